From an optimization exercise on the open Yosys and OpenROAD flow, aimed at small area; shortcuts taken in it are not production practice. RTL that was checked went through simulation tests only; none was proved equivalent to the original. Runs are listed by start time; runs that overlapped did not see each other's results, and the first one shown may already differ from the original design. The series may have gaps, and a smaller design here may also do less where the tests do not look. Function not checked in runs 3 to 8: the RTL went through the layout flow alone. Power figures rest on the tool's default switching activity, not on a simulated workload.

==> flow/design.v <==
`timescale 1ns / 1ps
module top_FIFO(Read_Data, Write_Data, Full, Empty, Half_Empty, Clock, Reset, WE, RE, EN);
parameter M = 32;
parameter N = 16;
localparam A = $clog2(M);          
integer i;                         
output logic [N-1:0] Read_Data;    
output logic Full, Empty, Half_Empty;
input [N-1:0] Write_Data;          
input Clock, Reset, WE, RE, EN;    
logic [A:0] Write_Pointer, Read_Pointer;  
logic [A:0] Count;                        
logic [N-1:0] Memory [M-1:0];     
assign Count = Write_Pointer - Read_Pointer;
assign Full = ( (Count == M) ? 1 : 0 );
assign Empty = (Write_Pointer == Read_Pointer) ? 1 : 0;
assign Half_Empty = ( (Count <= (M/2)) ? 1 : 0 );
always @(posedge Clock)
begin
  if (EN == 0)
  begin
    if (Reset)
      begin
        for (i=0; i<=(M-1); i++)
        begin
            Memory[i] <= 0;
        end
        Read_Data <= 0; Write_Pointer <= 0; Read_Pointer <= 0;
      end
    else if (WE & !Full)
      begin
        Memory[Write_Pointer[A-1:0]] <= Write_Data;
        Write_Pointer <= Write_Pointer + 1;
      end
    else if (RE & !Empty)
      begin
        Read_Data <= Memory[Read_Pointer[A-1:0]];
        Read_Pointer <= Read_Pointer + 1;
      end
  end
  else
  begin
  end
end
endmodule
==> flow/run.sh <==
#!/bin/bash
# synth_recipe.tcl (not shown) runs the flow's synth.tcl, then flattens the netlist and writes it again
# the make line also repeats each setting of config.mk as NAME=value (left out here)
make -C /OpenROAD-flow-scripts/flow DESIGN_CONFIG=/design/flow/config.mk WORK_HOME=/design/flow/orfs CLKGATE_MAP_FILE= SYNTH_SCRIPT=/design/flow/synth_recipe.tcl finish
==> flow/config.mk <==
export PLATFORM = sky130hd
export DESIGN_NAME = top_FIFO
export DESIGN_NICKNAME = top_FIFO
export VERILOG_FILES = /design/flow/design.v
export SDC_FILE = /design/flow/constraint.sdc
export NUM_CORES = 4
export LEC_CHECK = 0
export CAP_MARGIN = 20
export CORE_MARGIN = 2
export CORE_UTILIZATION = 40
export SLEW_MARGIN = 20
==> flow/constraint.sdc <==
create_clock -name core_clock -period 6.0 [get_ports {Clock}]
set_input_delay 1.2000 -clock core_clock [delete_from_list [all_inputs] [get_ports {Clock}]]
set_output_delay 1.2000 -clock core_clock [all_outputs]
set_load 0.01 [all_outputs]
==> notes.md, run 1 <==
postcts setup bufs 0; P&R area growth vs syn 12.8%; Post-synth top flop edfxtp_1; H-Tree Depth 2; layout cells sized above 1 0.186; number of placement rows 89; P_leak 8.75 nW; Worst setup EP type output port; RSZ-0062 raised after global routing false; flops & latches, synth 540; Die X 249 um; Max IR drop VDD between 200 and 300 uV; Worst-Skew Late Latency 0.63 ns; Worst Hold Depth 1; Detailed Place HPWL 44900 um; Worst Hold Class reg2reg; reg2reg start Read_Pointer[3]; DRT Wirelength 71500 um; mux share of post-synthesis cell area 0.119; die footprint 62000 um^2; root buf cell clkbuf_16; period utilisation layout 0.834; CTS tree done; die height around 250 um; drt via density between 5 and 6; GRT Overall Usage 0.232; reg2reg path depth 9; status complete, no violations; Ys Warns 1; met1 Use GR 0.320; CTS Buf Count 56; # setup viols final 0; Initial DRC Count roughly 1800; Async SR Flop Fraction 0; global-route met2 utilization 0.374; Mapped Area 24000 um^2; Final Critical Period 5.00 ns; Post-Synthesis Cells about 1700; PD cells 319 nW/um^2; routed via count 15100; DRC 0; Fin. Hold Viols 0; slew margin rel. 0.230; Post-CTS Hold Buffers 0; Reg2Reg Setup Slack between 2 and 2.5 ns; CP Launch Type register; IO Count 40; Synth Area in XOR/XNOR 0.00401; reg-to-reg endpoint Memory[30][3]; CP Class reg2out; total grt overflow 0; Worst Skew 0.0291 ns; most frequent cells in the layout nor2_1 (552), edfxtp_1 (540), nand2_1 (112), mux4_2 (101); Synth Area in Compound Gates 0.0525; post-route ant nets 0; worst slew pin tran 1.15 ns; fmax 200 MHz; first drt pass iteration count 7; CTS max path bufs 3; vias in the first global route around 15000; min-delay src Write_Pointer[0]; global-route wire length before repair 104000 um; Initial Util 0.406; critical path required time 4.80 ns; largest net degree at the start of global routing roughly 120; M3 GR Usage 0.0390; initial antenna violation count 0; Synth Area in Simple Gates 0.110; Tot Pwr around 0.0086 W; Fill cells 5192; Mean Syn Cell Area about 14 um^2; nets 1773; GRT Max-Usage Layer met2; n_diodes 0; commonest non-fill, non-tap cell in the layout nor2_1; Netlist cell types 50; Worst-path clk slew 0.06 ns; CP arrival 3.80 ns; Synth Area in Adders 0.00521; max_cap viols 0; routed len/inst 27.9 um; max-slew violations 0; Port Buffers 39; CP max FO 14; TNS Setup 0 ns; CTS Sinks 540; WHS Endpoint Write_Pointer[0]; EDFF count, synth 540; largest family of logic cells by synthesized area multiplexers; Final Wtd Congestion 0.860; register area share after synthesis 0.675; Core ar. 59100 um^2; cts repair resizes 0
[kinds of logic after synthesis]
kind of cell,after synthesis
flops,540
simple gates,689
mux,155
compound gates,173
buf+inv,123
xor+xnor,11
fa+ha+maj,10
[worst max-delay path by stage]
stage	startpoint	end	slack [ns]	depth (start not counted)
2_1_floorplan	Reset	Memory[16][0]	1.96	6
3_3_place_gp	Write_Pointer[2]	Full	1.76	7
3_5_place_dp	Write_Pointer[2]	Full	1.63	7
4_1_cts	Write_Pointer[2]	Full	0.98	7
5_1_grt	Read_Pointer[3]	Full	0.80	8
6_report	Write_Pointer[2]	Full	1.0	7
[per-stage QoR]
step / utilization / instances / cell area [um^2] / hold slack, ns / setup slack [ns]
after global placement: 0.426 / 2457 / 25200 / 0.642 / 1.76
after global routing: 0.458 / 2558 / 27100 / 0.697 / 0.805
after detailed placement: 0.426 / 2457 / 25200 / 0.655 / 1.63
after CTS: 0.458 / 2558 / 27100 / 0.663 / 0.983
final: 0.458 / 2558 / 27100 / 0.653 / 0.998
after floorplan: - / 1701 / 24000 / 0.599 / 1.96
[worst max-delay path, cell delays in order, from the launching register on]
cell	delay [ns]
edfxtp_1	0.53
ha_1	0.41
o21ai_1	0.14
a21oi_1	0.11
or4_1	0.43
o311a_2	0.31
nor2_1	0.58
clkdlybuf4s50_1	0.67
[sequential cells by signal, indices dropped and copies added (netlist names)]
register and flops:
Memory 512, Write_Pointer 6, Read_Pointer 6, Read_Data 16
[routing by layer]
layer | wire (um) | part of all wire | vias up
met1 | 28600 | 0.40 | 7854
li1 | - | - | 6379
met4 | 2190 | 0.031 | 0
met5 | 0 | 0 | -
met2 | 34100 | 0.48 | 745
met3 | 6550 | 0.092 | 137
[power breakdown]
group | leakage [nW] | switching, W | internal, W
combinational | 2.50 | 0.000525 | 0.000243
clock | 0.919 | 0.00151 | 0.00206
sequential | 5.33 | 0.0000356 | 0.00426
total | 8.75 | 0.00207 | 0.00656
[cell usage after synthesis, types with 2 or more instances]
cell type | count | area (um^2)
nor2_1 | 555 | 2080
edfxtp_1 | 540 | 16200
nand2_1 | 112 | 420
mux4_2 | 101 | 2270
o21ai_0 | 44 | 220
buf_6 | 37 | 417
mux2_2 | 36 | 405
clkbuf_1 | 32 | 120
buf_2 | 29 | 145
a21oi_1 | 22 | 110
mux2i_1 | 18 | 180
a221oi_1 | 17 | 149
a22oi_1 | 17 | 128
o22ai_1 | 14 | 87.6
buf_1 | 10 | 37.5
ha_1 | 10 | 125
a31oi_1 | 9 | 56.3
a211oi_1 | 8 | 60.1
a41o_1 | 8 | 80.1
inv_1 | 8 | 30.0
a22o_1 | 7 | 61.3
o32ai_1 | 7 | 61.3
xnor2_1 | 7 | 61.3
buf_4 | 6 | 45.0
o211ai_4 | 6 | 128
nor2b_1 | 5 | 31.3
xor2_1 | 4 | 35.0
nand2b_1 | 3 | 18.8
nand3_1 | 3 | 15.0
o21a_1 | 3 | 22.5
and2_1 | 2 | 12.5
o211ai_2 | 2 | 25.0
o21ai_1 | 2 | 10.0
[layout make-up]
type	count	area [um^2]	area share
Clock buffer	61	1420	0.0524
Clock inverter	40	440	0.0163
Inverter	9	33.8	0.00125
Multi-Input combinational cell	1038	7150	0.264
Sequential cell	540	16200	0.599
Tap cell	773	967	0.0357
Timing Repair Buffer	97	851	0.0314
==> inputs of run 2 (changes only) <==
==> flow/design.v (replaced) <==
`timescale 1ns / 1ps
module top_FIFO(Read_Data, Write_Data, Full, Empty, Half_Empty, Clock, Reset, WE, RE, EN);
parameter M = 32;
parameter N = 16;
localparam A = $clog2(M);
output logic [N-1:0] Read_Data;
output logic Full, Empty, Half_Empty;
input [N-1:0] Write_Data;
input Clock, Reset, WE, RE, EN;
logic [A:0] Count;                
logic [N-1:0] Memory [M-1:0];     
logic [N-1:0] Next [M-1:0];
logic Write, Read, Keep;
logic [M-1:0] Sel;                
logic [N-1:0] Oldest;
assign Full = Count[A];
assign Empty = (Count == 0);
assign Half_Empty = (Count <= (M/2));
assign Write = !EN && !Reset && WE && !Full;
assign Read  = !EN && !Reset && !(WE && !Full) && RE && !Empty;
assign Keep  = !Write;
genvar g, b;
generate
  for (g = 0; g < M; g++)
  begin : row
    for (b = 0; b < N; b++)
    begin : col
      fifo_hold h (.q(Memory[g][b]), .k(Keep), .qp(g == 0 ? Write_Data[b] : Memory[g == 0 ? 0 : g-1][b]),
                   .s(Write), .d(Next[g][b]));
    end
  end
endgenerate
always @(posedge Clock)
  for (int i = 0; i < M; i++) Memory[i] <= Next[i];
always_comb
  for (int i = 0; i < M; i++) Sel[i] = (Count == i + 1);
logic [N-1:0] Part_n [10:0];
generate
  for (g = 0; g < 11; g++)
  begin : grp
    for (b = 0; b < N; b++)
    begin : col
      fifo_ao222_n a (.a1(Sel[3*g]), .b1(Memory[3*g][b]),
                      .a2(Sel[3*g+1]), .b2(Memory[3*g+1][b]),
                      .a3(g < 10 ? Sel[g < 10 ? 3*g+2 : 0] : 1'b0),
                      .b3(g < 10 ? Memory[g < 10 ? 3*g+2 : 0][b] : 1'b0),
                      .y_n(Part_n[g][b]));
    end
  end
endgenerate
always_comb
begin
  Oldest = '0;
  for (int j = 0; j < 11; j++) Oldest = Oldest | ~Part_n[j];
end
always @(posedge Clock)
begin
  if (!EN)
  begin
    if (Reset)
    begin
      Count <= 0;
      Read_Data <= 0;
    end
    else if (Write)
      Count <= Count + 1;
    else if (Read)
    begin
      Count <= Count - 1;
      Read_Data <= Oldest;
    end
  end
end
endmodule
module fifo_hold(input q, input k, input qp, input s, output d);
assign d = (q & k) | (qp & s);
endmodule
module fifo_ao222_n(input a1, input b1, input a2, input b2, input a3, input b3, output y_n);
assign y_n = !((a1 & b1) | (a2 & b2) | (a3 & b3));
endmodule
--- a/flow/config.mk
+++ b/flow/config.mk
@@ -11 +11,3 @@
 export SLEW_MARGIN = 20
+export SYNTH_HIERARCHICAL = 1
+export SYNTH_MINIMUM_KEEP_SIZE = 0
==> notes.md, run 2 <==
worst slew pin tran 1.21 ns; PD cells about 350 nW/um^2; max-slew violations 0; P&R area growth vs syn 17.8%; dpl cells 2078; Worst Skew 0.0153 ns; P_int 0.00575 W; largest register by flop count Memory; top flop regs Memory x512, Read_Data x16, Count x6; post-route ant nets 0; critical path required time 6.52 ns; Initial Util 0.407; nets 1567; Setup WS pre-CTS 1.79 ns; CP Class in2reg; Die X 217 um; postcts setup bufs 0; # setup viols final 0; CTS tree done; root buf cell clkbuf_16; total grt overflow 0; die footprint 47000 um^2; Core ar. 44400 um^2; CTS max path bufs 3; Mapped Area 18100 um^2; status complete, no violations; number of placement rows 77; slew margin rel. 0.194; Max IR drop VDD about 210 uV; Largest register FFs 512; Mean Syn Cell Area between 10 and 15 um^2; Synth top cells by count a22o_1 (512), dfxtp_1 (512), a222oi_1 (176); CP max FO 158; Final Wtd Congestion 0.765; largest net degree at the start of global routing 256; Async SR Flop Fraction 0; flops & latches, synth 534; P_leak approximately 8 nW; clock power share 0.422; routed len/inst 19.5 um; most frequent cells in the layout dfxtp_1 (512), a22o_1 (512), a222oi_1 (176), nor2_1 (54), clkbuf_16 (53); Flop pwr share 0.525; CTS Sinks 534; first drt pass iteration count 9; EDFF count, synth 22; worst setup margin 2.24 ns; vias in the first global route 12000; area leader, netlist dfxtp_1; max_cap viols 0; GRT Overall Usage 0.177; share of the synthesized area in the top cell type 0.566; TNS Setup 0 ns; Post-CTS Hold Buffers 0; Post-Synthesis Cells 1386; Ys Warns 11; IO Count 40; H-Tree Depth 2; Netlist cell types 33; RSZ-0062 raised after global routing false; layout cells sized above 1 0.0810; global-route wire length before repair 68000 um; cts repair resizes 0; Fin. Hold Viols 0; Post-synth top flop dfxtp_1; CTS Buf Count 52; routed via count roughly 13000; DRC 0; Worst Hold Class reg2reg; Worst-path clk slew about 0.06 ns; Finished Layout Cells 2173; initial antenna violation count 0; drt via density 6.06; period utilisation layout 0.627; main area contributors after synthesis dfxtp_1 (57%), a22o_1 (25%), a222oi_1 (9.7%); Initial DRC Count 1815; Fill cells 3941; fmax about 270 MHz; Final Critical Period 3.76 ns; Comb pwr share 0.053; P_sw ~0.0017 W; Detailed Place HPWL 25600 um; register area share after synthesis 0.603; CP arrival 4.28 ns; n_diodes 0; CP Launch Type primary input; Port Buffers 39; DRT Wirelength 42400 um; Worst-Skew Late Latency 0.59 ns; Switching Share 0.224; Worst setup EP type register; Tot Pwr 0.00741 W; die height 217 um
==> run 2: worst paths after layout <==
| check | startpoint | end | slack, ns | cells past startpoint |
|---|---|---|---|---|
| worst max-delay path | Reset | Memory[26][3] | 2.24 | 7 |
| worst min-delay path | Memory[31][1] | Memory[31][1] | 0.49 | 1 |
| worst max register to register | Count[5] | Memory[26][3] | 2.92 | 5 |
| worst min register to register | Memory[31][1] | Memory[31][1] | 0.49 | 1 |
==> run 2: area by class of cell <==
| type | count | area, um^2 | area share |
|---|---|---|---|
| Clock buffer | 77 | 1520 | 0.0711 |
| Clock inverter | 17 | 119 | 0.00558 |
| Inverter | 6 | 30.0 | 0.00141 |
| Multi-Input combinational cell | 868 | 7250 | 0.340 |
| Sequential cell | 534 | 10900 | 0.512 |
| Tap cell | 592 | 741 | 0.0347 |
| Timing Repair Buffer | 79 | 748 | 0.0351 |
==> run 2: per-module statistics from Yosys (local to each module, per instance) <==
module	cells inside	area (um^2)	flops+latches	times used
fifo_ao222_n	1	10.0	0	176
fifo_hold	1	8.76	0	512
top_FIFO	698	11900	534	1
==> run 2: worst max-delay path, stage by stage <==
cell	delay [ns]
clkdlybuf4s50_1	0.40
buf_4	0.25
nor4b_4	0.47
buf_12	0.52
buf_12	0.47
buf_16	0.48
a22o_1	0.22
==> run 2: per-layer routing <==
layer	global-route usage	share of wire	up-vias
li1	-	-	6402
met1	0.270	0.51	6409
met5	0	0	-
met2	0.255	0.43	315
met4	0.0511	0.015	0
met3	0.0284	0.052	44
==> run 2: per-stage QoR <==
stage | cell area [um^2] | utilization | hold slack, ns
floorplan | 18200 | - | 0.456
global placement | 19700 | 0.443 | 0.468
detailed placement | 19700 | 0.443 | 0.472
CTS | 21300 | 0.479 | 0.492
global route | 21300 | 0.480 | 0.507
finish | 21300 | 0.480 | 0.490
==> run 2: cell families after synthesis <==
family	count (synthesis)	share of synthesized area
AO/OA/AOI/OAI	713	0.356
XOR/XNOR	2	0.000968
adder cells (fa/ha/maj)	5	0.00346
buffers and inverters	15	0.00366
flip-flops	534	0.603
multiplexers	4	0.00235
other	1	0.000207
AND/OR/NAND/NOR	112	0.0306
==> run 2: power by group through the flow <==
stage / registers (W) / clock network [W] / logic (W)
after floorplan: 0.00394 / 0 / 0.000288
after global placement: 0.00396 / 0 / 0.000379
after detailed placement: 0.00397 / 0 / 0.000389
after CTS: 0.00389 / 0.00321 / 0.000391
after global routing: 0.00392 / 0.00335 / 0.000429
final: 0.00389 / 0.00313 / 0.000392
==> inputs of run 3 (changes only) <==
==> flow/design.v (replaced) <==
`timescale 1ns / 1ps
module top_FIFO(Read_Data, Write_Data, Full, Empty, Half_Empty, Clock, Reset, WE, RE, EN);
parameter M = 32;
parameter N = 16;
localparam A = $clog2(M);
output logic [N-1:0] Read_Data;
output logic Full, Empty, Half_Empty;
input [N-1:0] Write_Data;
input Clock, Reset, WE, RE, EN;
logic [A:0] Count;                
logic [N-1:0] Memory [M-1:0];     
logic [N-1:0] Next [M-1:0];
logic Write, Read, Keep, Hold;
logic [M-1:0] Sel;                
logic [N-1:0] Part_n [10:0];
logic [N-1:0] Or_Part [2:0];
logic [N-1:0] Read_Next;
assign Full = Count[A];
assign Empty = (Count == 0);
assign Half_Empty = (Count <= (M/2));
assign Write = !EN && !Reset && WE && !Full;
assign Read  = !EN && !Reset && !(WE && !Full) && RE && !Empty;
assign Keep  = !Write;
assign Hold  = EN || (!Reset && !Read);    
genvar g, b;
generate
  for (g = 0; g < M; g++)
  begin : row
    for (b = 0; b < N; b++)
    begin : col
      if (g == 0)
        fifo_hold h (.q(Memory[g][b]), .k(Keep), .qp(Write_Data[b]), .s(Write), .d(Next[g][b]));
      else
        fifo_hold h (.q(Memory[g][b]), .k(Keep), .qp(Memory[g-1][b]), .s(Write), .d(Next[g][b]));
    end
  end
endgenerate
always @(posedge Clock)
  for (int i = 0; i < M; i++) Memory[i] <= Next[i];
always_comb
  for (int i = 0; i < M; i++) Sel[i] = Read && (Count == i + 1);
generate
  for (b = 0; b < N; b++)
  begin : rd
    for (g = 0; g < 11; g++)
    begin : grp
      if (g < 10)
        fifo_ao222_n a (.a1(Sel[3*g]), .b1(Memory[3*g][b]),
                        .a2(Sel[3*g+1]), .b2(Memory[3*g+1][b]),
                        .a3(Sel[3*g+2]), .b3(Memory[3*g+2][b]), .y_n(Part_n[g][b]));
      else
        fifo_ao222_n a (.a1(Sel[30]), .b1(Memory[30][b]),
                        .a2(Sel[31]), .b2(Memory[31][b]),
                        .a3(Hold), .b3(Read_Data[b]), .y_n(Part_n[g][b]));
    end
    fifo_nand4 n0 (.a(Part_n[0][b]), .b(Part_n[1][b]), .c(Part_n[2][b]), .d(Part_n[3][b]), .y(Or_Part[0][b]));
    fifo_nand4 n1 (.a(Part_n[4][b]), .b(Part_n[5][b]), .c(Part_n[6][b]), .d(Part_n[7][b]), .y(Or_Part[1][b]));
    fifo_nand3 n2 (.a(Part_n[8][b]), .b(Part_n[9][b]), .c(Part_n[10][b]), .y(Or_Part[2][b]));
    fifo_or3 o (.a(Or_Part[0][b]), .b(Or_Part[1][b]), .c(Or_Part[2][b]), .y(Read_Next[b]));
  end
endgenerate
always @(posedge Clock)
  Read_Data <= Read_Next;
always @(posedge Clock)
begin
  if (!EN)
  begin
    if (Reset)
      Count <= 0;
    else if (Write)
      Count <= Count + 1;
    else if (Read)
      Count <= Count - 1;
  end
end
endmodule
module fifo_hold(input q, input k, input qp, input s, output d);
assign d = (q & k) | (qp & s);
endmodule
module fifo_ao222_n(input a1, input b1, input a2, input b2, input a3, input b3, output y_n);
assign y_n = !((a1 & b1) | (a2 & b2) | (a3 & b3));
endmodule
module fifo_nand4(input a, input b, input c, input d, output y);
assign y = !(a & b & c & d);
endmodule
module fifo_nand3(input a, input b, input c, output y);
assign y = !(a & b & c);
endmodule
module fifo_or3(input a, input b, input c, output y);
assign y = a | b | c;
endmodule
--- a/flow/config.mk
+++ b/flow/config.mk
@@ -10,2 +10,5 @@
 export CORE_UTILIZATION = 40
+export CTS_BUF_LIST = sky130_fd_sc_hd__clkbuf_4
+export CTS_CLUSTER_DIAMETER = 30
+export CTS_CLUSTER_SIZE = 10
 export SLEW_MARGIN = 20
==> notes.md, run 3 <==
status complete, no violations; H-Tree Depth 3; Async SR Flop Fraction 0; initial antenna violation count 5; Reg2Reg Setup Slack 2.45 ns; first drt pass iteration count 9; share of the synthesized area in the top cell type 0.587; RSZ-0062 raised after global routing false; Netlist cell types 34; DRT Wirelength 48300 um; Detailed Place HPWL 27200 um; routed via count 14000; Ys Warns 12; drt via density 6.36; CP Launch Type register; area leader, netlist dfxtp_1; global-route wire length before repair 75200 um; Min Hold Slack 0.476 ns; root buf cell clkbuf_4; main area contributors after synthesis dfxtp_1 (59%), a22o_1 (25%), a222oi_1 (9.8%); Post-synth top flop dfxtp_1; Worst Hold Class reg2reg; Setup WS pre-CTS 1.57 ns; Initial DRC Count 2171; max-slew violations 0; Worst-Skew Late Latency 0.83 ns; Final Critical Period 4.30 ns; multi-input logic area 7260 um^2; max_cap viols 0; CP max FO 8; commonest non-fill, non-tap cell in the layout dfxtp_1; reg-to-reg endpoint Read_Data[5]; Mapped Area 18000 um^2; largest register by flop count Memory; Largest register FFs slightly above 500; Worst-path clk slew ~0.1 ns; total grt overflow 0; P_leak 7.92 nW; Port Buffers 39; Final Wtd Congestion 0.782; die footprint 46700 um^2; CP Class reg2out; vias in the first global route 13000; cts repair resizes 0; Initial Util 0.406; die height 216 um; Max IR drop VDD 215 uV; Post-Synthesis Cells 1382; period utilisation layout 0.717; critical path required time between 4 and 5 ns; register area share after synthesis 0.597; postcts setup bufs 0; layout cells sized above 1 0.123; IO Count 40; Worst Setup EP Half_Empty; CP startpoint Count[0]; reg2reg start Count[0]; worst setup margin 1.70 ns; Worst setup EP type output port; TNS Setup 0 ns; DRC 0; P&R area growth vs syn 16.6%; PD cells 351 nW/um^2; largest net degree at the start of global routing ~230; # setup viols final 0; Fill cells 4105; top flop regs Memory x512, Read_Data x16, Count x6; Worst Skew 0.0524 ns; reg2reg path depth 8; CTS Buf Count 100; Core ar. 44300 um^2; Synth top cells by count dfxtp_1 (528), a22o_1 (512), a222oi_1 (176); CTS tree done; FF+latch area 10800 um^2; worst slew pin tran 1.17 ns; CTS Sinks about 530; EDFF count, synth 6; fmax 233 MHz; Mean Syn Cell Area ~13 um^2; routed len/inst roughly 22 um; number of placement rows 77; slew margin rel. 0.220; most frequent cells in the layout dfxtp_1 (528), a22o_1 (512), a222oi_1 (176), clkbuf_4 (107), clkdlybuf4s50_1 (39); flops & latches, synth 534; GRT Overall Usage 0.201; Die X between 200 and 250 um; Post-CTS Hold Buffers 0; CTS max path bufs 3; nets 1552; CP arrival ~3.1 ns; most frequent cell after synthesis dfxtp_1; Fin. Hold Viols 0; post-route ant nets 0
run 3: kinds of logic after synthesis:
kind of cell	share of synthesized area
compound gates	0.349
buf+inv	0.00250
mux	0.00355
flops	0.597
simple gates	0.0433
xor+xnor	0.000487
fa+ha+maj	0.00348
run 3: report_power, final:
group	switching, W	internal [W]
Clock	0.00153	0.00164
Combinational	0.000132	0.000180
Sequential	0.000163	0.00373
Total	0.00182	0.00555
run 3: worst min path at each step:
stage	start	to	cells past startpoint
after floorplan	Memory[31][0]	Memory[31][0]	1
after CTS	Memory[6][6]	Memory[7][6]	1
after detailed placement	Memory[31][13]	Memory[31][13]	1
after global routing	Memory[4][1]	Memory[5][1]	1
after global placement	Memory[31][4]	Memory[31][4]	1
final	Memory[5][4]	Memory[6][4]	1
run 3: layout make-up:
class,instances,share of cell area
Clock buffer,107,0.0383
Antenna cell,1,0.000119
Multi-Input combinational cell,838,0.346
Clock inverter,79,0.0418
Timing Repair Buffer,49,0.0255
Tap cell,592,0.0353
Inverter,3,0.000894
Sequential cell,534,0.512
run 3: per-module statistics from Yosys, one instance, submodules excluded:
module / cell area, um^2 / flops+latches / copies in the design
fifo_nand3: 5.00 / 0 / 16
fifo_nand4: 6.26 / 0 / 32
top_FIFO: 11400 / 534 / 1
fifo_ao222_n: 10.0 / 0 / 176
fifo_hold: 8.76 / 0 / 512
fifo_or3: 6.26 / 0 / 16
run 3: per-layer routing:
layer	wire, um	vias to the layer above	GRT usage
met3	3790	92	0.0415
met1	23200	6892	0.305
met5	0	-	0
met4	1090	0	0.0662
li1	-	6479	-
met2	20300	540	0.283
run 3: per-stage QoR:
step,util,std cells,power (W),area (um^2)
final,0.474,2203,0.00737,21000
after global routing,0.474,2203,0.00766,21000
after CTS,0.473,2201,0.00744,21000
after detailed placement,0.435,2015,0.00429,19300
after global placement,0.435,2015,0.00429,19300
after floorplan,-,1382,0.00417,18000
run 3: critical path, stage by stage (launching register included):
cell and delay (ns):
edfxtp_1 0.51, inv_1 0.15, ha_1 0.32, or3b_2 0.57, a21oi_1 0.17, clkdlybuf4s50_1 0.55
==> inputs of run 4 (changes only) <==
--- a/flow/config.mk
+++ b/flow/config.mk
@@ -10,5 +10,5 @@
 export CORE_UTILIZATION = 40
-export CTS_BUF_LIST = sky130_fd_sc_hd__clkbuf_4
-export CTS_CLUSTER_DIAMETER = 30
-export CTS_CLUSTER_SIZE = 10
+export CTS_BUF_LIST = sky130_fd_sc_hd__clkbuf_8
+export CTS_CLUSTER_DIAMETER = 40
+export CTS_CLUSTER_SIZE = 16
 export SLEW_MARGIN = 20
==> notes.md, run 4 <==
Core ar. 44300 um^2; n_diodes 0; register area share after synthesis 0.597; Final Critical Period 4.12 ns; max_cap viols 0; Worst Hold Class reg2reg; slew margin rel. 0.200; most frequent cell after synthesis dfxtp_1; RSZ-0062 raised after global routing false; Mapped Area roughly 18000 um^2; area leader, netlist dfxtp_1; CTS max path bufs 3; fmax 243 MHz; Largest register FFs 512; Fill cells 4070; main area contributors after synthesis dfxtp_1 (59%), a22o_1 (25%), a222oi_1 (9.8%); Detailed Place HPWL 27200 um; Fin. Hold Viols 0; flops & latches, synth 534; CP Launch Type register; PD cells 345 nW/um^2; Worst Skew about 0.032 ns; DP Area 19300 um^2; Async SR Flop Fraction 0; Setup WS pre-CTS 1.57 ns; routed via count 13800; P&R area growth vs syn 15.8%; initial antenna violation count 7; share of the synthesized area in the top cell type 0.587; dpl cells just over 2000; EDFF count, synth 6; Netlist cell types 34; Mean Syn Cell Area 13.0 um^2; P_sw 0.00183 W; Ys Warns 12; DRC 0; P_leak 7.79 nW; Switching Share 0.255; die footprint ~47000 um^2; Post-CTS Hold Buffers 0; Initial Util 0.406; TNS Setup 0 ns; root buf cell clkbuf_8; vias in the first global route 12600; P_int 0.00535 W; Finished Layout Cells 2139; Post-synth top flop dfxtp_1; Final Core Density 0.470; H-Tree Depth 3; CP max FO 8; FF+latch area 10800 um^2; # setup viols final 0; drt via density 6.43; IO Count 40; Max IR drop VDD around 190 uV; multi-input logic area roughly 7300 um^2; largest net degree at the start of global routing 233; Worst-path clk slew 0.08 ns; CTS Sinks 534; CP arrival 2.92 ns; CTS tree done; worst slew pin tran 1.20 ns; Worst setup EP type output port; max-slew violations 0; status complete, no violations; CP Class reg2out; most frequent cells in the layout dfxtp_1 (528), a22o_1 (512), a222oi_1 (176), clkbuf_8 (73), clkdlybuf4s50_1 (39); period utilisation layout 0.687; cts repair resizes 0; clock power share 0.414; number of placement rows 77; nets 1519; top flop regs Memory x512, Read_Data x16, Count x6; total grt overflow 0; GRT Overall Usage 0.199; commonest non-fill, non-tap cell in the layout dfxtp_1; worst setup margin 1.88 ns; layout cells sized above 1 0.0944; routed len/inst 22.5 um; global-route wire length before repair roughly 74000 um; postcts setup bufs 0; DRT Wirelength 48200 um; CTS Buf Count 68; Flop pwr share 0.542; largest register by flop count Memory; fin area ~21000 um^2; Port Buffers 39; first drt pass iteration count 9; post-route ant nets 0; Final Wtd Congestion 0.782; critical path required time between 4 and 5 ns; Post-Synthesis Cells 1382; Synth top cells by count dfxtp_1 (528), a22o_1 (512), a222oi_1 (176); die height 216 um; Comb pwr share 0.043; Initial DRC Count 2244; Die X 216 um; Worst-Skew Late Latency 0.65 ns
## run 4: cell counts after synthesis
Identical to the previous run, type by type.
## run 4: critical path, stage by stage, from the launching register on
cell and delay [ns]:
edfxtp_1 0.51, inv_1 0.15, ha_1 0.32, or3b_2 0.57, a21oi_1 0.17, clkdlybuf4s50_1 0.55
## run 4: worst paths after layout
path,cells past startpoint,from,endpoint,slack (ns)
setup / recovery,5,Count[0],Half_Empty,1.88
hold / removal,1,Memory[25][10],Memory[26][10],0.49
setup reg to reg,8,Count[0],Read_Data[5],2.44
hold reg to reg,1,Memory[25][10],Memory[26][10],0.49
## run 4: Yosys stat by module, one instance, submodules excluded
module / cells / flops+latches / cell area, um^2
fifo_ao222_n: 1 / 0 / 10.0
fifo_hold: 1 / 0 / 8.76
fifo_nand3: 1 / 0 / 5.00
fifo_nand4: 1 / 0 / 6.26
fifo_or3: 1 / 0 / 6.26
top_FIFO: 630 / 534 / 11400
## run 4: logic make-up (layout without fill, tap and decap cells)
| logic type | after synthesis | in the layout | synth area share |
|---|---|---|---|
| muxes | 6 | 6 | 0.00355 |
| adders and majority gates | 5 | 5 | 0.00348 |
| xor gates and xnor gates | 1 | 1 | 0.000487 |
| AOI/OAI and AO/OA | 694 | 694 | 0.349 |
| buffers and inverters | 10 | 175 | 0.00250 |
| DFF | 534 | 534 | 0.597 |
| and+or+nand+nor | 132 | 132 | 0.0433 |
## run 4: final cells by class
type                            count  area share
Clock buffer                       73      0.0482
Clock inverter                     51      0.0267
Inverter                            3    0.000901
Multi-Input combinational cell    838       0.348
Sequential cell                   534       0.516
Tap cell                          592      0.0355
Timing Repair Buffer               48      0.0244
## run 4: per-layer routing
| layer | wire length, um | track usage | part of all wire | vias to the layer above |
|---|---|---|---|---|
| met5 | 0 | 0 | 0 | - |
| met4 | 1180 | 0.0646 | 0.025 | 0 |
| met3 | 3560 | 0.0364 | 0.074 | 90 |
| met2 | 19900 | 0.276 | 0.41 | 499 |
| met1 | 23500 | 0.308 | 0.49 | 6807 |
| li1 | - | - | - | 6357 |
## run 4: stage by stage
stage | power [W] | hold WS, ns
2_1_floorplan | 0.00417 | 0.456
3_3_place_gp | 0.00429 | 0.467
3_5_place_dp | 0.00429 | 0.470
4_1_cts | 0.00724 | 0.473
5_1_grt | 0.00745 | 0.494
6_report | 0.00718 | 0.487
## run 4: power groups by stage
stage	combinational, W	clock, W	sequential [W]
after detailed placement	0.000310	0	0.00398
after global routing	0.000341	0.00319	0.00392
final	0.000312	0.00298	0.00390
after floorplan	0.000253	0	0.00391
after CTS	0.000312	0.00304	0.00389
after global placement	0.000304	0	0.00398
==> inputs of run 5 (changes only) <==
==> flow/flow/run.sh (new file) <==
#!/bin/bash
# Layout flow: the standard ORFS flow, with the port buffers and the
# clock tree built from smaller cells and no CTS dummy loads.
export BUFFER_PORTS_ARGS="-buffer_cell sky130_fd_sc_hd__buf_1"
export CTS_ARGS="-sink_clustering_enable -repair_clock_nets -sink_clustering_size 20 -sink_clustering_max_diameter 45 -buf_list sky130_fd_sc_hd__clkbuf_8 -dont_use_dummy_load"
bash standard.sh > standard.log 2>&1
==> flow/standard.sh (new file) <==
#!/bin/bash
# synth_recipe.tcl (not shown) runs the flow's synth.tcl, then flattens the netlist and writes it again
# the make line also repeats each setting of config.mk as NAME=value (left out here)
make -C /OpenROAD-flow-scripts/flow DESIGN_CONFIG=/design/flow/config.mk WORK_HOME=/design/flow/orfs CLKGATE_MAP_FILE= SYNTH_SCRIPT=/design/flow/synth_recipe.tcl "${@:-finish}"
removed: flow/run.sh
==> notes.md, run 5 <==
# setup viols final 0; Netlist cell types 34; Port Buffers 39; clock power share 0.311; Synth Area in Compound Gates 0.349; Mean Syn Cell Area between 10 and 15 um^2; CTS Sinks 534; P_leak 7.29 nW; CP Class reg2out; CTS tree done; Initial DRC Count approximately 1900; status complete, no violations; Initial Util 0.406; CP arrival approximately 2.5 ns; CTS max path bufs 3; Async SR Flop Fraction 0; Synth Area in XOR/XNOR 0.000487; Synth top cells by count dfxtp_1 (528), a22o_1 (512), a222oi_1 (176); largest register by flop count Memory; vias in the first global route ~12000; Final Wtd Congestion ~0.76; CP max FO 8; DRT Wirelength around 47000 um; Max IR drop VDD 160 uV; largest family of logic cells by synthesized area compound AO/OA/AOI/OAI gates; flops & latches, synth between 500 and 600; Worst Skew 0.0665 ns; Post-CTS Hold Buffers 0; period utilisation layout 0.620; RSZ-0062 raised after global routing false; CP max stage cell or3b_2; slew margin rel. 0.253; commonest non-fill, non-tap cell in the layout dfxtp_1; fin area 19700 um^2; area leader, netlist dfxtp_1; initial antenna violation count 1; Reg2Reg Setup Slack 2.53 ns; post-route ant nets 0; Ys Warns 12; H-Tree Depth 2; global-route wire length before repair 73100 um; Post-synth top flop dfxtp_1; worst slew pin tran 1.12 ns; drt via density approximately 6.5; Detailed Place HPWL 26700 um; P&R area growth vs syn 9.61%; register area share after synthesis 0.597; fmax 269 MHz; Post-Synthesis Cells around 1400; P_int ~0.0047 W; Worst-Skew Late Latency 0.67 ns; CP startpoint Count[0]; routed via count 13400; Comb pwr share 0.049; critical path required time roughly 4.8 ns; CTS Buf Count 52; crit-path cells inv_1, ha_1, or3b_2, a21oi_1, buf_1; cts repair resizes 0; most frequent cell after synthesis dfxtp_1; nets 1501; crit-path max cell delay 0.59 ns; max-slew violations 0; layout cells sized above 1 0.0502; Worst setup EP type output port; Synth Area in Adders 0.00348; Fill cells 4117; Flop pwr share 0.639; reg-to-reg endpoint Read_Data[2]; CP Launch Type register; most frequent cells in the layout dfxtp_1 (528), a22o_1 (512), a222oi_1 (176), clkbuf_8 (52), buf_1 (39); Switching Share 0.232; Worst Hold Class reg2reg; die footprint 46700 um^2; DP Area 19000 um^2; share of the synthesized area in the top cell type 0.587; reg2reg path depth 8; Worst Setup EP Half_Empty; max_cap viols 0; Fin. Hold Viols 0; largest net degree at the start of global routing 214; EDFF count, synth 6; total grt overflow 0; die height around 220 um; Mapped Area 18000 um^2; root buf cell clkbuf_8; top flop regs Memory x512, Read_Data x16, Count x6; postcts setup bufs 0; Worst-path clk slew 0.09 ns; DRC 0; P_sw 0.00141 W; Die X between 200 and 250 um; Final Critical Period between 3 and 4 ns; mux share of post-synthesis cell area 0.00355; GRT Overall Usage 0.194; first drt pass iteration count 7; number of placement rows 77; Synth Area in Simple Gates 0.0433; PD cells 308 nW/um^2; routed len/inst 22.6 um; Largest register FFs 512; reg2reg start Count[0]; TNS Setup 0 ns; main area contributors after synthesis dfxtp_1 (59%), a22o_1 (25%), a222oi_1 (9.8%); Core ar. 44300 um^2; IO Count 40; min-delay src Memory[30][13]
[run 5: cell counts after synthesis]
Identical to the previous run, type by type.
[run 5: critical path, delay by kind of cell (launching register included)]
family          cells  cell delay, ns
fa+ha+maj           1            0.32
flops               1            0.51
compound gates      1            0.18
simple gates        1            0.59
buf+inv             2            0.31
[run 5: cell type report]
class | count | area [um^2] | area share
repair buffers | 46 | 249 | 0.0126
clock buffers | 52 | 716 | 0.0363
well taps | 592 | 741 | 0.0375
multi-input cells | 838 | 7250 | 0.368
diodes | 1 | 2.50 | 0.000127
flip-flops and latches | 534 | 10800 | 0.545
inverters | 3 | 18.8 | 0.000951
[run 5: through the flow]
step | utilization | total power [W] | instances | setup WS (ns) | hold slack (ns)
CTS | 0.445 | 0.00615 | 2065 | 2.26 | 0.441
floorplan | - | 0.00417 | 1382 | -24.76 | 0.456
global placement | 0.429 | 0.00427 | 2013 | 1.97 | 0.470
global route | 0.445 | 0.00633 | 2066 | 2.16 | 0.452
detailed placement | 0.429 | 0.00427 | 2013 | 1.93 | 0.470
finish | 0.445 | 0.00609 | 2066 | 2.28 | 0.451
[run 5: worst min path at each step]
stage,to,slack [ns],cells past startpoint
final,Memory[31][13],0.45,1
after global routing,Memory[27][11],0.45,1
after CTS,Memory[31][13],0.44,1
after detailed placement,Memory[31][10],0.47,1
after global placement,Memory[31][6],0.47,1
after floorplan,Memory[31][0],0.46,1
[run 5: per-module statistics from Yosys, one instance, submodules excluded]
module | copies in the design | cell area, um^2 | cells inside | flops+latches
top_FIFO | 1 | 11400 | 630 | 534
fifo_ao222_n | 176 | 10.0 | 1 | 0
fifo_hold | 512 | 8.76 | 1 | 0
fifo_nand4 | 32 | 6.26 | 1 | 0
fifo_or3 | 16 | 6.26 | 1 | 0
fifo_nand3 | 16 | 5.00 | 1 | 0
[run 5: layer usage]
metal,up-vias,GRT usage,wire (um)
met2,444,0.279,19700
met5,-,0,0
li1,6261,-,-
met4,0,0.0452,698
met1,6646,0.298,23000
met3,52,0.0382,3330
[run 5: kinds of logic after synthesis]
kind of cell             Yosys count
AO/OA/AOI/OAI                    694
XOR/XNOR                           1
adder cells (fa/ha/maj)            5
buffers and inverters             10
flip-flops                       534
multiplexers                       6
AND/OR/NAND/NOR                  132
[run 5: power by group through the flow]
stage               registers (W)  clock network [W]  logic, W
floorplan                 0.00391                  0  0.000253
global placement          0.00398                  0  0.000289
detailed placement        0.00397                  0  0.000299
CTS                       0.00389            0.00196  0.000300
global route              0.00392            0.00209  0.000330
finish                    0.00389            0.00190  0.000299
==> inputs of run 6 (changes only) <==
==> flow/flow/run.sh (replaced) <==
#!/bin/bash
# Layout flow: the standard ORFS flow, with the port buffers and the
# clock tree built from smaller cells and no CTS dummy loads.
export BUFFER_PORTS_ARGS="-buffer_cell sky130_fd_sc_hd__buf_1"
export CTS_ARGS="-sink_clustering_enable -repair_clock_nets -sink_clustering_size 30 -sink_clustering_max_diameter 60 -buf_list sky130_fd_sc_hd__clkbuf_16 -dont_use_dummy_load"
bash standard.sh > standard.log 2>&1
==> notes.md, run 6 <==
status complete, no violations; Async SR Flop Fraction 0; top flop regs Memory x512, Read_Data x16, Count x6; max-slew violations 0; Worst Hold Class reg2reg; die height 216 um; Post-Synthesis Cells between 1000 and 1500; post-route ant nets 0; Netlist cell types 34; commonest non-fill, non-tap cell in the layout dfxtp_1; met1 Use GR 0.297; Synth top cells by count dfxtp_1 (528), a22o_1 (512), a222oi_1 (176); main area contributors after synthesis dfxtp_1 (59%), a22o_1 (25%), a222oi_1 (9.8%); Final Core Density 0.449; Final Wtd Congestion 0.756; DRT Wirelength 46600 um; Port Buffers 39; postcts setup bufs 0; largest net degree at the start of global routing 214; Detailed Place HPWL 26700 um; Worst Skew 0.0792 ns; Core ar. 44300 um^2; RSZ-0062 raised after global routing false; drt via density 6.51; Max IR drop VDD 211 uV; share of the synthesized area in the top cell type 0.587; Initial Util 0.406; CTS max path bufs 3; root buf cell clkbuf_16; P&R area growth vs syn 10.6%; PD cells around 320 nW/um^2; total grt overflow 0; max_cap viols 0; fin area 19900 um^2; routed len/inst 22.8 um; Worst-Skew Late Latency 0.58 ns; DP Area 19000 um^2; H-Tree Depth 2; Mean Syn Cell Area roughly 13 um^2; largest register by flop count Memory; P_leak 7.36 nW; vias in the first global route 12200; Min Hold Slack 0.462 ns; global-route met2 utilization 0.276; flops & latches, synth 534; # setup viols final 0; period utilisation layout 0.600; Ys Warns 12; Worst setup EP type output port; CP Class reg2out; Initial DRC Count 2127; CTS Buf Count 36; global-route wire length before repair 72600 um; Mapped Area 18000 um^2; routed via count between 10000 and 15000; M3 GR Usage 0.0376; Post-CTS Hold Buffers 0; die footprint between 40000 and 50000 um^2; Fin. Hold Viols 0; cts repair resizes 0; register area share after synthesis 0.597; Reg2Reg Setup Slack around 2.6 ns; CP arrival 2.40 ns; fmax between 200 and 300 MHz; most frequent cell after synthesis dfxtp_1; worst slew pin tran 1.31 ns; GRT Overall Usage 0.193; Final Critical Period 3.60 ns; Worst-path clk slew 0.10 ns; CP max FO 8; EDFF count, synth 6; CP Launch Type register; critical path required time 4.80 ns; Largest register FFs between 500 and 600; first drt pass iteration count 8; Post-synth top flop dfxtp_1; IO Count 40; initial antenna violation count 2; CTS Sinks 534; number of placement rows 77; Die X ~220 um; nets about 1500; area leader, netlist dfxtp_1; slew margin rel. 0.124; CTS tree done; layout cells sized above 1 0.0398; n_diodes 0; TNS Setup 0 ns; most frequent cells in the layout dfxtp_1 (528), a22o_1 (512), a222oi_1 (176), buf_1 (39), clkbuf_16 (36); GRT Max-Usage Layer met1; DRC 0
## run 6: where the power goes
| part | total [W] | switching, W | internal, W |
|---|---|---|---|
| combinational | 0.000299 | 0.000131 | 0.000168 |
| sequential | 0.00389 | 0.000157 | 0.00373 |
| clock | 0.00222 | 0.00116 | 0.00107 |
| total | 0.00641 | 0.00144 | 0.00497 |
## run 6: final cells by class
| class | instances | area, um^2 |
|---|---|---|
| Fill cell | 4095 | 24400 |
| Sequential cell | 534 | 10800 |
| Multi-Input combinational cell | 838 | 7250 |
| Clock buffer | 36 | 901 |
| Tap cell | 592 | 741 |
| Timing Repair Buffer | 46 | 249 |
| Inverter | 3 | 18.8 |
## run 6: path summary, 6_finish.rpt
path | start | to | cells after the start
worst max register to register | Count[0] | Read_Data[8] | 8
worst max-delay path | Count[0] | Half_Empty | 5
worst min-delay path | Memory[4][2] | Memory[5][2] | 1
worst min register to register | Memory[4][2] | Memory[5][2] | 1
## run 6: kinds of logic after synthesis
family          after synthesis  share of synthesized area
simple gates                132                     0.0433
flops                       534                      0.597
fa+ha+maj                     5                    0.00348
buf+inv                      10                    0.00250
compound gates              694                      0.349
mux                           6                    0.00355
xor+xnor                      1                   0.000487
## run 6: metal layers
metal | routed length (um) | vias to the layer above
li1 | - | 6234
met1 | 23200 | 6659
met2 | 19600 | 400
met3 | 3070 | 48
met4 | 769 | 0
met5 | 0 | -
## run 6: worst max-delay path: stages, from the launching register on
cell and delay [ns]:
edfxtp_1 0.51, inv_1 0.15, ha_1 0.30, or3b_2 0.58, a21oi_1 0.18, buf_1 0.16
## run 6: stage by stage
step	setup WS, ns	power (W)	instances
floorplan	-24.76	0.00417	1382
global placement	1.97	0.00427	2013
detailed placement	1.93	0.00427	2013
CTS	2.37	0.00647	2049
global route	2.27	0.00665	2049
finish	2.40	0.00641	2049
## run 6: per-module statistics from Yosys, one instance, submodules excluded
module        cell area [um^2]  copies in the design  cells inside
fifo_ao222_n              10.0                   176             1
fifo_nand4                6.26                    32             1
top_FIFO                 11400                     1           630
fifo_nand3                5.00                    16             1
fifo_hold                 8.76                   512             1
fifo_or3                  6.26                    16             1
==> inputs of run 7 (changes only) <==
==> flow/flow/run.sh (replaced) <==
#!/bin/bash
# Layout flow: the standard ORFS flow, with the port buffers and the
# clock tree built from smaller cells and no CTS dummy loads.
export BUFFER_PORTS_ARGS="-buffer_cell sky130_fd_sc_hd__buf_1"
export CTS_ARGS="-sink_clustering_enable -repair_clock_nets -sink_clustering_size 12 -sink_clustering_max_diameter 25 -buf_list sky130_fd_sc_hd__clkbuf_4 -dont_use_dummy_load"
bash standard.sh > standard.log 2>&1
--- a/flow/config.mk
+++ b/flow/config.mk
@@ -9,6 +9,4 @@
 export CORE_MARGIN = 2
-export CORE_UTILIZATION = 40
-export CTS_BUF_LIST = sky130_fd_sc_hd__clkbuf_8
-export CTS_CLUSTER_DIAMETER = 40
-export CTS_CLUSTER_SIZE = 16
+export CORE_UTILIZATION = 60
+export PLACE_DENSITY = 0.75
 export SLEW_MARGIN = 20
==> notes.md, run 7 <==
Worst-Skew Late Latency approximately 0.73 ns; drt via density 7.09; critical path required time 4.80 ns; CP max FO 8; Post-Synthesis Cells 1382; Worst Skew 0.0540 ns; reg2reg start Count[0]; PD cells ~310 nW/um^2; Final Critical Period 3.79 ns; CP Class reg2out; root buf cell clkbuf_4; global-route wire length before repair 67600 um; number of placement rows 63; register area share after synthesis 0.597; largest net degree at the start of global routing 284; Worst Hold Depth 1; die height 177 um; period utilisation layout 0.631; Final Wtd Congestion 0.782; Post-CTS Hold Buffers 0; Synth top cells by count dfxtp_1 (528), a22o_1 (512), a222oi_1 (176); H-Tree Depth 3; share of the synthesized area in the top cell type 0.587; worst slew pin tran 1.09 ns; crit-path max cell delay 0.55 ns; P_leak 7.47 nW; EDFF count, synth 6; most frequent cell after synthesis dfxtp_1; Worst Hold Class reg2reg; Max IR drop VDD 225 uV; Finished Layout Cells slightly below 2000; Initial DRC Count 1848; CP max stage cell or3b_2; Netlist cell types 34; # setup viols final 0; area leader, netlist dfxtp_1; Fin. Hold Viols 0; Reg2Reg Setup Slack 2.65 ns; Mean Syn Cell Area 13.0 um^2; post-route ant nets 0; min-delay src Memory[4][12]; initial antenna violation count 3; max_cap viols 0; Detailed Place HPWL 24100 um; total grt overflow 0; CTS max path bufs 3; max-slew violations 0; Core ar. 29600 um^2; GRT Overall Usage 0.268; dpl cells 1813; Initial Util 0.609; Port Buffers 39; top flop regs Memory x512, Read_Data x16, Count x6; crit-path cells inv_1, ha_1, or3b_2, a21oi_1, buf_1; Die X 177 um; CP startpoint Count[0]; first drt pass iteration count 6; cts repair resizes 0; DRC 0; Ys Warns 12; fmax 264 MHz; main area contributors after synthesis dfxtp_1 (59%), a22o_1 (25%), a222oi_1 (9.8%); Worst-path clk slew around 0.060 ns; die footprint 31400 um^2; RSZ-0062 raised after global routing false; Final Core Density 0.665; Post-synth top flop dfxtp_1; CP arrival 2.59 ns; slew margin rel. 0.274; postcts setup bufs 0; Largest register FFs between 500 and 600; CTS Sinks 534; Async SR Flop Fraction 0; commonest non-fill, non-tap cell in the layout dfxtp_1; nets 1566; largest register by flop count Memory; reg-to-reg endpoint Read_Data[14]; layout cells sized above 1 0.0884; most frequent cells in the layout dfxtp_1 (528), a22o_1 (512), a222oi_1 (176), clkbuf_4 (114), buf_1 (39); P&R area growth vs syn 9.21%; Worst setup EP type output port; status complete, no violations; IO Count 40; Fill cells between 2000 and 2500; CP Launch Type register; vias in the first global route 12500; flops & latches, synth 534; WHS Endpoint Memory[5][12]; DRT Wirelength 42500 um; routed len/inst 22.0 um; CTS Buf Count 114; reg2reg path depth 8; Mapped Area 18000 um^2; TNS Setup 0 ns; CTS tree done; routed via count 13700
[run 7: cell types whose count changed in the layout (fill, tap and decap cells not counted)]
cell and change:
buf_4 +2, clkbuf_4 +114, nor2_1 +3, nor2_2 -3, diode_2 +3, buf_16 +1, clkbuf_16 -36
[run 7: metrics by stage]
stage | instance area, um^2 | hold WS (ns) | setup slack, ns | power [W]
after detailed placement | 18800 | 0.471 | 1.93 | 0.00425
final | 19700 | 0.442 | 2.21 | 0.00619
after global routing | 19700 | 0.490 | 2.01 | 0.00649
after floorplan | 18000 | 0.456 | -24.76 | 0.00417
after CTS | 19600 | 0.451 | 2.16 | 0.00624
after global placement | 18800 | 0.468 | 1.98 | 0.00424
[run 7: power by group]
part | total [W] | internal (W) | switching [W]
registers | 0.00388 | 0.00374 | 0.000146
clock network | 0.00201 | 0.000858 | 0.00115
logic | 0.000300 | 0.000170 | 0.000130
[run 7: how the worst max path moves through the flow]
stage	end	slack, ns	depth (start not counted)
finish	Half_Empty	2.21	5
global route	Half_Empty	2.01	5
CTS	Empty	2.16	5
detailed placement	Memory[31][6]	1.93	5
global placement	Memory[4][15]	1.98	5
floorplan	Count[3]	-24.76	4
[run 7: cell families (layout without fill, tap and decap cells)]
kind of cell	count (synthesis)	after routing	synth area share
flip-flops	534	534	0.597
other	0	3	0
multiplexers	6	6	0.00355
adder cells (fa/ha/maj)	5	5	0.00348
AO/OA/AOI/OAI	694	694	0.349
buffers and inverters	10	166	0.00250
AND/OR/NAND/NOR	132	132	0.0433
XOR/XNOR	1	1	0.000487
[run 7: critical path: cells and delay by family, from the launching register on]
| kind | cells | cell delay (ns) |
|---|---|---|
| adders and majority gates | 1 | 0.31 |
| and+or+nand+nor | 1 | 0.55 |
| DFF | 1 | 0.50 |
| buffers and inverters | 2 | 0.32 |
| AOI/OAI and AO/OA | 1 | 0.17 |
[run 7: area by class of cell]
type / count / area (um^2) / share of cell area
Inverter: 3 / 18.8 / 0.000955
Tap cell: 390 / 488 / 0.0248
Sequential cell: 534 / 10800 / 0.547
Multi-Input combinational cell: 838 / 7240 / 0.369
Antenna cell: 3 / 7.51 / 0.000382
Timing Repair Buffer: 49 / 292 / 0.0148
Clock buffer: 114 / 856 / 0.0435
[run 7: Yosys stat by module, one instance, submodules excluded]
module | flip-flops and latches | area (um^2) | times used
top_FIFO | 534 | 11400 | 1
fifo_ao222_n | 0 | 10.0 | 176
fifo_hold | 0 | 8.76 | 512
fifo_nand4 | 0 | 6.26 | 32
fifo_or3 | 0 | 6.26 | 16
fifo_nand3 | 0 | 5.00 | 16
[run 7: layer usage]
metal  track usage  wire, um  vias up
met2         0.378     18100      499
met5             0         0        -
met3        0.0595      3320       86
met1         0.400     20000     6678
li1              -         -     6420
met4        0.0985       991        0
==> inputs of run 8 (changes only) <==
==> flow/flow/run.sh (replaced) <==
#!/bin/bash
# Layout flow: the standard ORFS flow, with the port buffers and the
# clock tree built from smaller cells and no CTS dummy loads.
export BUFFER_PORTS_ARGS="-buffer_cell sky130_fd_sc_hd__buf_1"
export CTS_ARGS="-sink_clustering_enable -repair_clock_nets -sink_clustering_size 24 -sink_clustering_max_diameter 40 -buf_list sky130_fd_sc_hd__clkbuf_8 -dont_use_dummy_load"
bash standard.sh > standard.log 2>&1
==> notes.md, run 8 <==
Final Core Density 0.661; most frequent cells in the layout dfxtp_1 (528), a22o_1 (512), a222oi_1 (176), clkbuf_8 (54), buf_1 (39); number of placement rows 63; total grt overflow 0; EDFF count, synth 6; Synth top cells by count dfxtp_1 (528), a22o_1 (512), a222oi_1 (176); fmax 272 MHz; crit-path max cell delay 0.56 ns; PD cells 311 nW/um^2; Largest register FFs 512; post-route ant nets 0; crit-path cells inv_1, ha_1, or3b_2, a21oi_1, buf_1; DRC 0; P_sw 0.00138 W; Mapped Area 18000 um^2; Worst Hold Class reg2reg; max_cap viols 0; critical path required time 4.80 ns; Async SR Flop Fraction 0; Tot Pwr roughly 0.0061 W; Worst-path clk slew 0.09 ns; period utilisation layout 0.613; flops & latches, synth 534; Fin. Hold Viols 0; Initial Util 0.609; Post-synth top flop dfxtp_1; Reg2Reg Setup Slack ~2.6 ns; Post-Synthesis Cells 1382; largest net degree at the start of global routing 284; vias in the first global route around 12000; Worst Hold Depth 1; Worst-Skew Late Latency ~0.62 ns; Core ar. 29600 um^2; H-Tree Depth 2; worst slew pin tran 1.05 ns; die footprint 31400 um^2; clock power share 0.313; CP max FO 8; Max IR drop VDD 225 uV; Worst Skew 0.0509 ns; TNS Setup 0 ns; Die X 177 um; Detailed Place HPWL around 24000 um; CTS tree done; P_leak 7.33 nW; GRT Max-Usage Layer met1; Netlist cell types 34; P_int around 0.0047 W; main area contributors after synthesis dfxtp_1 (59%), a22o_1 (25%), a222oi_1 (9.8%); largest register by flop count Memory; global-route met2 utilization 0.375; met1 Use GR 0.403; die height 177 um; Port Buffers 39; layout cells sized above 1 0.0514; register area share after synthesis 0.597; CP max stage cell or3b_2; Comb pwr share 0.049; status complete, no violations; Final Critical Period about 3.7 ns; Flop pwr share 0.638; GRT Overall Usage 0.263; top flop regs Memory x512, Read_Data x16, Count x6; cts repair resizes 0; most frequent cell after synthesis dfxtp_1; IO Count 40; Ys Warns 12; CP arrival 2.48 ns; RSZ-0062 raised after global routing false; P&R area growth vs syn 8.56%; Finished Layout Cells 1869; postcts setup bufs 0; root buf cell clkbuf_8; routed via count roughly 13000; CTS Buf Count 54; routed len/inst 22.6 um; CP Launch Type register; global-route wire length before repair 66700 um; nets 1506; Mean Syn Cell Area 13.0 um^2; drt via density between 7 and 8; dpl cells 1813; CP Class reg2out; first drt pass iteration count 9; Worst setup EP type output port; reg2reg path depth 8; commonest non-fill, non-tap cell in the layout dfxtp_1; share of the synthesized area in the top cell type 0.587; Initial DRC Count roughly 1900; M3 GR Usage 0.0503; CTS max path bufs 3; Switching Share 0.227; slew margin rel. 0.302; CTS Sinks ~530; # setup viols final 0; Post-CTS Hold Buffers 0; initial antenna violation count 2; max-slew violations 0; area leader, netlist dfxtp_1; Final Wtd Congestion 0.782; Fill cells 2320; DRT Wirelength 42200 um
[run 8: cell count changes in the layout (fill, tap and decap cells not counted), sizes merged]
cell	change
clkbuf	-60
diode	-2
[run 8: cell type report]
type                            instances  area (um^2)  share of cell area
Inverter                                3         18.8            0.000961
Timing Repair Buffer                   49          292              0.0149
Antenna cell                            1         2.50            0.000128
Sequential cell                       534        10800               0.550
Multi-Input combinational cell        838         7240               0.371
Tap cell                              390          488              0.0250
Clock buffer                           54          743              0.0380
[run 8: kinds of logic (layout without fill, tap and decap cells)]
family          Yosys count  in the layout  synth area share
compound gates          694            694             0.349
fa+ha+maj                 5              5           0.00348
other cells               0              1                 0
xor+xnor                  1              1          0.000487
buf+inv                  10            106           0.00250
flops                   534            534             0.597
mux                       6              6           0.00355
simple gates            132            132            0.0433
[run 8: power by group through the flow]
| stage | registers (W) | clock network (W) | logic [W] |
|---|---|---|---|
| CTS | 0.00388 | 0.00193 | 0.000298 |
| finish | 0.00388 | 0.00190 | 0.000300 |
| detailed placement | 0.00396 | 0 | 0.000296 |
| global route | 0.00391 | 0.00208 | 0.000329 |
| floorplan | 0.00391 | 0 | 0.000253 |
| global placement | 0.00395 | 0 | 0.000287 |
[run 8: worst paths after layout]
kind	from	end
worst max-delay path	Count[0]	Half_Empty
worst min-delay path	Memory[10][0]	Memory[11][0]
worst max register to register	Count[0]	Read_Data[14]
worst min register to register	Memory[10][0]	Memory[11][0]
[run 8: per-layer routing]
| metal | vias up | share of wire |
|---|---|---|
| met4 | 0 | 0.022 |
| met1 | 6618 | 0.48 |
| met3 | 75 | 0.073 |
| met5 | - | 0 |
| met2 | 426 | 0.43 |
| li1 | 6263 | - |
[run 8: Yosys stat by module, one instance, submodules excluded]
module | flip-flops and latches | cell area, um^2 | cells | copies in the design
fifo_nand4 | 0 | 6.26 | 1 | 32
fifo_hold | 0 | 8.76 | 1 | 512
fifo_nand3 | 0 | 5.00 | 1 | 16
fifo_ao222_n | 0 | 10.0 | 1 | 176
top_FIFO | 534 | 11400 | 630 | 1
fifo_or3 | 0 | 6.26 | 1 | 16
[run 8: through the flow]
| step | instance area (um^2) | setup WS (ns) | hold WS (ns) |
|---|---|---|---|
| 2_1_floorplan | 18000 | -24.76 | 0.456 |
| 3_3_place_gp | 18800 | 1.98 | 0.468 |
| 3_5_place_dp | 18800 | 1.93 | 0.471 |
| 4_1_cts | 19500 | 2.29 | 0.469 |
| 5_1_grt | 19500 | 2.15 | 0.477 |
| 6_report | 19500 | 2.32 | 0.469 |
[run 8: worst max-delay path, delay by kind of cell, from the launching register on]
kind,cells,cell delay [ns]
and+or+nand+nor,1,0.56
DFF,1,0.51
buffers and inverters,2,0.33
adders and majority gates,1,0.31
AOI/OAI and AO/OA,1,0.17
==> inputs of run 9 (changes only) <==
--- a/flow/design.v
+++ b/flow/design.v
@@ -39,4 +39,3 @@
   for (int i = 0; i < M; i++) Memory[i] <= Next[i];
-always_comb
-  for (int i = 0; i < M; i++) Sel[i] = Read && (Count == i + 1);
+fifo_decode dec (.rd(Read), .count(Count), .sel(Sel));
 generate
@@ -91 +90,21 @@
 endmodule
+module fifo_decode(input rd, input [5:0] count, output logic [31:0] sel);
+logic [3:0] lo_n;    
+logic [7:0] hi_n;    
+always_comb
+begin
+  for (int j = 0; j < 4; j++) lo_n[j] = (count[1:0] != j);
+  for (int k = 0; k < 8; k++) hi_n[k] = !(rd && count[4:2] == k);
+end
+genvar v;
+generate
+  for (v = 1; v < 32; v++)
+  begin : line
+    fifo_nor2 n (.a(hi_n[v / 4]), .b(lo_n[v % 4]), .y(sel[v-1]));
+  end
+endgenerate
+assign sel[31] = rd && count[5];
+endmodule
+module fifo_nor2(input a, input b, output y);
+assign y = !(a | b);
+endmodule
==> flow/flow/run.sh (replaced) <==
#!/bin/bash
# Layout flow: the standard ORFS flow, with the port buffers and the
# clock tree built from smaller cells and no CTS dummy loads.
export BUFFER_PORTS_ARGS="-buffer_cell sky130_fd_sc_hd__buf_1"
export CTS_ARGS="-sink_clustering_enable -repair_clock_nets -sink_clustering_size 18 -sink_clustering_max_diameter 70 -buf_list sky130_fd_sc_hd__clkbuf_8 -dont_use_dummy_load"
bash standard.sh > standard.log 2>&1
--- a/flow/config.mk
+++ b/flow/config.mk
@@ -9,4 +9,6 @@
 export CORE_MARGIN = 2
-export CORE_UTILIZATION = 60
-export PLACE_DENSITY = 0.75
+export CORE_UTILIZATION = 40
+export CTS_BUF_LIST = sky130_fd_sc_hd__clkbuf_8
+export CTS_CLUSTER_DIAMETER = 40
+export CTS_CLUSTER_SIZE = 16
 export SLEW_MARGIN = 20
==> notes.md, run 9 <==
Initial Util 0.405; RSZ-0062 raised after global routing false; TNS Setup 0 ns; post-route ant nets 0; max_cap viols 0; Worst Skew 0.0319 ns; DRC 0; main area contributors after synthesis dfxtp_1 (59%), a22o_1 (25%), a222oi_1 (9.8%); reg2reg path depth 10; CP Class in2reg; drt via density 6.43; P_leak approximately 7 nW; Die X 216 um; Max IR drop VDD 126 uV; Worst Hold Depth 1; total grt overflow 0; Fill cells 4047; Synth top cells by count dfxtp_1 (528), a22o_1 (512), a222oi_1 (176); Core ar. roughly 44000 um^2; reg2reg start Count[0]; postcts setup bufs 0; EDFF count, synth 6; Port Buffers 39; CTS max path bufs 3; DRT Wirelength 43500 um; Final Wtd Congestion approximately 0.74; most frequent cell after synthesis dfxtp_1; P&R area growth vs syn 9.76%; CP max FO 149; GRT Overall Usage 0.179; min-delay src Memory[5][14]; Comb pwr share 0.060; Worst-Skew Late Latency 0.59 ns; status complete, no violations; P_sw 0.00139 W; routed len/inst about 21 um; largest register by flop count Memory; most frequent cells in the layout dfxtp_1 (528), a22o_1 (512), a222oi_1 (176), buf_1 (39), clkbuf_8 (36); Final Critical Period 3.43 ns; vias in the first global route 11800; CP startpoint Reset; Switching Share 0.237; die footprint 46500 um^2; Detailed Place HPWL 27400 um; slew margin rel. 0.259; Ys Warns 13; routed via count 13300; Netlist cell types 33; number of placement rows 77; max-slew violations 0; largest net degree at the start of global routing about 270; first drt pass iteration count 9; share of the synthesized area in the top cell type 0.590; PD cells 299 nW/um^2; CP arrival 3.74 ns; # setup viols final 0; CP Launch Type primary input; CTS tree done; global-route wire length before repair 68500 um; clock power share 0.273; layout cells sized above 1 0.0602; Mean Syn Cell Area 13.0 um^2; fmax 292 MHz; Initial DRC Count 1803; CTS Sinks 534; Flop pwr share 0.667; P_int ~0.0045 W; IO Count 40; Async SR Flop Fraction 0; CTS Buf Count 36; Fin. Hold Viols 0; Tot Pwr between 0.005 and 0.006 W; multi-input logic area around 7000 um^2; Post-Synthesis Cells 1375; commonest non-fill, non-tap cell in the layout dfxtp_1; period utilisation layout 0.571; Worst Hold Class reg2reg; flops & latches, synth 534; die height 216 um; register area share after synthesis 0.600; top flop regs Memory x512, Read_Data x16, Count x6; worst slew pin tran 1.11 ns; area leader, netlist dfxtp_1; root buf cell clkbuf_8; Mapped Area 17900 um^2; Worst setup EP type register; Largest register FFs between 500 and 600; Post-synth top flop dfxtp_1; H-Tree Depth 2; Post-CTS Hold Buffers 0; critical path required time 6.31 ns; nets 1507; Worst-path clk slew 0.10 ns; cts repair resizes 0; initial antenna violation count 2; FF+latch area approximately 11000 um^2
## run 9: changes by cell type after synthesis, sizes merged, moves of 3 or more
cell     before  now
nand3        19   16
nor2b         6    2
mux2          3    0
and3         25    0
clkbuf        6    1
nor3          7    3
nand4bb       0    3
mux2i         3    0
nand4b        0    3
nor2         14   38
o21ai         0    5
## run 9: path summary, 6_finish.rpt
path / endpoint / slack (ns)
worst min register to register: Memory[6][14] / 0.47
worst max-delay path: Count[4] / 2.57
worst max register to register: Read_Data[15] / 2.65
worst min-delay path: Memory[6][14] / 0.47
## run 9: logic make-up after synthesis
kind of cell	share of synthesized area
flip-flops	0.600
AND/OR/NAND/NOR	0.0394
AO/OA/AOI/OAI	0.355
adder cells (fa/ha/maj)	0.00391
buffers and inverters	0.00126
## run 9: layout make-up
type / instances / area share
well taps: 592 / 0.0377
diodes: 1 / 0.000127
repair buffers: 69 / 0.0226
flip-flops and latches: 534 / 0.547
multi-input cells: 835 / 0.366
inverters: 5 / 0.00134
clock buffers: 36 / 0.0252
## run 9: per-module statistics from Yosys, one instance, submodules excluded
| module | copies in the design | cells inside | cell area (um^2) |
|---|---|---|---|
| top_FIFO | 1 | 579 | 11100 |
| fifo_decode | 1 | 13 | 106 |
| fifo_ao222_n | 176 | 1 | 10.0 |
| fifo_hold | 512 | 1 | 8.76 |
| fifo_nand4 | 32 | 1 | 6.26 |
| fifo_or3 | 16 | 1 | 6.26 |
| fifo_nand3 | 16 | 1 | 5.00 |
| fifo_nor2 | 31 | 1 | 3.75 |
## run 9: power groups by stage
stage	sequential (W)	clock [W]	combinational, W
after CTS	0.00392	0.00166	0.000353
after detailed placement	0.00401	0	0.000349
final	0.00393	0.00160	0.000353
after global placement	0.00401	0	0.000338
after global routing	0.00395	0.00179	0.000390
after floorplan	0.00395	0	0.000282
## run 9: critical path: stages
cell and delay, ns:
buf_1 0.34, nor2_4 0.09, nand2_8 0.62, inv_8 0.30, fa_1 0.52, nor2b_1 0.17, o21ai_1 0.11, a21boi_0 0.18
nor3_1 0.07
## run 9: routing by layer
layer | wire [um] | vias up | part of all wire | track usage
met2 | 18300 | 380 | 0.42 | 0.260
met3 | 2340 | 46 | 0.054 | 0.0223
met4 | 649 | 0 | 0.015 | 0.0379
li1 | - | 6264 | - | -
met1 | 22200 | 6626 | 0.51 | 0.282
met5 | 0 | - | 0 | 0
## run 9: through the flow
step                      instance area (um^2)  cells  setup WS [ns]  hold WS [ns]   util
after CTS                                19600   2070           2.62         0.472  0.444
after floorplan                          18000   1375          -6.25         0.456      -
final                                    19700   2072           2.57         0.473  0.444
after detailed placement                 19100   2034           2.02         0.471  0.432
after global routing                     19600   2071           2.36         0.500  0.444
after global placement                   19100   2032           1.86         0.468  0.432
==> inputs of run 10 (changes only) <==
==> flow/flow/run.sh (replaced) <==
#!/bin/bash
# Layout flow: the standard ORFS flow, with the port buffers and the
# clock tree built from smaller cells and no CTS dummy loads.
export BUFFER_PORTS_ARGS="-buffer_cell sky130_fd_sc_hd__buf_1"
export CTS_ARGS="-sink_clustering_enable -repair_clock_nets -sink_clustering_size 20 -sink_clustering_max_diameter 55 -buf_list sky130_fd_sc_hd__clkbuf_8 -dont_use_dummy_load"
bash standard.sh > standard.log 2>&1
==> notes.md, run 10 <==
nets 1508; routed len/inst 21.0 um; Worst-path clk slew between 0.1 and 0.15 ns; reg-to-reg endpoint Read_Data[9]; Largest register FFs 512; top flop regs Memory x512, Read_Data x16, Count x6; largest register by flop count Memory; Fill cells 4055; FF+latch area 10800 um^2; flops & latches, synth 534; CP Launch Type primary input; CTS max path bufs 3; number of placement rows 77; most frequent cell after synthesis dfxtp_1; largest net degree at the start of global routing approximately 270; Final Wtd Congestion 0.740; EDFF count, synth 6; routed via count 13300; fmax 291 MHz; Initial Util 0.405; Post-CTS Hold Buffers 0; P_leak 7.17 nW; Core ar. about 44000 um^2; Async SR Flop Fraction 0; reg2reg path depth 10; global-route wire length before repair 68700 um; Max IR drop VDD 117 uV; # setup viols final 0; CP Class in2reg; Detailed Place HPWL 27400 um; Fin. Hold Viols 0; initial antenna violation count 0; PD cells 300 nW/um^2; postcts setup bufs 0; share of the synthesized area in the top cell type 0.590; CTS tree done; total grt overflow 0; CTS Sinks approximately 530; Worst Skew 0.0536 ns; critical path required time 6.29 ns; dpl cells 2034; main area contributors after synthesis dfxtp_1 (59%), a22o_1 (25%), a222oi_1 (9.8%); IO Count 40; Worst Hold Depth 1; DRT Wirelength 43500 um; RSZ-0062 raised after global routing false; max_cap viols 0; Worst-Skew Late Latency just over 0.6 ns; area leader, netlist dfxtp_1; cts repair resizes 0; Port Buffers 39; multi-input logic area 7190 um^2; CTS Buf Count 37; Worst Hold Class reg2reg; Die X 216 um; worst slew pin tran between 1 and 1.5 ns; GRT Overall Usage 0.180; period utilisation layout 0.573; Ys Warns 13; max-slew violations 0; Mapped Area 17900 um^2; Worst setup EP type register; die height 216 um; WHS Endpoint Memory[19][10]; n_diodes 0; TNS Setup 0 ns; reg2reg start Count[0]; vias in the first global route about 12000; P&R area growth vs syn 9.82%; Mean Syn Cell Area around 13 um^2; root buf cell clkbuf_8; status complete, no violations; first drt pass iteration count 9; Post-synth top flop dfxtp_1; Synth top cells by count dfxtp_1 (528), a22o_1 (512), a222oi_1 (176); register area share after synthesis 0.600; Initial DRC Count 1871; Finished Layout Cells 2072; CP max FO ~150; most frequent cells in the layout dfxtp_1 (528), a22o_1 (512), a222oi_1 (176), buf_1 (39), clkbuf_8 (37); slew margin rel. 0.247; H-Tree Depth 2; Post-Synthesis Cells 1375; commonest non-fill, non-tap cell in the layout dfxtp_1; die footprint roughly 46000 um^2; post-route ant nets 0; CP arrival 3.73 ns; drt via density between 6 and 7; min-delay src Memory[18][10]; layout cells sized above 1 0.0608; Tot Pwr 0.00590 W; Final Core Density 0.445; Final Critical Period around 3.4 ns; Reg2Reg Setup Slack 2.66 ns; DRC 0; Netlist cell types 33
==> run 10: cell counts after synthesis <==
Identical to the previous run, type by type.
==> run 10: power breakdown <==
group / total [W] / internal (W) / switching [W]
sequential: 0.00393 / 0.00375 / 0.000174
clock: 0.00162 / 0.000559 / 0.00106
combinational: 0.000353 / 0.000194 / 0.000158
==> run 10: worst max path at each step <==
| stage | startpoint | endpoint | slack, ns | cells past startpoint |
|---|---|---|---|---|
| after global routing | Reset | Count[4] | 2.35 | 9 |
| after floorplan | Reset | Count[4] | -6.25 | 9 |
| after global placement | WE | Read_Data[3] | 1.86 | 10 |
| final | Reset | Count[4] | 2.56 | 9 |
| after CTS | Reset | Count[4] | 2.62 | 9 |
| after detailed placement | Reset | Count[4] | 2.02 | 9 |
==> run 10: logic make-up (layout without fill, tap and decap cells) <==
family                   Yosys count  after routing  synth area share
AO/OA/AOI/OAI                    703            703             0.355
adder cells (fa/ha/maj)            5              5           0.00391
flip-flops                       534            534             0.600
AND/OR/NAND/NOR                  127            127            0.0394
buffers and inverters              6            111           0.00126
==> run 10: cell type report <==
cell class	count	share of cell area
Inverter	5	0.00134
Tap cell	592	0.0377
Clock buffer	37	0.0259
Sequential cell	534	0.547
Multi-Input combinational cell	835	0.366
Timing Repair Buffer	69	0.0226
==> run 10: critical path, cell delays in order <==
cell and delay, ns:
buf_1 0.34, nor2_4 0.09, nand2_8 0.62, inv_8 0.30
fa_1 0.52, nor2b_1 0.18, o21ai_1 0.10, a21boi_0 0.18
nor3_1 0.07
==> run 10: stage by stage <==
stage | cell area, um^2 | hold slack (ns) | worst slack, ns
6_report | 19700 | 0.449 | 2.56
5_1_grt | 19700 | 0.476 | 2.35
4_1_cts | 19600 | 0.452 | 2.62
3_5_place_dp | 19100 | 0.471 | 2.02
3_3_place_gp | 19100 | 0.468 | 1.86
2_1_floorplan | 18000 | 0.456 | -6.25
==> run 10: routing by layer <==
| metal | share of wire | vias to the layer above | track usage |
|---|---|---|---|
| met1 | 0.51 | 6641 | 0.282 |
| met3 | 0.058 | 39 | 0.0233 |
| met2 | 0.42 | 368 | 0.261 |
| met5 | 0 | - | 0 |
| li1 | - | 6260 | - |
| met4 | 0.014 | 0 | 0.0386 |
==> run 10: per-module statistics from Yosys (local to each module, per instance), a selection <==
module / copies in the design / cell area (um^2) / flip-flops and latches / cells
fifo_nand3: 16 / 5.00 / 0 / 1
fifo_nand4: 32 / 6.26 / 0 / 1
fifo_hold: 512 / 8.76 / 0 / 1
fifo_nor2: 31 / 3.75 / 0 / 1
top_FIFO: 1 / 11100 / 534 / 579
fifo_ao222_n: 176 / 10.0 / 0 / 1
fifo_decode: 1 / 106 / 0 / 13
==> inputs of run 11 (changes only) <==
==> flow/flow/run.sh (replaced) <==
#!/bin/bash
# Layout flow: the standard ORFS flow (standard.sh, unchanged synthesis),
# with small port buffers, a clock tree of clkbuf_8 leaf buffers driving up to
# 18 flip-flops each, and no CTS dummy loads. make's output goes to standard.log;
# each ORFS step's own log is under orfs/logs/.
export BUFFER_PORTS_ARGS="-buffer_cell sky130_fd_sc_hd__buf_1"
export CTS_ARGS="-sink_clustering_enable -repair_clock_nets -sink_clustering_size 18 -sink_clustering_max_diameter 70 -buf_list sky130_fd_sc_hd__clkbuf_8 -dont_use_dummy_load"
bash standard.sh > standard.log 2>&1
--- a/flow/config.mk
+++ b/flow/config.mk
@@ -10,5 +10,2 @@
 export CORE_UTILIZATION = 40
-export CTS_BUF_LIST = sky130_fd_sc_hd__clkbuf_8
-export CTS_CLUSTER_DIAMETER = 40
-export CTS_CLUSTER_SIZE = 16
 export SLEW_MARGIN = 20
==> notes.md, run 11 <==
Ys Warns 13; Mean Syn Cell Area 13.0 um^2; fmax 292 MHz; Detailed Place HPWL 27400 um; Worst Hold Class reg2reg; DRT Wirelength 43500 um; largest net degree at the start of global routing 269; P_int 0.00449 W; cts repair resizes 0; P_sw 0.00139 W; Post-CTS Hold Buffers 0; CP arrival 3.74 ns; Fin. Hold Viols 0; Post-Synthesis Cells 1375; Synth top cells by count dfxtp_1 (528), a22o_1 (512), a222oi_1 (176); Final Wtd Congestion ~0.74; CP startpoint Reset; Async SR Flop Fraction 0; number of placement rows 77; GRT Overall Usage 0.179; area leader, netlist dfxtp_1; commonest non-fill, non-tap cell in the layout dfxtp_1; status complete, no violations; slew margin rel. 0.259; Max IR drop VDD 126 uV; initial antenna violation count 2; vias in the first global route 11800; CP Class in2reg; register area share after synthesis 0.600; IO Count 40; post-route ant nets 0; main area contributors after synthesis dfxtp_1 (59%), a22o_1 (25%), a222oi_1 (9.8%); routed len/inst 21.0 um; CTS tree done; Core ar. 44200 um^2; Netlist cell types 33; Initial Util 0.405; Initial DRC Count 1803; routed via count between 10000 and 15000; root buf cell clkbuf_8; die height 216 um; flops & latches, synth 534; reg2reg start Count[0]; Worst-path clk slew approximately 0.10 ns; Fill cells 4047; most frequent cells in the layout dfxtp_1 (528), a22o_1 (512), a222oi_1 (176), buf_1 (39), clkbuf_8 (36); critical path required time 6.31 ns; TNS Setup 0 ns; max_cap viols 0; drt via density 6.43; Port Buffers 39; layout cells sized above 1 0.0602; first drt pass iteration count 9; Flop pwr share 0.667; max-slew violations 0; PD cells 299 nW/um^2; share of the synthesized area in the top cell type 0.590; Die X 216 um; Switching Share 0.237; global-route wire length before repair 68500 um; Min Hold Slack 0.473 ns; period utilisation layout 0.571; Post-synth top flop dfxtp_1; # setup viols final 0; clock power share 0.273; Mapped Area roughly 18000 um^2; Worst Skew 0.0319 ns; most frequent cell after synthesis dfxtp_1; DRC 0; CP max FO 149; Largest register FFs 512; min-delay src Memory[5][14]; postcts setup bufs 0; CTS Buf Count 36; worst slew pin tran 1.11 ns; Comb pwr share 0.060; EDFF count, synth 6; CP Launch Type primary input; Worst-Skew Late Latency between 0.5 and 0.6 ns; Worst setup EP type register; largest register by flop count Memory; CTS max path bufs 3; P&R area growth vs syn 9.76%; die footprint 46500 um^2; H-Tree Depth 2; total grt overflow 0; Final Critical Period ~3.4 ns; top flop regs Memory x512, Read_Data x16, Count x6; nets 1507; CTS Sinks 534; P_leak 7.17 nW; RSZ-0062 raised after global routing false
## run 11: logic make-up after synthesis
logic type | Yosys count | share of synthesized area
compound gates | 703 | 0.355
fa+ha+maj | 5 | 0.00391
buf+inv | 6 | 0.00126
flops | 534 | 0.600
simple gates | 127 | 0.0394
## run 11: layer usage
layer / vias up / GRT usage / wire length (um)
met5: - / 0 / 0
met4: 0 / 0.0379 / 649
met3: 46 / 0.0223 / 2340
met2: 380 / 0.260 / 18300
met1: 6626 / 0.282 / 22200
li1: 6264 / - / -
## run 11: critical path, cell delays in order
cell and delay (ns):
buf_1 0.34, nor2_4 0.09, nand2_8 0.62, inv_8 0.30, fa_1 0.52, nor2b_1 0.17
o21ai_1 0.11, a21boi_0 0.18, nor3_1 0.07
## run 11: worst paths after layout
path / to / slack (ns) / depth (start not counted)
hold / removal: Memory[6][14] / 0.47 / 1
hold reg to reg: Memory[6][14] / 0.47 / 1
setup reg to reg: Read_Data[15] / 2.65 / 10
setup / recovery: Count[4] / 2.57 / 9
## run 11: final cells by class
type | instances | area, um^2 | share of cell area
Antenna cell | 1 | 2.50 | 0.000127
Inverter | 5 | 26.3 | 0.00134
Sequential cell | 534 | 10800 | 0.547
Clock buffer | 36 | 495 | 0.0252
Multi-Input combinational cell | 835 | 7190 | 0.366
Timing Repair Buffer | 69 | 444 | 0.0226
Tap cell | 592 | 741 | 0.0377
## run 11: stage by stage
step / setup WS, ns / total power [W] / util / cells / cell area, um^2
after floorplan: -6.25 / 0.00423 / - / 1375 / 18000
after global placement: 1.86 / 0.00435 / 0.432 / 2032 / 19100
after detailed placement: 2.02 / 0.00436 / 0.432 / 2034 / 19100
after CTS: 2.62 / 0.00594 / 0.444 / 2070 / 19600
after global routing: 2.36 / 0.00613 / 0.444 / 2071 / 19600
final: 2.57 / 0.00588 / 0.444 / 2072 / 19700
## run 11: Yosys stat by module, one instance, submodules excluded
module        area [um^2]  times used  cells inside
fifo_decode           106           1            13
fifo_ao222_n         10.0         176             1
fifo_or3             6.26          16             1
top_FIFO            11100           1           579
fifo_nand3           5.00          16             1
fifo_nand4           6.26          32             1
fifo_hold            8.76         512             1
fifo_nor2            3.75          31             1
## run 11: power by group through the flow
stage | sequential [W] | combinational, W | clock [W]
finish | 0.00393 | 0.000353 | 0.00160
global route | 0.00395 | 0.000390 | 0.00179
CTS | 0.00392 | 0.000353 | 0.00166
detailed placement | 0.00401 | 0.000349 | 0
global placement | 0.00401 | 0.000338 | 0
floorplan | 0.00395 | 0.000282 | 0
==> inputs of run 12 (changes only) <==
--- a/flow/design.v
+++ b/flow/design.v
@@ -91,8 +91,8 @@
 module fifo_decode(input rd, input [5:0] count, output logic [31:0] sel);
-logic [3:0] lo_n;    
-logic [7:0] hi_n;    
+logic [3:0] lo;      
+logic [7:0] hi;      
 always_comb
 begin
-  for (int j = 0; j < 4; j++) lo_n[j] = (count[1:0] != j);
-  for (int k = 0; k < 8; k++) hi_n[k] = !(rd && count[4:2] == k);
+  for (int j = 0; j < 4; j++) lo[j] = (count[1:0] == j);
+  for (int k = 0; k < 8; k++) hi[k] = rd && count[4:2] == k;
 end
@@ -102,3 +102,3 @@
   begin : line
-    fifo_nor2 n (.a(hi_n[v / 4]), .b(lo_n[v % 4]), .y(sel[v-1]));
+    fifo_and2 n (.a(hi[v / 4]), .b(lo[v % 4]), .y(sel[v-1]));
   end
@@ -107,4 +107,4 @@
 endmodule
-module fifo_nor2(input a, input b, output y);
-assign y = !(a | b);
+module fifo_and2(input a, input b, output y);
+assign y = a & b;
 endmodule
==> notes.md, run 12 <==
top flop regs Memory x512, Read_Data x16, Count x6; Die X about 220 um; crit-path cells or4_4, o31ai_4, nor4_2, nor4b_2, and2_1, a222oi_1, nand4_1, or3_1; vias in the first global route roughly 12000; Tot Pwr around 0.006 W; routed len/inst roughly 21 um; Largest register FFs 512; M3 GR Usage 0.0337; Final Critical Period 3.74 ns; flops & latches, synth ~530; P_sw about 0.0014 W; max_cap viols 0; Initial Util 0.406; largest net degree at the start of global routing around 280; Worst-Skew Late Latency 0.60 ns; register area share after synthesis 0.597; TNS Setup 0 ns; nets ~1500; CTS Buf Count 36; initial antenna violation count 4; most frequent cells in the layout dfxtp_1 (528), a22o_1 (512), a222oi_1 (176), buf_1 (39), clkbuf_8 (36); CTS max path bufs 3; layout cells sized above 1 0.0419; P_leak 7.12 nW; Async SR Flop Fraction 0; CTS tree done; CP max stage cell or4_4; max-slew violations 0; Worst setup EP type register; Fin. Hold Viols 0; crit-path max cell delay roughly 0.58 ns; critical path required time 6.45 ns; largest register by flop count Memory; DRT Wirelength roughly 44000 um; die footprint 46700 um^2; main area contributors after synthesis dfxtp_1 (59%), a22o_1 (25%), a222oi_1 (9.8%); Reg2Reg Setup Slack roughly 2.3 ns; post-route ant nets 0; GRT Overall Usage 0.182; Max IR drop VDD 125 uV; Final Wtd Congestion 0.726; number of placement rows just under 80; global-route met2 utilization 0.274; postcts setup bufs 0; total grt overflow 0; DP Area 19000 um^2; Flop pwr share 0.668; fmax 267 MHz; period utilisation layout 0.623; Detailed Place HPWL approximately 26000 um; CP max FO 16; P_int 0.00449 W; Min Hold Slack around 0.47 ns; Core ar. 44300 um^2; fin area just under 20000 um^2; Synth top cells by count dfxtp_1 (528), a22o_1 (512), a222oi_1 (176); most frequent cell after synthesis dfxtp_1; Comb pwr share 0.059; Port Buffers 39; first drt pass iteration count 8; GRT Max-Usage Layer met2; RSZ-0062 raised after global routing false; CP Launch Type register; Mean Syn Cell Area about 13 um^2; Mapped Area 18000 um^2; Post-Synthesis Cells roughly 1400; Netlist cell types 33; H-Tree Depth 2; Worst Skew 0.0497 ns; met1 Use GR 0.271; Switching Share 0.235; Ys Warns 13; # setup viols final 0; CTS Sinks 534; Post-synth top flop dfxtp_1; clock power share 0.273; Initial DRC Count 1974; status complete, no violations; worst slew pin tran 0.994 ns; EDFF count, synth 6; CP arrival around 4.2 ns; global-route wire length before repair 70100 um; slew margin rel. 0.337; P&R area growth vs syn 8.55%; drt via density 6.40; commonest non-fill, non-tap cell in the layout dfxtp_1; area leader, netlist dfxtp_1; CP Class reg2reg; cts repair resizes 0; Worst-path clk slew about 0.11 ns; Post-CTS Hold Buffers 0; PD cells 300 nW/um^2; Worst Hold Class reg2reg; IO Count 40; share of the synthesized area in the top cell type 0.587; die height approximately 220 um; routed via count 13100; root buf cell clkbuf_8; DRC 0
run 12: routing by layer:
metal  vias up  part of all wire
li1       6218                 -
met1      6500              0.48
met2       350              0.44
met3        53             0.063
met4         0             0.015
met5         -                 0
run 12: area by class of cell:
cell class | instances | area [um^2]
Tap cell | 592 | 741
Inverter | 5 | 26.3
Timing Repair Buffer | 46 | 260
Antenna cell | 1 | 2.50
Clock buffer | 36 | 495
Multi-Input combinational cell | 835 | 7260
Sequential cell | 534 | 10800
Fill cell | 4127 | 24800
run 12: logic make-up after synthesis:
group	share of synthesized area
AOI/OAI and AO/OA	0.353
DFF	0.597
and+or+nand+nor	0.0446
buffers and inverters	0.00125
adders and majority gates	0.00389
run 12: critical path: cells and delay by family, from the launching register on:
kind            cells  cell delay (ns)
simple gates        6             2.25
flops               1             0.55
compound gates      2             0.82
run 12: per-module statistics from Yosys, one instance, submodules excluded:
module	times used	cell area (um^2)
fifo_ao222_n	176	10.0
fifo_hold	512	8.76
fifo_nand4	32	6.26
fifo_or3	16	6.26
top_FIFO	1	11100
fifo_decode	1	125
fifo_nand3	16	5.00
fifo_and2	31	6.26
run 12: worst paths after layout:
| kind | startpoint | end | depth (start not counted) |
|---|---|---|---|
| worst max-delay path | Count[3] | Read_Data[7] | 8 |
| worst min-delay path | Memory[16][3] | Memory[17][3] | 1 |
| worst max register to register | Count[3] | Read_Data[7] | 8 |
| worst min register to register | Memory[16][3] | Memory[17][3] | 1 |
run 12: power groups by stage:
| stage | combinational, W | clock (W) | sequential (W) |
|---|---|---|---|
| global route | 0.000383 | 0.00180 | 0.00395 |
| floorplan | 0.000280 | 0 | 0.00395 |
| CTS | 0.000347 | 0.00167 | 0.00392 |
| detailed placement | 0.000345 | 0 | 0.00400 |
| finish | 0.000346 | 0.00160 | 0.00392 |
| global placement | 0.000335 | 0 | 0.00399 |
run 12: metrics by stage:
stage,std cells,setup slack [ns],utilization
after floorplan,1375,-6.25,-
after global placement,2011,1.34,0.429
after detailed placement,2011,1.80,0.429
after CTS,2047,2.30,0.440
after global routing,2048,2.06,0.441
final,2049,2.26,0.441
==> inputs of run 13 (changes only) <==
--- a/flow/flow/run.sh
+++ b/flow/flow/run.sh
@@ -6,3 +6,3 @@
 export BUFFER_PORTS_ARGS="-buffer_cell sky130_fd_sc_hd__buf_1"
-export CTS_ARGS="-sink_clustering_enable -repair_clock_nets -sink_clustering_size 18 -sink_clustering_max_diameter 70 -buf_list sky130_fd_sc_hd__clkbuf_8 -dont_use_dummy_load"
+export CTS_ARGS="-sink_clustering_enable -repair_clock_nets -sink_clustering_size 10 -sink_clustering_max_diameter 45 -buf_list sky130_fd_sc_hd__clkbuf_4 -dont_use_dummy_load"
 bash standard.sh > standard.log 2>&1
==> notes.md, run 13 <==
period utilisation layout 0.621; reg2reg path depth 8; clock power share 0.277; CP Class reg2reg; fmax 268 MHz; Initial DRC Count 2003; largest register by flop count Memory; RSZ-0062 raised after global routing false; die footprint between 40000 and 50000 um^2; Worst-path clk slew 0.10 ns; number of placement rows 77; Post-synth top flop dfxtp_1; Worst Skew 0.0589 ns; CTS Sinks approximately 530; Post-CTS Hold Buffers 0; critical path required time roughly 6.6 ns; EDFF count, synth 6; TNS Setup 0 ns; die height 216 um; register area share after synthesis 0.597; Switching Share 0.244; worst slew pin tran 0.974 ns; Finished Layout Cells between 2000 and 2500; Die X 216 um; P_sw around 0.0014 W; layout cells sized above 1 0.0619; Worst setup EP type register; nets about 1500; most frequent cell after synthesis dfxtp_1; status complete, no violations; Setup WS pre-CTS about 1.8 ns; initial antenna violation count 5; drt via density roughly 6.4; Flop pwr share 0.664; Synth top cells by count dfxtp_1 (528), a22o_1 (512), a222oi_1 (176); flops & latches, synth 534; P&R area growth vs syn 8.62%; Final Critical Period 3.73 ns; max_cap viols 0; Detailed Place HPWL between 20000 and 30000 um; first drt pass iteration count 7; Worst-Skew Late Latency around 0.75 ns; routed via count 13300; Worst Hold Class reg2reg; Netlist cell types 33; main area contributors after synthesis dfxtp_1 (59%), a22o_1 (25%), a222oi_1 (9.8%); CP arrival 4.37 ns; DRC 0; CP max FO 16; worst setup margin 2.27 ns; DRT Wirelength 44600 um; share of the synthesized area in the top cell type 0.587; P_int 0.00446 W; Largest register FFs 512; # setup viols final 0; H-Tree Depth 3; CP Launch Type register; Async SR Flop Fraction 0; Max IR drop VDD 143 uV; CTS Buf Count between 60 and 70; root buf cell clkbuf_4; largest net degree at the start of global routing about 280; PD cells 302 nW/um^2; P_leak roughly 7 nW; IO Count 40; global-route wire length before repair 71000 um; Final Wtd Congestion 0.726; routed len/inst 21.4 um; most frequent cells in the layout dfxtp_1 (528), a22o_1 (512), a222oi_1 (176), clkbuf_4 (67), buf_1 (39); dpl cells between 2000 and 2500; Final Core Density 0.441; slew margin rel. 0.350; GRT Overall Usage 0.186; area leader, netlist dfxtp_1; cts repair resizes 0; top flop regs Memory x512, Read_Data x16, Count x6; total grt overflow 0; Ys Warns 13; CTS tree done; Comb pwr share 0.059; postcts setup bufs 0; Initial Util 0.406; Port Buffers 39; Mean Syn Cell Area 13.1 um^2; Mapped Area 18000 um^2; max-slew violations 0; vias in the first global route roughly 12000; Worst Hold Depth 1; Fin. Hold Viols 0; Core ar. 44300 um^2; post-route ant nets 0; commonest non-fill, non-tap cell in the layout dfxtp_1; CTS max path bufs 3; Post-Synthesis Cells 1375
[run 13: cell counts after synthesis]
No cell type changed its count.
[run 13: kinds of logic after synthesis]
logic type               synth area share
AO/OA/AOI/OAI                       0.353
flip-flops                          0.597
AND/OR/NAND/NOR                    0.0446
buffers and inverters             0.00125
adder cells (fa/ha/maj)           0.00389
[run 13: layer usage]
metal / GRT usage / routed length (um) / vias up
met2: 0.274 / 19300 / 411
met1: 0.271 / 21300 / 6546
met3: 0.0390 / 3000 / 75
met5: 0 / 0 / -
li1: - / - / 6315
met4: 0.0612 / 947 / 0
[run 13: path summary, 6_finish.rpt]
kind                startpoint           end  slack (ns)
setup / recovery      Count[3]  Read_Data[9]        2.27
hold / removal    Memory[4][5]  Memory[5][5]        0.47
setup reg to reg      Count[3]  Read_Data[9]        2.27
hold reg to reg   Memory[4][5]  Memory[5][5]        0.47
[run 13: stage by stage]
| step | instance area (um^2) | hold WS [ns] | total power (W) |
|---|---|---|---|
| 2_1_floorplan | 18100 | 0.456 | 0.00423 |
| 3_3_place_gp | 19000 | 0.472 | 0.00433 |
| 3_5_place_dp | 19000 | 0.471 | 0.00434 |
| 4_1_cts | 19500 | 0.466 | 0.00597 |
| 5_1_grt | 19500 | 0.487 | 0.00618 |
| 6_report | 19600 | 0.468 | 0.00590 |
[run 13: power groups by stage]
| stage | Combinational (W) | Sequential [W] | Clock, W |
|---|---|---|---|
| after floorplan | 0.000280 | 0.00395 | 0 |
| after detailed placement | 0.000345 | 0.00400 | 0 |
| after global routing | 0.000382 | 0.00395 | 0.00186 |
| after global placement | 0.000335 | 0.00399 | 0 |
| final | 0.000347 | 0.00392 | 0.00163 |
| after CTS | 0.000347 | 0.00392 | 0.00170 |
[run 13: modules after synthesis (local to each module, per instance)]
module | cells inside | flops+latches | times used
fifo_or3 | 1 | 0 | 16
top_FIFO | 579 | 534 | 1
fifo_nand3 | 1 | 0 | 16
fifo_decode | 13 | 0 | 1
fifo_ao222_n | 1 | 0 | 176
fifo_hold | 1 | 0 | 512
fifo_and2 | 1 | 0 | 31
fifo_nand4 | 1 | 0 | 32
[run 13: worst max-delay path, cell delays in order (launching register included)]
cell	delay, ns
edfxtp_1	0.56
or4_4	0.58
o31ai_4	0.26
nor4_2	0.15
nor4b_2	0.22
and2_1	0.49
a222oi_1	0.59
nand4_1	0.36
or3_1	0.43
[run 13: area by class of cell]
cell class	instances	area, um^2
diodes	3	7.51
clock buffers	67	503
fillers	4179	24800
inverters	5	26.3
multi-input cells	835	7260
flip-flops and latches	534	10800
well taps	592	741
repair buffers	46	260
==> inputs of run 14 (changes only) <==
--- a/flow/flow/run.sh
+++ b/flow/flow/run.sh
@@ -6,3 +6,3 @@
 export BUFFER_PORTS_ARGS="-buffer_cell sky130_fd_sc_hd__buf_1"
-export CTS_ARGS="-sink_clustering_enable -repair_clock_nets -sink_clustering_size 10 -sink_clustering_max_diameter 45 -buf_list sky130_fd_sc_hd__clkbuf_4 -dont_use_dummy_load"
+export CTS_ARGS="-sink_clustering_enable -repair_clock_nets -sink_clustering_size 28 -sink_clustering_max_diameter 100 -buf_list sky130_fd_sc_hd__clkbuf_16 -dont_use_dummy_load"
 bash standard.sh > standard.log 2>&1
--- a/flow/config.mk
+++ b/flow/config.mk
@@ -7,6 +7,6 @@
 export LEC_CHECK = 0
-export CAP_MARGIN = 20
+export CAP_MARGIN = 0
 export CORE_MARGIN = 2
 export CORE_UTILIZATION = 40
-export SLEW_MARGIN = 20
+export SLEW_MARGIN = 0
 export SYNTH_HIERARCHICAL = 1
==> notes.md, run 14 <==
RSZ-0062 raised after global routing false; flops & latches, synth 534; vias in the first global route 12000; GRT Overall Usage 0.181; initial antenna violation count 3; Post-Synthesis Cells roughly 1400; Core ar. 44300 um^2; Post-CTS Hold Buffers 0; H-Tree Depth 1; Netlist cell types 33; largest net degree at the start of global routing 282; register area share after synthesis 0.597; most frequent cell after synthesis dfxtp_1; n_diodes 0; EDFF count, synth 6; max-slew violations 0; Final Wtd Congestion 0.726; layout cells sized above 1 0.0319; Die X about 220 um; drt via density 6.42; Initial Util 0.406; PD cells a little over 300 nW/um^2; critical path required time 6.51 ns; max_cap viols 0; status complete, no violations; DRT Wirelength 43600 um; P_leak 7.13 nW; # setup viols final 0; WHS Endpoint Memory[3][15]; Port Buffers 39; post-route ant nets 0; total grt overflow 0; Fill cells 4136; CTS Sinks between 500 and 600; routed via count 13100; top flop regs Memory x512, Read_Data x16, Count x6; period utilisation layout 0.665; P&R area growth vs syn 8.77%; IO Count 40; Initial DRC Count 1937; first drt pass iteration count 8; min-delay src Memory[2][15]; dpl cells 2011; slew margin rel. 0.136; CP arrival 4.50 ns; worst slew pin tran about 1.3 ns; Worst setup EP type register; CP Class in2reg; Worst-Skew Late Latency 0.56 ns; Worst-path clk slew 0.10 ns; CTS Buf Count 23; Max IR drop VDD 249 uV; Fin. Hold Viols 0; main area contributors after synthesis dfxtp_1 (59%), a22o_1 (25%), a222oi_1 (9.8%); Largest register FFs 512; reg2reg path depth 7; Post-synth top flop dfxtp_1; Tot Pwr around 0.0060 W; share of the synthesized area in the top cell type 0.587; most frequent cells in the layout dfxtp_1 (528), a22o_1 (512), a222oi_1 (176), buf_1 (39), and2_1 (33); area leader, netlist dfxtp_1; Worst Hold Depth 1; fmax 251 MHz; CTS max path bufs 3; root buf cell clkbuf_16; Reg2Reg Setup Slack 2.15 ns; nets 1470; number of placement rows 77; routed len/inst 21.4 um; global-route wire length before repair 69900 um; CP Launch Type primary input; Ys Warns 13; Async SR Flop Fraction 0; commonest non-fill, non-tap cell in the layout dfxtp_1; Final Critical Period ~4 ns; worst setup margin 2.01 ns; CP max FO 16; largest register by flop count Memory; Mapped Area 18000 um^2; Worst Skew 0.0574 ns; Finished Layout Cells 2034; Setup WS pre-CTS 1.46 ns; die footprint between 40000 and 50000 um^2; postcts setup bufs 0; Detailed Place HPWL 25800 um; reg-to-reg endpoint Read_Data[14]; cts repair resizes 0; Synth top cells by count dfxtp_1 (528), a22o_1 (512), a222oi_1 (176); Min Hold Slack 0.441 ns; reg2reg start Count[5]; DRC 0; die height 216 um; CTS tree done; Worst Hold Class reg2reg; Mean Syn Cell Area 13.1 um^2
[run 14: cell counts after synthesis]
No cell type changed its count.
[run 14: worst max path at each step]
stage,start,end,slack [ns],depth (start not counted)
after floorplan,Reset,Count[4],-6.25,9
after global placement,WE,Read_Data[7],1.34,8
after detailed placement,WE,Read_Data[14],1.46,8
after CTS,WE,Read_Data[14],2.06,8
after global routing,WE,Read_Data[14],1.72,8
final,WE,Read_Data[14],2.01,8
[run 14: Yosys stat by module (local to each module, per instance)]
module        copies in the design  flip-flops and latches
fifo_nand3                      16                       0
fifo_hold                      512                       0
fifo_and2                       31                       0
fifo_decode                      1                       0
fifo_or3                        16                       0
top_FIFO                         1                     534
fifo_nand4                      32                       0
fifo_ao222_n                   176                       0
[run 14: per-stage QoR]
| stage | utilization | TNS (ns) | area (um^2) |
|---|---|---|---|
| after floorplan | - | -2708.53 | 18100 |
| after global placement | 0.429 | 0 | 19000 |
| after detailed placement | 0.429 | 0 | 19000 |
| after CTS | 0.442 | 0 | 19600 |
| after global routing | 0.442 | 0 | 19600 |
| final | 0.442 | 0 | 19600 |
[run 14: cell type report]
class / count / area (um^2) / area share
flip-flops and latches: 534 / 10800 / 0.549
multi-input cells: 835 / 7260 / 0.371
well taps: 592 / 741 / 0.0378
clock buffers: 23 / 576 / 0.0294
repair buffers: 45 / 229 / 0.0117
inverters: 5 / 26.3 / 0.00134
[run 14: report_power, final]
group          switching [W]  internal, W  leakage (nW)
logic               0.000153     0.000192          2.51
registers           0.000164      0.00375          4.33
clock network        0.00106     0.000691         0.283
[run 14: cells by family after synthesis]
| kind of cell | share of synthesized area |
|---|---|
| AOI/OAI and AO/OA | 0.353 |
| DFF | 0.597 |
| adders and majority gates | 0.00389 |
| and+or+nand+nor | 0.0446 |
| buffers and inverters | 0.00125 |
[run 14: critical path, stage by stage]
cell      delay, ns
buf_1          0.08
and2b_2        0.25
nor4_1         1.04
nor4b_2        0.42
and2_1         0.73
a222oi_1       0.30
nand4_1        0.30
or3_1          0.17
[run 14: layer usage]
layer / track usage / up-vias / wire length, um
li1: - / 6200 / -
met4: 0.0406 / 0 / 698
met5: 0 / - / 0
met1: 0.281 / 6482 / 21700
met3: 0.0216 / 41 / 2290
met2: 0.268 / 335 / 18900
==> inputs of run 15 (changes only) <==
--- a/flow/flow/run.sh
+++ b/flow/flow/run.sh
@@ -6,3 +6,3 @@
 export BUFFER_PORTS_ARGS="-buffer_cell sky130_fd_sc_hd__buf_1"
-export CTS_ARGS="-sink_clustering_enable -repair_clock_nets -sink_clustering_size 28 -sink_clustering_max_diameter 100 -buf_list sky130_fd_sc_hd__clkbuf_16 -dont_use_dummy_load"
+export CTS_ARGS="-sink_clustering_enable -repair_clock_nets -sink_clustering_size 18 -sink_clustering_max_diameter 70 -buf_list sky130_fd_sc_hd__clkbuf_8 -dont_use_dummy_load"
 bash standard.sh > standard.log 2>&1
==> notes.md, run 15 <==
status complete, no violations; crit-path max cell delay 1.02 ns; commonest non-fill, non-tap cell in the layout dfxtp_1; postcts setup bufs 0; cts repair resizes 0; slew margin rel. 0.156; CP max stage cell nor4_1; Port Buffers 39; root buf cell clkbuf_8; CTS max path bufs 3; register area share after synthesis 0.597; Ys Warns 13; CP Launch Type primary input; fmax 252 MHz; CP arrival between 4 and 5 ns; most frequent cell after synthesis dfxtp_1; CTS Sinks about 530; drt via density 6.45; H-Tree Depth 2; routed len/inst 21.4 um; DRT Wirelength 43900 um; Netlist cell types 33; flops & latches, synth 534; Worst-path clk slew around 0.11 ns; Worst Setup EP Read_Data[14]; first drt pass iteration count 7; share of the synthesized area in the top cell type 0.587; dpl cells just over 2000; Fill cells 4149; Die X 216 um; max-slew violations 0; main area contributors after synthesis dfxtp_1 (59%), a22o_1 (25%), a222oi_1 (9.8%); Mean Syn Cell Area 13.1 um^2; nets 1484; global-route wire length before repair 70300 um; Min Hold Slack 0.440 ns; CTS tree done; EDFF count, synth 6; initial antenna violation count 3; IO Count 40; GRT Overall Usage 0.184; routed via count 13200; CP Class in2reg; CTS Buf Count 37; worst setup margin 2.04 ns; Worst-Skew Late Latency 0.61 ns; Initial DRC Count 1922; Final Critical Period 3.96 ns; Finished Layout Cells 2049; Detailed Place HPWL 25800 um; Worst Skew 0.0470 ns; Initial Util 0.406; total grt overflow 0; number of buffers and inverters on the critical path 1; worst slew pin tran 1.25 ns; Worst path top cell family by delay simple AND/OR/NAND/NOR gates; RSZ-0062 raised after global routing false; vias in the first global route 12100; post-route ant nets 0; Async SR Flop Fraction 0; Worst Hold Class reg2reg; Fin. Hold Viols 0; Synth top cells by count dfxtp_1 (528), a22o_1 (512), a222oi_1 (176); reg2reg start Count[5]; PD cells between 300 and 400 nW/um^2; layout cells sized above 1 0.0412; max_cap viols 0; # setup viols final 0; die footprint 46700 um^2; die height 216 um; Final Wtd Congestion 0.726; critical path required time ~6.6 ns; CP startpoint WE; Max IR drop VDD 144 uV; Reg2Reg Setup Slack 2.14 ns; Post-CTS Hold Buffers 0; reg-to-reg endpoint Read_Data[14]; period utilisation layout 0.660; number of placement rows 77; most frequent cells in the layout dfxtp_1 (528), a22o_1 (512), a222oi_1 (176), buf_1 (39), clkbuf_8 (37); area leader, netlist dfxtp_1; Largest register FFs a little over 500; CP max FO 16; DRC 0; Post-synth top flop dfxtp_1; Core ar. 44300 um^2; largest net degree at the start of global routing 282; Setup WS pre-CTS 1.46 ns; reg2reg path depth 7; P&R area growth vs syn 8.42%; Mapped Area 18000 um^2; largest register by flop count Memory; P_leak 7.11 nW; top flop regs Memory x512, Read_Data x16, Count x6; CP Depth 8; crit-path cells buf_1, and2b_2, nor4_1, and4bb_2, and2_1, a222oi_1, nand4_1, or3_1; Worst setup EP type register; Post-Synthesis Cells around 1400
==> run 15: final cells by class <==
cell class                      instances  area, um^2  area share
Tap cell                              592         741      0.0380
Sequential cell                       534       10800       0.551
Clock buffer                           37         509      0.0261
Multi-Input combinational cell        835        7260       0.372
Antenna cell                            1        2.50    0.000128
Timing Repair Buffer                   45         229      0.0117
Inverter                                5        26.3     0.00135
==> run 15: worst min-delay path by stage <==
| stage | from | endpoint | slack, ns | cells after the start |
|---|---|---|---|---|
| 6_report | Memory[1][5] | Memory[2][5] | 0.44 | 1 |
| 5_1_grt | Memory[1][5] | Memory[2][5] | 0.48 | 1 |
| 4_1_cts | Memory[1][5] | Memory[2][5] | 0.45 | 1 |
| 3_5_place_dp | Memory[31][10] | Memory[31][10] | 0.47 | 1 |
| 3_3_place_gp | Memory[7][14] | Memory[8][14] | 0.47 | 1 |
| 2_1_floorplan | Memory[31][0] | Memory[31][0] | 0.46 | 1 |
==> run 15: power breakdown <==
part,switching (W),internal (W),leakage [nW]
registers,0.000164,0.00375,4.33
logic,0.000153,0.000192,2.51
clock network,0.00108,0.000559,0.266
==> run 15: Yosys stat by module, one instance, submodules excluded <==
module,cell area (um^2),copies in the design
fifo_hold,8.76,512
top_FIFO,11100,1
fifo_nand3,5.00,16
fifo_decode,125,1
fifo_or3,6.26,16
fifo_ao222_n,10.0,176
fifo_nand4,6.26,32
fifo_and2,6.26,31
==> run 15: cells by family after synthesis <==
| kind of cell | after synthesis | synth area share |
|---|---|---|
| AO/OA/AOI/OAI | 703 | 0.353 |
| buffers and inverters | 6 | 0.00125 |
| AND/OR/NAND/NOR | 127 | 0.0446 |
| adder cells (fa/ha/maj) | 5 | 0.00389 |
| flip-flops | 534 | 0.597 |
==> run 15: routing by layer <==
| metal | vias up | part of all wire | GRT usage |
|---|---|---|---|
| li1 | 6229 | - | - |
| met1 | 6541 | 0.49 | 0.280 |
| met2 | 392 | 0.43 | 0.269 |
| met3 | 58 | 0.062 | 0.0293 |
| met4 | 0 | 0.019 | 0.0518 |
| met5 | - | 0 | 0 |
==> run 15: stage by stage <==
stage | total power, W | area (um^2) | util | TNS, ns
floorplan | 0.00423 | 18100 | - | -2708.53
global placement | 0.00433 | 19000 | 0.429 | 0
CTS | 0.00597 | 19500 | 0.440 | 0
detailed placement | 0.00434 | 19000 | 0.429 | 0
global route | 0.00617 | 19500 | 0.440 | 0
finish | 0.00590 | 19500 | 0.440 | 0
==> inputs of run 16 (changes only) <==
--- a/flow/design.v
+++ b/flow/design.v
@@ -12,3 +12,4 @@
 logic [N-1:0] Next [M-1:0];
-logic Write, Read, Keep, Hold;
+logic Write, Read, Keep, Hold, Up, Count_En;
+logic [A:0] Count_Next;
 logic [M-1:0] Sel;                
@@ -62,14 +63,7 @@
   Read_Data <= Read_Next;
+assign Up = WE && !Full;
+assign Count_En = !EN && (Reset || Up || (RE && !Empty));
+fifo_count_next cn (.count(Count), .up(Up), .clear(Reset), .next(Count_Next));
 always @(posedge Clock)
-begin
-  if (!EN)
-  begin
-    if (Reset)
-      Count <= 0;
-    else if (Write)
-      Count <= Count + 1;
-    else if (Read)
-      Count <= Count - 1;
-  end
-end
+  if (Count_En) Count <= Count_Next;
 endmodule
@@ -110 +104,27 @@
 endmodule
+module fifo_count_next(input [5:0] count, input up, input clear, output [5:0] next);
+wire [4:0] same;      
+wire [5:0] toggle;
+wire [5:1] kept;      
+genvar i;
+assign toggle[0] = 1'b1;
+fifo_nor2 n0 (.a(clear), .b(count[0]), .y(next[0]));
+generate
+  for (i = 0; i < 5; i++)
+  begin : slice
+    fifo_xnor2 s (.a(count[i]), .b(up), .y(same[i]));
+    if (i == 0)
+      assign toggle[1] = same[0];
+    else
+      fifo_and2 t (.a(toggle[i]), .b(same[i]), .y(toggle[i+1]));
+    fifo_xnor2 k (.a(count[i+1]), .b(toggle[i+1]), .y(kept[i+1]));
+    fifo_nor2 n (.a(clear), .b(kept[i+1]), .y(next[i+1]));
+  end
+endgenerate
+endmodule
+module fifo_xnor2(input a, input b, output y);
+assign y = !(a ^ b);
+endmodule
+module fifo_nor2(input a, input b, output y);
+assign y = !(a | b);
+endmodule
==> notes.md, run 16 <==
status complete, no violations; # setup viols final 0; CTS tree done; Max IR drop VDD 118 uV; CP Launch Type register; Largest register FFs approximately 510; Synth top cells by count dfxtp_1 (528), a22o_1 (512), a222oi_1 (176); Die X 216 um; die height between 200 and 250 um; TNS Setup 0 ns; most frequent cells in the layout dfxtp_1 (528), a22o_1 (512), a222oi_1 (176), buf_1 (39); Worst Hold Class reg2reg; Async SR Flop Fraction 0; DRC 0; Worst setup EP type register; number of placement rows 77; drt via density 6.59; post-route ant nets 0; RSZ-0062 raised after global routing false; Fin. Hold Viols 0; Ys Warns 13; vias in the first global route 12000; Worst-Skew Late Latency 0.62 ns; CTS max path bufs 3; P_leak 7.08 nW; layout cells sized above 1 0.0401; largest register by flop count Memory; largest net degree at the start of global routing 208; fmax 258 MHz; routed via count 13400; cts repair resizes 0; Netlist cell types 24; max-slew violations 0; total grt overflow 0; initial antenna violation count 1; Post-Synthesis Cells 1363; EDFF count, synth 6; Final Core Density 0.440; Final Wtd Congestion 0.777; Mean Syn Cell Area about 13 um^2; first drt pass iteration count 8; Final Critical Period 3.88 ns; Mapped Area 17900 um^2; critical path required time 6.54 ns; CP max FO 16; Initial DRC Count 2252; CP arrival 4.42 ns; Post-CTS Hold Buffers 0; global-route wire length before repair roughly 76000 um; H-Tree Depth 2; commonest non-fill, non-tap cell in the layout dfxtp_1; Port Buffers 39; routed len/inst 24.0 um; GRT Overall Usage 0.204; Initial Util 0.405; n_diodes 0; flops & latches, synth 534; max_cap viols 0; register area share after synthesis 0.600; DRT Wirelength around 50000 um; Post-synth top flop dfxtp_1; PD cells 301 nW/um^2; top flop regs Memory x512, Read_Data x16, Count x6; area leader, netlist dfxtp_1; main area contributors after synthesis dfxtp_1 (59%), a22o_1 (25%), a222oi_1 (9.8%); slew margin rel. 0.270; CTS Buf Count 37; root buf cell clkbuf_8; Worst-path clk slew ~0.11 ns; postcts setup bufs 0; CTS Sinks 534; share of the synthesized area in the top cell type 0.590; period utilisation layout 0.646; P&R area growth vs syn 8.59%; nets 1471; Worst Skew 0.0731 ns; IO Count 40; Core ar. 44200 um^2; CP Class reg2reg; Detailed Place HPWL 29100 um; most frequent cell after synthesis dfxtp_1; worst slew pin tran 1.10 ns; die footprint 46500 um^2; Min Hold Slack 0.432 ns
run 16: cell count changes after synthesis, moves of 2 or more:
cell / before / now
a211oi_1: 2 / 0
a21oi_1: 4 / 2
and2_1: 33 / 37
ha_1: 4 / 0
inv_1: 5 / 2
nor2b_1: 4 / 2
nor3_1: 3 / 1
o21ai_0: 4 / 0
xnor2_1: 0 / 10
run 16: worst paths after layout:
path,slack [ns],cells past startpoint,to,startpoint
worst max-delay path,2.12,8,Read_Data[12],Count[3]
worst min-delay path,0.43,1,Memory[4][10],Memory[3][10]
worst max register to register,2.12,8,Read_Data[12],Count[3]
worst min register to register,0.43,1,Memory[4][10],Memory[3][10]
run 16: metrics by stage:
stage / power (W) / setup WS (ns) / std cells / instance area [um^2]
2_1_floorplan: 0.00419 / -7.05 / 1363 / 17900
3_3_place_gp: 0.00428 / 1.70 / 2003 / 18900
3_5_place_dp: 0.00429 / 1.72 / 2003 / 18900
4_1_cts: 0.00592 / 2.17 / 2040 / 19500
5_1_grt: 0.00609 / 1.92 / 2040 / 19500
6_report: 0.00586 / 2.12 / 2040 / 19500
run 16: logic make-up after synthesis:
logic type,synth area share
AND/OR/NAND/NOR,0.0439
XOR/XNOR,0.00489
buffers and inverters,0.000419
AO/OA/AOI/OAI,0.351
flip-flops,0.600
run 16: cell type report:
cell class	count	area, um^2
Inverter	2	15.0
Sequential cell	534	10800
Timing Repair Buffer	48	277
Multi-Input combinational cell	827	7160
Tap cell	592	741
Clock buffer	37	509
Fill cell	4020	24800
run 16: modules after synthesis, one instance, submodules excluded, a selection:
module,cells inside,times used
fifo_and2,1,35
fifo_ao222_n,1,176
fifo_decode,13,1
fifo_hold,1,512
fifo_nand3,1,16
fifo_nand4,1,32
fifo_nor2,1,6
fifo_or3,1,16
fifo_xnor2,1,10
top_FIFO,547,1
run 16: metal layers:
layer | vias up | global-route usage | share of wire
li1 | 6156 | - | -
met1 | 6594 | 0.317 | 0.47
met2 | 617 | 0.286 | 0.42
met3 | 71 | 0.0335 | 0.088
met4 | 0 | 0.0625 | 0.022
met5 | - | 0 | 0
run 16: power breakdown:
group	total [W]	internal [W]	switching, W
clock network	0.00165	0.000558	0.00109
logic	0.000320	0.000179	0.000141
registers	0.00389	0.00374	0.000154
run 16: worst max-delay path, stage by stage, from the launching register on:
cell      delay [ns]
edfxtp_1        0.55
or4_4           0.62
o31ai_1         0.31
nor4_1          0.20
and4bb_2        0.32
and2_1          0.45
a222oi_1        0.63
nand4_1         0.31
or3_1           0.41
==> inputs of run 17 (changes only) <==
--- a/flow/flow/run.sh
+++ b/flow/flow/run.sh
@@ -6,3 +6,3 @@
 export BUFFER_PORTS_ARGS="-buffer_cell sky130_fd_sc_hd__buf_1"
-export CTS_ARGS="-sink_clustering_enable -repair_clock_nets -sink_clustering_size 18 -sink_clustering_max_diameter 70 -buf_list sky130_fd_sc_hd__clkbuf_8 -dont_use_dummy_load"
+export CTS_ARGS="-sink_clustering_enable -repair_clock_nets -sink_clustering_size 19 -sink_clustering_max_diameter 60 -buf_list sky130_fd_sc_hd__clkbuf_8 -dont_use_dummy_load"
 bash standard.sh > standard.log 2>&1
==> notes.md, run 17 <==
EDFF count, synth 6; IO Count 40; main area contributors after synthesis dfxtp_1 (59%), a22o_1 (25%), a222oi_1 (9.8%); routed len/inst 24.0 um; Mean Syn Cell Area 13.1 um^2; routed via count 13500; postcts setup bufs 0; post-route ant nets 0; period utilisation layout 0.648; Initial DRC Count 2310; nets 1473; P&R area growth vs syn 8.74%; Worst-path clk slew 0.11 ns; Final Wtd Congestion 0.777; Tot Pwr 0.00589 W; Worst Hold Class reg2reg; most frequent cell after synthesis dfxtp_1; Synth top cells by count dfxtp_1 (528), a22o_1 (512), a222oi_1 (176); worst slew pin tran 1.09 ns; GRT Overall Usage 0.204; Max IR drop VDD 111 uV; critical path required time 6.51 ns; die footprint 46500 um^2; cts repair resizes 0; global-route wire length before repair ~76000 um; Initial Util 0.405; slew margin rel. 0.272; CP max FO 16; number of placement rows 77; Post-synth top flop dfxtp_1; drt via density 6.61; Core ar. about 44000 um^2; die height 216 um; layout cells sized above 1 0.0414; share of the synthesized area in the top cell type 0.590; initial antenna violation count 1; flops & latches, synth 534; DRT Wirelength 49000 um; Netlist cell types 24; Final Critical Period ~3.9 ns; CTS max path bufs 3; top flop regs Memory x512, Read_Data x16, Count x6; CP arrival 4.40 ns; first drt pass iteration count 9; # setup viols final 0; fin area 19500 um^2; n_diodes 0; Post-Synthesis Cells ~1400; most frequent cells in the layout dfxtp_1 (528), a22o_1 (512), a222oi_1 (176), clkbuf_8 (39), buf_1 (39); largest net degree at the start of global routing 208; DRC 0; Worst-Skew Late Latency approximately 0.64 ns; max-slew violations 0; DP Area 18900 um^2; CTS Sinks 534; Mapped Area 17900 um^2; Ys Warns 13; root buf cell clkbuf_8; status complete, no violations; Fin. Hold Viols 0; Largest register FFs 512; register area share after synthesis 0.600; P_leak 7.09 nW; fmax 257 MHz; area leader, netlist dfxtp_1; CTS Buf Count 39; Port Buffers 39; Fill cells 4026; Die X 216 um; total grt overflow 0; vias in the first global route 12000; Worst setup EP type register; Async SR Flop Fraction 0; PD cells between 300 and 400 nW/um^2; CP Launch Type register; Worst Skew 0.0557 ns; CP Class reg2reg; Detailed Place HPWL 29100 um; RSZ-0062 raised after global routing false; H-Tree Depth 2; CTS tree done; largest register by flop count Memory; Post-CTS Hold Buffers 0; max_cap viols 0; commonest non-fill, non-tap cell in the layout dfxtp_1
==> run 17: cell counts after synthesis <==
Identical to the previous run, type by type.
==> run 17: per-layer routing <==
metal / up-vias / part of all wire / GRT usage
met4: 0 / 0.022 / 0.0618
li1: 6176 / - / -
met5: - / 0 / 0
met3: 68 / 0.084 / 0.0314
met1: 6640 / 0.48 / 0.318
met2: 612 / 0.42 / 0.287
==> run 17: worst max-delay path, cell delays in order, from the launching register on <==
cell	delay [ns]
edfxtp_1	0.55
or4_4	0.62
o31ai_1	0.31
nor4_1	0.19
and4bb_2	0.32
and2_1	0.45
a222oi_1	0.60
nand4_1	0.31
or3_1	0.41
==> run 17: metrics by stage <==
step / hold WS, ns / worst slack, ns / std cells / setup TNS, ns / utilization
2_1_floorplan: 0.456 / -7.05 / 1363 / -3610.01 / -
5_1_grt: 0.477 / 1.89 / 2042 / 0 / 0.441
3_3_place_gp: 0.466 / 1.70 / 2003 / 0 / 0.428
6_report: 0.452 / 2.11 / 2042 / 0 / 0.441
4_1_cts: 0.450 / 2.12 / 2042 / 0 / 0.441
3_5_place_dp: 0.472 / 1.72 / 2003 / 0 / 0.428
==> run 17: modules after synthesis (local to each module, per instance), a selection <==
module        flip-flops and latches  cells inside  times used
fifo_and2                          0             1          35
fifo_ao222_n                       0             1         176
fifo_decode                        0            13           1
fifo_hold                          0             1         512
fifo_nand3                         0             1          16
fifo_nand4                         0             1          32
fifo_nor2                          0             1           6
fifo_or3                           0             1          16
fifo_xnor2                         0             1          10
top_FIFO                         534           547           1
==> run 17: cells by family after synthesis <==
logic type      count (synthesis)  share of synthesized area
flops                         534                      0.600
buf+inv                         2                   0.000419
compound gates                693                      0.351
simple gates                  124                     0.0439
xor+xnor                       10                    0.00489
==> run 17: power by group <==
part           internal (W)  switching [W]
combinational      0.000179       0.000140
clock              0.000587        0.00109
sequential          0.00374       0.000154
==> run 17: final timing paths <==
kind | slack [ns] | cells past startpoint | end | from
setup / recovery | 2.11 | 8 | Read_Data[12] | Count[3]
hold / removal | 0.45 | 1 | Memory[4][10] | Memory[3][10]
setup reg to reg | 2.11 | 8 | Read_Data[12] | Count[3]
hold reg to reg | 0.45 | 1 | Memory[4][10] | Memory[3][10]
==> run 17: cell type report <==
cell class | instances | area [um^2] | area share
Tap cell | 592 | 741 | 0.0380
Inverter | 2 | 15.0 | 0.000771
Multi-Input combinational cell | 827 | 7160 | 0.368
Sequential cell | 534 | 10800 | 0.552
Clock buffer | 39 | 537 | 0.0276
Timing Repair Buffer | 48 | 277 | 0.0142
==> inputs of run 18 (changes only) <==
--- a/flow/flow/run.sh
+++ b/flow/flow/run.sh
@@ -6,3 +6,3 @@
 export BUFFER_PORTS_ARGS="-buffer_cell sky130_fd_sc_hd__buf_1"
-export CTS_ARGS="-sink_clustering_enable -repair_clock_nets -sink_clustering_size 19 -sink_clustering_max_diameter 60 -buf_list sky130_fd_sc_hd__clkbuf_8 -dont_use_dummy_load"
+export CTS_ARGS="-sink_clustering_enable -repair_clock_nets -sink_clustering_size 18 -sink_clustering_max_diameter 70 -buf_list sky130_fd_sc_hd__clkbuf_8 -dont_use_dummy_load"
 bash standard.sh > standard.log 2>&1
--- a/flow/config.mk
+++ b/flow/config.mk
@@ -10,2 +10,3 @@
 export CORE_UTILIZATION = 40
+export GPL_TIMING_DRIVEN = 0
 export SLEW_MARGIN = 0
==> notes.md, run 18 <==
root buf cell clkbuf_8; Ys Warns 13; CP Launch Type primary input; Initial Util 0.405; vias in the first global route 11600; die footprint 46500 um^2; Max IR drop VDD 120 uV; worst slew pin tran between 1 and 1.5 ns; routed via count roughly 13000; H-Tree Depth 2; postcts setup bufs 0; largest net degree at the start of global routing 178; Worst Skew roughly 0.046 ns; Worst setup EP type register; status complete, no violations; Fill cells 4089; Mapped Area 17900 um^2; Largest register FFs around 510; Post-synth top flop dfxtp_1; max_cap viols 0; CP max FO ~180; Worst-path clk slew ~0.11 ns; Detailed Place HPWL about 25000 um; Synth top cells by count dfxtp_1 (528), a22o_1 (512), a222oi_1 (176); period utilisation layout 0.767; die height 216 um; Async SR Flop Fraction 0; Post-CTS Hold Buffers 0; number of placement rows 77; RSZ-0062 raised after global routing false; Die X around 220 um; Port Buffers 39; slew margin rel. 0.279; IO Count 40; largest register by flop count Memory; CP Class in2reg; Worst-Skew Late Latency 0.59 ns; DRC 0; most frequent cell after synthesis dfxtp_1; CTS max path bufs 3; first drt pass iteration count 9; layout cells sized above 1 0.0381; Initial DRC Count 1831; Netlist cell types 24; commonest non-fill, non-tap cell in the layout dfxtp_1; top flop regs Memory x512, Read_Data x16, Count x6; post-route ant nets 0; Final Critical Period 4.60 ns; CP arrival 5.04 ns; most frequent cells in the layout dfxtp_1 (528), a22o_1 (512), a222oi_1 (176), buf_1 (39), and2_1 (37); area leader, netlist dfxtp_1; cts repair resizes 0; fmax 217 MHz; EDFF count, synth 6; CTS Buf Count 36; P_leak approximately 7.1 nW; drt via density approximately 6.4; total grt overflow 0; Fin. Hold Viols 0; Mean Syn Cell Area 13.1 um^2; Setup WS pre-CTS 1.07 ns; register area share after synthesis 0.600; Worst Hold Class reg2reg; nets 1468; flops & latches, synth between 500 and 600; TNS Setup 0 ns; CTS tree done; max-slew violations 0; Final Wtd Congestion 0.736; Post-Synthesis Cells 1363; global-route wire length before repair around 67000 um; PD cells 298 nW/um^2; P&R area growth vs syn 8.88%; GRT Overall Usage 0.173; CTS Sinks 534; Final Core Density 0.441; Tot Pwr 0.00581 W; Core ar. 44200 um^2; routed len/inst 20.5 um; # setup viols final 0; main area contributors after synthesis dfxtp_1 (59%), a22o_1 (25%), a222oi_1 (9.8%); share of the synthesized area in the top cell type 0.590; worst setup margin 1.40 ns; critical path required time 6.44 ns; initial antenna violation count 2; DRT Wirelength 41700 um
[run 18: cell counts after synthesis]
No cell type changed its count.
[run 18: report_power, final]
part           leakage [nW]  internal (W)  total [W]  switching [W]
clock network         0.259      0.000545    0.00160        0.00106
registers              4.33       0.00374    0.00388       0.000145
logic                  2.51      0.000182   0.000318       0.000136
[run 18: routing by layer]
metal / vias up / wire length (um) / part of all wire / track usage
li1: 6153 / - / - / -
met1: 6464 / 21300 / 0.51 / 0.278
met2: 338 / 17300 / 0.42 / 0.241
met3: 40 / 2460 / 0.059 / 0.0248
met4: 0 / 600 / 0.014 / 0.0391
met5: - / 0 / 0 / 0
[run 18: per-stage QoR]
stage | hold WS, ns | cell area (um^2) | instances
floorplan | 0.456 | 17900 | 1363
detailed placement | 0.471 | 19000 | 2001
global route | 0.511 | 19500 | 2038
CTS | 0.486 | 19500 | 2037
global placement | 0.469 | 18800 | 1994
finish | 0.484 | 19500 | 2038
[run 18: final cells by class]
cell class                 instances  area (um^2)  share of cell area
timing repair buffer              46          339              0.0174
clock buffer                      36          495              0.0254
antenna                            1         2.50            0.000128
tap                              592          741              0.0380
sequential                       534        10800               0.551
inverter                           2         15.0            0.000770
multi-input combinational        827         7160               0.367
[run 18: cells by family after synthesis]
| group | after synthesis | share of synthesized area |
|---|---|---|
| simple gates | 124 | 0.0439 |
| compound gates | 693 | 0.351 |
| flops | 534 | 0.600 |
| xor+xnor | 10 | 0.00489 |
| buf+inv | 2 | 0.000419 |
[run 18: path summary, 6_finish.rpt]
kind / start / end / slack (ns) / cells past startpoint
worst min-delay path: Memory[16][15] / Memory[17][15] / 0.48 / 1
worst max register to register: Count[5] / Memory[7][2] / 1.70 / 8
worst min register to register: Memory[16][15] / Memory[17][15] / 0.48 / 1
worst max-delay path: Reset / Memory[7][2] / 1.40 / 8
[run 18: critical path, stage by stage]
cell and delay [ns]:
buf_1 0.36, or3_4 0.85, buf_16 0.40, buf_16 0.36, buf_16 0.36, inv_8 0.30
buf_16 0.43, a22o_1 0.31
[run 18: per-module statistics from Yosys (local to each module, per instance), excerpt]
module,copies in the design,flip-flops and latches
top_FIFO,1,534
fifo_decode,1,0
fifo_ao222_n,176,0
fifo_hold,512,0
fifo_xnor2,10,0
fifo_and2,35,0
fifo_nand4,32,0
fifo_or3,16,0
fifo_nand3,16,0
fifo_nor2,6,0
==> inputs of run 19 (changes only) <==
--- a/flow/design.v
+++ b/flow/design.v
@@ -87,7 +87,19 @@
 logic [7:0] hi;      
-always_comb
-begin
-  for (int j = 0; j < 4; j++) lo[j] = (count[1:0] == j);
-  for (int k = 0; k < 8; k++) hi[k] = rd && count[4:2] == k;
-end
+logic [4:0] count_n;
+genvar j, k;
+generate
+  for (j = 0; j < 5; j++)
+  begin : inv
+    fifo_inv i (.a(count[j]), .y(count_n[j]));
+  end
+  for (j = 0; j < 4; j++)
+  begin : pre_lo
+    fifo_nor2 n (.a(j[0] ? count_n[0] : count[0]), .b(j[1] ? count_n[1] : count[1]), .y(lo[j]));
+  end
+  for (k = 0; k < 8; k++)
+  begin : pre_hi
+    fifo_and4 a (.a(rd), .b(k[0] ? count[2] : count_n[2]), .c(k[1] ? count[3] : count_n[3]),
+                 .d(k[2] ? count[4] : count_n[4]), .y(hi[k]));
+  end
+endgenerate
 genvar v;
@@ -99,3 +111,3 @@
 endgenerate
-assign sel[31] = rd && count[5];
+fifo_and2 top (.a(rd), .b(count[5]), .y(sel[31]));
 endmodule
@@ -130 +142,7 @@
 endmodule
+module fifo_inv(input a, output y);
+assign y = !a;
+endmodule
+module fifo_and4(input a, input b, input c, input d, output y);
+assign y = a & b & c & d;
+endmodule
--- a/flow/config.mk
+++ b/flow/config.mk
@@ -10,3 +10,2 @@
 export CORE_UTILIZATION = 40
-export GPL_TIMING_DRIVEN = 0
 export SLEW_MARGIN = 0
==> notes.md, run 19 <==
critical path required time ~6.5 ns; Max IR drop VDD 112 uV; global-route wire length before repair roughly 67000 um; area leader, netlist dfxtp_1; nets 1475; Synth Area in Compound Gates 0.351; postcts setup bufs 0; layout cells sized above 1 0.0337; TNS Setup 0 ns; DRT Wirelength between 40000 and 50000 um; CP arrival ~4.3 ns; number of buffers and inverters on the critical path 0; max-slew violations 0; largest family of logic cells by synthesized area compound AO/OA/AOI/OAI gates; Final Critical Period 3.82 ns; crit-path cells or4_4, o31ai_1, nor4_1, and4_1, and2_1, a222oi_1, nand4_1, or3_1; initial antenna violation count 3; total grt overflow 0; max_cap viols 0; DRC 0; most frequent cell after synthesis dfxtp_1; CP max stage cell or4_4; vias in the first global route approximately 12000; Mapped Area 17900 um^2; Initial Util 0.405; Finished Layout Cells 2045; Synth Area in Simple Gates 0.0420; flops & latches, synth 534; Post-CTS Hold Buffers 0; Core ar. around 44000 um^2; most frequent cells in the layout dfxtp_1 (528), a22o_1 (512), a222oi_1 (176), buf_1 (39); Worst Hold Class reg2reg; CTS tree done; PD cells 300 nW/um^2; post-route ant nets 0; top flop regs Memory x512, Read_Data x16, Count x6; cts repair resizes 0; first drt pass iteration count 9; routed len/inst about 21 um; Worst Hold Depth 1; Worst path top cell family by delay simple AND/OR/NAND/NOR gates; CP Launch Type register; register area share after synthesis 0.601; commonest non-fill, non-tap cell in the layout dfxtp_1; Tot Pwr 0.00581 W; IO Count 40; # setup viols final 0; share of the synthesized area in the top cell type 0.590; Final Wtd Congestion 0.731; routed via count 13000; Synth Area in XOR/XNOR 0.00489; P&R area growth vs syn 8.32%; Port Buffers 39; CP Class reg2reg; mux share of post-synthesis cell area 0; EDFF count, synth 6; Synth Area in Adders 0; number of placement rows 77; Worst-Skew Late Latency 0.60 ns; dpl cells 2008; GRT Overall Usage 0.174; die footprint 46500 um^2; Worst-path clk slew 0.11 ns; largest net degree at the start of global routing 276; Worst Skew 0.0368 ns; Detailed Place HPWL 25400 um; CP max FO 16; Die X 216 um; reg2reg path depth 8; Final Core Density 0.439; RSZ-0062 raised after global routing false; root buf cell clkbuf_8; P_leak 7.07 nW; Post-Synthesis Cells 1368; CTS Buf Count 36; Mean Syn Cell Area 13.1 um^2; status complete, no violations; Ys Warns 12; Worst setup EP type register; Initial DRC Count roughly 1700; slew margin rel. 0.227; Fill cells 4084; largest register by flop count Memory; Largest register FFs 512; crit-path max cell delay 0.61 ns; Synth top cells by count dfxtp_1 (528), a22o_1 (512), a222oi_1 (176); Post-synth top flop dfxtp_1; CP Depth 8; period utilisation layout 0.637; Fin. Hold Viols 0; CTS Sinks 534; worst slew pin tran 1.16 ns; CTS max path bufs 3; Netlist cell types 20; die height 216 um; H-Tree Depth 2; fmax between 200 and 300 MHz; drt via density 6.35; main area contributors after synthesis dfxtp_1 (59%), a22o_1 (25%), a222oi_1 (9.8%); Min Hold Slack 0.480 ns; Async SR Flop Fraction 0
==> run 19: changes by cell type after synthesis, sizes merged <==
cell | before | now
nor4b | 1 | 0
nor2 | 8 | 11
and4 | 1 | 8
and2 | 37 | 36
inv | 2 | 7
and4bb | 3 | 0
and4b | 3 | 0
nor2b | 2 | 0
==> run 19: Yosys stat by module, one instance, submodules excluded, a selection <==
module | flip-flops and latches | copies in the design
fifo_nand3 | 0 | 16
fifo_or3 | 0 | 16
fifo_and2 | 0 | 36
fifo_xnor2 | 0 | 10
fifo_nor2 | 0 | 10
fifo_inv | 0 | 5
==> run 19: final cells by class <==
| cell class | count | area [um^2] | share of cell area |
|---|---|---|---|
| sequential | 534 | 10800 | 0.554 |
| multi-input combinational | 827 | 7130 | 0.368 |
| tap | 592 | 741 | 0.0382 |
| clock buffer | 36 | 495 | 0.0256 |
| timing repair buffer | 48 | 239 | 0.0123 |
| inverter | 7 | 33.8 | 0.00174 |
| antenna | 1 | 2.50 | 0.000129 |
==> run 19: per-stage QoR <==
step	setup WS, ns	instance area [um^2]
floorplan	-7.05	17900
global placement	1.91	18900
detailed placement	1.77	18900
CTS	2.23	19400
global route	2.02	19400
finish	2.18	19400
==> run 19: kinds of logic after synthesis <==
kind of cell | count (synthesis)
AOI/OAI and AO/OA | 693
DFF | 534
and+or+nand+nor | 124
xor gates and xnor gates | 10
buffers and inverters | 7
==> run 19: worst paths after layout <==
path / from / end / slack, ns
hold / removal: Memory[5][1] / Memory[6][1] / 0.48
setup / recovery: Count[3] / Read_Data[15] / 2.18
setup reg to reg: Count[3] / Read_Data[15] / 2.18
hold reg to reg: Memory[5][1] / Memory[6][1] / 0.48
==> run 19: where the power goes <==
group / switching, W / total, W / internal [W]
logic: 0.000142 / 0.000318 / 0.000176
clock network: 0.00106 / 0.00161 / 0.000545
registers: 0.000147 / 0.00388 / 0.00374
total: 0.00135 / 0.00581 / 0.00446
==> run 19: layer usage <==
layer	up-vias	track usage	wire length, um
li1	6158	-	-
met1	6475	0.269	21100
met2	313	0.255	18400
met3	38	0.0257	2150
met4	0	0.0400	571
met5	-	0	0
==> run 19: worst reg2reg max path: cells and delay by family (launching register included) <==
kind | cells | cell delay (ns)
simple gates | 6 | 2.33
compound gates | 2 | 0.91
flops | 1 | 0.52
==> inputs of run 20 (changes only) <==
--- a/flow/flow/run.sh
+++ b/flow/flow/run.sh
@@ -6,3 +6,3 @@
 export BUFFER_PORTS_ARGS="-buffer_cell sky130_fd_sc_hd__buf_1"
-export CTS_ARGS="-sink_clustering_enable -repair_clock_nets -sink_clustering_size 18 -sink_clustering_max_diameter 70 -buf_list sky130_fd_sc_hd__clkbuf_8 -dont_use_dummy_load"
+export CTS_ARGS="-sink_clustering_enable -repair_clock_nets -sink_clustering_size 18 -sink_clustering_max_diameter 70 -buf_list sky130_fd_sc_hd__clkbuf_8 -dont_use_dummy_load -root_buf sky130_fd_sc_hd__clkbuf_4 -tree_buf sky130_fd_sc_hd__clkbuf_4"
 bash standard.sh > standard.log 2>&1
==> notes.md, run 20 <==
EDFF count, synth 6; vias in the first global route roughly 12000; Comb pwr share 0.055; CTS Buf Count 36; Die X 216 um; min-delay src Memory[17][7]; CP max FO 16; most frequent cell after synthesis dfxtp_1; reg2reg path depth 8; main area contributors after synthesis dfxtp_1 (59%), a22o_1 (25%), a222oi_1 (9.8%); crit-path cells or4_4, o31ai_1, nor4_1, and4_1, and2_1, a222oi_1, nand4_1, or3_1; post-route ant nets 0; Detailed Place HPWL 25400 um; reg-to-reg endpoint Read_Data[6]; first drt pass iteration count 13; CP Class reg2reg; Synth top cells by count dfxtp_1 (528), a22o_1 (512), a222oi_1 (176); Fin. Hold Viols 0; fmax 264 MHz; P_leak 7.06 nW; critical path required time 6.58 ns; # setup viols final 0; Initial Util 0.405; Initial DRC Count around 1700; Worst setup EP type register; RSZ-0062 raised after global routing false; CP max stage cell or4_4; max-slew violations 0; drt via density 6.36; largest net degree at the start of global routing 276; reg2reg start Count[3]; layout cells sized above 1 0.0337; initial antenna violation count 3; max_cap viols 0; routed len/inst a little over 20 um; CTS tree done; P_sw 0.00134 W; Final Critical Period about 3.8 ns; TNS Setup 0 ns; Flop pwr share 0.675; Largest register FFs 512; Reg2Reg Setup Slack 2.22 ns; Worst Hold Class reg2reg; P_int 0.00441 W; nets 1475; H-Tree Depth 2; GRT Overall Usage 0.174; Final Wtd Congestion around 0.73; Post-synth top flop dfxtp_1; Netlist cell types 20; total grt overflow 0; Post-Synthesis Cells 1368; Core ar. 44200 um^2; flops & latches, synth 534; P&R area growth vs syn 8.15%; area leader, netlist dfxtp_1; root buf cell clkbuf_4; Worst-path clk slew 0.11 ns; Mean Syn Cell Area 13.1 um^2; Worst-Skew Late Latency 0.75 ns; global-route wire length before repair 67300 um; Async SR Flop Fraction 0; DRC 0; CTS Sinks 534; Mapped Area 17900 um^2; CP arrival 4.36 ns; Port Buffers 39; Worst Hold Depth 1; largest register by flop count Memory; postcts setup bufs 0; clock power share 0.270; top flop regs Memory x512, Read_Data x16, Count x6; Max IR drop VDD 114 uV; CTS max path bufs 3; period utilisation layout 0.630; Post-CTS Hold Buffers 0; number of placement rows 77; die height 216 um; DRT Wirelength 42200 um; commonest non-fill, non-tap cell in the layout dfxtp_1; cts repair resizes 0; PD cells 297 nW/um^2; Worst Skew approximately 0.064 ns; Switching Share 0.233; register area share after synthesis 0.601; status complete, no violations; die footprint 46500 um^2; routed via count roughly 13000; Tot Pwr 0.00576 W; WHS Endpoint Memory[18][7]; most frequent cells in the layout dfxtp_1 (528), a22o_1 (512), a222oi_1 (176), buf_1 (39), and2_1 (36); Ys Warns 12; worst slew pin tran 1.25 ns; IO Count 40; crit-path max cell delay 0.61 ns; share of the synthesized area in the top cell type 0.590; CP Launch Type register; slew margin rel. 0.166
## run 20: cell counts after synthesis
No cell type changed its count.
## run 20: stage by stage
stage               hold slack (ns)  setup slack [ns]   util  cells  area (um^2)
floorplan                     0.456             -7.05      -   1368        17900
global placement              0.467              1.91  0.427   2008        18900
detailed placement            0.471              1.77  0.427   2008        18900
CTS                           0.458              2.23  0.438   2044        19400
global route                  0.493              2.00  0.438   2045        19400
finish                        0.454              2.22  0.438   2045        19400
## run 20: cell families (layout without fill, tap and decap cells)
group | count (synthesis) | in the layout | share of synthesized area
buffers and inverters | 7 | 91 | 0.00147
other | 0 | 1 | 0
and+or+nand+nor | 124 | 124 | 0.0420
AOI/OAI and AO/OA | 693 | 693 | 0.351
DFF | 534 | 534 | 0.601
xor gates and xnor gates | 10 | 10 | 0.00489
## run 20: area by class of cell
cell class	instances	area, um^2
antenna	1	2.50
clock buffer	36	464
fill	4091	24900
inverter	7	33.8
multi-input combinational	827	7130
sequential	534	10800
tap	592	741
timing repair buffer	48	239
## run 20: power groups by stage
stage | registers (W) | clock network [W] | logic, W
6_report | 0.00389 | 0.00155 | 0.000318
5_1_grt | 0.00391 | 0.00174 | 0.000349
4_1_cts | 0.00388 | 0.00162 | 0.000319
3_5_place_dp | 0.00397 | 0 | 0.000317
3_3_place_gp | 0.00396 | 0 | 0.000306
2_1_floorplan | 0.00393 | 0 | 0.000256
## run 20: worst max-delay path by stage
stage          startpoint             to  slack (ns)  depth (start not counted)
2_1_floorplan          WE   Memory[0][0]       -7.05                          4
3_3_place_gp        Reset  Memory[25][8]        1.91                          5
3_5_place_dp        Reset  Memory[27][4]        1.77                          5
4_1_cts          Count[3]   Read_Data[9]        2.23                          8
5_1_grt          Count[2]   Read_Data[6]        2.00                          8
6_report         Count[3]   Read_Data[6]        2.22                          8
## run 20: metal layers
layer	GRT usage	wire, um	vias up
li1	-	-	6165
met1	0.269	20900	6464
met2	0.255	18300	338
met3	0.0261	2440	39
met4	0.0377	589	0
met5	0	0	-
## run 20: modules after synthesis (local to each module, per instance), a selection
module        cells  area, um^2
fifo_xnor2        1        8.76
fifo_nor2         1        3.75
fifo_or3          1        6.26
fifo_nand4        1        6.26
fifo_hold         1        8.76
fifo_inv          1        3.75
fifo_ao222_n      1        10.0
fifo_and4         1        8.76
fifo_and2         1        6.26
top_FIFO        547       10800
fifo_nand3        1        5.00
## run 20: critical path: cells and delay by family, from the launching register on
| kind | cells | cell delay, ns |
|---|---|---|
| AO/OA/AOI/OAI | 2 | 0.87 |
| flip-flops | 1 | 0.52 |
| AND/OR/NAND/NOR | 6 | 2.26 |
==> inputs of run 21 (changes only) <==
--- a/flow/config.mk
+++ b/flow/config.mk
@@ -9,3 +9,3 @@
 export CORE_MARGIN = 2
-export CORE_UTILIZATION = 40
+export CORE_UTILIZATION = 50
 export SLEW_MARGIN = 0
==> notes.md, run 21 <==
status complete, no violations; clock power share 0.267; EDFF count, synth 6; Die X 193 um; max_cap viols 0; CTS Sinks 534; DRT Wirelength 45100 um; crit-path max cell delay 0.89 ns; most frequent cell after synthesis dfxtp_1; routed len/inst 23.5 um; Final Wtd Congestion around 0.80; crit-path cells nand2b_1, inv_1, nor4_1, and4_1, and2_1, a222oi_1, nand3_1, or3_1; Post-Synthesis Cells 1368; cts repair resizes 0; Fin. Hold Viols 0; Post-CTS Hold Buffers 0; Worst Skew slightly above 0.04 ns; Mapped Area 17900 um^2; mux share of post-synthesis cell area 0; max-slew violations 0; CTS max path bufs 3; P&R area growth vs syn 7.41%; P_sw around 0.0014 W; Flop pwr share 0.677; P_leak 7.08 nW; vias in the first global route 11900; Mean Syn Cell Area 13.1 um^2; Synth Area in XOR/XNOR 0.00489; Initial Util 0.506; Worst setup EP type register; Synth Area in Adders 0; worst slew pin tran 1.17 ns; Port Buffers 39; # setup viols final 0; Final Core Density 0.543; flops & latches, synth 534; largest register by flop count Memory; Worst-Skew Late Latency 0.70 ns; Synth Area in Compound Gates 0.351; Synth top cells by count dfxtp_1 (528), a22o_1 (512), a222oi_1 (176); number of buffers and inverters on the critical path 1; Largest register FFs just over 500; Min Hold Slack 0.464 ns; CP Launch Type register; register area share after synthesis 0.601; Post-synth top flop dfxtp_1; P_int between 0.004 and 0.005 W; H-Tree Depth 2; CP max FO 16; Async SR Flop Fraction 0; top flop regs Memory x512, Read_Data x16, Count x6; RSZ-0062 raised after global routing false; nets between 1000 and 1500; Tot Pwr 0.00576 W; Switching Share 0.236; routed via count between 10000 and 15000; root buf cell clkbuf_4; post-route ant nets 0; period utilisation layout 0.619; global-route wire length before repair around 71000 um; fmax 269 MHz; dpl cells 1881; commonest non-fill, non-tap cell in the layout dfxtp_1; most frequent cells in the layout dfxtp_1 (528), a22o_1 (512), a222oi_1 (176), buf_1 (39), and2_1 (36); CP Class reg2reg; first drt pass iteration count 9; Ys Warns 12; area leader, netlist dfxtp_1; CTS tree done; Core ar. around 35000 um^2; IO Count 40; die height 193 um; largest net degree at the start of global routing about 240; die footprint between 30000 and 40000 um^2; CTS Buf Count 35; total grt overflow 0; Fill cells 3122; initial antenna violation count 1; Netlist cell types 20; main area contributors after synthesis dfxtp_1 (59%), a22o_1 (25%), a222oi_1 (9.8%); PD cells 300 nW/um^2; Comb pwr share 0.056; CP arrival 4.35 ns; GRT Overall Usage 0.231; Finished Layout Cells ~1900; layout cells sized above 1 0.0357; DRC 0; largest family of logic cells by synthesized area compound AO/OA/AOI/OAI gates; Initial DRC Count 1780; TNS Setup 0 ns; Worst Hold Class reg2reg; postcts setup bufs 0; number of placement rows 69; Worst path top cell family by delay simple AND/OR/NAND/NOR gates; drt via density 6.87; Max IR drop VDD 187 uV; critical path required time 6.64 ns; Final Critical Period 3.71 ns; slew margin rel. 0.217; Worst-path clk slew 0.11 ns; CP max stage cell nor4_1; Synth Area in Simple Gates 0.0420; share of the synthesized area in the top cell type 0.590; Detailed Place HPWL 26900 um
==> run 21: cell types whose count changed in the layout (fill, tap and decap cells not counted), sizes merged <==
cell	previous run	this run
clkbuf	36	35
buf	48	52
diode	1	2
==> run 21: modules after synthesis, one instance, submodules excluded, a selection <==
module	copies in the design	area (um^2)
fifo_and2	36	6.26
fifo_nor2	10	3.75
fifo_and4	8	8.76
fifo_ao222_n	176	10.0
fifo_nand4	32	6.26
top_FIFO	1	10800
fifo_xnor2	10	8.76
fifo_or3	16	6.26
fifo_hold	512	8.76
fifo_nand3	16	5.00
fifo_inv	5	3.75
==> run 21: power groups by stage <==
stage               Clock [W]  Sequential (W)  Combinational, W
floorplan                   0         0.00393          0.000256
global placement            0         0.00399          0.000312
detailed placement          0         0.00398          0.000320
CTS                   0.00159         0.00390          0.000322
global route          0.00171         0.00393          0.000354
finish                0.00154         0.00390          0.000321
==> run 21: final timing paths <==
path | startpoint | endpoint | slack [ns] | depth (start not counted)
worst max-delay path | Count[5] | Read_Data[14] | 2.29 | 8
worst min-delay path | Memory[16][13] | Memory[17][13] | 0.46 | 1
worst max register to register | Count[5] | Read_Data[14] | 2.29 | 8
worst min register to register | Memory[16][13] | Memory[17][13] | 0.46 | 1
==> run 21: layer usage <==
metal,track usage,vias to the layer above,wire length (um),part of all wire
li1,-,6177,-,-
met1,0.370,6473,22400,0.50
met2,0.325,476,18800,0.42
met3,0.0340,60,3130,0.069
met4,0.0512,0,820,0.018
met5,0,-,0,0
==> run 21: worst reg2reg max path, cell delays in order, from the launching register on <==
cell	delay (ns)
edfxtp_1	0.51
nand2b_1	0.19
inv_1	0.16
nor4_1	0.89
and4_1	0.38
and2_1	0.85
a222oi_1	0.30
nand3_1	0.26
or3_1	0.13
==> run 21: cell type report <==
type | instances | area [um^2] | share of cell area
flip-flops and latches | 534 | 10800 | 0.559
multi-input cells | 827 | 7130 | 0.371
well taps | 461 | 577 | 0.0300
clock buffers | 35 | 450 | 0.0234
repair buffers | 52 | 282 | 0.0146
inverters | 7 | 33.8 | 0.00176
diodes | 2 | 5.00 | 0.000260
==> run 21: cells by family after synthesis <==
group                     Yosys count
AOI/OAI and AO/OA                 693
DFF                               534
and+or+nand+nor                   124
xor gates and xnor gates           10
buffers and inverters               7
==> run 21: per-stage QoR <==
stage / worst slack [ns] / cell area [um^2]
after floorplan: -7.05 / 17900
after CTS: 2.38 / 19200
after detailed placement: 1.75 / 18800
after global routing: 1.94 / 19200
after global placement: 1.70 / 18800
final: 2.29 / 19200
==> inputs of run 22 (changes only) <==
--- a/flow/config.mk
+++ b/flow/config.mk
@@ -9,3 +9,3 @@
 export CORE_MARGIN = 2
-export CORE_UTILIZATION = 50
+export CORE_UTILIZATION = 30
 export SLEW_MARGIN = 0
==> notes.md, run 22 <==
met1 Use GR 0.219; Mapped Area 17900 um^2; largest family of logic cells by synthesized area compound AO/OA/AOI/OAI gates; vias in the first global route between 10000 and 15000; Fin. Hold Viols 0; die height between 200 and 250 um; worst slew pin tran between 1 and 1.5 ns; CP Class reg2reg; Netlist cell types 20; Ys Warns 12; CP Depth 8; Final Wtd Congestion 0.788; fin area 19600 um^2; Setup WS pre-CTS 1.85 ns; Synth Area in Compound Gates 0.351; CP max FO 16; share of the synthesized area in the top cell type 0.590; P_leak between 7 and 8 nW; Post-Synthesis Cells approximately 1400; Worst path top cell family by delay simple AND/OR/NAND/NOR gates; H-Tree Depth 2; Reg2Reg Setup Slack 2.27 ns; # setup viols final 0; RSZ-0062 raised after global routing false; max_cap viols 0; Worst Skew 0.0839 ns; TNS Setup 0 ns; Max IR drop VDD approximately 110 uV; Finished Layout Cells 2226; cts repair resizes 0; DRT Wirelength about 48000 um; CP Launch Type register; DRC 0; main area contributors after synthesis dfxtp_1 (59%), a22o_1 (25%), a222oi_1 (9.8%); GRT Overall Usage 0.152; global-route met2 utilization 0.235; die footprint 61600 um^2; DP Area 19200 um^2; Worst-Skew Late Latency ~0.75 ns; P&R area growth vs syn 9.56%; flops & latches, synth 534; Synth top cells by count dfxtp_1 (528), a22o_1 (512), a222oi_1 (176); Detailed Place HPWL 28800 um; crit-path cells or4_4, o31ai_1, nor4_1, and4_1, and2_1, a222oi_1, nand4_1, or3_1; Initial DRC Count approximately 2200; crit-path max cell delay roughly 0.6 ns; Initial Util 0.303; max-slew violations 0; EDFF count, synth 6; routed len/inst about 22 um; largest net degree at the start of global routing 184; PD cells a little under 300 nW/um^2; Post-synth top flop dfxtp_1; status complete, no violations; root buf cell clkbuf_4; most frequent cell after synthesis dfxtp_1; Port Buffers 39; Worst Hold Depth 1; mux share of post-synthesis cell area 0; postcts setup bufs 0; M3 GR Usage 0.0190; CTS tree done; worst setup margin 2.27 ns; Tot Pwr between 0.005 and 0.006 W; Synth Area in Simple Gates 0.0420; CTS Sinks 534; Worst setup EP type register; CTS Buf Count 35; slew margin rel. 0.255; critical path required time between 6 and 7 ns; initial antenna violation count 4; largest register by flop count Memory; routed via count between 10000 and 15000; period utilisation layout 0.621; reg2reg path depth 8; IO Count 40; top flop regs Memory x512, Read_Data x16, Count x6; CTS max path bufs 3; Largest register FFs 512; global-route wire length before repair 74800 um; CP arrival 4.33 ns; Async SR Flop Fraction 0; drt via density 5.99; Mean Syn Cell Area between 10 and 15 um^2; CP max stage cell or4_4; number of placement rows 89; number of buffers and inverters on the critical path 0; post-route ant nets 0; Worst-path clk slew 0.11 ns; fmax 268 MHz; first drt pass iteration count 7; register area share after synthesis 0.601; Worst Hold Class reg2reg; area leader, netlist dfxtp_1; Synth Area in XOR/XNOR 0.00489; Die X 248 um; commonest non-fill, non-tap cell in the layout dfxtp_1; most frequent cells in the layout dfxtp_1 (528), a22o_1 (512), a222oi_1 (176), buf_1 (39), and2_1 (36); Post-CTS Hold Buffers 0; GRT Max-Usage Layer met2; Final Critical Period 3.73 ns; Core ar. ~59000 um^2; Synth Area in Adders 0; dpl cells 2189; nets 1474; total grt overflow 0; layout cells sized above 1 0.0331
run 22: changes by cell type in the layout (fill, tap and decap cells not counted), sizes merged:
| cell | previous run | this run |
|---|---|---|
| buf | 52 | 48 |
run 22: worst paths after layout:
kind	start	to
setup / recovery	Count[3]	Read_Data[1]
hold / removal	Memory[22][5]	Memory[23][5]
setup reg to reg	Count[3]	Read_Data[1]
hold reg to reg	Memory[22][5]	Memory[23][5]
run 22: per-layer routing:
layer	vias up	wire, um
li1	6168	-
met5	-	0
met4	0	1040
met3	68	3130
met1	6611	22500
met2	478	21300
run 22: cell type report:
cell class	instances	area, um^2
fillers	5880	39400
well taps	773	967
clock buffers	35	450
diodes	2	5.00
inverters	7	33.8
flip-flops and latches	534	10800
repair buffers	48	277
multi-input cells	827	7130
run 22: kinds of logic (layout without fill, tap and decap cells):
| logic type | count (synthesis) | after routing |
|---|---|---|
| DFF | 534 | 534 |
| AOI/OAI and AO/OA | 693 | 693 |
| xor gates and xnor gates | 10 | 10 |
| and+or+nand+nor | 124 | 124 |
| other | 0 | 2 |
| buffers and inverters | 7 | 90 |
run 22: power breakdown:
part           switching, W  total [W]  internal, W
clock network       0.00106    0.00155     0.000487
logic              0.000142   0.000320     0.000178
registers          0.000151    0.00389      0.00374
total               0.00135    0.00576      0.00440
run 22: modules after synthesis (local to each module, per instance), excerpt:
| module | copies in the design | flops+latches | cell area, um^2 | cells inside |
|---|---|---|---|---|
| fifo_nand4 | 32 | 0 | 6.26 | 1 |
| fifo_hold | 512 | 0 | 8.76 | 1 |
| fifo_ao222_n | 176 | 0 | 10.0 | 1 |
| fifo_nand3 | 16 | 0 | 5.00 | 1 |
| fifo_and2 | 36 | 0 | 6.26 | 1 |
| fifo_nor2 | 10 | 0 | 3.75 | 1 |
| fifo_inv | 5 | 0 | 3.75 | 1 |
| top_FIFO | 1 | 534 | 10800 | 547 |
| fifo_and4 | 8 | 0 | 8.76 | 1 |
| fifo_or3 | 16 | 0 | 6.26 | 1 |
| fifo_xnor2 | 10 | 0 | 8.76 | 1 |
run 22: per-stage QoR:
step | util | hold WS [ns]
global route | 0.332 | 0.500
detailed placement | 0.325 | 0.471
global placement | 0.325 | 0.467
floorplan | - | 0.456
finish | 0.332 | 0.471
CTS | 0.332 | 0.478

separate check: timing with driven ports:
In the flow no input, the clock included, has a driving cell. The finished layouts below were timed again as built, in two steps. Step 1 assumes that a clkbuf_16 drives the clock port and a buf_2 every other input. Step 2 moves the port delays by t, midway between the first and last clock arrival at a register: inputs arrive t later, outputs are due t later. That takes back most of the time a late clock gives input paths. Three values: no drivers, after step 1, after step 2; two values: the first two.
run | shift t [ns] | setup WS [ns] | clock arrival spread, ns
run 1 | 0.667 | 0.998 / 0.944 / 1.611 | 0.031 / 0.031
run 2 | 0.635 | 2.240 / 2.269 / 1.634 | 0.017 / 0.018
run 3 | 0.856 | 1.700 / 1.649 / 1.510 | 0.058 / 0.058
run 4 | 0.682 | 1.881 / 1.830 / 1.520 | 0.040 / 0.040
run 5 | 0.674 | 2.280 / 2.233 / 1.883 | 0.080 / 0.080
run 6 | 0.592 | 2.399 / 2.345 / 1.929 | 0.080 / 0.079
run 7 | 0.758 | 2.214 / 2.168 / 1.827 | 0.071 / 0.072
run 8 | 0.637 | 2.320 / 2.274 / 1.770 | 0.051 / 0.051
run 9 | 0.623 | 2.571 / 2.597 / 1.974 | 0.035 / 0.035
run 10 | 0.629 | 2.559 / 2.589 / 1.959 | 0.059 / 0.059
run 11 | 0.623 | 2.571 / 2.597 / 1.974 | 0.035 / 0.035
run 12 | 0.624 | 2.260 / 2.260 / 1.733 | 0.052 / 0.052
run 13 | 0.770 | 2.272 / 2.272 / 1.767 | 0.072 / 0.072
run 14 | 0.592 | 2.010 / 2.044 / 1.453 | 0.061 / 0.061
run 15 | 0.645 | 2.038 / 2.069 / 1.424 | 0.062 / 0.062
run 16 | 0.642 | 2.121 / 2.121 / 1.585 | 0.095 / 0.094
run 17 | 0.647 | 2.112 / 2.111 / 1.636 | 0.073 / 0.073
run 18 | 0.620 | 1.399 / 1.428 / 0.808 | 0.046 / 0.046
run 19 | 0.622 | 2.181 / 2.181 / 1.678 | 0.044 / 0.044
run 20 | 0.758 | 2.218 / 2.218 / 1.630 | 0.069 / 0.069
run 21 | 0.731 | 2.287 / 2.287 / 1.587 | 0.041 / 0.042
run 22 | 0.764 | 2.273 / 2.273 / 1.753 | 0.084 / 0.084
After both steps every run listed still meets setup and hold. The setup slack of run 21, which loses most, moves by 0.000 ns with the drivers and by -0.700 ns with both steps.
